What follows belongs to an exercise in optimizing a design on an open flow for small area and a short achievable clock period; a production flow would make more cautious choices.
RTL that was checked went through simulation tests only; none was proved equivalent to the original.
Order is by start time. A run may have started before the one above it ended, and the first run may already hold edits.
The series may have gaps, and a smaller design here may also do less where the tests do not look.
Only the layout flow was run in run 1; the RTL was not checked for function there.
No driver is modelled on the clock port, so clocking that relies on it looks cheaper here than on a real chip.
Power and IR drop assume default switching activity.

$ cat flow/design.v
`timescale 1ns / 1ps
module Pipelined(s0, s1, s2, s3, s4, s5, s6, s7, t0, t1, t2, t3, t4, t5, t6, t7, t8, t9, CurrentPC, Instruction, SwitchClk_10, reset);
	input SwitchClk_10, reset;
	input [31:0] Instruction;
	output [31:0] s0, s1, s2, s3, s4, s5, s6, s7, t0, t1, t2, t3, t4, t5, t6, t7, t8, t9;
	output [31:0] CurrentPC;
	wire [31:0] ShowNum, PCAddFour, ReadData1, ReadData2, Immediate_32, s0, s1, s2, s3, s4, s5, s6, s7, t0, t1, t2, t3, t4, t5, t6, t7, t8, t9, WriteData;
	wire [31:0] BranchAddr, ALUResult, ReadData2toEXMEM, MemData;
	wire [27:0] JumpAddr_28; 
	wire PCWrite, BranchMuxSignal, RegWrite, MemtoReg, Branch, BranchN, MemWrite, MemRead, Jump, RegDst, ALUSrc;
	wire IFIDWrite, IDEXFlush1, Zero, IFIDFlush, IDEXFlush2, EXMEMFlush; 
	wire [1:0] ALUOp; 
	wire [4:0] RegDstAddr;
	reg [31:0] IFID_PC, IFID_Instruction, IDEX_JumpAddr, IDEX_PC, IDEX_ReadData1, IDEX_ReadData2, IDEX_Immediate_32;
	reg [31:0] EXMEM_JumpAddr, EXMEM_BranchAddr, EXMEM_ALUResult, EXMEM_ReadData2, MEMWB_MemData, MEMWB_ALUData;
	reg [1:0] IDEX_WB, EXMEM_WB, MEMWB_WB;
	reg [4:0] IDEX_MEM, IDEX_Rt, IDEX_Rd, IDEX_Rs, EXMEM_MEM, EXMEM_RegDst, MEMWB_RegDst;
	reg [3:0] IDEX_EX;
	reg EXMEM_Zero;
	reg [31:0] CurrentPC;
	always @(PCAddFour)
		CurrentPC=PCAddFour-4;
	IFStage M_IF(PCAddFour, PCWrite, EXMEM_MEM[0], EXMEM_JumpAddr, BranchMuxSignal, EXMEM_BranchAddr, SwitchClk_10, reset);
	IDStage M_ID(JumpAddr_28, RegWrite, MemtoReg, Branch, BranchN, MemWrite, MemRead, Jump, RegDst, ALUSrc, ALUOp, ReadData1, ReadData2, Immediate_32, PCWrite, IFIDWrite, IDEXFlush1, s0, s1, s2, s3, s4, s5, s6, s7, t0, t1, t2, t3, t4, t5, t6, t7, t8, t9, IFID_Instruction, MEMWB_RegDst, WriteData, MEMWB_WB[1], IDEX_Rt, IDEX_MEM[1], SwitchClk_10, reset);
	EXStage M_EX(BranchAddr, Zero, ALUResult, ReadData2toEXMEM, RegDstAddr, IDEX_PC, IDEX_ReadData1, IDEX_ReadData2, IDEX_Immediate_32, IDEX_Rt, IDEX_Rd, IDEX_Rs, WriteData, EXMEM_ALUResult, EXMEM_RegDst, EXMEM_WB[1], MEMWB_RegDst, MEMWB_WB[1], IDEX_EX);
	MEMStage M_MEM(IFIDFlush, IDEXFlush2, EXMEMFlush, MemData, BranchMuxSignal, EXMEM_MEM, EXMEM_Zero, EXMEM_ALUResult, EXMEM_ReadData2, WriteData, EXMEM_RegDst, MEMWB_WB[0], MEMWB_RegDst, SwitchClk_10, reset);
	WBStage M_WB(WriteData, MEMWB_MemData, MEMWB_ALUData, MEMWB_WB[0]);
	always @(posedge SwitchClk_10, posedge reset) begin
		if (reset==1) begin
			IFID_PC<=0;
			IFID_Instruction<=0;
		end
		else if (IFIDFlush==1) begin
			IFID_PC<=0;
			IFID_Instruction<=0;
		end
		else if (IFIDWrite==0) begin
			IFID_PC<=IFID_PC;
			IFID_Instruction<=IFID_Instruction;
		end
		else begin
			IFID_PC<=PCAddFour;
			IFID_Instruction<=Instruction;
		end
	end
	always @(posedge SwitchClk_10, posedge reset) begin
		if (reset==1) begin
			IDEX_JumpAddr<=0; 
			IDEX_PC<=0;
			IDEX_ReadData1<=0;
			IDEX_ReadData2<=0;
			IDEX_Immediate_32<=0;
			IDEX_WB<=0;
			IDEX_MEM<=0; 
			IDEX_Rt<=0; 
			IDEX_Rd<=0; 
			IDEX_Rs<=0;
			IDEX_EX<=0;
		end
		else if (IDEXFlush1==1) begin
			IDEX_JumpAddr<=0; 
			IDEX_PC<=0;
			IDEX_ReadData1<=0;
			IDEX_ReadData2<=0;
			IDEX_Immediate_32<=0;
			IDEX_WB<=0;
			IDEX_MEM<=0; 
			IDEX_Rt<=0; 
			IDEX_Rd<=0; 
			IDEX_Rs<=0;
			IDEX_EX<=0;
		end
		else if (IDEXFlush2==1) begin
			IDEX_JumpAddr<=0; 
			IDEX_PC<=0;
			IDEX_ReadData1<=0;
			IDEX_ReadData2<=0;
			IDEX_Immediate_32<=0;
			IDEX_WB<=0;
			IDEX_MEM<=0; 
			IDEX_Rt<=0; 
			IDEX_Rd<=0; 
			IDEX_Rs<=0;
			IDEX_EX<=0;
		end
		else begin
			IDEX_JumpAddr<={IFID_PC[31:20], JumpAddr_28}; 
			IDEX_PC<=IFID_PC;
			IDEX_ReadData1<=ReadData1;
			IDEX_ReadData2<=ReadData2;
			IDEX_Immediate_32<=Immediate_32;
			IDEX_WB<={RegWrite, MemtoReg};
			IDEX_MEM<={Branch, BranchN, MemWrite, MemRead, Jump}; 
			IDEX_Rt<=IFID_Instruction[20:16]; 
			IDEX_Rd<=IFID_Instruction[15:11]; 
			IDEX_Rs<=IFID_Instruction[25:21];
			IDEX_EX<={RegDst, ALUSrc, ALUOp};
		end
	end
	always @(posedge SwitchClk_10, posedge reset) begin
		if (reset==1) begin
			EXMEM_JumpAddr<=0; 
			EXMEM_BranchAddr<=0; 
			EXMEM_ALUResult<=0; 
			EXMEM_ReadData2<=0;
			EXMEM_WB<=0;
			EXMEM_MEM<=0; 
			EXMEM_RegDst<=0;
			EXMEM_Zero<=0;
		end
		else if (EXMEMFlush==1) begin
			EXMEM_JumpAddr<=0; 
			EXMEM_BranchAddr<=0; 
			EXMEM_ALUResult<=0; 
			EXMEM_ReadData2<=0;
			EXMEM_WB<=0;
			EXMEM_MEM<=0; 
			EXMEM_RegDst<=0;
			EXMEM_Zero<=0;
		end
		else begin
			EXMEM_JumpAddr<=IDEX_JumpAddr;
			EXMEM_BranchAddr<=BranchAddr; 
			EXMEM_ALUResult<=ALUResult;
			EXMEM_ReadData2<=ReadData2toEXMEM;
			EXMEM_WB<=IDEX_WB;
			EXMEM_MEM<=IDEX_MEM; 
			EXMEM_RegDst<=RegDstAddr;
			EXMEM_Zero<=Zero; 
		end
	end
	always @(posedge SwitchClk_10, posedge reset) begin
		if (reset==1) begin
			MEMWB_MemData<=0;
			MEMWB_ALUData<=0;
			MEMWB_WB<=0;
			MEMWB_RegDst<=0;
		end
		else begin
			MEMWB_MemData<=MemData;
			MEMWB_ALUData<=EXMEM_ALUResult;
			MEMWB_WB<=EXMEM_WB;
			MEMWB_RegDst<=EXMEM_RegDst;
		end
	end
endmodule
module IFStage(PCAddFour, PCWrite, Jump, JumpAddress, Branch, BranchAddress, clock, reset);
	input PCWrite, Jump, Branch, clock, reset;
	input [31:0] JumpAddress, BranchAddress;
	output [31:0] PCAddFour;
	wire [31:0] PCAddFour, PCIn, BranchOut;
	reg [31:0] PCOut; 
	always @(posedge clock, posedge reset) begin
		if(reset==1) PCOut<=0;
		else if(PCWrite==0 && Jump==0 && Branch==0) PCOut<=PCOut;
		else PCOut<=PCIn;
	end
	AddFour M_AddFour(PCAddFour, PCOut);
	Mux_32bit_2to1 M_Mux_Branch(BranchOut, PCAddFour, BranchAddress, Branch);
	Mux_32bit_2to1 M_Mux_Jump(PCIn, BranchOut, JumpAddress, Jump);
endmodule
module IDStage(JumpAddr_28, RegWrite, MemtoReg, Branch, BranchN, MemWrite, MemRead, Jump, RegDst, ALUSrc, ALUOp, ReadData1, ReadData2, Immediate_32, PCWrite, IFID_Write, IDEX_Flush1, s0, s1, s2, s3, s4, s5, s6, s7, t0, t1, t2, t3, t4, t5, t6, t7, t8, t9, Instruction, WriteReg, WriteData, MEMWB_RegWrite, IDEX_Rt, IDEX_MemRead, clock, reset);
	input MEMWB_RegWrite, IDEX_MemRead, clock, reset;
	input [31:0] Instruction, WriteData;
	input [4:0] IDEX_Rt, WriteReg;
	output [27:0] JumpAddr_28;
	output RegWrite, MemtoReg, Branch, BranchN, MemWrite, MemRead, Jump, RegDst, ALUSrc, PCWrite, IFID_Write, IDEX_Flush1;
	output [1:0] ALUOp;
	output [31:0] ReadData1, ReadData2, Immediate_32,s0, s1, s2, s3, s4, s5, s6, s7, t0, t1, t2, t3, t4, t5, t6, t7, t8, t9;
	wire [27:0] JumpAddr_28;
	wire RegWrite, MemtoReg, Branch, BranchN, MemWrite, MemRead, Jump, RegDst, ALUSrc, PCWrite, IFID_Write, IDEX_Flush1, Andi;
	wire [1:0] ALUOp;
	wire [31:0] ReadData1, ReadData2, Immediate_32, s0, s1, s2, s3, s4, s5, s6, s7, t0, t1, t2, t3, t4, t5, t6, t7, t8, t9, Immediate_Zero, Immediate_Sign;
	RegisterFile M_RegFile(ReadData1,ReadData2,s0, s1, s2, s3, s4, s5, s6, s7, t0, t1, t2, t3, t4, t5, t6, t7, t8, t9,Instruction[25:21],Instruction[20:16],WriteReg,WriteData,MEMWB_RegWrite,clock, reset);
	Control M_Control(RegDst, Jump, Branch, BranchN, MemRead, MemtoReg, ALUOp, MemWrite, ALUSrc, RegWrite, Andi, Instruction[31:26]);
	ZeroExtend M_ZeroExtend(Immediate_Zero, Instruction[15:0]);
	SignExtend M_SignExtend(Immediate_Sign, Instruction[15:0]);
	Mux_32bit_2to1 M_Mux_Addi(Immediate_32, Immediate_Sign, Immediate_Zero, Andi);
	ShiftLeftTwo_26to28 M_Shift_Jump(JumpAddr_28, Instruction[25:0]);
	LoadUseHazardDetectionUnit M_LoadUse(PCWrite, IFID_Write, IDEX_Flush1, Instruction[31:26], Instruction[25:21], Instruction[20:16], IDEX_MemRead, IDEX_Rt);
endmodule
module EXStage(BranchAddr, Zero, ALUResult, ReadData2, RegDst, IDEX_PC, IDEX_ReadData1, IDEX_ReadData2, IDEX_Immediate_32, IDEX_Rt, IDEX_Rd, IDEX_Rs, WriteData, EXMEM_ALUResult, EXMEM_RegDst, EXMEM_RegWrite, MEMWB_RegDst, MEMWB_RegWrite, IDEX_EX);
	input [31:0] IDEX_PC, IDEX_ReadData1, IDEX_ReadData2, IDEX_Immediate_32, WriteData, EXMEM_ALUResult;
	input [4:0] IDEX_Rt, IDEX_Rd, IDEX_Rs, EXMEM_RegDst, MEMWB_RegDst;
	input [3:0] IDEX_EX;
	input EXMEM_RegWrite, MEMWB_RegWrite;
	output [31:0] BranchAddr, ALUResult, ReadData2;
	output Zero;
	output [4:0] RegDst;
	wire [31:0] BranchAddr, ALUResult, ReadData2, BranchOffset, ALUInput1, ALUInput2;
	wire Zero;
	wire [4:0] RegDst;
	wire [1:0] ForwardA, ForwardB;
	wire [3:0] ALUControlSignal;
	Mux_5bit_2to1 M_Mux_RegDst(RegDst, IDEX_Rt, IDEX_Rd, IDEX_EX[3]);
	ForwardingUnit M_Forward(ForwardA, ForwardB, IDEX_Rs, IDEX_Rt, EXMEM_RegDst, EXMEM_RegWrite, MEMWB_RegDst, MEMWB_RegWrite);
	Alucontrol M_Alucontrol(ALUControlSignal,IDEX_EX[1:0],IDEX_Immediate_32[5:0]);
	ShiftLeftTwo_32to32 M_Shift_Immediate(BranchOffset, IDEX_Immediate_32);
	Adder_32bit M_Adder(BranchAddr, IDEX_PC, BranchOffset);
	Mux_32bit_3to1 M_Mux_ForwardA(ALUInput1, IDEX_ReadData1, WriteData, EXMEM_ALUResult, ForwardA);
	Mux_32bit_3to1 M_Mux_ForwardB(ReadData2, IDEX_ReadData2, WriteData, EXMEM_ALUResult, ForwardB);
	Mux_32bit_2to1 M_Mux_ALUSrc(ALUInput2, IDEX_Immediate_32, ReadData2, IDEX_EX[2]);
	ALU M_ALU(ALUResult,Zero,ALUControlSignal,ALUInput1,ALUInput2);
endmodule
module MEMStage(IFIDFlush, IDEXFlush2, EXMEMFlush, MemData, BranchMuxSignal, EXMEM_MEM, EXMEM_Zero, EXMEM_ALUResult, EXMEM_ReadData2, WriteData, EXMEM_RegDst, MEMWB_MemtoReg, MEMWB_RegDst, clock, reset);
	input [4:0] EXMEM_MEM;
	input EXMEM_Zero, MEMWB_MemtoReg, clock, reset;
	input [31:0] EXMEM_ALUResult, EXMEM_ReadData2, WriteData;
	input [4:0] EXMEM_RegDst, MEMWB_RegDst;
	output IFIDFlush, IDEXFlush2, EXMEMFlush, BranchMuxSignal;
	output [31:0] MemData;
	wire IFIDFlush, IDEXFlush2, EXMEMFlush, ForwardC;
	wire [31:0] MemData, MemWriteData;
	BrenchDetection M_BranchDetection(BranchMuxSignal, EXMEM_MEM[4], EXMEM_MEM[3], EXMEM_Zero);
	ControlHazardDetectionUnit M_ControlHazard(IFIDFlush, IDEXFlush2, EXMEMFlush, BranchMuxSignal, EXMEM_MEM[0]);
	LoadStoreHazardDetectionUnit M_LoadStore(ForwardC, EXMEM_MEM[2], EXMEM_RegDst, MEMWB_MemtoReg, MEMWB_RegDst);
	Mux_32bit_2to1 M_Mux_WriteData(MemWriteData, EXMEM_ReadData2, WriteData, ForwardC);
	DataMemory M_Dmemory(MemData, EXMEM_ALUResult, MemWriteData, EXMEM_MEM[2], EXMEM_MEM[1], clock, reset);
endmodule
module WBStage(WriteData, MEMWB_MemData, MEMWB_ALUData, MEMWB_MemtoReg);
	input [31:0] MEMWB_MemData, MEMWB_ALUData;
	input MEMWB_MemtoReg;
	output [31:0] WriteData;
	wire [31:0] WriteData;
	Mux_32bit_2to1 M_Mux_WriteData(WriteData, MEMWB_ALUData, MEMWB_MemData, MEMWB_MemtoReg);
endmodule
module RegisterFile(rddata1,rddata2,s0, s1, s2, s3, s4, s5, s6, s7, t0, t1, t2, t3, t4, t5, t6, t7, t8, t9, rdreg1,rdreg2,wrtreg,wrtdata,RegWrite,clock,reset);
	input [4:0] rdreg1,rdreg2,wrtreg;
	input [31:0] wrtdata;
	input RegWrite, clock, reset;
	output [31:0] rddata1,rddata2;
	output [31:0] s0, s1, s2, s3, s4, s5, s6, s7, t0, t1, t2, t3, t4, t5, t6, t7, t8, t9;
	wire [31:0] RegFile [31:0];
	assign RegFile[0] = 0;
	genvar g;
	generate
		for (g=1; g<32; g=g+1) begin : regs
			reg [31:0] r;
			always @(negedge clock, posedge reset) begin
				if (reset==1) r <= 0;
				else if (RegWrite && wrtreg==g) r <= wrtdata;
			end
			assign RegFile[g] = r;
		end
	endgenerate
	assign rddata1 = RegFile[rdreg1];
	assign rddata2 = RegFile[rdreg2];
	assign s0=RegFile[16];
	assign s1=RegFile[17];
	assign s2=RegFile[18];
	assign s3=RegFile[19];
	assign s4=RegFile[20];
	assign s5=RegFile[21];
	assign s6=RegFile[22];
	assign s7=RegFile[23];
	assign t0=RegFile[8];
	assign t1=RegFile[9];
	assign t2=RegFile[10];
	assign t3=RegFile[11];
	assign t4=RegFile[12];
	assign t5=RegFile[13];
	assign t6=RegFile[14];
	assign t7=RegFile[15];
	assign t8=RegFile[24];
	assign t9=RegFile[25];
endmodule
module ShiftLeftTwo_26to28(Q, I);
	input [25:0] I;
	output [27:0] Q;
	reg [27:0] Q;
	always @ (I)
	begin
		Q[27:2] = I[25:0];
		Q[1:0] = 2'b00;
	end
endmodule
module ShiftLeftTwo_32to32(Q, I);
	input [31:0] I;
	output [31:0] Q;
	reg [31:0] Q;
	always @ (I)
	begin
		Q[31:2] = I[29:0];
		Q[1:0] = 'b0;
	end
endmodule
module ALU(Alurlt,zero,Aluctrl,I1,I2);
	input [31:0] I1,I2;
	input [3:0] Aluctrl;
	output [31:0] Alurlt;
	output zero;
	reg [31:0] Alurlt;
	reg zero;
	always @ (I1 or I2 or Aluctrl)
	begin
		if(Aluctrl==4'b0010) Alurlt = I1 + I2;
		else if(Aluctrl==4'b0110) Alurlt=I1-I2;
		else if(Aluctrl==4'b0000) Alurlt = I1 & I2; 
		else if(Aluctrl==4'b0001) Alurlt = I1 | I2; 
		else begin
			if(I1<I2) Alurlt=1;
			else Alurlt=0;
		end
		if (I1==I2) zero=1;
		else zero=0;
	end
endmodule
module Alucontrol(Aluctrl,Aluop,funct);
	input [5:0] funct;
	input [1:0] Aluop;
	output [3:0] Aluctrl;
	reg [3:0] Aluctrl;
	always @ (Aluop or funct)
	begin
		Aluctrl=4'b0111;
		if(Aluop==2'b00) Aluctrl=4'b0010;
		else if(Aluop==2'b01) Aluctrl=4'b0110;
		else if(Aluop==2'b11) Aluctrl=4'b0000;
		else if(Aluop==2'b10 && funct==6'b100000) Aluctrl=4'b0010;
		else if(Aluop==2'b10 && funct==6'b100010) Aluctrl=4'b0110;
		else if(Aluop==2'b10 && funct==6'b100100) Aluctrl=4'b0000;
		else if(Aluop==2'b10 && funct==6'b100101) Aluctrl=4'b0001;
		else if(Aluop==2'b10 && funct==6'b101010) Aluctrl=4'b0111;
	end
endmodule
module ZeroExtend(Q, I);
	input [15:0] I;
	output [31:0] Q;
	reg [31:0] Q;
	always @ (I)
	begin
		Q[15:0] = I[15:0];
		Q[31:16] = 16'b0;
	end
endmodule
module SignExtend(Q, I);
	input [15:0] I;
	output [31:0] Q;
	reg [31:0] Q;
	always @ (I)
	begin
		Q[15:0] = I[15:0];
		Q[31:16] = {16{I[15]}};
	end
endmodule
module AddFour(Q, I);
	input [31:0] I;
	output [31:0] Q;
	reg [31:0] Q;
	always @ (I) begin
		Q=I+4;
	end
endmodule
module Adder_32bit(Q, I1, I2);
	input [31:0] I1;
	input [31:0] I2;
	output [31:0] Q;
	reg [31:0] Q;
	always @(I1, I2) begin
		Q=I1+I2;
	end
endmodule
module Mux_32bit_2to1(Q, I1, I2, s);
	input [31:0] I1;
	input [31:0] I2;
	input s;
	output [31:0] Q;
	reg [31:0] Q;
	always @(I1, I2, s) begin
		if (s==0) Q=I1;
		else Q=I2;
	end
endmodule
module Mux_32bit_3to1(Q, I0, I1, I2, s);
	input [31:0] I0, I1, I2;
	input [1:0] s;
	output [31:0] Q;
	reg [31:0] Q; 
	always @(I0, I1, I2, s) begin
		if (s==0) Q=I0;
		else if (s==1) Q=I1;
		else Q=I2;
	end
endmodule
module Mux_5bit_2to1(Q, I1, I2, s);
	input [4:0] I1;
	input [4:0] I2;
	input s;
	output [4:0] Q;
	reg [4:0] Q;
	always @(I1, I2, s) begin
		if (s==0) Q=I1;
		else Q=I2;
	end
endmodule
module Control(RegDst, Jump, Branch, BranchN, MemRead, MemtoReg, ALUOp, MemWrite, ALUSrc, RegWrite, Andi, I);
	input [5:0] I;
	output RegDst, Jump, Branch, BranchN, MemRead, MemtoReg, MemWrite, ALUSrc, RegWrite, Andi;
	output [1:0] ALUOp;
	reg RegDst, Jump, Branch, BranchN, MemRead, MemtoReg, MemWrite, ALUSrc, RegWrite, Andi;
	reg [1:0] ALUOp;
	always @(I) begin
		if (I==0) RegDst=1;
		else RegDst=0;
		if (I==2) Jump=1;
		else Jump=0;
		if (I==4) Branch=1;
		else Branch=0;
		if (I==5) BranchN=1;
		else BranchN=0;
		if (I==6'h23) MemRead=1;
		else MemRead=0;
		if (I==6'h23) MemtoReg=1;
		else MemtoReg=0;
		if (I==6'h23 || I==6'h2b || I==8) ALUOp=0;
		else if (I==4 || I==5) ALUOp=1;
		else if (I==6'h0c) ALUOp=3;
		else ALUOp=2;
		if (I==6'h2b) MemWrite=1;
		else MemWrite=0;
		if (I==0 || I==4 || I==5) ALUSrc=1;
		else ALUSrc=0;
		if (I==4 || I==5 || I==2 || I==6'h2b) RegWrite=0;
		else RegWrite=1;
		if (I==6'h0c) Andi=1;
		else Andi=0;
	end
endmodule
module DataMemory(ReadData, Address, WriteData, MemWrite, MemRead, clock, reset);
	input [31:0] Address, WriteData;
	input MemWrite, MemRead, clock, reset;
	output [31:0] ReadData;
	wire [31:0] Dmemory [31:0];
	genvar g;
	generate
		for (g=0; g<32; g=g+1) begin : words
			reg [31:0] m;
			always @(negedge clock, posedge reset) begin
				if (reset) m <= 0;
				else if (MemWrite && Address[6:2]==g) m <= WriteData;
			end
			assign Dmemory[g] = m;
		end
	endgenerate
	assign ReadData = Dmemory[Address[6:2]];
endmodule
module BrenchDetection(BranchMuxSignal, Branch, BranchN, Zero);
	input Branch, BranchN, Zero;
	output BranchMuxSignal;
	reg BranchMuxSignal;
	always @(Branch, BranchN, Zero) begin
		if (Branch && Zero || BranchN && ~Zero) BranchMuxSignal=1;
		else BranchMuxSignal=0;
	end
endmodule
module ForwardingUnit(ForwardA, ForwardB, IDEX_Rs, IDEX_Rt, EXMEM_RegDst, EXMEM_RegWrite, MEMWB_RegDst, MEMWB_RegWrite);
	input [4:0] IDEX_Rs, IDEX_Rt, EXMEM_RegDst, MEMWB_RegDst;
	input EXMEM_RegWrite, MEMWB_RegWrite;
	output [1:0] ForwardA, ForwardB;
	reg [1:0] ForwardA, ForwardB;
	always @(IDEX_Rs, IDEX_Rt, EXMEM_RegDst, EXMEM_RegWrite, MEMWB_RegDst, MEMWB_RegWrite) begin
		if (EXMEM_RegWrite==1 && EXMEM_RegDst!=0 && (EXMEM_RegDst==IDEX_Rs)) ForwardA=2'b10;
		else if (MEMWB_RegWrite==1 && MEMWB_RegDst!=0 && (MEMWB_RegDst==IDEX_Rs)) ForwardA=2'b01;
		else ForwardA=2'b00;
		if (EXMEM_RegWrite==1 && EXMEM_RegDst!=0 && (EXMEM_RegDst==IDEX_Rt)) ForwardB=2'b10;
		else if (MEMWB_RegWrite==1 && MEMWB_RegDst!=0 && (MEMWB_RegDst==IDEX_Rt)) ForwardB=2'b01;
		else ForwardB=2'b00;
	end
endmodule
module LoadUseHazardDetectionUnit(PCWrite, IFID_Write, IDEX_Flush1, IFID_Opcode, IFID_Rs, IFID_Rt, IDEX_MemRead, IDEX_Rt);
	input [5:0] IFID_Opcode;
	input [4:0] IFID_Rs, IFID_Rt, IDEX_Rt;
	input IDEX_MemRead;
	output PCWrite, IFID_Write, IDEX_Flush1;
	reg PCWrite, IFID_Write, IDEX_Flush1;
	always @(IFID_Opcode, IFID_Rs, IFID_Rt, IDEX_MemRead, IDEX_Rt) begin
		if ((IFID_Opcode!=2 && IDEX_MemRead==1 && IFID_Rs==IDEX_Rt) || ((IFID_Opcode==0 || IFID_Opcode==4 || IFID_Opcode==5) && IDEX_MemRead==1 && IFID_Rt==IDEX_Rt)) begin
			PCWrite=0; IFID_Write=0; IDEX_Flush1=1;
		end
		else begin
			PCWrite=1; IFID_Write=1; IDEX_Flush1=0; 
		end
	end
endmodule
module ControlHazardDetectionUnit(IFIDFlush, IDEXFlush2, EXMEMFlush, Branch, Jump);
	input Branch, Jump;
	output IFIDFlush, IDEXFlush2, EXMEMFlush;
	reg IFIDFlush, IDEXFlush2, EXMEMFlush;
	always @(Branch, Jump) begin
		if (Branch==1 || Jump==1) begin
			IFIDFlush=1;
			IDEXFlush2=1;
			EXMEMFlush=1;
		end
		else begin
			IFIDFlush=0;
			IDEXFlush2=0;
			EXMEMFlush=0;
		end
	end
endmodule
module LoadStoreHazardDetectionUnit(ForwardC, EXMEM_MemWrite, EXMEM_RegDst, MEMWB_MemtoReg, MEMWB_RegDst);
	input EXMEM_MemWrite, MEMWB_MemtoReg;
	input [4:0] EXMEM_RegDst, MEMWB_RegDst;
	output ForwardC;
	reg ForwardC;
	always @(EXMEM_MemWrite, EXMEM_RegDst, MEMWB_MemtoReg, MEMWB_RegDst) begin
		if(EXMEM_MemWrite==1 && MEMWB_MemtoReg==1 && MEMWB_RegDst!=0 && EXMEM_RegDst==MEMWB_RegDst) ForwardC=1;
		else ForwardC=0;
	end
endmodule
$ cat flow/run.sh
#!/bin/bash
# synth_recipe.tcl (not shown) runs the flow's synth.tcl, then flattens the netlist and writes it again
# the make line also repeats each setting of config.mk as NAME=value (left out here)
make -C /OpenROAD-flow-scripts/flow DESIGN_CONFIG=/design/flow/config.mk WORK_HOME=/design/flow/orfs CLKGATE_MAP_FILE= SYNTH_SCRIPT=/design/flow/synth_recipe.tcl finish
$ cat flow/constraint.sdc
create_clock -name core_clock -period 9.0 [get_ports {SwitchClk_10}]
set_input_delay 1.8000 -clock core_clock [delete_from_list [all_inputs] [get_ports {SwitchClk_10}]]
set_output_delay 1.8000 -clock core_clock [all_outputs]
set_load 0.01 [all_outputs]
$ cat flow/config.mk
export PLATFORM = sky130hd
export DESIGN_NAME = Pipelined
export DESIGN_NICKNAME = Pipelined
export VERILOG_FILES = /design/flow/design.v
export SDC_FILE = /design/flow/constraint.sdc
export NUM_CORES = 4
export LEC_CHECK = 0
export CAP_MARGIN = 20
export CORE_MARGIN = 2
export CORE_UTILIZATION = 30
export PLACE_DENSITY = 0.4
export SLEW_MARGIN = 20
==> results of run 1 <==
worst register-to-register path, cell delays in order, from the launching register on:
cell	delay (ns)
dfrtp_1	0.51
nand2b_1	0.27
nor3b_1	0.79
nand2_2	0.83
buf_4	0.54
nand2_1	0.11
o21ai_0	0.08
cells in the mapped netlist (126+ instances only):
library cell / count / area [µm²]
nand4_1: 144 / 901
nand2_1: 1683 / 6320
a221oi_1: 493 / 4320
o21ai_0: 1630 / 8160
a22oi_1: 444 / 3330
a21oi_1: 860 / 4300
nand3_1: 213 / 1070
dfrtn_1: 2016 / 50400
dfrtp_1: 438 / 11000
ha_1: 126 / 1580
a22o_1: 508 / 4450
nor2_1: 1092 / 4100
clkbuf_1: 988 / 3710
worst paths after layout:
kind	from	endpoint	slack [ns]	cells after the start
min	EXMEM_MEM[1]$_DFF_PP0_	MEMWB_WB[0]$_DFF_PP0_	0.35	0
min in group asynchronous	reset	IDEX_ReadData2[3]$_DFF_PP0_	1.74	3
max reg2reg	MEMWB_RegDst[1]$_DFF_PP0_	M_ID.M_RegFile.regs[1].r[3]$_DFFE_NP0P_	1.16	6
max in group asynchronous	reset	M_MEM.M_Dmemory.words[12].m[31]$_DFFE_NP0P_	1.55	4
min reg2reg	EXMEM_MEM[1]$_DFF_PP0_	MEMWB_WB[0]$_DFF_PP0_	0.35	0
max	M_ID.M_RegFile.regs[16].r[22]$_DFFE_NP0P_	s0[22]	0.40	1
power breakdown:
| group | total (µW) | switching, µW | leakage, µW | internal (µW) |
|---|---|---|---|---|
| Sequential | 17700 | 3950 | 0.0322 | 13800 |
| Combinational | 11700 | 7180 | 0.0196 | 4560 |
| Clock | 12600 | 5230 | 0.00492 | 7350 |
| Total | 42000 | 16400 | 0.0567 | 25700 |
flip-flops by register name (all words and copies together), names as in the netlist, 4 cells and up:
register and flops:
M_MEM.M_Dmemory.words.m 1024, M_ID.M_RegFile.regs.r 992, EXMEM_ALUResult 32, EXMEM_BranchAddr 32
EXMEM_ReadData2 32, IDEX_PC 32, IDEX_ReadData1 32, IDEX_ReadData2 32
IFID_Instruction 32, IFID_PC 32, MEMWB_ALUData 32, MEMWB_MemData 32
M_IF.PCOut 32, EXMEM_JumpAddr 30, IDEX_Immediate_32 13, EXMEM_MEM 5
EXMEM_RegDst 5, IDEX_MEM 5, MEMWB_RegDst 5, IDEX_EX 4
IDEX_Rd 4, IDEX_Rs 4, IDEX_Rt 4
cell type report:
type | instances | area share (%)
Sequential cell | 2454 | 45.3
Multi-Input combinational cell | 8037 | 34.5
Timing Repair Buffer | 1061 | 7.80
Clock buffer | 434 | 6.51
Tap cell | 4950 | 4.57
Clock inverter | 104 | 0.860
Inverter | 125 | 0.349
Antenna cell | 22 | 0.0406
metal layers:
metal | global-route usage, % | vias up | wire (µm)
li1 | - | 42700 | -
met1 | 42.0 | 52400 | 253000
met2 | 51.3 | 6073 | 281000
met3 | 8.02 | 1827 | 54400
met4 | 13.5 | 18 | 32500
met5 | 0 | - | 115
per-stage QoR:
stage	power (µW)	instance area, µm²
2_1_floorplan	21700	111000
3_3_place_gp	29100	125000
3_5_place_dp	29200	125000
4_1_cts	41900	135000
5_1_grt	43600	135000
6_report	42000	135000
kinds of logic (layout without fill, tap and decap cells):
logic type               count (synthesis)  in the layout  synth area share [%]
XOR/XNOR                               130            130                  1.03
other                                    0             22                     0
buffers and inverters                 1188           1724                  4.06
flip-flops                            2454           2454                  55.3
multiplexers                            44             44                 0.398
AO/OA/AOI/OAI                         4270           4270                  24.7
AND/OR/NAND/NOR                       3464           3464                  13.0
adder cells (fa/ha/maj)                129            129                  1.47
==> results by group, run 1 <==
Cells and area
  – Non-filler instance count after layout: 17,200
  – Leading cell type in the layout, fill and taps excluded: dfrtn_1
  – Net count, final: 12,100
  – Fill cell instance count of the final layout: 36,800
  – Multi-input gate area: 0.0468 mm²
  – Final standard cell utilization of the core: 36.7%
  – Leading cell types in the layout, fill and taps excluded: dfrtn_1 (2,016), nand2_1 (1,638), o21ai_0 (1,629)
  – Area growth from synthesis to final layout: 22.0%
  – Fraction of layout instances using a drive strength above 1: 9.53%
  – FF/Latch Area: 0.0614 mm²

STA
  – RSZ-0062 raised after global routing: no
  – Post-route worst setup slack: 0.402 ns
  – Setup Total Neg Slack: 0 ns
  – Finish-stage setup viols: 0
  – Measured slew at the worst slew-check pin: 1.32 ns
  – Final Hold Vio Count: 0
  – Hold Slack: 0.355 ns
  – Final-report max-slew violation count: 0
  – Slew HR: 11.4%
  – Max Clock Skew: 0.100 ns

CTS
  – Setup Fix Bufs, Post-CTS: 0
  – Root Buffer: clkbuf_16
  – Level count of the clock H-tree: 5
  – TritonCTS Buffers: 299
  – Number of clock sinks: 2,454
  – Post-CTS resize count: 0
  – CTS tree: built
  – CTS Hold Buffers Added: 0
  – Worst skew pair latency: 0.94 ns
  – Clock-pin transition on the worst setup and hold timing paths: 0.05 ns
  – Maximum count of clock buffers along a single path: 4

Place
  – DP Cell Count: 16,600
  – HPWL Detailed: 388,000 µm
  – Port Buffer Count: 641
  – GP Congestion: 0.945
  – Worst Setup Slack post-DPL: 0.624 ns

Run status
  – Status: complete, no violations

Synthesis
  – Cells after Synth: 11,700
  – Per-instance average area after synthesis: 9.50 µm²
  – Part of the Yosys area used for sequential elements: 55.3%
  – Number of enable-type register cells in the synthesized netlist: 0
  – Synthesized cell area: 0.111 mm²
  – Number of warnings printed during yosys synthesis: 21
  – Flip-flop and latch count after synthesis: 2,454
  – Post-synth ARST share: 100%
  – Primary flip-flop cell chosen by synthesis mapping: dfrtn_1
  – Post-synthesis cell type count: 82

Critical path
  – Critical Path Slowest Stage Cell: clkdlybuf4s50_1
  – Endpoint class of the critical path: output pin
  – WP buf/inv: 1
  – Series of cell instances along the critical path: clkdlybuf4s50_1
  – Required time worst endpoint: 7.20 ns
  – Largest stage delay, worst path: 0.95 ns
  – Startpoint-to-endpoint class of the critical path: reg -> out
  – Nature of the critical path startpoint: register
  – WP data arrival: 6.80 ns
  – Critical Path Fanout Max: 4
  – Family with the most delay on the worst path: buffers and inverters

Route
  – Remaining DRCs: 0
  – Count of routing violations after the opening detailed-route iteration: 13,200
  – Number of detailed-route iterations in the first pass: 9
  – Count of vias placed by the detailed router: 103,000
  – Detailed-route wire length: 621,000 µm
  – Ratio of routed vias to standard cells: 5.99
  – Number of routed nets with antenna violations: 0
  – Routed wirelength normalized by instance count: 36.1 µm

Floorplanning
  – Starting density of the core: 30.1%
  – Floorplan die width: 612 µm
  – Standard-cell row count: 223
  – Core region area: 0.369 mm²
  – Die boundary height: 612 µm
  – Number of top-level pins: 642
  – Die Footprint: 0.375 mm²

Run
  – Number of violations of the max-capacitance limit: 0

Power and ir drop
  – Cell leakage power: 0.0567 µW
  – Total power divided by cell area: 310 mW/mm²
  – Worst ir drop on vdd: 0.000187 V

Global routing
  – Combined global-route utilization of all metal layers: 32.4%
  – GR Overflow Total: 0
  – Largest net degree at the start of global routing: 124
  – Number of global-route vias before repair: 99,500
  – Antenna violations before repair: 35
  – Wire length of the first global-routing pass: 852,000 µm

Worst hold path
  – Worst min-delay path class: reg -> reg
==> run 2: changes to the inputs <==
==> flow/design.v (replaced) <==
`timescale 1ns / 1ps
module Pipelined(s0, s1, s2, s3, s4, s5, s6, s7, t0, t1, t2, t3, t4, t5, t6, t7, t8, t9, CurrentPC, Instruction, SwitchClk_10, reset);
	input SwitchClk_10, reset;
	input [31:0] Instruction;
	output [31:0] s0, s1, s2, s3, s4, s5, s6, s7, t0, t1, t2, t3, t4, t5, t6, t7, t8, t9;
	output [31:0] CurrentPC;
	wire clk = SwitchClk_10;
	reg [31:2] PC;
	reg [31:0] IFID_Instr;
	reg [31:0] IDEX_RD1, IDEX_RD2, IDEX_Imm;
	reg [4:0]  IDEX_Dest;
	reg        IDEX_RegWrite, IDEX_MemRead, IDEX_MemWrite, IDEX_Beq, IDEX_Bne, IDEX_Jump;
	reg        IDEX_FA, IDEX_FB, IDEX_UseRt, IDEX_BJ;
	reg        IDEX_Sub, IDEX_And, IDEX_Or, IDEX_Slt;
	reg [31:0] EXMEM_ALU, EXMEM_Data;
	reg [4:0]  EXMEM_Dest;
	reg        EXMEM_RegWrite, EXMEM_MemRead, EXMEM_MemWrite, EXMEM_Taken;
	assign CurrentPC = {PC, 2'b00};
	wire taken = EXMEM_Taken;
	wire [4:0] maddr = EXMEM_ALU[6:2];
	wire [31:0] dmem [0:31];
	wire [31:0] rf [0:31];
	assign rf[0] = 32'd0;
	genvar g;
	generate
		for (g = 0; g < 32; g = g + 1) begin : words
			reg [31:0] m;
			always @(posedge clk, posedge reset) begin
				if (reset) m <= 0;
				else if (EXMEM_MemWrite && maddr == g) m <= EXMEM_Data;
			end
			assign dmem[g] = m;
		end
	endgenerate
	wire [31:0] MemData = dmem[maddr];
	wire [31:0] WD = EXMEM_MemRead ? MemData : EXMEM_ALU;
	generate
		for (g = 1; g < 32; g = g + 1) begin : regs
			reg [31:0] r;
			always @(posedge clk, posedge reset) begin
				if (reset) r <= 0;
				else if (EXMEM_RegWrite && EXMEM_Dest == g) r <= WD;
			end
			assign rf[g] = r;
		end
	endgenerate
	assign t0 = rf[8];  assign t1 = rf[9];  assign t2 = rf[10]; assign t3 = rf[11];
	assign t4 = rf[12]; assign t5 = rf[13]; assign t6 = rf[14]; assign t7 = rf[15];
	assign s0 = rf[16]; assign s1 = rf[17]; assign s2 = rf[18]; assign s3 = rf[19];
	assign s4 = rf[20]; assign s5 = rf[21]; assign s6 = rf[22]; assign s7 = rf[23];
	assign t8 = rf[24]; assign t9 = rf[25];
	wire [5:0] op = IFID_Instr[31:26];
	wire [4:0] rs = IFID_Instr[25:21];
	wire [4:0] rt = IFID_Instr[20:16];
	wire [4:0] rd = IFID_Instr[15:11];
	wire [5:0] fn = IFID_Instr[5:0];
	wire [15:0] imm = IFID_Instr[15:0];
	wire isR   = op == 6'h00;
	wire isJ   = op == 6'h02;
	wire isBeq = op == 6'h04;
	wire isBne = op == 6'h05;
	wire isAndi = op == 6'h0c;
	wire isLw  = op == 6'h23;
	wire isSw  = op == 6'h2b;
	wire [4:0] dest = isR ? rd : rt;
	wire regWrite = !(isBeq || isBne || isJ || isSw) && dest != 0;
	wire useRt = isR || isBeq || isBne;
	wire stall = IDEX_MemRead && ((!isJ && rs == IDEX_Dest) || (useRt && rt == IDEX_Dest));
	wire fwdMemRs = EXMEM_RegWrite && EXMEM_Dest == rs;
	wire fwdMemRt = EXMEM_RegWrite && EXMEM_Dest == rt;
	wire [31:0] RD1 = fwdMemRs ? WD : rf[rs];
	wire [31:0] RD2 = fwdMemRt ? WD : rf[rt];
	wire [31:2] brTarget = PC + {{14{imm[15]}}, imm};
	wire [31:0] immOut = isJ ? {PC[23:20], IFID_Instr[25:0], 2'b00} :
	                     (isBeq || isBne) ? {brTarget, 2'b00} :
	                     isAndi ? {16'd0, imm} : {{16{imm[15]}}, imm};
	wire kill = stall || taken;
	always @(posedge clk, posedge reset) begin
		if (reset) begin
			IDEX_RegWrite <= 0; IDEX_MemRead <= 0; IDEX_MemWrite <= 0;
			IDEX_Beq <= 0; IDEX_Bne <= 0; IDEX_Jump <= 0;
		end else if (kill) begin
			IDEX_RegWrite <= 0; IDEX_MemRead <= 0; IDEX_MemWrite <= 0;
			IDEX_Beq <= 0; IDEX_Bne <= 0; IDEX_Jump <= 0;
		end else begin
			IDEX_RegWrite <= regWrite; IDEX_MemRead <= isLw; IDEX_MemWrite <= isSw;
			IDEX_Beq <= isBeq; IDEX_Bne <= isBne; IDEX_Jump <= isJ;
		end
	end
	always @(posedge clk) begin
		IDEX_RD1 <= RD1;
		IDEX_RD2 <= RD2;
		IDEX_Imm <= immOut;
		IDEX_Dest <= dest;
		IDEX_FA <= IDEX_RegWrite && IDEX_Dest == rs;
		IDEX_FB <= IDEX_RegWrite && IDEX_Dest == rt;
		IDEX_UseRt <= useRt;
		IDEX_BJ <= isBeq || isBne || isJ;
		IDEX_Sub <= isR && fn[2:1] == 2'b01 && !fn[3];
		IDEX_Slt <= isR && fn[2:1] == 2'b01 && fn[3];
		IDEX_And <= isAndi || (isR && fn[2] && !fn[0]);
		IDEX_Or  <= isR && fn[2] && fn[0];
	end
	wire [31:0] A = IDEX_FA ? EXMEM_ALU : IDEX_RD1;
	wire [31:0] Breg = IDEX_FB ? EXMEM_ALU : IDEX_RD2;
	wire [31:0] B = IDEX_UseRt ? Breg : IDEX_Imm;
	wire subOp = IDEX_Sub || IDEX_Slt;
	wire [32:0] sum = {1'b0, A} + {1'b0, subOp ? ~B : B} + {32'd0, subOp};
	wire [31:0] ALU = IDEX_And ? (A & B) :
	                  IDEX_Or ? (A | B) :
	                  IDEX_Slt ? {31'd0, !sum[32]} : sum[31:0];
	wire eq = A == Breg;
	wire fwdC = IDEX_MemWrite && EXMEM_MemRead && EXMEM_RegWrite && EXMEM_Dest == IDEX_Dest;
	wire [31:0] data = fwdC ? WD : IDEX_BJ ? IDEX_Imm : Breg;
	always @(posedge clk, posedge reset) begin
		if (reset) begin
			EXMEM_RegWrite <= 0; EXMEM_MemRead <= 0; EXMEM_MemWrite <= 0; EXMEM_Taken <= 0;
		end else if (taken) begin
			EXMEM_RegWrite <= 0; EXMEM_MemRead <= 0; EXMEM_MemWrite <= 0; EXMEM_Taken <= 0;
		end else begin
			EXMEM_RegWrite <= IDEX_RegWrite; EXMEM_MemRead <= IDEX_MemRead; EXMEM_MemWrite <= IDEX_MemWrite;
			EXMEM_Taken <= IDEX_Jump || (IDEX_Beq && eq) || (IDEX_Bne && !eq);
		end
	end
	always @(posedge clk) begin
		EXMEM_ALU <= ALU;
		EXMEM_Data <= data;
		EXMEM_Dest <= IDEX_Dest;
	end
	always @(posedge clk, posedge reset) begin
		if (reset) begin
			PC <= 0;
			IFID_Instr <= 0;
		end else if (taken) begin
			PC <= EXMEM_Data[31:2];
			IFID_Instr <= 0;
		end else if (!stall) begin
			PC <= PC + 1'b1;
			IFID_Instr <= Instruction;
		end
	end
endmodule
==> results by group, run 2 <==
Synthesis
  – Ranking of synthesized cells by area: dfrtp_1 (50%), mux2_2 (11%), a22oi_1 (4.1%)
  – Post-synth ARST share: 92.1%
  – Share of the synthesized area in the top cell type: 50.1%
  – Adder-Cell Fraction of Synth Area: 0.831%
  – Cell with the most instances after synthesis: dfrtp_1
  – Part of the Yosys area used for sequential elements: 53.6%
  – Number of warnings printed during yosys synthesis: 1
  – Per-instance average area after synthesis: 10.8 µm²
  – Primary flip-flop cell chosen by synthesis mapping: dfrtp_1
  – Post-synthesis mux area share: 12.2%
  – Simple-gate area share of the yosys netlist: 8.69%
  – Number of enable-type register cells in the synthesized netlist: 0
  – Share of the synthesized area in compound gates (AO/OA/AOI/OAI): 19.8%
  – Cells after Synth: 9,630
  – Leading post-synthesis cells by instance count: dfrtp_1 (2,088), mux2_2 (1,052), nor2_1 (707)
  – Post-synthesis cell type count: 80
  – Synthesized cell area: 0.104 mm²
  – Flip-flop and latch count after synthesis: 2,266
  – Xor/xnor cell area share of the yosys netlist: 1.34%
  – Top cell type by total area after synthesis: dfrtp_1
  – Main combinational cell family by area after synthesis: compound AO/OA/AOI/OAI gates

CTS
  – Clock-pin transition on the worst setup and hold timing paths: 0.06 ns
  – Number of clock sinks: 2,266
  – Setup Fix Bufs, Post-CTS: 0
  – Maximum count of clock buffers along a single path: 4
  – TritonCTS Buffers: 280
  – CTS tree: built
  – Post-CTS resize count: 0
  – CTS Hold Buffers Added: 0
  – Root Buffer: clkbuf_16
  – Worst skew pair latency: 0.98 ns
  – Level count of the clock H-tree: 5

Cells and area
  – Fraction of layout instances using a drive strength above 1: 20.4%
  – Largest registers: words.m x1024, regs.r x992
  – Largest reg by FF count: words.m
  – Leading cell types in the layout, fill and taps excluded: dfrtp_1 (2,085), mux2_2 (1,052), clkdlybuf4s50_1 (639)
  – Area growth from synthesis to final layout: 21.5%
  – Final cell area excluding filler cells: 0.127 mm²
  – Net count, final: 10,100
  – Leading cell type in the layout, fill and taps excluded: dfrtp_1
  – Flip-flop count of the largest register after layout: 1,024

Critical path
  – Launch point of the critical path: EXMEM_ALU[3]$_DFF_P_
  – Startpoint-to-endpoint class of the critical path: reg -> reg
  – Endpoint class of the critical path: register
  – Worst reg2reg startpoint: EXMEM_ALU[3]$_DFF_P_
  – Required time worst endpoint: 9.80 ns
  – Setup slack on the worst flop-to-flop path: 3.41 ns
  – Reg-to-reg endpoint: regs[4].r[22]$_DFFE_PP0P_
  – Nature of the critical path startpoint: register
  – Critical Path Fanout Max: 34
  – Depth of the worst register-to-register path: 10
  – WP data arrival: 6.38 ns

STA
  – Fin crit period: 5.59 ns
  – Finish-stage setup viols: 0
  – Slew HR: 18.2%
  – Final-report max-slew violation count: 0
  – Final Hold Vio Count: 0
  – Post-route worst setup slack: 3.41 ns
  – Setup Total Neg Slack: 0 ns
  – Maximum clock frequency: 179 MHz
  – RSZ-0062 raised after global routing: no
  – Max Clock Skew: 0.0824 ns
  – Period utilization: 62.1%
  – Measured slew at the worst slew-check pin: 1.23 ns

Route
  – Ratio of routed vias to standard cells: 6.22
  – Count of vias placed by the detailed router: 92,100
  – Number of routed nets with antenna violations: 0
  – Detailed-route wire length: 606,000 µm
  – Routed wirelength normalized by instance count: 40.9 µm
  – Remaining DRCs: 0
  – Number of detailed-route iterations in the first pass: 10
  – Count of routing violations after the opening detailed-route iteration: 12,600

Power and ir drop
  – Cell leakage power: 0.0553 µW
  – Total power divided by cell area: 336 mW/mm²
  – Worst ir drop on vdd: 0.000190 V
  – Total Power Consumption: 42,600 µW

Worst hold path
  – Worst min-delay path class: reg -> reg
  – Endpoint, Worst Hold: EXMEM_Dest[1]$_DFF_P_
  – Hold path start: IDEX_Dest[1]$_DFF_P_
  – Instance count along the most critical hold path: 0

Place
  – Port Buffer Count: 639
  – HPWL Detailed: 390,000 µm
  – Worst Setup Slack post-DPL: 3.41 ns
  – GP Congestion: 0.946
  – DP Area: 0.117 mm²

Floorplanning
  – Number of top-level pins: 642
  – Standard-cell row count: 216
  – Die boundary height: 593 µm
  – Floorplan die width: 593 µm
  – Core region area: 0.346 mm²
  – Die Footprint: 0.352 mm²
  – Starting density of the core: 30.1%

Global routing
  – Wire length of the first global-routing pass: 813,000 µm
  – Combined global-route utilization of all metal layers: 33.6%
  – Largest net degree at the start of global routing: 157
  – Number of global-route vias before repair: 90,100
  – Antenna violations before repair: 37
  – GR Overflow Total: 0

Run status
  – Status: complete, no violations

Run
  – Number of violations of the max-capacitance limit: 0
run 2: worst max path at each step:
stage	endpoint	slack, ns	depth (start not counted)
2_1_floorplan	EXMEM_MemRead$_DFF_PP0_	-21.80	1
3_3_place_gp	regs[8].r[24]$_DFFE_PP0P_	3.43	9
3_5_place_dp	regs[16].r[24]$_DFFE_PP0P_	3.41	10
4_1_cts	EXMEM_Data[24]$_DFF_P_	3.40	10
5_1_grt	regs[16].r[22]$_DFFE_PP0P_	3.29	10
6_report	regs[4].r[22]$_DFFE_PP0P_	3.41	10
run 2: layer usage:
layer / routed length [µm] / global-route usage (%) / vias to the layer above
met5: 149 / 0 / -
met4: 43500 / 19.7 / 22
met3: 52600 / 7.97 / 1929
met2: 271000 / 52.8 / 5845
met1: 238000 / 42.1 / 47600
li1: - / - / 36700
run 2: cells by family after synthesis:
family / count (synthesis)
flops: 2266
simple gates: 2044
compound gates: 3003
buf+inv: 955
mux: 1133
other cells: 1
xor+xnor: 160
fa+ha+maj: 68
run 2: layout make-up:
cell class	count	area (µm²)
diodes	15	37.5
clock buffers	423	8480
clock inverters	80	1050
fillers	34100	219000
inverters	51	195
multi-input cells	6410	46000
flip-flops and latches	2266	55800
well taps	4578	5730
repair buffers	976	9260
run 2: through the flow:
step | cells | hold slack (ns) | util, %
6_report | 14800 | 0.423 | 36.6
5_1_grt | 14800 | 0.440 | 36.6
4_1_cts | 14800 | 0.425 | 36.6
3_5_place_dp | 14300 | 0.417 | 33.8
3_3_place_gp | 14300 | 0.414 | 33.8
2_1_floorplan | 9631 | 0.395 | -
run 2: where the power goes:
group,internal [µW],switching [µW]
combinational,4950,7680
clock,7090,4830
sequential,12900,5110
run 2: critical path, cell delays in order, from the launching register on:
cell and delay [ns]:
dfxtp_1 0.86, nand2b_1 0.81, nor2_4 0.35, buf_4 0.35
buf_4 0.24, a22oi_1 0.19, nand4_1 0.13, nor4_2 0.91
nor3_1 0.38, a21oi_4 0.90, o21ai_0 0.23
==> run 3: changes to the inputs <==
--- a/flow/design.v
+++ b/flow/design.v
@@ -24,2 +24,3 @@
 	genvar g;
+	reg [31:0] dvalid;
 	generate
@@ -27,6 +28,7 @@
 			reg [31:0] m;
-			always @(posedge clk, posedge reset) begin
-				if (reset) m <= 0;
-				else if (EXMEM_MemWrite && maddr == g) m <= EXMEM_Data;
-			end
+			always @(posedge clk)
+				if (EXMEM_MemWrite && maddr == g) m <= EXMEM_Data;
+			always @(posedge clk, posedge reset)
+				if (reset) dvalid[g] <= 1'b0;
+				else if (EXMEM_MemWrite && maddr == g) dvalid[g] <= 1'b1;
 			assign dmem[g] = m;
@@ -34,4 +36,6 @@
 	endgenerate
-	wire [31:0] MemData = dmem[maddr];
+	wire [31:0] MemData = dvalid[maddr] ? dmem[maddr] : 32'd0;
 	wire [31:0] WD = EXMEM_MemRead ? MemData : EXMEM_ALU;
+	wire [31:0] rvalid;
+	assign rvalid[0] = 1'b1;
 	generate
@@ -39,5 +43,16 @@
 			reg [31:0] r;
-			always @(posedge clk, posedge reset) begin
-				if (reset) r <= 0;
-				else if (EXMEM_RegWrite && EXMEM_Dest == g) r <= WD;
+			if (g >= 8 && g <= 25) begin : vis
+				always @(posedge clk, posedge reset) begin
+					if (reset) r <= 0;
+					else if (EXMEM_RegWrite && EXMEM_Dest == g) r <= WD;
+				end
+				assign rvalid[g] = 1'b1;
+			end else begin : hid
+				reg v;
+				always @(posedge clk)
+					if (EXMEM_RegWrite && EXMEM_Dest == g) r <= WD;
+				always @(posedge clk, posedge reset)
+					if (reset) v <= 1'b0;
+					else if (EXMEM_RegWrite && EXMEM_Dest == g) v <= 1'b1;
+				assign rvalid[g] = v;
 			end
@@ -70,4 +85,4 @@
 	wire fwdMemRt = EXMEM_RegWrite && EXMEM_Dest == rt;
-	wire [31:0] RD1 = fwdMemRs ? WD : rf[rs];
-	wire [31:0] RD2 = fwdMemRt ? WD : rf[rt];
+	wire [31:0] RD1 = fwdMemRs ? WD : rvalid[rs] ? rf[rs] : 32'd0;
+	wire [31:0] RD2 = fwdMemRt ? WD : rvalid[rt] ? rf[rt] : 32'd0;
 	wire [31:2] brTarget = PC + {{14{imm[15]}}, imm};
@@ -107,3 +122,4 @@
 	wire subOp = IDEX_Sub || IDEX_Slt;
-	wire [32:0] sum = {1'b0, A} + {1'b0, subOp ? ~B : B} + {32'd0, subOp};
+	wire [33:0] sum2 = {1'b0, A, 1'b1} + {1'b0, subOp ? ~B : B, subOp};
+	wire [32:0] sum = sum2[33:1];
 	wire [31:0] ALU = IDEX_And ? (A & B) :
--- a/flow/config.mk
+++ b/flow/config.mk
@@ -11,2 +11,3 @@
 export PLACE_DENSITY = 0.4
+export SETUP_SLACK_MARGIN = 5
 export SLEW_MARGIN = 20
==> results by group, run 3 <==
Worst hold path
  – Hold path start: IDEX_Dest[3]$_DFF_P_
  – Worst min-delay path class: reg -> reg

Route
  – Detailed-route wire length: 578,000 µm
  – Routed wirelength normalized by instance count: 44.6 µm
  – Number of detailed-route iterations in the first pass: 14
  – Remaining DRCs: 0
  – Ratio of routed vias to standard cells: 6.34
  – Number of routed nets with antenna violations: 0
  – Count of routing violations after the opening detailed-route iteration: 13,800
  – Count of vias placed by the detailed router: 82,300

CTS
  – CTS Hold Buffers Added: 0
  – Root Buffer: clkbuf_16
  – Number of clock sinks: 2,311
  – CTS tree: built
  – Level count of the clock H-tree: 5
  – Maximum count of clock buffers along a single path: 4
  – Clock-pin transition on the worst setup and hold timing paths: 0.07 ns
  – Worst skew pair latency: 0.94 ns
  – TritonCTS Buffers: 274

Synthesis
  – Leading post-synthesis cells by instance count: edfxtp_1 (1,440), a22oi_1 (743), dfrtp_1 (693)
  – Post-synthesis cell type count: 89
  – Cells after Synth: 7,728
  – Number of enable-type register cells in the synthesized netlist: 1,440
  – Part of the Yosys area used for sequential elements: 65.9%
  – Xor/xnor cell area share of the yosys netlist: 1.40%
  – Main combinational cell family by area after synthesis: compound AO/OA/AOI/OAI gates
  – Cell with the most instances after synthesis: edfxtp_1
  – Number of warnings printed during yosys synthesis: 1
  – Post-synthesis mux area share: 1.32%
  – Flip-flop and latch count after synthesis: 2,311
  – Synthesized cell area: 0.0973 mm²
  – Per-instance average area after synthesis: 12.6 µm²
  – Top cell type by total area after synthesis: edfxtp_1
  – Share of the synthesized area in compound gates (AO/OA/AOI/OAI): 19.1%
  – Simple-gate area share of the yosys netlist: 8.48%
  – Share of the synthesized area in the top cell type: 44.4%
  – Post-synth ARST share: 30.0%
  – Adder-Cell Fraction of Synth Area: 0.828%
  – Primary flip-flop cell chosen by synthesis mapping: edfxtp_1
  – Ranking of synthesized cells by area: edfxtp_1 (44%), dfrtp_1 (18%), a22oi_1 (5.7%)

Place
  – Worst Setup Slack post-DPL: 3.64 ns
  – Port Buffer Count: 639
  – DP Cell Count: 12,400
  – GP Congestion: 0.948
  – HPWL Detailed: 369,000 µm

STA
  – Measured slew at the worst slew-check pin: 1.39 ns
  – Post-route worst setup slack: 4.79 ns
  – RSZ-0062 raised after global routing: yes
  – Final-report max-slew violation count: 0
  – Maximum clock frequency: 238 MHz
  – Slew HR: 6.72%
  – Final Hold Vio Count: 0
  – Period utilization: 46.7%
  – Max Clock Skew: 0.0647 ns
  – Finish-stage setup viols: 0
  – Fin crit period: 4.21 ns

Floorplanning
  – Floorplan die width: 573 µm
  – Die Footprint: 0.329 mm²
  – Standard-cell row count: 209
  – Die boundary height: 573 µm
  – Starting density of the core: 30.1%
  – Number of top-level pins: 642
  – Core region area: 0.323 mm²

Critical path
  – WP data arrival: 4.94 ns
  – Startpoint-to-endpoint class of the critical path: reg -> reg
  – Critical Path Fanout Max: 27
  – Crit path top cell by count: buf_4
  – Series of cell instances along the critical path: buf_4 > nand2_1 > nor2_4 > buf_4 > a22o_1 > a221oi_1 > nand4_1 > nor3_1 > o22ai_1
  – Largest stage delay, worst path: 0.86 ns
  – Launch point of the critical path: IFID_Instr[17]$_DFFE_PP0P_
  – Endpoint class of the critical path: register
  – Nature of the critical path startpoint: register
  – Required time worst endpoint: 9.73 ns
  – Family with the most delay on the worst path: simple AND/OR/NAND/NOR gates
  – Critical Path Slowest Stage Cell: nor3_1
  – WP buf/inv: 2
  – Worst reg2reg startpoint: IFID_Instr[17]$_DFFE_PP0P_

Cells and area
  – Largest registers: words.m x1024, regs.r x992
  – Largest reg by FF count: words.m
  – Fill cell instance count of the final layout: 31,000
  – Non-filler instance count after layout: 13,000
  – Leading cell type in the layout, fill and taps excluded: edfxtp_1
  – Leading cell types in the layout, fill and taps excluded: edfxtp_1 (1,440), a22oi_1 (742), dfrtp_1 (672)
  – Flip-flop count of the largest register after layout: 1,024
  – Net count, final: 8,516
  – Area growth from synthesis to final layout: 23.9%
  – Fraction of layout instances using a drive strength above 1: 14.0%

Global routing
  – Met2 Use GR: 53.0%
  – Combined global-route utilization of all metal layers: 33.9%
  – Wire length of the first global-routing pass: 757,000 µm
  – Gr busiest metal: met2
  – Number of global-route vias before repair: 77,100
  – GR Overflow Total: 0
  – Largest net degree at the start of global routing: 155
  – GRT met3 Usage: 9.29%
  – Antenna violations before repair: 35
  – Met1 Track Usage GR: 44.1%

Power and ir drop
  – Cell leakage power: 0.0428 µW
  – Worst ir drop on vdd: 0.000162 V
  – Total power divided by cell area: 340 mW/mm²

Run status
  – Status: complete, no violations

Run
  – Number of violations of the max-capacitance limit: 0
==> run 3: cell count changes after synthesis, moves of 91 or more <==
cell      delta
clkbuf_1   -248
edfxtp_1  +1440
a221oi_1   -105
o21ai_0    -193
a22o_1      -94
dfrtp_1   -1395
nor2_1     -164
buf_1       -91
a21oi_1    -190
mux2_2    -1034
a22oi_1    +170
nand2_1    -167
==> run 3: through the flow <==
stage | power [µW] | TNS, ns | util (%) | hold WS [ns] | instance area [µm²]
global route | 42000 | 0 | 37.2 | 0.452 | 120000
detailed placement | 28900 | 0 | 34.0 | 0.441 | 110000
global placement | 28900 | 0 | 34.0 | 0.437 | 110000
finish | 41000 | 0 | 37.2 | 0.449 | 120000
floorplan | 20300 | -1582.86 | - | 0.395 | 97300
CTS | 40400 | 0 | 37.0 | 0.453 | 120000
==> run 3: metal layers <==
metal	up-vias	share of wire, %
met5	-	0.021
met4	14	5.2
met3	1619	10
met2	6186	45
met1	42700	40
li1	31700	-
==> run 3: logic make-up after synthesis <==
family          Yosys count
simple gates           1785
mux                     109
flops                  2311
buf+inv                 682
fa+ha+maj                64
compound gates         2621
other cells               1
xor+xnor                155
==> run 3: layout make-up <==
class	instances	area, µm²	area share (%)
Antenna cell	19	47.5	0.0395
Clock buffer	364	7600	6.31
Clock inverter	128	1330	1.10
Inverter	85	372	0.308
Multi-Input combinational cell	4737	32000	26.6
Sequential cell	2311	64200	53.3
Tap cell	4325	5410	4.49
Timing Repair Buffer	997	9440	7.83
Timing Repair inverter	13	92.6	0.0768
==> run 3: power by group <==
group          leakage [µW]  total [µW]  internal (µW)  switching (µW)
Combinational        0.0154       12400           4680            7700
Sequential           0.0230       17300          13600            3650
Clock               0.00437       11300           6550            4750
Total                0.0428       41000          24800           16100
==> run 3: timing repair <==
action / 4_1_cts / 5_1_grt
setup endpoints to repair: 1392 / 367
buffers inserted: 34 / 18
gates resized for setup: 131 / 111
cloned: 6 / 9
pin swaps: 19 / 18
==> run 3: path summary, 6_finish.rpt <==
| path | endpoint | slack (ns) | depth (start not counted) |
|---|---|---|---|
| max | IDEX_RD2[29]$_DFF_P_ | 4.79 | 9 |
| min in group asynchronous | regs[24].r[12]$_DFFE_PP0P_ | 1.31 | 2 |
| max in group asynchronous | regs[17].r[5]$_DFFE_PP0P_ | 5.73 | 4 |
| min | EXMEM_Dest[3]$_DFF_P_ | 0.45 | 0 |
| max reg2reg | IDEX_RD2[29]$_DFF_P_ | 4.79 | 9 |
| min reg2reg | EXMEM_Dest[3]$_DFF_P_ | 0.45 | 0 |
==> run 4: changes to the inputs <==
==> flow/flow/run.sh (new file) <==
#!/bin/bash
# Own layout flow: the standard ORFS flow (standard.sh, unchanged synthesis),
# with a few extra optimisation knobs passed through the environment:
#  - ports are buffered with a small plain buffer instead of the delay buffer
#    OpenROAD picks by default (every port still gets its own buffer)
set -euo pipefail
export BUFFER_PORTS_ARGS="-buffer_cell sky130_fd_sc_hd__buf_2"
export SETUP_SLACK_MARGIN=${FLOW_FLOW_MARGIN:-5.6}
bash standard.sh finish > flow_standard.log 2>&1
==> flow/standard.sh (new file) <==
#!/bin/bash
# synth_recipe.tcl (not shown) runs the flow's synth.tcl, then flattens the netlist and writes it again
# the make line also repeats each setting of config.mk as NAME=value (left out here)
make -C /OpenROAD-flow-scripts/flow DESIGN_CONFIG=/design/flow/config.mk WORK_HOME=/design/flow/orfs CLKGATE_MAP_FILE= SYNTH_SCRIPT=/design/flow/synth_recipe.tcl "${@:-finish}"
--- a/flow/config.mk
+++ b/flow/config.mk
@@ -10,4 +10,5 @@
 export CORE_UTILIZATION = 30
+export CTS_CLUSTER_DIAMETER = 100
+export CTS_CLUSTER_SIZE = 24
 export PLACE_DENSITY = 0.4
-export SETUP_SLACK_MARGIN = 5
 export SLEW_MARGIN = 20
removed: flow/run.sh
==> results by group, run 4 <==
Synthesis
  – Post-synth ARST share: 30.0%
  – Cells after Synth: 7,728
  – Leading post-synthesis cells by instance count: edfxtp_1 (1,440), a22oi_1 (743), dfrtp_1 (693)
  – Share of the synthesized area in the top cell type: 44.4%
  – Top cell type by total area after synthesis: edfxtp_1
  – Part of the Yosys area used for sequential elements: 65.9%
  – Per-instance average area after synthesis: 12.6 µm²
  – Flip-flop and latch count after synthesis: 2,311
  – Number of warnings printed during yosys synthesis: 1
  – Number of enable-type register cells in the synthesized netlist: 1,440
  – Cell with the most instances after synthesis: edfxtp_1
  – Synthesized cell area: 0.0973 mm²
  – Primary flip-flop cell chosen by synthesis mapping: edfxtp_1
  – Ranking of synthesized cells by area: edfxtp_1 (44%), dfrtp_1 (18%), a22oi_1 (5.7%)
  – Post-synthesis cell type count: 89

STA
  – Slew HR: 6.81%
  – RSZ-0062 raised after global routing: yes
  – Hold Slack: 0.435 ns
  – Measured slew at the worst slew-check pin: 1.39 ns
  – Final-report max-slew violation count: 0
  – Period utilization: 41.7%
  – Fin crit period: 3.75 ns
  – Max Clock Skew: 0.0662 ns
  – Maximum clock frequency: 267 MHz
  – Final Hold Vio Count: 0
  – Finish-stage setup viols: 0
  – Setup Total Neg Slack: 0 ns

Global routing
  – Antenna violations before repair: 35
  – Wire length of the first global-routing pass: 779,000 µm
  – Combined global-route utilization of all metal layers: 35.0%
  – Number of global-route vias before repair: 77,900
  – Largest net degree at the start of global routing: 120
  – GR Overflow Total: 0

Power and ir drop
  – Sw Share: 42.9%
  – Total power divided by cell area: 327 mW/mm²
  – Sequential fraction of design power: 39.5%
  – Cell leakage power: 0.0462 µW
  – Share of total power in combinational logic: 44.4%
  – Total Power Consumption: 41,600 µW
  – Worst ir drop on vdd: 0.000195 V
  – Clock power share: 16.1%
  – Internal Dissipation: 23,800 µW
  – Net switching power figure: 17,900 µW

CTS
  – CTS tree: built
  – Maximum count of clock buffers along a single path: 4
  – Root Buffer: clkbuf_16
  – Worst skew pair latency: 0.96 ns
  – TritonCTS Buffers: 124
  – Clock-pin transition on the worst setup and hold timing paths: 0.10 ns
  – CTS Hold Buffers Added: 0
  – Number of clock sinks: 2,311
  – Level count of the clock H-tree: 3

Floorplanning
  – Starting density of the core: 30.1%
  – Floorplan die width: 573 µm
  – Number of top-level pins: 642
  – Standard-cell row count: 209
  – Die boundary height: 573 µm
  – Core region area: 0.323 mm²
  – Die Footprint: 0.329 mm²

Run status
  – Status: complete, no violations

Cells and area
  – Fill cell instance count of the final layout: 30,800
  – Final cell area excluding filler cells: 0.127 mm²
  – Leading cell type in the layout, fill and taps excluded: edfxtp_1
  – Largest registers: words.m x1024, regs.r x992
  – Area growth from synthesis to final layout: 30.7%
  – Flip-flop count of the largest register after layout: 1,024
  – Net count, final: 9,144
  – Leading cell types in the layout, fill and taps excluded: edfxtp_1 (1,440), buf_4 (779), a22oi_1 (676)
  – Fraction of layout instances using a drive strength above 1: 38.3%
  – Largest reg by FF count: words.m

Critical path
  – WP data arrival: 4.57 ns
  – Critical Path Fanout Max: 8
  – Endpoint class of the critical path: register
  – Required time worst endpoint: 9.82 ns
  – Nature of the critical path startpoint: register
  – Startpoint-to-endpoint class of the critical path: reg -> reg
  – Setup slack on the worst flop-to-flop path: 5.25 ns

Route
  – Remaining DRCs: 0
  – Ratio of routed vias to standard cells: 6.45
  – Count of routing violations after the opening detailed-route iteration: 14,600
  – Routed wirelength normalized by instance count: 45.8 µm
  – Count of vias placed by the detailed router: 86,900
  – Number of routed nets with antenna violations: 0
  – Number of detailed-route iterations in the first pass: 17
  – Detailed-route wire length: 617,000 µm

Worst hold path
  – Worst min-delay path class: reg -> reg

Place
  – GP Congestion: 0.951
  – HPWL Detailed: 364,000 µm
  – Port Buffer Count: 639
  – DP Area: 0.107 mm²

Run
  – Number of violations of the max-capacitance limit: 0
run 4: cell counts after synthesis:
No cell type changed its count.
run 4: per-layer routing:
layer	GRT usage, %	routed length [µm]
met2	53.7	267000
met4	16.7	40200
met1	45.6	240000
met5	0	301
met3	9.69	70200
run 4: per-stage QoR:
step	util (%)	std cells	setup slack, ns
3_3_place_gp	33.0	12400	3.67
3_5_place_dp	33.0	12400	3.74
4_1_cts	37.0	13200	5.19
5_1_grt	39.3	13500	5.15
2_1_floorplan	-	7729	-2.28
6_report	39.3	13500	5.25
run 4: worst paths after layout:
path | startpoint | to | depth (start not counted)
worst max-delay path | IDEX_FB$_DFF_P_ | EXMEM_ALU[30]$_DFF_P_ | 16
worst min-delay path | IDEX_Dest[4]$_DFF_P_ | EXMEM_Dest[4]$_DFF_P_ | 0
worst max register to register | IDEX_FB$_DFF_P_ | EXMEM_ALU[30]$_DFF_P_ | 16
worst min register to register | IDEX_Dest[4]$_DFF_P_ | EXMEM_Dest[4]$_DFF_P_ | 0
max in group asynchronous | reset | PC[9]$_DFFE_PP0P_ | 4
min in group asynchronous | reset | regs[9].r[16]$_DFFE_PP0P_ | 2
run 4: layout make-up:
class / count / area, µm² / area share (%)
diodes: 23 / 57.6 / 0.0453
clock inverters: 41 / 479 / 0.377
repair inverters: 28 / 210 / 0.165
multi-input cells: 4740 / 35900 / 28.3
well taps: 4325 / 5410 / 4.26
flip-flops and latches: 2311 / 64700 / 50.9
repair buffers: 1757 / 16500 / 13.0
clock buffers: 172 / 3360 / 2.64
inverters: 85 / 445 / 0.350
run 4: kinds of logic (layout without fill, tap and decap cells):
group | count (synthesis) | after routing | share of synthesized area (%)
multiplexers | 109 | 109 | 1.32
AO/OA/AOI/OAI | 2621 | 2621 | 19.1
flip-flops | 2311 | 2311 | 65.9
XOR/XNOR | 155 | 155 | 1.40
adder cells (fa/ha/maj) | 64 | 64 | 0.828
other | 1 | 25 | 0.00385
buffers and inverters | 682 | 2083 | 2.92
AND/OR/NAND/NOR | 1785 | 1789 | 8.48
run 4: what timing repair did:
action,CTS,global route
setup endpoints to repair,2342,1090
pin swaps,135,398
gates cloned,63,66
setup buffers,517,222
resized for setup,1158,1089
run 4: power by group through the flow:
stage	Clock (µW)	Combinational, µW	Sequential [µW]
floorplan	0	4420	15900
global placement	0	10600	17100
detailed placement	0	10700	17100
CTS	6710	15000	16300
global route	7040	18800	16500
finish	6690	18500	16400
run 4: worst max-delay path: stages, from the launching register on:
cell	delay, ns
dfxtp_4	0.45
buf_16	0.22
mux2i_4	0.25
nand2_1	0.08
o21ai_2	0.14
xor2_2	0.20
ha_4	0.24
buf_12	0.13
o21ai_1	0.36
nor3_2	0.13
o2111ai_4	0.15
nand3_2	0.14
a41o_4	0.31
a221oi_4	0.27
o21a_1	0.20
xnor2_1	0.09
o2111a_1	0.25
==> run 5: changes to the inputs <==
--- a/flow/design.v
+++ b/flow/design.v
@@ -9,8 +9,9 @@
 	reg [31:0] IFID_Instr;
-	reg [31:0] IDEX_RD1, IDEX_RD2, IDEX_Imm;
+	reg [31:0] IDEX_A, IDEX_B, IDEX_X;
 	reg [4:0]  IDEX_Dest;
 	reg        IDEX_RegWrite, IDEX_MemRead, IDEX_MemWrite, IDEX_Beq, IDEX_Bne, IDEX_Jump;
-	reg        IDEX_FA, IDEX_FB, IDEX_UseRt, IDEX_BJ;
-	reg        IDEX_Sub, IDEX_And, IDEX_Or, IDEX_Slt;
+	reg        IDEX_FA, IDEX_FBp, IDEX_FBn, IDEX_FX;
+	reg        IDEX_SubOp, IDEX_And, IDEX_Or, IDEX_Slt, IDEX_Logic;
 	reg [31:0] EXMEM_ALU, EXMEM_Data;
+	reg [31:0] EXMEM_AddrOH;	 
 	reg [4:0]  EXMEM_Dest;
@@ -19,3 +20,2 @@
 	wire taken = EXMEM_Taken;
-	wire [4:0] maddr = EXMEM_ALU[6:2];
 	wire [31:0] dmem [0:31];
@@ -29,6 +29,6 @@
 			always @(posedge clk)
-				if (EXMEM_MemWrite && maddr == g) m <= EXMEM_Data;
+				if (EXMEM_MemWrite && EXMEM_AddrOH[g]) m <= EXMEM_Data;
 			always @(posedge clk, posedge reset)
 				if (reset) dvalid[g] <= 1'b0;
-				else if (EXMEM_MemWrite && maddr == g) dvalid[g] <= 1'b1;
+				else if (EXMEM_MemWrite && EXMEM_AddrOH[g]) dvalid[g] <= 1'b1;
 			assign dmem[g] = m;
@@ -36,3 +36,9 @@
 	endgenerate
-	wire [31:0] MemData = dvalid[maddr] ? dmem[maddr] : 32'd0;
+	reg [31:0] MemData;
+	integer k;
+	always @* begin
+		MemData = 32'd0;
+		for (k = 0; k < 32; k = k + 1)
+			MemData = MemData | (dmem[k] & {32{EXMEM_AddrOH[k] & dvalid[k]}});
+	end
 	wire [31:0] WD = EXMEM_MemRead ? MemData : EXMEM_ALU;
@@ -87,2 +93,4 @@
 	wire [31:0] RD2 = fwdMemRt ? WD : rvalid[rt] ? rf[rt] : 32'd0;
+	wire subOp = isR && fn[2:1] == 2'b01;
+	wire fwdExRt = IDEX_RegWrite && IDEX_Dest == rt;
 	wire [31:2] brTarget = PC + {{14{imm[15]}}, imm};
@@ -105,27 +113,28 @@
 	always @(posedge clk) begin
-		IDEX_RD1 <= RD1;
-		IDEX_RD2 <= RD2;
-		IDEX_Imm <= immOut;
+		IDEX_A <= RD1;
+		IDEX_B <= useRt ? (RD2 ^ {32{subOp}}) : immOut;
+		IDEX_X <= isSw ? RD2 : immOut;
 		IDEX_Dest <= dest;
 		IDEX_FA <= IDEX_RegWrite && IDEX_Dest == rs;
-		IDEX_FB <= IDEX_RegWrite && IDEX_Dest == rt;
-		IDEX_UseRt <= useRt;
-		IDEX_BJ <= isBeq || isBne || isJ;
-		IDEX_Sub <= isR && fn[2:1] == 2'b01 && !fn[3];
-		IDEX_Slt <= isR && fn[2:1] == 2'b01 && fn[3];
+		IDEX_FBp <= fwdExRt && useRt && !subOp;
+		IDEX_FBn <= fwdExRt && useRt && subOp;
+		IDEX_FX <= fwdExRt && isSw;
+		IDEX_SubOp <= subOp;
+		IDEX_Slt <= subOp && fn[3];
 		IDEX_And <= isAndi || (isR && fn[2] && !fn[0]);
 		IDEX_Or  <= isR && fn[2] && fn[0];
+		IDEX_Logic <= isAndi || (isR && fn[2]);
 	end
-	wire [31:0] A = IDEX_FA ? EXMEM_ALU : IDEX_RD1;
-	wire [31:0] Breg = IDEX_FB ? EXMEM_ALU : IDEX_RD2;
-	wire [31:0] B = IDEX_UseRt ? Breg : IDEX_Imm;
-	wire subOp = IDEX_Sub || IDEX_Slt;
-	wire [33:0] sum2 = {1'b0, A, 1'b1} + {1'b0, subOp ? ~B : B, subOp};
+	wire [31:0] A = IDEX_FA ? EXMEM_ALU : IDEX_A;
+	wire [31:0] B = ({32{IDEX_FBp}} & EXMEM_ALU) | ({32{IDEX_FBn}} & ~EXMEM_ALU) |
+	                ({32{!(IDEX_FBp || IDEX_FBn)}} & IDEX_B);
+	wire [33:0] sum2 = {1'b0, A, 1'b1} + {1'b0, B, IDEX_SubOp};
 	wire [32:0] sum = sum2[33:1];
-	wire [31:0] ALU = IDEX_And ? (A & B) :
-	                  IDEX_Or ? (A | B) :
+	wire [31:0] logicRes = IDEX_And ? (A & B) : (A | B);
+	wire [31:0] ALU = IDEX_Logic ? logicRes :
 	                  IDEX_Slt ? {31'd0, !sum[32]} : sum[31:0];
-	wire eq = A == Breg;
+	wire eq = A == B;	 
 	wire fwdC = IDEX_MemWrite && EXMEM_MemRead && EXMEM_RegWrite && EXMEM_Dest == IDEX_Dest;
-	wire [31:0] data = fwdC ? WD : IDEX_BJ ? IDEX_Imm : Breg;
+	wire [31:0] data = fwdC ? WD : IDEX_FX ? EXMEM_ALU : IDEX_X;
+	wire [4:0] addr = sum[6:2];	 
 	always @(posedge clk, posedge reset) begin
@@ -142,2 +151,3 @@
 		EXMEM_ALU <= ALU;
+		EXMEM_AddrOH <= 32'd1 << addr;
 		EXMEM_Data <= data;
--- a/flow/flow/run.sh
+++ b/flow/flow/run.sh
@@ -7,3 +7,3 @@
 export BUFFER_PORTS_ARGS="-buffer_cell sky130_fd_sc_hd__buf_2"
-export SETUP_SLACK_MARGIN=${FLOW_FLOW_MARGIN:-5.6}
+export SETUP_SLACK_MARGIN=${FLOW_FLOW_MARGIN:-5.7}
 bash standard.sh finish > flow_standard.log 2>&1
==> results by group, run 5 <==
Critical path
  – Critical Path Fanout Max: 32
  – Critical Path Slowest Stage Cell: buf_4
  – WP data arrival: 4.09 ns
  – Launch point of the critical path: IFID_Instr[22]$_DFFE_PP0P_
  – Required time worst endpoint: 9.68 ns
  – Startpoint-to-endpoint class of the critical path: reg -> reg
  – Series of cell instances along the critical path: buf_4 > nor2b_1 > nand2_2 > nor2_4 > buf_4 > a22o_1 > a221oi_1 > nand4_1 > nor3_2 > o21ai_0
  – Crit path top cell by count: buf_4
  – Setup slack on the worst flop-to-flop path: 5.59 ns
  – Reg-to-reg endpoint: IDEX_A[9]$_DFF_P_
  – Depth of the worst register-to-register path: 10
  – Largest stage delay, worst path: 0.84 ns
  – Nature of the critical path startpoint: register
  – Worst reg2reg startpoint: IFID_Instr[22]$_DFFE_PP0P_
  – Endpoint class of the critical path: register

STA
  – Period utilization: 37.9%
  – Post-route worst setup slack: 5.59 ns
  – Max Clock Skew: 0.0815 ns
  – Final Hold Vio Count: 0
  – Finish-stage setup viols: 0
  – Measured slew at the worst slew-check pin: 1.21 ns
  – Slew HR: 19.4%
  – Fin crit period: 3.41 ns
  – Final-report max-slew violation count: 0
  – Setup Total Neg Slack: 0 ns
  – Maximum clock frequency: 293 MHz
  – RSZ-0062 raised after global routing: yes

Cells and area
  – Net count, final: 8,806
  – Fill cell instance count of the final layout: 31,800
  – Flip-flop count of the largest register after layout: 1,024
  – Fraction of layout instances using a drive strength above 1: 40.5%
  – Area growth from synthesis to final layout: 25.2%
  – Largest registers: words.m x1024, regs.r x992
  – Final standard cell utilization of the core: 37.7%
  – Largest reg by FF count: words.m
  – Leading cell type in the layout, fill and taps excluded: edfxtp_1
  – Leading cell types in the layout, fill and taps excluded: edfxtp_1 (1,440), buf_4 (944), a22oi_1 (922)
  – Non-filler instance count after layout: 13,200

CTS
  – CTS Hold Buffers Added: 0
  – CTS tree: built
  – Worst skew pair latency: 0.90 ns
  – Root Buffer: clkbuf_16
  – TritonCTS Buffers: 135
  – Number of clock sinks: 2,343
  – Level count of the clock H-tree: 4
  – Clock-pin transition on the worst setup and hold timing paths: 0.10 ns
  – Maximum count of clock buffers along a single path: 4

Synthesis
  – Primary flip-flop cell chosen by synthesis mapping: edfxtp_1
  – Cell with the most instances after synthesis: edfxtp_1
  – Flip-flop and latch count after synthesis: 2,343
  – Leading post-synthesis cells by instance count: edfxtp_1 (1,440), a22oi_1 (947), dfrtp_1 (693)
  – Number of enable-type register cells in the synthesized netlist: 1,440
  – Share of the synthesized area in the top cell type: 43.4%
  – Top cell type by total area after synthesis: edfxtp_1
  – Post-synthesis cell type count: 87
  – Cells after Synth: 7,416
  – Part of the Yosys area used for sequential elements: 65.0%
  – Post-synth ARST share: 29.6%
  – Ranking of synthesized cells by area: edfxtp_1 (43%), dfrtp_1 (17%), a22oi_1 (7.1%)
  – Per-instance average area after synthesis: 13.4 µm²
  – Synthesized cell area: 0.0996 mm²
  – Number of warnings printed during yosys synthesis: 1

Place
  – GP Congestion: 0.938
  – HPWL Detailed: 369,000 µm
  – Worst Setup Slack post-DPL: 4.47 ns
  – DP Cell Count: 12,100
  – Port Buffer Count: 639

Run status
  – Status: complete, no violations

Run
  – Number of violations of the max-capacitance limit: 0

Route
  – Remaining DRCs: 0
  – Detailed-route wire length: 608,000 µm
  – Count of vias placed by the detailed router: 82,700
  – Number of routed nets with antenna violations: 0
  – Routed wirelength normalized by instance count: 46.2 µm
  – Count of routing violations after the opening detailed-route iteration: 12,600
  – Ratio of routed vias to standard cells: 6.29
  – Number of detailed-route iterations in the first pass: 10

Power and ir drop
  – Total power divided by cell area: 298 mW/mm²
  – Sequential fraction of design power: 42.9%
  – Share of total power in combinational logic: 37.8%
  – Internal Dissipation: 22,400 µW
  – Cell leakage power: 0.0461 µW
  – Net switching power figure: 14,800 µW
  – Clock power share: 19.2%
  – Sw Share: 39.9%
  – Worst ir drop on vdd: 0.000224 V

Global routing
  – Combined global-route utilization of all metal layers: 34.9%
  – Wire length of the first global-routing pass: 790,000 µm
  – GR Overflow Total: 0
  – Number of global-route vias before repair: 79,500
  – Antenna violations before repair: 41
  – Largest net degree at the start of global routing: 128

Worst hold path
  – Instance count along the most critical hold path: 0
  – Worst min-delay path class: reg -> reg
  – Endpoint, Worst Hold: EXMEM_Dest[0]$_DFF_P_
  – Hold path start: IDEX_Dest[0]$_DFF_P_

Floorplanning
  – Core region area: 0.331 mm²
  – Floorplan die width: 580 µm
  – Number of top-level pins: 642
  – Starting density of the core: 30.1%
  – Die boundary height: 580 µm
  – Standard-cell row count: 211
  – Die Footprint: 0.337 mm²
## run 5: cell types whose count changed in the layout (fill, tap and decap cells not counted), sizes merged, moves of 49 or more
cell,delta
inv,+49
mux2,+567
a22o,-96
o22ai,-63
clkinvlp,-60
nand2,-51
nand3,-73
nor2,-203
o21ai,-266
a221oi,-66
a21oi,-276
a22oi,+179
## run 5: worst max path at each step
stage                                   end  slack, ns
detailed placement       IDEX_B[27]$_DFF_P_       4.47
global route           EXMEM_ALU[0]$_DFF_P_       5.56
floorplan           EXMEM_MemRead$_DFF_PP0_      -2.28
global placement         IDEX_B[27]$_DFF_P_       4.55
CTS                                  s1[14]       5.57
finish                    IDEX_A[9]$_DFF_P_       5.59
## run 5: metrics by stage
| stage | area (µm²) | hold WS, ns | total power, µW |
|---|---|---|---|
| floorplan | 99700 | 0.397 | 19200 |
| global placement | 109000 | 0.422 | 26000 |
| detailed placement | 109000 | 0.419 | 26000 |
| CTS | 123000 | 0.437 | 36500 |
| global route | 125000 | 0.443 | 38000 |
| finish | 125000 | 0.440 | 37200 |
## run 5: kinds of logic after synthesis
| family | count (synthesis) | share of synthesized area (%) |
|---|---|---|
| flops | 2343 | 65.0 |
| compound gates | 1989 | 15.0 |
| simple gates | 1477 | 7.07 |
| mux | 697 | 7.78 |
| buf+inv | 677 | 2.66 |
| xor+xnor | 136 | 1.20 |
| fa+ha+maj | 96 | 1.22 |
| other cells | 1 | 0.00376 |
## run 5: critical path, delay by kind of cell, from the launching register on
kind            cells  cell delay [ns]
buf+inv             2             1.11
simple gates        5             0.96
compound gates      3             0.79
flops               1             0.33
## run 5: repair_timing
item                       in CTS  in global routing
setup endpoints to repair    1576                282
hold endpoints to repair        0                  0
setup buffers                 712                 52
resized for setup            1217                199
gates cloned                   10                  4
pin swaps                      89                 92
## run 5: power groups by stage
stage | clock [µW] | sequential (µW) | combinational, µW
floorplan | 0 | 15600 | 3590
global placement | 0 | 17700 | 8240
detailed placement | 0 | 17700 | 8290
CTS | 7220 | 15900 | 13400
global route | 7570 | 16000 | 14400
finish | 7160 | 16000 | 14100
## run 5: final cells by class
type / instances / area [µm²] / area share, %
flip-flops and latches: 2343 / 65600 / 52.6
clock buffers: 188 / 3730 / 2.99
diodes: 21 / 52.6 / 0.0421
well taps: 4366 / 5460 / 4.38
inverters: 97 / 375 / 0.301
multi-input cells: 4403 / 35000 / 28.1
clock inverters: 47 / 508 / 0.407
repair buffers: 1696 / 14000 / 11.2
## run 5: per-layer routing
metal | GRT usage, % | vias up | part of all wire (%)
li1 | - | 31500 | -
met1 | 44.8 | 43600 | 39
met2 | 53.4 | 5874 | 44
met3 | 8.38 | 1696 | 9.2
met4 | 20.7 | 36 | 7.6
met5 | 0.0142 | - | 0.057
==> run 6: changes to the inputs <==
==> flow/flow/run.sh (replaced) <==
#!/bin/bash
# Own layout flow: the standard ORFS flow (standard.sh, unchanged synthesis
# and SDC), run in two parts with a few optimisation knobs set through the
# environment:
#  - ports are buffered with a plain buf_2 instead of the delay buffer OpenROAD
#    picks by default (every port still gets its own buffer)
set -euo pipefail
export BUFFER_PORTS_ARGS="-buffer_cell sky130_fd_sc_hd__buf_2"
export SETUP_SLACK_MARGIN=5.6
bash standard.sh cts > flow_to_cts.log 2>&1
export SETUP_SLACK_MARGIN=4.8
bash standard.sh finish > flow_to_finish.log 2>&1
==> results by group, run 6 <==
Run status
  – Status: complete, no violations

Power and ir drop
  – Cell leakage power: 0.0424 µW
  – Total power divided by cell area: 291 mW/mm²
  – Worst ir drop on vdd: 0.000200 V
  – Total Power Consumption: 33,900 µW

Cells and area
  – Final cell area excluding filler cells: 0.117 mm²
  – Leading cell type in the layout, fill and taps excluded: edfxtp_1
  – Net count, final: 8,186
  – Flip-flop count of the largest register after layout: 1,024
  – Largest reg by FF count: words.m
  – Leading cell types in the layout, fill and taps excluded: edfxtp_1 (1,440), a22oi_1 (926), buf_2 (609)
  – Fraction of layout instances using a drive strength above 1: 32.3%
  – Area growth from synthesis to final layout: 17.1%
  – Largest registers: words.m x1024, regs.r x992

Synthesis
  – Cells after Synth: 7,416
  – Cell with the most instances after synthesis: edfxtp_1
  – Number of enable-type register cells in the synthesized netlist: 1,440
  – Post-synthesis cell type count: 87
  – Post-synth ARST share: 29.6%
  – Flip-flop and latch count after synthesis: 2,343
  – Share of the synthesized area in the top cell type: 43.4%
  – Synthesized cell area: 0.0996 mm²
  – Leading post-synthesis cells by instance count: edfxtp_1 (1,440), a22oi_1 (947), dfrtp_1 (693)
  – Top cell type by total area after synthesis: edfxtp_1
  – Primary flip-flop cell chosen by synthesis mapping: edfxtp_1
  – Per-instance average area after synthesis: 13.4 µm²
  – Number of warnings printed during yosys synthesis: 1
  – Part of the Yosys area used for sequential elements: 65.0%
  – Ranking of synthesized cells by area: edfxtp_1 (43%), dfrtp_1 (17%), a22oi_1 (7.1%)

Route
  – Number of detailed-route iterations in the first pass: 10
  – Count of vias placed by the detailed router: 80,300
  – Remaining DRCs: 0
  – Routed wirelength normalized by instance count: 47.1 µm
  – Count of routing violations after the opening detailed-route iteration: 13,300
  – Detailed-route wire length: 591,000 µm
  – Ratio of routed vias to standard cells: 6.41
  – Number of routed nets with antenna violations: 0

Critical path
  – Startpoint-to-endpoint class of the critical path: reg -> reg
  – WP data arrival: 4.37 ns
  – Nature of the critical path startpoint: register
  – Required time worst endpoint: 9.69 ns
  – Critical Path Fanout Max: 25
  – Endpoint class of the critical path: register
  – Depth of the worst register-to-register path: 10

Place
  – GP Congestion: 0.949
  – DP Area: 0.109 mm²
  – HPWL Detailed: 363,000 µm
  – Port Buffer Count: 639
  – Worst Setup Slack post-DPL: 4.66 ns

Floorplanning
  – Die Footprint: 0.337 mm²
  – Standard-cell row count: 211
  – Core region area: 0.331 mm²
  – Starting density of the core: 30.1%
  – Floorplan die width: 580 µm
  – Number of top-level pins: 642
  – Die boundary height: 580 µm

STA
  – Fin crit period: 3.68 ns
  – Hold Slack: 0.443 ns
  – Final-report max-slew violation count: 0
  – Period utilization: 40.9%
  – Maximum clock frequency: 272 MHz
  – Slew HR: 17.8%
  – Post-route worst setup slack: 5.32 ns
  – Finish-stage setup viols: 0
  – Measured slew at the worst slew-check pin: 1.23 ns
  – Max Clock Skew: 0.0783 ns
  – RSZ-0062 raised after global routing: no
  – Final Hold Vio Count: 0

Global routing
  – Antenna violations before repair: 38
  – Wire length of the first global-routing pass: 768,000 µm
  – Largest net degree at the start of global routing: 152
  – Met1 Track Usage GR: 44.0%
  – Number of global-route vias before repair: 76,500
  – Combined global-route utilization of all metal layers: 33.9%
  – GRT met3 Usage: 7.67%
  – Met2 Use GR: 52.4%
  – GR Overflow Total: 0
  – Gr busiest metal: met2

CTS
  – Maximum count of clock buffers along a single path: 4
  – CTS tree: built
  – Worst skew pair latency: 0.91 ns
  – TritonCTS Buffers: 134
  – Number of clock sinks: 2,343
  – Level count of the clock H-tree: 4
  – Clock-pin transition on the worst setup and hold timing paths: 0.10 ns
  – Root Buffer: clkbuf_16

Worst hold path
  – Worst min-delay path class: reg -> reg
  – Instance count along the most critical hold path: 0

Run
  – Number of violations of the max-capacitance limit: 0
[run 6: changes by cell type in the layout (fill, tap and decap cells not counted), moves of 30 or more]
| cell | before | now |
|---|---|---|
| buf_6 | 315 | 59 |
| buf_2 | 357 | 609 |
| dfrtp_1 | 120 | 301 |
| dfrtp_2 | 566 | 385 |
| buf_4 | 944 | 378 |
| buf_12 | 51 | 21 |
[run 6: cells by family (layout without fill, tap and decap cells)]
kind of cell | count (synthesis) | count (layout) | share of synthesized area (%)
DFF | 2343 | 2343 | 65.0
AOI/OAI and AO/OA | 1989 | 1995 | 15.0
and+or+nand+nor | 1477 | 1477 | 7.07
muxes | 697 | 697 | 7.78
buffers and inverters | 677 | 1397 | 2.66
xor gates and xnor gates | 136 | 136 | 1.20
adders and majority gates | 96 | 96 | 1.22
other | 1 | 22 | 0.00376
[run 6: per-layer routing]
layer,part of all wire (%),routed length (µm),vias up
met5,0.033,195,-
met4,6.9,40800,16
met3,9.2,54600,1549
met2,44,261000,5879
met1,40,234000,42600
li1,-,-,30300
[run 6: critical path, cell delays in order (launching register included)]
cell	delay, ns
dfrtp_1	0.35
buf_4	0.28
nor2b_1	0.27
nand2_1	0.33
nor2_4	0.59
buf_6	0.57
a22o_1	0.24
a221oi_1	0.07
nand4_1	0.15
nor3_1	0.09
o21ai_1	0.50
[run 6: where the power goes]
part	switching [µW]	total (µW)	internal (µW)
sequential	3740	17400	13600
combinational	6130	9530	3410
clock	4090	7060	2970
[run 6: cell type report]
type,instances,area [µm²]
inverters,97,372
clock inverters,44,462
diodes,20,50.0
clock buffers,179,3640
fillers,32400,214000
repair buffers,1077,7170
multi-input cells,4403,34200
flip-flops and latches,2343,65300
well taps,4366,5460
[run 6: path summary, 6_finish.rpt]
check	startpoint	end	slack, ns
setup / recovery	IFID_Instr[21]$_DFFE_PP0P_	IDEX_A[17]$_DFF_P_	5.32
hold / removal	IDEX_Dest[2]$_DFF_P_	EXMEM_Dest[2]$_DFF_P_	0.44
setup reg to reg	IFID_Instr[21]$_DFFE_PP0P_	IDEX_A[17]$_DFF_P_	5.32
hold reg to reg	IDEX_Dest[2]$_DFF_P_	EXMEM_Dest[2]$_DFF_P_	0.44
max in group asynchronous	reset	regs[8].r[29]$_DFFE_PP0P_	6.24
min in group asynchronous	reset	IFID_Instr[29]$_DFFE_PP0P_	0.99
[run 6: metrics by stage]
stage	TNS, ns	util (%)	cells
2_1_floorplan	-1582.86	-	7417
3_3_place_gp	0	33.1	12100
3_5_place_dp	0	33.1	12100
4_1_cts	0	35.3	12500
5_1_grt	0	35.3	12500
6_report	0	35.3	12500
[run 6: what timing repair did]
item,CTS,global route
hold buffers,0,0
buffers inserted,163,0
endpoints found under the setup margin,1023,0
gates resized for setup,657,0
==> run 7: changes to the inputs <==
--- a/flow/config.mk
+++ b/flow/config.mk
@@ -9,6 +9,6 @@
 export CORE_MARGIN = 2
-export CORE_UTILIZATION = 30
+export CORE_UTILIZATION = 42
 export CTS_CLUSTER_DIAMETER = 100
 export CTS_CLUSTER_SIZE = 24
-export PLACE_DENSITY = 0.4
+export PLACE_DENSITY = 0.52
 export SLEW_MARGIN = 20
==> results by group, run 7 <==
Run status
  – Status: complete, no violations

STA
  – Maximum clock frequency: 254 MHz
  – Final-report max-slew violation count: 0
  – Slew HR: 17.8%
  – Period utilization: 43.8%
  – Measured slew at the worst slew-check pin: 1.22 ns
  – Finish-stage setup viols: 0
  – Final Hold Vio Count: 0
  – Max Clock Skew: 0.0626 ns
  – Post-route worst setup slack: 5.06 ns
  – Fin crit period: 3.94 ns
  – Setup Total Neg Slack: 0 ns
  – RSZ-0062 raised after global routing: no

CTS
  – Number of clock sinks: 2,343
  – Clock-pin transition on the worst setup and hold timing paths: 0.11 ns
  – Maximum count of clock buffers along a single path: 3
  – Root Buffer: clkbuf_16
  – CTS tree: built
  – TritonCTS Buffers: 116
  – Level count of the clock H-tree: 3
  – Worst skew pair latency: 0.90 ns

Synthesis
  – Synthesized cell area: 0.0996 mm²
  – Number of warnings printed during yosys synthesis: 1
  – Part of the Yosys area used for sequential elements: 65.0%
  – Cells after Synth: 7,416
  – Share of the synthesized area in the top cell type: 43.4%
  – Primary flip-flop cell chosen by synthesis mapping: edfxtp_1
  – Ranking of synthesized cells by area: edfxtp_1 (43%), dfrtp_1 (17%), a22oi_1 (7.1%)
  – Post-synth ARST share: 29.6%
  – Number of enable-type register cells in the synthesized netlist: 1,440
  – Cell with the most instances after synthesis: edfxtp_1
  – Post-synthesis cell type count: 87
  – Flip-flop and latch count after synthesis: 2,343
  – Leading post-synthesis cells by instance count: edfxtp_1 (1,440), a22oi_1 (947), dfrtp_1 (693)
  – Per-instance average area after synthesis: 13.4 µm²
  – Top cell type by total area after synthesis: edfxtp_1

Place
  – Worst Setup Slack post-DPL: 4.55 ns
  – GP Congestion: 0.968
  – HPWL Detailed: 327,000 µm
  – Port Buffer Count: 639
  – DP Cell Count: 10,900

Power and ir drop
  – Share of total power in combinational logic: 27.0%
  – Worst ir drop on vdd: 0.000191 V
  – Total power divided by cell area: 288 mW/mm²
  – Net switching power figure: 13,300 µW
  – Clock power share: 19.8%
  – Sequential fraction of design power: 53.2%
  – Sw Share: 40.9%
  – Cell leakage power: 0.0417 µW
  – Internal Dissipation: 19,300 µW

Route
  – Detailed-route wire length: 537,000 µm
  – Remaining DRCs: 0
  – Count of routing violations after the opening detailed-route iteration: 15,100
  – Routed wirelength normalized by instance count: 48.0 µm
  – Ratio of routed vias to standard cells: 7.26
  – Count of vias placed by the detailed router: 81,200
  – Number of routed nets with antenna violations: 0
  – Number of detailed-route iterations in the first pass: 14

Cells and area
  – Flip-flop count of the largest register after layout: 1,024
  – Largest reg by FF count: words.m
  – Non-filler instance count after layout: 11,200
  – Final standard cell utilization of the core: 48.1%
  – Area growth from synthesis to final layout: 13.8%
  – Leading cell types in the layout, fill and taps excluded: edfxtp_1 (1,440), a22oi_1 (937), buf_2 (615)
  – Leading cell type in the layout, fill and taps excluded: edfxtp_1
  – Fraction of layout instances using a drive strength above 1: 28.8%
  – Net count, final: 8,047
  – Fill cell instance count of the final layout: 21,000
  – Largest registers: words.m x1024, regs.r x992

Critical path
  – Largest stage delay, worst path: 0.92 ns
  – Startpoint-to-endpoint class of the critical path: reg -> reg
  – Depth of the worst register-to-register path: 11
  – Worst reg2reg startpoint: IFID_Instr[21]$_DFFE_PP0P_
  – Reg-to-reg endpoint: IDEX_A[25]$_DFF_P_
  – Crit path top cell by count: buf_4
  – Critical Path Slowest Stage Cell: nor3_2
  – Critical Path Fanout Max: 17
  – Required time worst endpoint: 9.75 ns
  – WP data arrival: 4.69 ns
  – Nature of the critical path startpoint: register
  – Setup slack on the worst flop-to-flop path: 5.06 ns
  – Endpoint class of the critical path: register
  – Series of cell instances along the critical path: buf_4 > or3_1 > nor2_4 > buf_4 > buf_4 > a22o_1 > a221oi_1 > nand4_1 > nor3_2 > buf_4 > o21ai_0

Floorplanning
  – Core region area: 0.236 mm²
  – Floorplan die width: 491 µm
  – Die boundary height: 491 µm
  – Die Footprint: 0.241 mm²
  – Number of top-level pins: 642
  – Standard-cell row count: 178
  – Starting density of the core: 42.3%

Worst hold path
  – Endpoint, Worst Hold: EXMEM_Dest[2]$_DFF_P_
  – Instance count along the most critical hold path: 0
  – Hold path start: IDEX_Dest[2]$_DFF_P_
  – Worst min-delay path class: reg -> reg

Global routing
  – Wire length of the first global-routing pass: 709,000 µm
  – Met2 Use GR: 61.4%
  – GR Overflow Total: 0
  – Gr busiest metal: met2
  – Number of global-route vias before repair: 76,300
  – Met1 Track Usage GR: 57.3%
  – GRT met3 Usage: 13.5%
  – Largest net degree at the start of global routing: 169
  – Combined global-route utilization of all metal layers: 43.2%
  – Antenna violations before repair: 37

Run
  – Number of violations of the max-capacitance limit: 0
run 7: cell counts after synthesis:
Identical to the previous run, type by type.
run 7: area by class of cell:
cell class	instances	area, µm²	share of cell area [%]
inverters	97	375	0.331
well taps	3150	3940	3.48
clock inverters	26	392	0.346
flip-flops and latches	2343	65100	57.5
diodes	19	47.5	0.0419
multi-input cells	4403	34100	30.1
repair buffers	956	6070	5.35
clock buffers	193	3270	2.88
run 7: worst max path at each step:
stage | from | to | slack (ns) | cells after the start
2_1_floorplan | reset | EXMEM_MemRead$_DFF_PP0_ | -2.28 | 1
3_3_place_gp | IFID_Instr[16]$_DFFE_PP0P_ | IDEX_B[5]$_DFF_P_ | 4.61 | 10
3_5_place_dp | IFID_Instr[16]$_DFFE_PP0P_ | IDEX_B[27]$_DFF_P_ | 4.55 | 10
4_1_cts | IDEX_FBp$_DFF_P_ | EXMEM_ALU[30]$_DFF_P_ | 5.60 | 15
5_1_grt | IFID_Instr[21]$_DFFE_PP0P_ | IDEX_A[25]$_DFF_P_ | 5.11 | 11
6_report | IFID_Instr[21]$_DFFE_PP0P_ | IDEX_A[25]$_DFF_P_ | 5.06 | 11
run 7: cells by family after synthesis:
kind of cell             share of synthesized area (%)
AO/OA/AOI/OAI                                     15.0
XOR/XNOR                                          1.20
adder cells (fa/ha/maj)                           1.22
buffers and inverters                             2.66
flip-flops                                        65.0
multiplexers                                      7.78
other                                          0.00376
AND/OR/NAND/NOR                                   7.07
run 7: what timing repair did:
item | CTS | global route
hold buffers | 0 | 0
buffers inserted | 79 | 0
resized for setup | 453 | 0
endpoints found under the setup margin | 799 | 0
run 7: worst max-delay path: cells and delay by family, from the launching register on:
family / cells / cell delay [ns]
AND/OR/NAND/NOR: 4 / 1.47
buffers and inverters: 4 / 1.28
AO/OA/AOI/OAI: 3 / 0.61
flip-flops: 1 / 0.36
run 7: layer usage:
layer	routed length (µm)	share of wire (%)
met2	222000	41
met5	419	0.078
met1	203000	38
met4	41900	7.8
met3	68900	13
run 7: power groups by stage:
stage	registers, µW	logic [µW]	clock network (µW)
2_1_floorplan	15600	3590	0
3_3_place_gp	17200	7980	0
3_5_place_dp	17200	8080	0
4_1_cts	17000	8510	6420
5_1_grt	17200	9080	6790
6_report	17300	8790	6470
run 7: through the flow:
stage | total power, µW | area (µm²) | hold slack [ns]
after floorplan | 19200 | 99600 | 0.397
after global placement | 25200 | 108000 | 0.414
after detailed placement | 25300 | 108000 | 0.414
after CTS | 32000 | 113000 | 0.428
after global routing | 33100 | 113000 | 0.441
final | 32600 | 113000 | 0.428
==> run 8: changes to the inputs <==
--- a/flow/flow/run.sh
+++ b/flow/flow/run.sh
@@ -8,5 +8,9 @@
 export BUFFER_PORTS_ARGS="-buffer_cell sky130_fd_sc_hd__buf_2"
-export SETUP_SLACK_MARGIN=5.6
+
+export SETUP_SLACK_MARGIN=5.65
 bash standard.sh cts > flow_to_cts.log 2>&1
-export SETUP_SLACK_MARGIN=4.8
+ws=$(sed -n 's/^worst slack max \([-0-9.]*\).*/\1/p' orfs/reports/*/Pipelined/base/4_cts_final.rpt | tail -1)
+m=$(awk -v w="${ws:-0}" 'BEGIN { m = w - 0.02; if (m > 5.65) m = 5.65; if (m < 0) m = 0; printf "%.2f", m }')
+echo "worst slack after CTS: ${ws:-unknown}; margin from global route on: $m" > flow_margin.log
+export SETUP_SLACK_MARGIN=$m
 bash standard.sh finish > flow_to_finish.log 2>&1
==> results by group, run 8 <==
Critical path
  – Critical Path Slowest Stage Cell: dfrtp_4
  – Crit path top cell by count: buf_6
  – Critical Path Fanout Max: 23
  – Series of cell instances along the critical path: buf_6 > or3b_4 > buf_4 > nor2_4 > buf_6 > a22oi_1 > and4_1 > nand4_1 > a22oi_2 > a221oi_1
  – Nature of the critical path startpoint: register
  – Setup slack on the worst flop-to-flop path: 5.48 ns
  – Required time worst endpoint: 9.70 ns
  – Endpoint class of the critical path: register
  – Largest stage delay, worst path: 0.58 ns
  – Startpoint-to-endpoint class of the critical path: reg -> reg
  – WP data arrival: 4.22 ns
  – Worst reg2reg startpoint: IFID_Instr[19]$_DFFE_PP0P_
  – Launch point of the critical path: IFID_Instr[19]$_DFFE_PP0P_

Synthesis
  – Cells after Synth: 7,416
  – Cell with the most instances after synthesis: edfxtp_1
  – Per-instance average area after synthesis: 13.4 µm²
  – Part of the Yosys area used for sequential elements: 65.0%
  – Primary flip-flop cell chosen by synthesis mapping: edfxtp_1
  – Flip-flop and latch count after synthesis: 2,343
  – Synthesized cell area: 0.0996 mm²
  – Leading post-synthesis cells by instance count: edfxtp_1 (1,440), a22oi_1 (947), dfrtp_1 (693)
  – Post-synth ARST share: 29.6%
  – Number of warnings printed during yosys synthesis: 1
  – Top cell type by total area after synthesis: edfxtp_1
  – Post-synthesis cell type count: 87
  – Ranking of synthesized cells by area: edfxtp_1 (43%), dfrtp_1 (17%), a22oi_1 (7.1%)
  – Number of enable-type register cells in the synthesized netlist: 1,440
  – Share of the synthesized area in the top cell type: 43.4%

Worst hold path
  – Hold path start: IDEX_Dest[0]$_DFF_P_
  – Worst min-delay path class: reg -> reg

Route
  – Count of vias placed by the detailed router: 81,800
  – Top layer used by detailed routing: met5
  – Detailed-route wire length: 543,000 µm
  – Remaining DRCs: 0
  – Ratio of routed vias to standard cells: 7.17
  – Count of routing violations after the opening detailed-route iteration: 15,700
  – Number of routed nets with antenna violations: 0
  – Met3 wire len: 67,300 µm
  – Met1 Wirelength: 196,000 µm
  – Detailed-routed wire length on met2: 229,000 µm
  – Number of detailed-route iterations in the first pass: 14
  – Routed wirelength normalized by instance count: 47.6 µm

STA
  – Final-report max-slew violation count: 0
  – Setup Total Neg Slack: 0 ns
  – Finish-stage setup viols: 0
  – Measured slew at the worst slew-check pin: 1.23 ns
  – Period utilization: 39.2%
  – Maximum clock frequency: 284 MHz
  – Final Hold Vio Count: 0
  – Fin crit period: 3.52 ns
  – Max Clock Skew: 0.0933 ns
  – Slew HR: 17.1%
  – Hold Slack: 0.430 ns
  – RSZ-0062 raised after global routing: yes

Power and ir drop
  – Total power divided by cell area: 289 mW/mm²
  – Sequential fraction of design power: 50.6%
  – Internal Dissipation: 20,000 µW
  – Sw Share: 40.4%
  – Total Power Consumption: 33,500 µW
  – Clock power share: 18.8%
  – Share of total power in combinational logic: 30.6%
  – Net switching power figure: 13,500 µW
  – Worst ir drop on vdd: 0.000231 V
  – Cell leakage power: 0.0428 µW

Run status
  – Status: complete, no violations

Place
  – DP Cell Count: 10,900
  – HPWL Detailed: 323,000 µm
  – Port Buffer Count: 639
  – GP Congestion: 0.993
  – DP Area: 0.107 mm²

Cells and area
  – Multi-input gate area: 0.0344 mm²
  – Non-filler instance count after layout: 11,400
  – Leading cell type in the layout, fill and taps excluded: edfxtp_1
  – Leading cell types in the layout, fill and taps excluded: edfxtp_1 (1,440), a22oi_1 (932), mux2_2 (585)
  – Net count, final: 8,281
  – Largest registers: words.m x1024, regs.r x992
  – Final cell area excluding filler cells: 0.116 mm²
  – Largest reg by FF count: words.m
  – Fill cell instance count of the final layout: 20,800
  – FF/Latch Area: 0.0654 mm²
  – Fraction of layout instances using a drive strength above 1: 33.7%
  – Flip-flop count of the largest register after layout: 1,024
  – Area growth from synthesis to final layout: 16.6%

Floorplanning
  – Standard-cell row count: 178
  – Die Footprint: 0.241 mm²
  – Number of top-level pins: 642
  – Floorplan die width: 491 µm
  – Core region area: 0.236 mm²
  – Starting density of the core: 42.3%
  – Die boundary height: 491 µm

Run
  – Number of violations of the max-capacitance limit: 0

CTS
  – Maximum count of clock buffers along a single path: 3
  – TritonCTS Buffers: 115
  – Number of clock sinks: 2,343
  – Root Buffer: clkbuf_16
  – Clock-pin transition on the worst setup and hold timing paths: 0.10 ns
  – Worst skew pair latency: 0.88 ns
  – CTS tree: built
  – Level count of the clock H-tree: 3

Global routing
  – Combined global-route utilization of all metal layers: 43.6%
  – Wire length of the first global-routing pass: 712,000 µm
  – GR Overflow Total: 0
  – Number of global-route vias before repair: 76,600
  – Largest net degree at the start of global routing: 166
  – Antenna violations before repair: 31
## run 8: cell counts after synthesis
No cell type changed its count.
## run 8: cells by family after synthesis
kind of cell	count (synthesis)	share of synthesized area [%]
buf+inv	677	2.66
flops	2343	65.0
simple gates	1477	7.07
other cells	1	0.00376
compound gates	1989	15.0
mux	697	7.78
fa+ha+maj	96	1.22
xor+xnor	136	1.20
## run 8: critical path, delay by kind of cell, from the launching register on
family	cells	cell delay [ns]
buf+inv	3	0.78
simple gates	4	1.31
flops	1	0.58
compound gates	3	0.69
## run 8: worst paths after layout
check	end	cells past startpoint
setup / recovery	IDEX_X[18]$_DFF_P_	10
hold / removal	EXMEM_Dest[0]$_DFF_P_	0
setup reg to reg	IDEX_X[18]$_DFF_P_	10
hold reg to reg	EXMEM_Dest[0]$_DFF_P_	0
max in group asynchronous	regs[10].r[25]$_DFFE_PP0P_	4
min in group asynchronous	regs[17].r[3]$_DFFE_PP0P_	2
## run 8: through the flow
stage                     utilization, %  setup WS (ns)
after detailed placement            45.6           4.73
after global routing                49.3           5.52
after floorplan                        -          -2.28
after CTS                           48.8           5.61
final                               49.3           5.48
after global placement              45.6           4.72
## run 8: per-layer routing
metal / up-vias / global-route usage [%]
met5: - / 0.952
met4: 22 / 30.5
met3: 2017 / 14.8
met2: 7156 / 63.3
met1: 42100 / 54.5
li1: 30500 / -
## run 8: timing repair
item	4_1_cts	5_1_grt
resized for setup	697	134
hold buffers	0	0
setup endpoints to repair	1024	89
pin swaps	60	43
setup buffers	268	45
cloned	9	1
## run 8: final cells by class
class	instances	share of cell area, %
flip-flops and latches	2343	56.3
multi-input cells	4402	29.6
repair buffers	1192	7.24
well taps	3150	3.39
clock buffers	174	2.74
clock inverters	29	0.329
inverters	97	0.323
diodes	20	0.0431
## run 8: power by group through the flow
| stage | sequential, µW | combinational, µW | clock, µW |
|---|---|---|---|
| floorplan | 15600 | 3590 | 0 |
| global placement | 17300 | 7970 | 0 |
| detailed placement | 17300 | 8040 | 0 |
| CTS | 16700 | 9680 | 6300 |
| global route | 16900 | 10500 | 6660 |
| finish | 17000 | 10200 | 6320 |
==> run 9: changes to the inputs <==
--- a/flow/design.v
+++ b/flow/design.v
@@ -15,3 +15,2 @@
 	reg [31:0] EXMEM_ALU, EXMEM_Data;
-	reg [31:0] EXMEM_AddrOH;	 
 	reg [4:0]  EXMEM_Dest;
@@ -29,6 +28,6 @@
 			always @(posedge clk)
-				if (EXMEM_MemWrite && EXMEM_AddrOH[g]) m <= EXMEM_Data;
+				if (EXMEM_MemWrite && EXMEM_ALU[6:2] == g) m <= EXMEM_Data;
 			always @(posedge clk, posedge reset)
 				if (reset) dvalid[g] <= 1'b0;
-				else if (EXMEM_MemWrite && EXMEM_AddrOH[g]) dvalid[g] <= 1'b1;
+				else if (EXMEM_MemWrite && EXMEM_ALU[6:2] == g) dvalid[g] <= 1'b1;
 			assign dmem[g] = m;
@@ -36,9 +35,3 @@
 	endgenerate
-	reg [31:0] MemData;
-	integer k;
-	always @* begin
-		MemData = 32'd0;
-		for (k = 0; k < 32; k = k + 1)
-			MemData = MemData | (dmem[k] & {32{EXMEM_AddrOH[k] & dvalid[k]}});
-	end
+	wire [31:0] MemData = dvalid[EXMEM_ALU[6:2]] ? dmem[EXMEM_ALU[6:2]] : 32'd0;
 	wire [31:0] WD = EXMEM_MemRead ? MemData : EXMEM_ALU;
@@ -138,3 +131,2 @@
 	wire [31:0] data = fwdC ? WD : IDEX_FX ? EXMEM_ALU : IDEX_X;
-	wire [4:0] addr = sum[6:2];	 
 	always @(posedge clk, posedge reset) begin
@@ -151,3 +143,2 @@
 		EXMEM_ALU <= ALU;
-		EXMEM_AddrOH <= 32'd1 << addr;
 		EXMEM_Data <= data;
==> results by group, run 9 <==
Worst hold path
  – Instance count along the most critical hold path: 0
  – Worst min-delay path class: reg -> reg
  – Hold path start: IDEX_Dest[0]$_DFF_P_
  – Endpoint, Worst Hold: EXMEM_Dest[0]$_DFF_P_

Floorplanning
  – Die boundary height: 489 µm
  – Standard-cell row count: 177
  – Floorplan die width: 489 µm
  – Core region area: 0.233 mm²
  – Starting density of the core: 42.3%
  – Number of top-level pins: 642
  – Die Footprint: 0.239 mm²

Cells and area
  – Fill cell instance count of the final layout: 20,800
  – Largest registers: words.m x1024, regs.r x992
  – FF/Latch Area: 0.0645 mm²
  – Leading cell type in the layout, fill and taps excluded: edfxtp_1
  – Leading cell types in the layout, fill and taps excluded: edfxtp_1 (1,440), a22oi_1 (1,104), nand2_1 (679)
  – Fraction of layout instances using a drive strength above 1: 23.7%
  – Largest reg by FF count: words.m
  – Area growth from synthesis to final layout: 16.2%
  – Multi-input gate area: 0.0341 mm²
  – Net count, final: 8,899
  – Flip-flop count of the largest register after layout: 1,024
  – Non-filler instance count after layout: 12,000

Place
  – Worst Setup Slack post-DPL: 3.87 ns
  – HPWL Detailed: 309,000 µm
  – DP Cell Count: 11,500
  – Port Buffer Count: 639
  – GP Congestion: 0.981

Synthesis
  – Cells after Synth: 8,130
  – Top cell type by total area after synthesis: edfxtp_1
  – Number of warnings printed during yosys synthesis: 1
  – Part of the Yosys area used for sequential elements: 65.0%
  – Per-instance average area after synthesis: 12.1 µm²
  – Leading post-synthesis cells by instance count: edfxtp_1 (1,440), a22oi_1 (1,110), dfrtp_1 (693)
  – Ranking of synthesized cells by area: edfxtp_1 (44%), dfrtp_1 (18%), a22oi_1 (8.4%)
  – Post-synth ARST share: 30.0%
  – Flip-flop and latch count after synthesis: 2,311
  – Cell with the most instances after synthesis: edfxtp_1
  – Share of the synthesized area in the top cell type: 43.8%
  – Post-synthesis cell type count: 81
  – Post-synthesis mux area share: 1.87%
  – Synthesized cell area: 0.0987 mm²
  – Main combinational cell family by area after synthesis: compound AO/OA/AOI/OAI gates
  – Simple-gate area share of the yosys netlist: 9.14%
  – Number of enable-type register cells in the synthesized netlist: 1,440
  – Adder-Cell Fraction of Synth Area: 1.23%
  – Share of the synthesized area in compound gates (AO/OA/AOI/OAI): 19.0%
  – Primary flip-flop cell chosen by synthesis mapping: edfxtp_1
  – Xor/xnor cell area share of the yosys netlist: 0.781%

STA
  – Fin crit period: 3.66 ns
  – Measured slew at the worst slew-check pin: 1.25 ns
  – Period utilization: 40.7%
  – Post-route worst setup slack: 5.34 ns
  – Finish-stage setup viols: 0
  – RSZ-0062 raised after global routing: yes
  – Maximum clock frequency: 273 MHz
  – Max Clock Skew: 0.0516 ns
  – Setup Total Neg Slack: 0 ns
  – Slew HR: 16.6%
  – Final Hold Vio Count: 0
  – Final-report max-slew violation count: 0

Global routing
  – Antenna violations before repair: 34
  – Wire length of the first global-routing pass: 693,000 µm
  – Number of global-route vias before repair: 79,300
  – Largest net degree at the start of global routing: 151
  – Combined global-route utilization of all metal layers: 42.5%
  – GR Overflow Total: 0

Power and ir drop
  – Clock power share: 17.9%
  – Share of total power in combinational logic: 35.4%
  – Sequential fraction of design power: 46.7%
  – Total power divided by cell area: 307 mW/mm²
  – Sw Share: 43.0%
  – Internal Dissipation: 20,000 µW
  – Worst ir drop on vdd: 0.000229 V
  – Cell leakage power: 0.0422 µW
  – Net switching power figure: 15,100 µW

CTS
  – Clock-pin transition on the worst setup and hold timing paths: 0.10 ns
  – Level count of the clock H-tree: 3
  – Maximum count of clock buffers along a single path: 3
  – Root Buffer: clkbuf_16
  – Number of clock sinks: 2,311
  – TritonCTS Buffers: 116
  – Worst skew pair latency: 0.87 ns
  – CTS Hold Buffers Added: 0
  – CTS tree: built

Critical path
  – Reg-to-reg endpoint: IDEX_A[26]$_DFF_P_
  – Required time worst endpoint: 9.71 ns
  – Nature of the critical path startpoint: register
  – Startpoint-to-endpoint class of the critical path: reg -> reg
  – Depth of the worst register-to-register path: 8
  – Endpoint class of the critical path: register
  – Critical Path Fanout Max: 24
  – Worst reg2reg startpoint: IFID_Instr[22]$_DFFE_PP0P_
  – Setup slack on the worst flop-to-flop path: 5.34 ns
  – WP data arrival: 4.37 ns

Route
  – Ratio of routed vias to standard cells: 7.04
  – Count of vias placed by the detailed router: 84,400
  – Met1 Wirelength: 185,000 µm
  – Count of routing violations after the opening detailed-route iteration: 15,700
  – Detailed-routed wire length on met2: 227,000 µm
  – Met3 wire len: 68,900 µm
  – Top layer used by detailed routing: met5
  – Detailed-route wire length: 521,000 µm
  – Routed wirelength normalized by instance count: 43.5 µm
  – Number of detailed-route iterations in the first pass: 14
  – Remaining DRCs: 0
  – Number of routed nets with antenna violations: 0

Run
  – Number of violations of the max-capacitance limit: 0

Run status
  – Status: complete, no violations
run 9: cell types whose count changed after synthesis, sizes merged, moves of 83 or more:
cell    previous run  this run
mux2             585         1
a21oi            152       593
nor2             348       583
nand2            461       691
o21ai            189       406
a22oi            948      1110
clkbuf           481       564
run 9: cell families after synthesis:
kind of cell,count (synthesis)
compound gates,2729
flops,2311
simple gates,1982
buf+inv,756
mux,167
fa+ha+maj,96
xor+xnor,88
other cells,1
run 9: area by class of cell:
class	instances	area share, %
sequential	2311	56.3
multi-input combinational	5071	29.7
timing repair buffer	1130	6.92
tap	3132	3.42
clock buffer	161	2.73
inverter	127	0.475
clock inverter	34	0.334
timing repair inverter	12	0.0764
antenna	16	0.0349
run 9: worst max-delay path by stage:
stage | from | endpoint
after floorplan | reset | EXMEM_MemRead$_DFF_PP0_
after global placement | EXMEM_ALU[5]$_DFF_P_ | regs[28].r[14]$_DFFE_PP_
after detailed placement | EXMEM_ALU[5]$_DFF_P_ | regs[7].r[14]$_DFFE_PP_
after CTS | IDEX_FBn$_DFF_P_ | EXMEM_ALU[29]$_DFF_P_
after global routing | IDEX_FBn$_DFF_P_ | EXMEM_ALU[26]$_DFF_P_
final | IFID_Instr[22]$_DFFE_PP0P_ | IDEX_A[26]$_DFF_P_
run 9: worst max-delay path: stages, from the launching register on:
cell      delay [ns]
dfrtp_2         0.67
or2_2           0.45
nor2_4          0.21
buf_4           0.42
a22o_1          0.36
a221oi_1        0.33
nand3_1         0.16
nor4_2          0.69
o22ai_1         0.15
run 9: what timing repair did:
action | 4_1_cts | 5_1_grt
buffers inserted | 224 | 7
pin swaps | 72 | 8
setup endpoints to repair | 1753 | 57
gates resized for setup | 661 | 40
cloned | 27 | 2
run 9: layer usage:
layer	global-route usage, %	up-vias
li1	-	32500
met1	52.2	42400
met2	63.9	7336
met3	15.5	2155
met4	25.4	22
met5	0.490	-
run 9: power by group through the flow:
stage                     logic, µW  registers, µW  clock network (µW)
after floorplan                4730          15500                   0
after global placement        10000          16500                   0
final                         12500          16400                6280
after detailed placement      10100          16500                   0
after CTS                     11900          16200                6260
after global routing          13000          16400                6600
run 9: per-stage QoR:
stage          hold slack (ns)  utilization (%)  area, µm²  total power, µW
2_1_floorplan            0.395                -      98700            20200
3_3_place_gp             0.428             45.7     107000            26500
3_5_place_dp             0.426             45.7     107000            26600
4_1_cts                  0.432             49.1     114000            34300
5_1_grt                  0.447             49.2     115000            36000
6_report                 0.445             49.2     115000            35200
==> run 10: changes to the inputs <==
--- a/flow/design.v
+++ b/flow/design.v
@@ -9,2 +9,3 @@
 	reg [31:0] IFID_Instr;
+	reg [31:1] IFID_RsOH, IFID_RtOH;
 	reg [31:0] IDEX_A, IDEX_B, IDEX_X;
@@ -15,2 +16,3 @@
 	reg [31:0] EXMEM_ALU, EXMEM_Data;
+	reg [31:0] EXMEM_AddrOH;	 
 	reg [4:0]  EXMEM_Dest;
@@ -28,6 +30,6 @@
 			always @(posedge clk)
-				if (EXMEM_MemWrite && EXMEM_ALU[6:2] == g) m <= EXMEM_Data;
+				if (EXMEM_MemWrite && EXMEM_AddrOH[g]) m <= EXMEM_Data;
 			always @(posedge clk, posedge reset)
 				if (reset) dvalid[g] <= 1'b0;
-				else if (EXMEM_MemWrite && EXMEM_ALU[6:2] == g) dvalid[g] <= 1'b1;
+				else if (EXMEM_MemWrite && EXMEM_AddrOH[g]) dvalid[g] <= 1'b1;
 			assign dmem[g] = m;
@@ -35,3 +37,9 @@
 	endgenerate
-	wire [31:0] MemData = dvalid[EXMEM_ALU[6:2]] ? dmem[EXMEM_ALU[6:2]] : 32'd0;
+	reg [31:0] MemData;
+	integer k;
+	always @* begin
+		MemData = 32'd0;
+		for (k = 0; k < 32; k = k + 1)
+			MemData = MemData | (dmem[k] & {32{EXMEM_AddrOH[k] & dvalid[k]}});
+	end
 	wire [31:0] WD = EXMEM_MemRead ? MemData : EXMEM_ALU;
@@ -84,4 +92,14 @@
 	wire fwdMemRt = EXMEM_RegWrite && EXMEM_Dest == rt;
-	wire [31:0] RD1 = fwdMemRs ? WD : rvalid[rs] ? rf[rs] : 32'd0;
-	wire [31:0] RD2 = fwdMemRt ? WD : rvalid[rt] ? rf[rt] : 32'd0;
+	reg [31:0] rfRs, rfRt;
+	integer j;
+	always @* begin
+		rfRs = 32'd0;
+		rfRt = 32'd0;
+		for (j = 1; j < 32; j = j + 1) begin
+			rfRs = rfRs | (rf[j] & {32{IFID_RsOH[j] & rvalid[j]}});
+			rfRt = rfRt | (rf[j] & {32{IFID_RtOH[j] & rvalid[j]}});
+		end
+	end
+	wire [31:0] RD1 = fwdMemRs ? WD : rfRs;
+	wire [31:0] RD2 = fwdMemRt ? WD : rfRt;
 	wire subOp = isR && fn[2:1] == 2'b01;
@@ -131,2 +149,3 @@
 	wire [31:0] data = fwdC ? WD : IDEX_FX ? EXMEM_ALU : IDEX_X;
+	wire [4:0] addr = sum[6:2];	 
 	always @(posedge clk, posedge reset) begin
@@ -143,2 +162,3 @@
 		EXMEM_ALU <= ALU;
+		EXMEM_AddrOH <= 32'd1 << addr;
 		EXMEM_Data <= data;
@@ -146,2 +166,7 @@
 	end
+	function [31:1] onehot(input [4:0] r);
+		integer i;
+		for (i = 1; i < 32; i = i + 1)
+			onehot[i] = r == i;
+	endfunction
 	always @(posedge clk, posedge reset) begin
@@ -150,2 +175,4 @@
 			IFID_Instr <= 0;
+			IFID_RsOH <= 0;
+			IFID_RtOH <= 0;
 		end else if (taken) begin
@@ -153,2 +180,4 @@
 			IFID_Instr <= 0;
+			IFID_RsOH <= 0;
+			IFID_RtOH <= 0;
 		end else if (!stall) begin
@@ -156,2 +185,4 @@
 			IFID_Instr <= Instruction;
+			IFID_RsOH <= onehot(Instruction[25:21]);
+			IFID_RtOH <= onehot(Instruction[20:16]);
 		end
==> results by group, run 10 <==
Cells and area
  – Area growth from synthesis to final layout: 14.1%
  – Leading cell type in the layout, fill and taps excluded: edfxtp_1
  – Leading cell types in the layout, fill and taps excluded: edfxtp_1 (1,440), a22oi_1 (606), mux2_2 (584)
  – Flip-flop count of the largest register after layout: 1,024
  – Net count, final: 8,150
  – Largest reg by FF count: words.m
  – Largest registers: words.m x1024, regs.r x992
  – Non-filler instance count after layout: 11,300
  – Final standard cell utilization of the core: 48.1%
  – Fill cell instance count of the final layout: 21,400
  – Fraction of layout instances using a drive strength above 1: 29.8%

Critical path
  – Nature of the critical path startpoint: register
  – Endpoint class of the critical path: register
  – Startpoint-to-endpoint class of the critical path: reg -> reg
  – Depth of the worst register-to-register path: 11
  – Setup slack on the worst flop-to-flop path: 5.49 ns
  – WP data arrival: 4.30 ns
  – Critical Path Fanout Max: 34
  – Series of cell instances along the critical path: and2_2 > buf_6 > a22o_1 > a221oi_1 > nand4_1 > o32a_1 > buf_4 > o21ai_4 > xnor2_1 > nor2_1 > a31oi_1
  – Critical Path Slowest Stage Cell: a221oi_1
  – Required time worst endpoint: 9.79 ns
  – Largest stage delay, worst path: 0.43 ns

Floorplanning
  – Floorplan die width: 496 µm
  – Standard-cell row count: 180
  – Die boundary height: 496 µm
  – Starting density of the core: 42.2%
  – Die Footprint: 0.246 mm²
  – Number of top-level pins: 642
  – Core region area: 0.241 mm²

Synthesis
  – Post-synth ARST share: 31.4%
  – Post-synthesis mux area share: 7.18%
  – Ranking of synthesized cells by area: edfxtp_1 (43%), dfrtp_1 (19%), mux2_2 (6.5%)
  – Number of enable-type register cells in the synthesized netlist: 1,440
  – Part of the Yosys area used for sequential elements: 65.3%
  – Leading post-synthesis cells by instance count: edfxtp_1 (1,440), dfrtp_1 (755), a22oi_1 (606)
  – Share of the synthesized area in compound gates (AO/OA/AOI/OAI): 15.6%
  – Main combinational cell family by area after synthesis: compound AO/OA/AOI/OAI gates
  – Cell with the most instances after synthesis: edfxtp_1
  – Flip-flop and latch count after synthesis: 2,405
  – Number of warnings printed during yosys synthesis: 1
  – Adder-Cell Fraction of Synth Area: 1.20%
  – Simple-gate area share of the yosys netlist: 6.70%
  – Top cell type by total area after synthesis: edfxtp_1
  – Post-synthesis cell type count: 82
  – Primary flip-flop cell chosen by synthesis mapping: edfxtp_1
  – Share of the synthesized area in the top cell type: 42.6%
  – Synthesized cell area: 0.102 mm²
  – Xor/xnor cell area share of the yosys netlist: 1.22%
  – Per-instance average area after synthesis: 13.6 µm²
  – Cells after Synth: 7,450

Power and ir drop
  – Total power divided by cell area: 285 mW/mm²
  – Cell leakage power: 0.0425 µW
  – Worst ir drop on vdd: 0.000198 V
  – Total Power Consumption: 33,000 µW

Route
  – Count of vias placed by the detailed router: 80,700
  – Number of detailed-route iterations in the first pass: 9
  – Remaining DRCs: 0
  – Ratio of routed vias to standard cells: 7.13
  – Count of routing violations after the opening detailed-route iteration: 13,900
  – Detailed-route wire length: 530,000 µm
  – Routed wirelength normalized by instance count: 46.9 µm
  – Number of routed nets with antenna violations: 0

STA
  – Post-route worst setup slack: 5.49 ns
  – Max Clock Skew: 0.0709 ns
  – Measured slew at the worst slew-check pin: 1.32 ns
  – Final Hold Vio Count: 0
  – Setup Total Neg Slack: 0 ns
  – Period utilization: 39.0%
  – Final-report max-slew violation count: 0
  – Slew HR: 11.5%
  – Finish-stage setup viols: 0
  – Maximum clock frequency: 285 MHz
  – Fin crit period: 3.51 ns
  – RSZ-0062 raised after global routing: yes

Global routing
  – Largest net degree at the start of global routing: 149
  – Number of global-route vias before repair: 76,200
  – Combined global-route utilization of all metal layers: 42.0%
  – GR Overflow Total: 0
  – Antenna violations before repair: 48
  – Wire length of the first global-routing pass: 698,000 µm

Worst hold path
  – Worst min-delay path class: reg -> reg
  – Instance count along the most critical hold path: 0

Run status
  – Status: complete, no violations

CTS
  – CTS tree: built
  – Maximum count of clock buffers along a single path: 3
  – TritonCTS Buffers: 121
  – CTS Hold Buffers Added: 0
  – Worst skew pair latency: 0.91 ns
  – Clock-pin transition on the worst setup and hold timing paths: 0.11 ns
  – Level count of the clock H-tree: 3
  – Root Buffer: clkbuf_16
  – Number of clock sinks: 2,405

Place
  – Port Buffer Count: 639
  – GP Congestion: 1.01
  – DP Cell Count: 10,900
  – Worst Setup Slack post-DPL: 4.82 ns
  – HPWL Detailed: 328,000 µm

Run
  – Number of violations of the max-capacitance limit: 0
-- run 10: cell count changes after synthesis, moves of 81 or more --
cell and delta:
mux2i_1 -81, mux2_2 +583, a22o_1 +201, nor2_1 -289
nand2_1 -379, a21oi_1 -340, a221oi_1 +233, a22oi_1 -504
o21ai_0 -246
-- run 10: worst max-delay path: cells and delay by family (launching register included) --
family          cells  cell delay, ns
xor+xnor            1            0.16
flops               1            0.38
buf+inv             2            0.58
simple gates        3            0.64
compound gates      5            1.60
-- run 10: path summary, 6_finish.rpt --
kind                                        start                         end
setup / recovery           dvalid[18]$_DFFE_PP0P_           IDEX_B[6]$_DFF_P_
hold / removal               IDEX_Dest[1]$_DFF_P_       EXMEM_Dest[1]$_DFF_P_
setup reg to reg           dvalid[18]$_DFFE_PP0P_           IDEX_B[6]$_DFF_P_
hold reg to reg              IDEX_Dest[1]$_DFF_P_       EXMEM_Dest[1]$_DFF_P_
max in group asynchronous                   reset  regs[14].r[11]$_DFFE_PP0P_
min in group asynchronous                   reset   regs[4].hid.v$_DFFE_PP0P_
-- run 10: area by class of cell --
cell class | instances | area (µm²) | area share (%)
inverter | 98 | 377 | 0.325
tap | 3185 | 3990 | 3.44
clock buffer | 163 | 3250 | 2.81
multi-input combinational | 4325 | 33700 | 29.1
timing repair buffer | 1069 | 7270 | 6.28
antenna | 21 | 52.6 | 0.0454
sequential | 2405 | 66700 | 57.6
clock inverter | 38 | 468 | 0.404
-- run 10: where the power goes --
group	internal, µW	switching (µW)	leakage (µW)	total [µW]
sequential	13800	2880	0.0239	16700
clock	2670	3910	0.00180	6580
combinational	3660	6130	0.0167	9790
total	20100	12900	0.0425	33000
-- run 10: per-stage QoR --
step,hold WS [ns],instance area (µm²)
after global routing,0.426,116000
after floorplan,0.397,102000
after CTS,0.421,116000
after global placement,0.415,109000
after detailed placement,0.409,109000
final,0.425,116000
-- run 10: routing by layer --
layer  global-route usage, %  share of wire, %  vias to the layer above
met5                       0             0.021                        -
li1                        -                 -                    30500
met4                    29.8               9.0                       16
met1                    52.9                36                    41800
met3                    11.8                12                     1769
met2                    62.5                43                     6607
-- run 10: timing repair --
action / in CTS / in global routing
gates cloned: 7 / 0
setup endpoints to repair: 627 / 15
resized for setup: 482 / 18
buffers inserted: 177 / 5
pin swaps: 37 / 8
-- run 10: cell families after synthesis --
family	count (synthesis)
AO/OA/AOI/OAI	2073
XOR/XNOR	142
adder cells (fa/ha/maj)	96
buffers and inverters	726
flip-flops	2405
multiplexers	655
other	1
AND/OR/NAND/NOR	1352
==> run 11: changes to the inputs <==
--- a/flow/design.v
+++ b/flow/design.v
@@ -9,3 +9,2 @@
 	reg [31:0] IFID_Instr;
-	reg [31:1] IFID_RsOH, IFID_RtOH;
 	reg [31:0] IDEX_A, IDEX_B, IDEX_X;
@@ -92,14 +91,4 @@
 	wire fwdMemRt = EXMEM_RegWrite && EXMEM_Dest == rt;
-	reg [31:0] rfRs, rfRt;
-	integer j;
-	always @* begin
-		rfRs = 32'd0;
-		rfRt = 32'd0;
-		for (j = 1; j < 32; j = j + 1) begin
-			rfRs = rfRs | (rf[j] & {32{IFID_RsOH[j] & rvalid[j]}});
-			rfRt = rfRt | (rf[j] & {32{IFID_RtOH[j] & rvalid[j]}});
-		end
-	end
-	wire [31:0] RD1 = fwdMemRs ? WD : rfRs;
-	wire [31:0] RD2 = fwdMemRt ? WD : rfRt;
+	wire [31:0] RD1 = fwdMemRs ? WD : rvalid[rs] ? rf[rs] : 32'd0;
+	wire [31:0] RD2 = fwdMemRt ? WD : rvalid[rt] ? rf[rt] : 32'd0;
 	wire subOp = isR && fn[2:1] == 2'b01;
@@ -107,5 +96,4 @@
 	wire [31:2] brTarget = PC + {{14{imm[15]}}, imm};
-	wire [31:0] immOut = isJ ? {PC[23:20], IFID_Instr[25:0], 2'b00} :
-	                     (isBeq || isBne) ? {brTarget, 2'b00} :
-	                     isAndi ? {16'd0, imm} : {{16{imm[15]}}, imm};
+	wire [31:0] target = isJ ? {PC[23:20], IFID_Instr[25:0], 2'b00} : {brTarget, 2'b00};
+	wire [31:0] immOut = isAndi ? {16'd0, imm} : {{16{imm[15]}}, imm};
 	wire kill = stall || taken;
@@ -126,3 +114,3 @@
 		IDEX_B <= useRt ? (RD2 ^ {32{subOp}}) : immOut;
-		IDEX_X <= isSw ? RD2 : immOut;
+		IDEX_X <= isSw ? RD2 : target;
 		IDEX_Dest <= dest;
@@ -166,7 +154,2 @@
 	end
-	function [31:1] onehot(input [4:0] r);
-		integer i;
-		for (i = 1; i < 32; i = i + 1)
-			onehot[i] = r == i;
-	endfunction
 	always @(posedge clk, posedge reset) begin
@@ -175,4 +158,2 @@
 			IFID_Instr <= 0;
-			IFID_RsOH <= 0;
-			IFID_RtOH <= 0;
 		end else if (taken) begin
@@ -180,4 +161,2 @@
 			IFID_Instr <= 0;
-			IFID_RsOH <= 0;
-			IFID_RtOH <= 0;
 		end else if (!stall) begin
@@ -185,4 +164,2 @@
 			IFID_Instr <= Instruction;
-			IFID_RsOH <= onehot(Instruction[25:21]);
-			IFID_RtOH <= onehot(Instruction[20:16]);
 		end
==> results by group, run 11 <==
Run
  – Number of violations of the max-capacitance limit: 0

Global routing
  – Combined global-route utilization of all metal layers: 45.8%
  – Largest net degree at the start of global routing: 161
  – Number of global-route vias before repair: 78,100
  – GR Overflow Total: 0
  – Wire length of the first global-routing pass: 749,000 µm
  – Antenna violations before repair: 46

Floorplanning
  – Standard-cell row count: 179
  – Number of top-level pins: 642
  – Die Footprint: 0.243 mm²
  – Starting density of the core: 42.3%
  – Core region area: 0.238 mm²
  – Die boundary height: 493 µm
  – Floorplan die width: 493 µm

Critical path
  – Required time worst endpoint: 9.82 ns
  – WP data arrival: 4.50 ns
  – Critical Path Fanout Max: 22
  – Endpoint class of the critical path: register
  – Startpoint-to-endpoint class of the critical path: reg -> reg
  – Nature of the critical path startpoint: register

Cells and area
  – Net count, final: 8,472
  – Largest reg by FF count: words.m
  – Area growth from synthesis to final layout: 17.0%
  – Leading cell type in the layout, fill and taps excluded: edfxtp_1
  – Largest registers: words.m x1024, regs.r x992
  – Leading cell types in the layout, fill and taps excluded: edfxtp_1 (1,440), a22oi_1 (935), buf_4 (627)
  – Final standard cell utilization of the core: 49.4%
  – Fraction of layout instances using a drive strength above 1: 35.7%
  – Flip-flop count of the largest register after layout: 1,024

Synthesis
  – Ranking of synthesized cells by area: edfxtp_1 (43%), dfrtp_1 (17%), a22oi_1 (7.0%)
  – Post-synthesis cell type count: 89
  – Share of the synthesized area in the top cell type: 43.0%
  – Number of enable-type register cells in the synthesized netlist: 1,440
  – Number of warnings printed during yosys synthesis: 1
  – Synthesized cell area: 0.101 mm²
  – Flip-flop and latch count after synthesis: 2,343
  – Cells after Synth: 7,503
  – Leading post-synthesis cells by instance count: edfxtp_1 (1,440), a22oi_1 (936), dfrtp_1 (693)
  – Primary flip-flop cell chosen by synthesis mapping: edfxtp_1
  – Cell with the most instances after synthesis: edfxtp_1
  – Post-synth ARST share: 29.6%
  – Per-instance average area after synthesis: 13.4 µm²
  – Top cell type by total area after synthesis: edfxtp_1
  – Part of the Yosys area used for sequential elements: 64.4%

CTS
  – CTS Hold Buffers Added: 0
  – CTS tree: built
  – Maximum count of clock buffers along a single path: 3
  – Number of clock sinks: 2,343
  – TritonCTS Buffers: 117
  – Root Buffer: clkbuf_16
  – Clock-pin transition on the worst setup and hold timing paths: 0.11 ns
  – Worst skew pair latency: 0.90 ns
  – Level count of the clock H-tree: 3

Route
  – Ratio of routed vias to standard cells: 7.31
  – Number of detailed-route iterations in the first pass: 22
  – Detailed-route wire length: 574,000 µm
  – Count of vias placed by the detailed router: 85,000
  – Routed wirelength normalized by instance count: 49.4 µm
  – Remaining DRCs: 0
  – Number of routed nets with antenna violations: 0
  – Count of routing violations after the opening detailed-route iteration: 16,500

Place
  – Worst Setup Slack post-DPL: 4.15 ns
  – HPWL Detailed: 358,000 µm
  – GP Congestion: 1.04
  – Port Buffer Count: 639

Worst hold path
  – Worst min-delay path class: reg -> reg

Run status
  – Status: complete, no violations

STA
  – Hold Slack: 0.446 ns
  – Max Clock Skew: 0.0585 ns
  – Final Hold Vio Count: 0
  – Finish-stage setup viols: 0
  – Measured slew at the worst slew-check pin: 1.31 ns
  – Final-report max-slew violation count: 0
  – Setup Total Neg Slack: 0 ns
  – Period utilization: 40.9%
  – Post-route worst setup slack: 5.32 ns
  – Fin crit period: 3.68 ns
  – Slew HR: 12.6%
  – RSZ-0062 raised after global routing: yes
  – Maximum clock frequency: 272 MHz

Power and ir drop
  – Total Power Consumption: 37,200 µW
  – Cell leakage power: 0.0443 µW
  – Worst ir drop on vdd: 0.000216 V
  – Total power divided by cell area: 316 mW/mm²
[run 11: cell count changes in the layout (fill, tap and decap cells not counted), sizes merged, moves of 48 or more]
| cell | delta |
|---|---|
| dfrtp | -62 |
| o21ai | -48 |
| mux2i | +49 |
| nand3 | +70 |
| a22o | -236 |
| nor3 | -71 |
| a22oi | +329 |
| a21oi | -132 |
| a221oi | -257 |
| nand2 | +100 |
| and3 | +232 |
| buf | +245 |
| a2111oi | +75 |
[run 11: timing repair]
action / CTS / global route
endpoints found under the setup margin: 813 / 21
setup buffers: 393 / 11
resized for setup: 864 / 18
pin swaps: 40 / 9
gates cloned: 3 / 1
[run 11: final timing paths]
path | slack (ns) | depth (start not counted) | startpoint | to
worst min register to register | 0.45 | 0 | IDEX_Dest[1]$_DFF_P_ | EXMEM_Dest[1]$_DFF_P_
worst min-delay path | 0.45 | 0 | IDEX_Dest[1]$_DFF_P_ | EXMEM_Dest[1]$_DFF_P_
worst max register to register | 5.32 | 8 | IFID_Instr[22]$_DFFE_PP0P_ | IDEX_A[0]$_DFF_P_
max in group asynchronous | 5.84 | 5 | reset | PC[12]$_DFFE_PP0P_
worst max-delay path | 5.32 | 8 | IFID_Instr[22]$_DFFE_PP0P_ | IDEX_A[0]$_DFF_P_
min in group asynchronous | 1.06 | 3 | reset | regs[25].r[11]$_DFFE_PP0P_
[run 11: through the flow]
stage,instances,instance area (µm²)
floorplan,7504,101000
global placement,11000,109000
detailed placement,11000,109000
CTS,11600,117000
global route,11600,118000
finish,11600,118000
[run 11: routing by layer]
metal | part of all wire (%) | track usage [%]
met1 | 39 | 64.1
met3 | 14 | 15.7
met2 | 40 | 62.7
met5 | 0.084 | 1.04
met4 | 6.3 | 23.3
[run 11: cells by family (layout without fill, tap and decap cells)]
| logic type | count (synthesis) | in the layout | synth area share [%] |
|---|---|---|---|
| buffers and inverters | 695 | 1631 | 2.79 |
| other | 1 | 19 | 0.00373 |
| AO/OA/AOI/OAI | 1895 | 1896 | 14.4 |
| adder cells (fa/ha/maj) | 97 | 97 | 1.22 |
| XOR/XNOR | 85 | 85 | 0.740 |
| multiplexers | 708 | 708 | 7.82 |
| AND/OR/NAND/NOR | 1679 | 1680 | 8.61 |
| flip-flops | 2343 | 2343 | 64.4 |
[run 11: layout make-up]
class	instances	area, µm²
fill	20900	120000
sequential	2343	65500
multi-input combinational	4468	35100
timing repair buffer	1316	9020
tap	3167	3960
clock buffer	183	3210
clock inverter	36	523
inverter	96	372
antenna	17	42.5
[run 11: where the power goes]
| part | internal (µW) | switching (µW) | leakage (µW) |
|---|---|---|---|
| combinational | 4610 | 8420 | 0.0198 |
| sequential | 14400 | 3200 | 0.0227 |
| clock | 2610 | 3900 | 0.00178 |
[run 11: critical path, cell delays in order (launching register included)]
cell,delay [ns]
dfrtp_2,0.72
nand3b_1,0.30
nor2_4,0.70
buf_4,0.71
a22oi_1,0.19
nand4_1,0.27
nor3_1,0.09
nand3_1,0.33
a22o_1,0.20
==> run 12: changes to the inputs <==
--- a/flow/design.v
+++ b/flow/design.v
@@ -9,2 +9,3 @@
 	reg [31:0] IFID_Instr;
+	reg [31:1] IFID_RsOH, IFID_RtOH;
 	reg [31:0] IDEX_A, IDEX_B, IDEX_X;
@@ -91,4 +92,14 @@
 	wire fwdMemRt = EXMEM_RegWrite && EXMEM_Dest == rt;
-	wire [31:0] RD1 = fwdMemRs ? WD : rvalid[rs] ? rf[rs] : 32'd0;
-	wire [31:0] RD2 = fwdMemRt ? WD : rvalid[rt] ? rf[rt] : 32'd0;
+	reg [31:0] rfRs, rfRt;
+	integer j;
+	always @* begin
+		rfRs = 32'd0;
+		rfRt = 32'd0;
+		for (j = 1; j < 32; j = j + 1) begin
+			rfRs = rfRs | (rf[j] & {32{IFID_RsOH[j] & rvalid[j]}});
+			rfRt = rfRt | (rf[j] & {32{IFID_RtOH[j] & rvalid[j]}});
+		end
+	end
+	wire [31:0] RD1 = fwdMemRs ? WD : rfRs;
+	wire [31:0] RD2 = fwdMemRt ? WD : rfRt;
 	wire subOp = isR && fn[2:1] == 2'b01;
@@ -154,2 +165,7 @@
 	end
+	function [31:1] onehot(input [4:0] r);
+		integer i;
+		for (i = 1; i < 32; i = i + 1)
+			onehot[i] = r == i;
+	endfunction
 	always @(posedge clk, posedge reset) begin
@@ -158,2 +174,4 @@
 			IFID_Instr <= 0;
+			IFID_RsOH <= 0;
+			IFID_RtOH <= 0;
 		end else if (taken) begin
@@ -161,2 +179,4 @@
 			IFID_Instr <= 0;
+			IFID_RsOH <= 0;
+			IFID_RtOH <= 0;
 		end else if (!stall) begin
@@ -164,2 +184,4 @@
 			IFID_Instr <= Instruction;
+			IFID_RsOH <= onehot(Instruction[25:21]);
+			IFID_RtOH <= onehot(Instruction[20:16]);
 		end
==> results by group, run 12 <==
Worst hold path
  – Instance count along the most critical hold path: 0
  – Worst min-delay path class: reg -> reg

Cells and area
  – Largest registers: words.m x1024, regs.r x992
  – FF/Latch Area: 0.0667 mm²
  – Final cell area excluding filler cells: 0.115 mm²
  – Leading cell types in the layout, fill and taps excluded: edfxtp_1 (1,440), a22oi_1 (662), mux2_2 (581)
  – Flip-flop count of the largest register after layout: 1,024
  – Fraction of layout instances using a drive strength above 1: 29.6%
  – Non-filler instance count after layout: 11,100
  – Area growth from synthesis to final layout: 13.8%
  – Leading cell type in the layout, fill and taps excluded: edfxtp_1
  – Fill cell instance count of the final layout: 21,300
  – Largest reg by FF count: words.m
  – Multi-input gate area: 0.0338 mm²
  – Net count, final: 7,962

Route
  – Number of routed nets with antenna violations: 0
  – Count of routing violations after the opening detailed-route iteration: 14,300
  – Remaining DRCs: 0
  – Ratio of routed vias to standard cells: 7.19
  – Number of detailed-route iterations in the first pass: 10
  – Count of vias placed by the detailed router: 79,900
  – Detailed-route wire length: 529,000 µm
  – Routed wirelength normalized by instance count: 47.5 µm

Place
  – DP Area: 0.109 mm²
  – DP Cell Count: 10,700
  – GP Congestion: 1.00
  – HPWL Detailed: 333,000 µm
  – Port Buffer Count: 639

Critical path
  – Critical Path Fanout Max: 19
  – Depth of the worst register-to-register path: 8
  – Endpoint class of the critical path: register
  – Required time worst endpoint: 9.73 ns
  – Startpoint-to-endpoint class of the critical path: reg -> reg
  – WP data arrival: 4.34 ns
  – Nature of the critical path startpoint: register

STA
  – Final-report max-slew violation count: 0
  – Fin crit period: 3.61 ns
  – Max Clock Skew: 0.0468 ns
  – Measured slew at the worst slew-check pin: 1.30 ns
  – Maximum clock frequency: 277 MHz
  – Final Hold Vio Count: 0
  – Finish-stage setup viols: 0
  – Period utilization: 40.1%
  – RSZ-0062 raised after global routing: yes
  – Slew HR: 13.0%

Synthesis
  – Post-synth ARST share: 31.4%
  – Post-synthesis cell type count: 93
  – Ranking of synthesized cells by area: edfxtp_1 (43%), dfrtp_1 (19%), mux2_2 (6.5%)
  – Flip-flop and latch count after synthesis: 2,405
  – Number of enable-type register cells in the synthesized netlist: 1,440
  – Per-instance average area after synthesis: 13.9 µm²
  – Leading post-synthesis cells by instance count: edfxtp_1 (1,440), dfrtp_1 (755), a22oi_1 (662)
  – Cell with the most instances after synthesis: edfxtp_1
  – Cells after Synth: 7,269
  – Synthesized cell area: 0.101 mm²
  – Share of the synthesized area in the top cell type: 42.7%
  – Part of the Yosys area used for sequential elements: 65.6%
  – Top cell type by total area after synthesis: edfxtp_1
  – Primary flip-flop cell chosen by synthesis mapping: edfxtp_1
  – Number of warnings printed during yosys synthesis: 1

CTS
  – Worst skew pair latency: 0.88 ns
  – Clock-pin transition on the worst setup and hold timing paths: 0.11 ns
  – Level count of the clock H-tree: 3
  – Number of clock sinks: 2,405
  – CTS tree: built
  – Root Buffer: clkbuf_16
  – Maximum count of clock buffers along a single path: 3
  – TritonCTS Buffers: 115

Power and ir drop
  – Clock power share: 18.2%
  – Cell leakage power: 0.0422 µW
  – Sw Share: 40.3%
  – Worst ir drop on vdd: 0.000239 V
  – Total power divided by cell area: 305 mW/mm²
  – Sequential fraction of design power: 51.8%
  – Share of total power in combinational logic: 30.1%
  – Internal Dissipation: 20,900 µW
  – Net switching power figure: 14,200 µW

Floorplanning
  – Die boundary height: 495 µm
  – Standard-cell row count: 180
  – Die Footprint: 0.245 mm²
  – Starting density of the core: 42.1%
  – Core region area: 0.240 mm²
  – Number of top-level pins: 642
  – Floorplan die width: 495 µm

Global routing
  – Number of global-route vias before repair: 74,900
  – Largest net degree at the start of global routing: 145
  – Combined global-route utilization of all metal layers: 42.1%
  – Antenna violations before repair: 40
  – Wire length of the first global-routing pass: 697,000 µm
  – GR Overflow Total: 0

Run status
  – Status: complete, no violations

Run
  – Number of violations of the max-capacitance limit: 0
## run 12: power groups by stage
| stage | logic (µW) | registers [µW] | clock network [µW] |
|---|---|---|---|
| 3_5_place_dp | 9020 | 18300 | 0 |
| 4_1_cts | 10100 | 17900 | 6340 |
| 5_1_grt | 10800 | 18200 | 6720 |
| 3_3_place_gp | 8950 | 18200 | 0 |
| 6_report | 10500 | 18200 | 6380 |
| 2_1_floorplan | 3880 | 17000 | 0 |
## run 12: repair_timing
item,4_1_cts,5_1_grt
endpoints found under the setup margin,751,17
pin swaps,63,13
resized for setup,488,15
buffers inserted,140,3
hold buffers,0,0
cloned,13,0
## run 12: critical path, stage by stage, from the launching register on
cell and delay, ns:
dfrtp_2 0.80, buf_4 0.50, a22o_1 0.32, a221oi_1 0.69, nand4_1 0.21, nand4b_1 0.43, o22ai_2 0.26, xnor2_1 0.15
o21ai_0 0.09
## run 12: routing by layer
metal  GRT usage (%)  part of all wire, %  vias up
met5               0                0.042        -
met4            29.2                  9.0       24
met3            15.8                   13     1912
met2            62.3                   43     6653
met1            50.8                   35    41200
li1                -                    -    30100
## run 12: path summary, 6_finish.rpt
| check | start | endpoint | slack, ns |
|---|---|---|---|
| max | IFID_RtOH[16]$_DFFE_PP0P_ | IDEX_B[17]$_DFF_P_ | 5.39 |
| max in group asynchronous | reset | regs[12].r[30]$_DFFE_PP0P_ | 5.96 |
| min | IDEX_Dest[3]$_DFF_P_ | EXMEM_Dest[3]$_DFF_P_ | 0.44 |
| max reg2reg | IFID_RtOH[16]$_DFFE_PP0P_ | IDEX_B[17]$_DFF_P_ | 5.39 |
| min in group asynchronous | reset | regs[24].r[8]$_DFFE_PP0P_ | 0.95 |
| min reg2reg | IDEX_Dest[3]$_DFF_P_ | EXMEM_Dest[3]$_DFF_P_ | 0.44 |
## run 12: cell families (layout without fill, tap and decap cells)
kind of cell,Yosys count,in the layout,share of synthesized area (%)
AND/OR/NAND/NOR,1269,1270,6.49
buffers and inverters,670,1308,2.66
AO/OA/AOI/OAI,2064,2073,15.9
flip-flops,2405,2405,65.6
multiplexers,651,651,7.16
other,1,21,0.00371
adder cells (fa/ha/maj),96,96,1.20
XOR/XNOR,113,113,0.978
## run 12: metrics by stage
step	worst slack, ns	hold WS, ns	util, %	setup TNS, ns	power [µW]
after floorplan	-3.15	0.397	-	-2379.23	20800
after global placement	4.13	0.442	45.2	0	27100
after detailed placement	4.49	0.445	45.2	0	27300
after CTS	5.52	0.446	47.9	0	34400
after global routing	5.38	0.463	47.9	0	35700
final	5.39	0.437	48.0	0	35100
## run 12: layout make-up
| cell class | instances | area share, % |
|---|---|---|
| sequential | 2405 | 57.9 |
| multi-input combinational | 4205 | 29.3 |
| timing repair buffer | 1014 | 5.93 |
| tap | 3185 | 3.46 |
| clock buffer | 179 | 2.78 |
| inverter | 91 | 0.300 |
| clock inverter | 24 | 0.274 |
| antenna | 19 | 0.0413 |
==> run 13: changes to the inputs <==
--- a/flow/design.v
+++ b/flow/design.v
@@ -42,5 +42,6 @@
 		for (k = 0; k < 32; k = k + 1)
-			MemData = MemData | (dmem[k] & {32{EXMEM_AddrOH[k] & dvalid[k]}});
+			MemData = MemData | (dmem[k] & {32{EXMEM_AddrOH[k]}});
 	end
-	wire [31:0] WD = EXMEM_MemRead ? MemData : EXMEM_ALU;
+	wire memOK = |(EXMEM_AddrOH & dvalid);
+	wire [31:0] WD = EXMEM_MemRead ? (memOK ? MemData : 32'd0) : EXMEM_ALU;
 	wire [31:0] rvalid;
@@ -102,4 +103,2 @@
 	end
-	wire [31:0] RD1 = fwdMemRs ? WD : rfRs;
-	wire [31:0] RD2 = fwdMemRt ? WD : rfRt;
 	wire subOp = isR && fn[2:1] == 2'b01;
@@ -123,5 +122,7 @@
 	always @(posedge clk) begin
-		IDEX_A <= RD1;
-		IDEX_B <= useRt ? (RD2 ^ {32{subOp}}) : immOut;
-		IDEX_X <= isSw ? RD2 : target;
+		IDEX_A <= fwdMemRs ? WD : rfRs;
+		IDEX_B <= (useRt && fwdMemRt && !subOp) ? WD :
+		          (useRt && fwdMemRt && subOp) ? ~WD :
+		          useRt ? (rfRt ^ {32{subOp}}) : immOut;
+		IDEX_X <= (isSw && fwdMemRt) ? WD : isSw ? rfRt : target;
 		IDEX_Dest <= dest;
==> results by group, run 13 <==
Synthesis
  – Flip-flop and latch count after synthesis: 2,405
  – Synthesized cell area: 0.100 mm²
  – Top cell type by total area after synthesis: edfxtp_1
  – Post-synth ARST share: 31.4%
  – Post-synthesis cell type count: 69
  – Cell with the most instances after synthesis: edfxtp_1
  – Per-instance average area after synthesis: 12.5 µm²
  – Share of the synthesized area in the top cell type: 43.3%
  – Cells after Synth: 7,971
  – Leading post-synthesis cells by instance count: edfxtp_1 (1,440), a22oi_1 (847), nand2_1 (764)
  – Part of the Yosys area used for sequential elements: 66.4%
  – Ranking of synthesized cells by area: edfxtp_1 (43%), dfrtp_1 (19%), a22oi_1 (6.4%)
  – Primary flip-flop cell chosen by synthesis mapping: edfxtp_1
  – Number of warnings printed during yosys synthesis: 1
  – Number of enable-type register cells in the synthesized netlist: 1,440

Global routing
  – Wire length of the first global-routing pass: 675,000 µm
  – Antenna violations before repair: 30
  – Gr busiest metal: met2
  – Number of global-route vias before repair: 76,600
  – Met1 Track Usage GR: 50.1%
  – Met2 Use GR: 62.1%
  – GR Overflow Total: 0
  – Combined global-route utilization of all metal layers: 40.5%
  – Largest net degree at the start of global routing: 165
  – GRT met3 Usage: 12.5%

Worst hold path
  – Worst min-delay path class: reg -> reg

Place
  – HPWL Detailed: 310,000 µm
  – Worst Setup Slack post-DPL: 4.38 ns
  – Port Buffer Count: 639
  – GP Congestion: 0.985
  – DP Area: 0.107 mm²

Route
  – Count of vias placed by the detailed router: 82,500
  – Count of routing violations after the opening detailed-route iteration: 14,300
  – Detailed-route wire length: 506,000 µm
  – Remaining DRCs: 0
  – Routed wirelength normalized by instance count: 42.9 µm
  – Number of detailed-route iterations in the first pass: 11
  – Number of routed nets with antenna violations: 0
  – Ratio of routed vias to standard cells: 7.00

Cells and area
  – Net count, final: 8,632
  – Leading cell type in the layout, fill and taps excluded: edfxtp_1
  – Flip-flop count of the largest register after layout: 1,024
  – Final standard cell utilization of the core: 47.9%
  – Largest registers: words.m x1024, regs.r x992
  – Multi-input gate area: 0.0315 mm²
  – Fill cell instance count of the final layout: 21,300
  – Fraction of layout instances using a drive strength above 1: 21.5%
  – Leading cell types in the layout, fill and taps excluded: edfxtp_1 (1,440), a22oi_1 (847), nand2_1 (749)
  – FF/Latch Area: 0.0668 mm²
  – Final cell area excluding filler cells: 0.114 mm²
  – Area growth from synthesis to final layout: 13.6%
  – Largest reg by FF count: words.m

STA
  – Measured slew at the worst slew-check pin: 1.40 ns
  – Post-route worst setup slack: 5.43 ns
  – Maximum clock frequency: 280 MHz
  – Final Hold Vio Count: 0
  – RSZ-0062 raised after global routing: yes
  – Setup Total Neg Slack: 0 ns
  – Final-report max-slew violation count: 0
  – Slew HR: 6.66%
  – Finish-stage setup viols: 0
  – Fin crit period: 3.57 ns
  – Period utilization: 39.7%
  – Max Clock Skew: 0.0641 ns

Run status
  – Status: complete, no violations

Floorplanning
  – Starting density of the core: 42.2%
  – Die Footprint: 0.242 mm²
  – Core region area: 0.237 mm²
  – Die boundary height: 492 µm
  – Number of top-level pins: 642
  – Floorplan die width: 492 µm
  – Standard-cell row count: 179

CTS
  – Level count of the clock H-tree: 3
  – Number of clock sinks: 2,405
  – CTS tree: built
  – Worst skew pair latency: 0.87 ns
  – Clock-pin transition on the worst setup and hold timing paths: 0.11 ns
  – Maximum count of clock buffers along a single path: 3
  – Root Buffer: clkbuf_16
  – TritonCTS Buffers: 119

Critical path
  – Nature of the critical path startpoint: register
  – Endpoint class of the critical path: register
  – Required time worst endpoint: 9.68 ns
  – WP data arrival: 4.25 ns
  – Startpoint-to-endpoint class of the critical path: reg -> reg
  – Critical Path Fanout Max: 14

Power and ir drop
  – Cell leakage power: 0.0421 µW
  – Total power divided by cell area: 323 mW/mm²
  – Total Power Consumption: 36,700 µW
  – Worst ir drop on vdd: 0.000210 V

Run
  – Number of violations of the max-capacitance limit: 0
## run 13: changes by cell type in the layout (fill, tap and decap cells not counted), moves of 45 or more
cell	previous run	this run
o21ai_0	132	732
mux2_2	581	5
nand2_1	270	749
a22oi_1	662	847
a22o_1	428	366
dfrtp_1	514	454
dfrtp_2	240	298
buf_4	385	432
nor2_1	215	260
nor2b_1	14	59
## run 13: routing by layer
layer  vias to the layer above  routed length (µm)
li1                      32000                   -
met1                     42100              180000
met2                      6628              225000
met3                      1769               62300
met4                        18               38600
met5                         -                 106
## run 13: power breakdown
part           internal, µW  leakage [µW]  switching (µW)  total, µW
Sequential            14500        0.0239            3460      18000
Combinational          3970        0.0164            8090      12100
Clock                  2720       0.00180            3870       6590
Total                 21200        0.0421           15400      36700
## run 13: critical path, cell delays in order, from the launching register on
cell and delay, ns:
dfrtp_2 0.63, buf_4 0.36, buf_4 0.34, a22o_1 0.28, a221oi_1 0.25, nand4_1 0.14, nor2_1 0.15, nand4_1 0.52
o21ai_0 0.57, a22oi_1 0.12
## run 13: layout make-up
type	count	share of cell area, %
clock inverters	28	0.304
repair buffers	1069	6.19
inverters	121	0.408
multi-input cells	4786	27.7
flip-flops and latches	2405	58.8
diodes	19	0.0419
well taps	3167	3.49
clock buffers	187	2.99
## run 13: path summary, 6_finish.rpt
check                      slack (ns)                    endpoint  cells past startpoint                       from
max                              5.43          IDEX_X[17]$_DFF_P_                      9  IFID_RtOH[21]$_DFFE_PP0P_
min                              0.44       EXMEM_Dest[1]$_DFF_P_                      0       IDEX_Dest[1]$_DFF_P_
max reg2reg                      5.43          IDEX_X[17]$_DFF_P_                      9  IFID_RtOH[21]$_DFFE_PP0P_
min reg2reg                      0.44       EXMEM_Dest[1]$_DFF_P_                      0       IDEX_Dest[1]$_DFF_P_
max in group asynchronous        5.86  regs[11].r[26]$_DFFE_PP0P_                      4                      reset
min in group asynchronous        1.07   IFID_Instr[9]$_DFFE_PP0P_                      2                      reset
## run 13: cells by family (layout without fill, tap and decap cells)
kind of cell / after synthesis / after routing / share of synthesized area (%)
xor gates and xnor gates: 131 / 131 / 1.26
adders and majority gates: 96 / 96 / 1.22
DFF: 2405 / 2405 / 66.4
buffers and inverters: 783 / 1405 / 2.99
other: 1 / 21 / 0.00375
AOI/OAI and AO/OA: 2793 / 2795 / 19.7
muxes: 42 / 42 / 0.427
and+or+nand+nor: 1720 / 1720 / 8.09
## run 13: what timing repair did
action | CTS | global route
buffers inserted | 179 | 11
endpoints found under the setup margin | 941 | 16
pin swaps | 16 | 11
resized for setup | 422 | 30
hold buffers | 0 | 0
gates cloned | 5 | 1
## run 13: through the flow
| step | hold slack (ns) | cells |
|---|---|---|
| floorplan | 0.397 | 7972 |
| global placement | 0.424 | 11400 |
| detailed placement | 0.424 | 11400 |
| CTS | 0.444 | 11800 |
| global route | 0.451 | 11800 |
| finish | 0.441 | 11800 |
==> run 14: changes to the inputs <==
==> flow/flow/run.sh (replaced) <==
#!/bin/bash
# Own layout flow: the standard ORFS flow (standard.sh, unchanged synthesis
# and SDC), run in two parts with a few optimisation knobs set through the
# environment:
#  - ports are buffered with a plain buf_1 instead of the delay buffer OpenROAD
#    picks by default (every port still gets its own buffer)
set -euo pipefail
export BUFFER_PORTS_ARGS="-buffer_cell sky130_fd_sc_hd__buf_1"

export SETUP_SLACK_MARGIN=5.65
bash standard.sh cts > flow_to_cts.log 2>&1
ws=$(sed -n 's/^worst slack max \([-0-9.]*\).*/\1/p' orfs/reports/*/Pipelined/base/4_cts_final.rpt | tail -1)
m=$(awk -v w="${ws:-0}" 'BEGIN { m = w + 0.05; if (m > 5.7) m = 5.7; if (m < 0) m = 0; printf "%.2f", m }')
echo "worst slack after CTS: ${ws:-unknown}; margin from global route on: $m" > flow_margin.log
export SETUP_SLACK_MARGIN=$m
bash standard.sh finish > flow_to_finish.log 2>&1
==> results by group, run 14 <==
Run status
  – Status: complete, no violations

Power and ir drop
  – Share of total power in combinational logic: 32.7%
  – Internal Dissipation: 20,900 µW
  – Cell leakage power: 0.0405 µW
  – Total power divided by cell area: 324 mW/mm²
  – Net switching power figure: 15,600 µW
  – Clock power share: 18.0%
  – Total Power Consumption: 36,500 µW
  – Worst ir drop on vdd: 0.000187 V
  – Sequential fraction of design power: 49.3%
  – Sw Share: 42.6%

Floorplanning
  – Floorplan die width: 492 µm
  – Core region area: 0.237 mm²
  – Die boundary height: 492 µm
  – Standard-cell row count: 179
  – Die Footprint: 0.242 mm²
  – Starting density of the core: 42.2%
  – Number of top-level pins: 642

Cells and area
  – Net count, final: 8,572
  – Largest registers: words.m x1024, regs.r x992
  – Final standard cell utilization of the core: 47.5%
  – Area growth from synthesis to final layout: 12.8%
  – Fraction of layout instances using a drive strength above 1: 15.6%
  – Non-filler instance count after layout: 11,700
  – Flip-flop count of the largest register after layout: 1,024
  – Leading cell types in the layout, fill and taps excluded: edfxtp_1 (1,440), a22oi_1 (846), nand2_1 (750)
  – Leading cell type in the layout, fill and taps excluded: edfxtp_1
  – Largest reg by FF count: words.m

Synthesis
  – Primary flip-flop cell chosen by synthesis mapping: edfxtp_1
  – Post-synth ARST share: 31.4%
  – Synthesized cell area: 0.100 mm²
  – Post-synthesis cell type count: 69
  – Share of the synthesized area in the top cell type: 43.3%
  – Ranking of synthesized cells by area: edfxtp_1 (43%), dfrtp_1 (19%), a22oi_1 (6.4%)
  – Flip-flop and latch count after synthesis: 2,405
  – Cells after Synth: 7,971
  – Part of the Yosys area used for sequential elements: 66.4%
  – Number of warnings printed during yosys synthesis: 1
  – Top cell type by total area after synthesis: edfxtp_1
  – Per-instance average area after synthesis: 12.5 µm²
  – Leading post-synthesis cells by instance count: edfxtp_1 (1,440), a22oi_1 (847), nand2_1 (764)
  – Cell with the most instances after synthesis: edfxtp_1
  – Number of enable-type register cells in the synthesized netlist: 1,440

STA
  – Post-route worst setup slack: 5.40 ns
  – Maximum clock frequency: 278 MHz
  – Final Hold Vio Count: 0
  – Max Clock Skew: 0.0518 ns
  – Slew HR: 14.7%
  – Finish-stage setup viols: 0
  – RSZ-0062 raised after global routing: yes
  – Fin crit period: 3.60 ns
  – Period utilization: 40.0%
  – Measured slew at the worst slew-check pin: 1.28 ns
  – Final-report max-slew violation count: 0

CTS
  – TritonCTS Buffers: 118
  – CTS tree: built
  – Level count of the clock H-tree: 3
  – CTS Hold Buffers Added: 0
  – Maximum count of clock buffers along a single path: 3
  – Worst skew pair latency: 0.85 ns
  – Root Buffer: clkbuf_16
  – Number of clock sinks: 2,405
  – Clock-pin transition on the worst setup and hold timing paths: 0.10 ns

Critical path
  – Reg-to-reg endpoint: IDEX_X[23]$_DFF_P_
  – Setup slack on the worst flop-to-flop path: 5.40 ns
  – Startpoint-to-endpoint class of the critical path: reg -> reg
  – WP data arrival: 4.31 ns
  – Launch point of the critical path: IFID_RtOH[21]$_DFFE_PP0P_
  – Worst reg2reg startpoint: IFID_RtOH[21]$_DFFE_PP0P_
  – Worst setup path end: IDEX_X[23]$_DFF_P_
  – Endpoint class of the critical path: register
  – Required time worst endpoint: 9.71 ns
  – Depth of the worst register-to-register path: 9
  – Critical Path Fanout Max: 18
  – Nature of the critical path startpoint: register

Route
  – Number of routed nets with antenna violations: 0
  – Number of detailed-route iterations in the first pass: 7
  – Count of vias placed by the detailed router: 82,100
  – Ratio of routed vias to standard cells: 7.01
  – Routed wirelength normalized by instance count: 43.5 µm
  – Detailed-route wire length: 509,000 µm
  – Count of routing violations after the opening detailed-route iteration: 13,700
  – Remaining DRCs: 0

Global routing
  – Largest net degree at the start of global routing: 134
  – Combined global-route utilization of all metal layers: 40.8%
  – Number of global-route vias before repair: 77,000
  – Antenna violations before repair: 28
  – Wire length of the first global-routing pass: 679,000 µm
  – GR Overflow Total: 0

Worst hold path
  – Hold path start: IDEX_Dest[1]$_DFF_P_
  – Worst min-delay path class: reg -> reg

Place
  – GP Congestion: 0.965
  – HPWL Detailed: 309,000 µm
  – Port Buffer Count: 639
  – Worst Setup Slack post-DPL: 4.45 ns
  – DP Cell Count: 11,300

Run
  – Number of violations of the max-capacitance limit: 0
==> run 14: cell counts after synthesis <==
No cell type changed its count.
==> run 14: how the worst min path moves through the flow <==
stage | cells after the start | to
2_1_floorplan | 0 | EXMEM_Dest[0]$_DFF_P_
3_3_place_gp | 0 | EXMEM_Dest[1]$_DFF_P_
3_5_place_dp | 0 | EXMEM_Dest[1]$_DFF_P_
4_1_cts | 0 | EXMEM_Dest[1]$_DFF_P_
5_1_grt | 0 | EXMEM_Dest[1]$_DFF_P_
6_report | 0 | EXMEM_Dest[1]$_DFF_P_
==> run 14: per-layer routing <==
metal  GRT usage [%]  up-vias  wire length (µm)
li1                -    31800                 -
met1            49.8    41900            179000
met5               0        -               219
met2            61.9     6498            223000
met3            13.8     1866             65100
met4            25.9       32             41000
==> run 14: logic make-up after synthesis <==
family	count (synthesis)	synth area share [%]
flops	2405	66.4
fa+ha+maj	96	1.22
xor+xnor	131	1.26
compound gates	2793	19.7
mux	42	0.427
other cells	1	0.00375
buf+inv	783	2.99
simple gates	1720	8.09
==> run 14: power by group through the flow <==
stage               Combinational, µW  Clock (µW)  Sequential, µW
finish                          11900        6580           18000
global placement                10200           0           18100
floorplan                        4710           0           16900
detailed placement              10200           0           18200
global route                    12400        6920           18000
CTS                             11500        6560           17800
==> run 14: final cells by class <==
class | instances | area [µm²]
Antenna cell | 11 | 27.5
Clock buffer | 185 | 3330
Clock inverter | 28 | 395
Fill cell | 21300 | 124000
Inverter | 121 | 460
Multi-Input combinational cell | 4787 | 31600
Sequential cell | 2405 | 66700
Tap cell | 3167 | 3960
Timing Repair Buffer | 1009 | 6220
==> run 14: critical path: stages (launching register included) <==
cell,delay [ns]
dfrtp_2,1.13
buf_4,0.59
a222oi_1,0.22
nand4_1,0.12
nor2_1,0.06
nand4_1,0.28
nor2_1,0.09
a211oi_2,0.50
a21oi_1,0.15
o21ai_1,0.27
==> run 14: repair_timing <==
| item | CTS | global route |
|---|---|---|
| cloned | 8 | 0 |
| endpoints found under the setup margin | 1181 | 48 |
| pin swaps | 27 | 9 |
| resized for setup | 681 | 15 |
| buffers inserted | 138 | 3 |
==> run 14: through the flow <==
step | setup TNS [ns] | hold WS (ns) | instance area, µm²
3_5_place_dp | 0 | 0.425 | 106000
5_1_grt | 0 | 0.452 | 113000
3_3_place_gp | 0 | 0.426 | 106000
2_1_floorplan | -2379.23 | 0.397 | 100000
6_report | 0 | 0.441 | 113000
4_1_cts | 0 | 0.439 | 113000
==> run 15: changes to the inputs <==
==> flow/run.sh (new file) <==
#!/bin/bash
# synth_recipe.tcl (not shown) runs the flow's synth.tcl, then flattens the netlist and writes it again
# the make line also repeats each setting of config.mk as NAME=value (left out here)
make -C /OpenROAD-flow-scripts/flow DESIGN_CONFIG=/design/flow/config.mk WORK_HOME=/design/flow/orfs CLKGATE_MAP_FILE= SYNTH_SCRIPT=/design/flow/synth_recipe.tcl finish
--- a/flow/config.mk
+++ b/flow/config.mk
@@ -13,2 +13,3 @@
 export PLACE_DENSITY = 0.52
+export SETUP_SLACK_MARGIN = 5
 export SLEW_MARGIN = 20
removed: flow/flow/run.sh
removed: flow/standard.sh
==> results by group, run 15 <==
Cells and area
  – Final cell area excluding filler cells: 0.114 mm²
  – Net count, final: 8,429
  – Leading cell types in the layout, fill and taps excluded: edfxtp_1 (1,440), a22oi_1 (847), nand2_1 (750)
  – Non-filler instance count after layout: 11,600
  – Flip-flop count of the largest register after layout: 1,024
  – Leading cell type in the layout, fill and taps excluded: edfxtp_1
  – Largest reg by FF count: words.m
  – Largest registers: words.m x1024, regs.r x992
  – Area growth from synthesis to final layout: 14.2%
  – Fill cell instance count of the final layout: 21,000
  – Fraction of layout instances using a drive strength above 1: 8.54%

STA
  – Final-report max-slew violation count: 0
  – Post-route worst setup slack: 4.95 ns
  – Final Hold Vio Count: 0
  – Maximum clock frequency: 247 MHz
  – Hold Slack: 0.422 ns
  – Finish-stage setup viols: 0
  – RSZ-0062 raised after global routing: yes
  – Measured slew at the worst slew-check pin: 1.28 ns
  – Fin crit period: 4.05 ns
  – Slew HR: 14.3%
  – Period utilization: 45.0%
  – Max Clock Skew: 0.0470 ns

Global routing
  – Wire length of the first global-routing pass: 675,000 µm
  – Antenna violations before repair: 30
  – Number of global-route vias before repair: 76,200
  – GR Overflow Total: 0
  – GRT met3 Usage: 11.6%
  – Met2 Use GR: 63.4%
  – Gr busiest metal: met2
  – Largest net degree at the start of global routing: 164
  – Met1 Track Usage GR: 51.1%
  – Combined global-route utilization of all metal layers: 40.6%

Critical path
  – Endpoint class of the critical path: output pin
  – Setup slack on the worst flop-to-flop path: 5.06 ns
  – Critical Path Slowest Stage Cell: dfrtp_1
  – Worst reg2reg startpoint: EXMEM_AddrOH[25]$_SDFF_PP0_
  – Critical Path Fanout Max: 4
  – WP buf/inv: 1
  – Family with the most delay on the worst path: flip-flops
  – Largest stage delay, worst path: 0.74 ns
  – WP data arrival: 2.25 ns
  – Depth of the worst register-to-register path: 10
  – Series of cell instances along the critical path: clkdlybuf4s50_1
  – Nature of the critical path startpoint: register
  – Reg-to-reg endpoint: IDEX_A[1]$_DFF_P_
  – Required time worst endpoint: 7.20 ns
  – Startpoint-to-endpoint class of the critical path: reg -> out

CTS
  – Number of clock sinks: 2,405
  – Level count of the clock H-tree: 3
  – CTS tree: built
  – Clock-pin transition on the worst setup and hold timing paths: 0.10 ns
  – Root Buffer: clkbuf_16
  – Worst skew pair latency: 0.86 ns
  – Maximum count of clock buffers along a single path: 3
  – TritonCTS Buffers: 119

Synthesis
  – Flip-flop and latch count after synthesis: 2,405
  – Ranking of synthesized cells by area: edfxtp_1 (43%), dfrtp_1 (19%), a22oi_1 (6.4%)
  – Primary flip-flop cell chosen by synthesis mapping: edfxtp_1
  – Number of warnings printed during yosys synthesis: 1
  – Post-synth ARST share: 31.4%
  – Number of enable-type register cells in the synthesized netlist: 1,440
  – Per-instance average area after synthesis: 12.5 µm²
  – Cells after Synth: 7,971
  – Share of the synthesized area in the top cell type: 43.3%
  – Cell with the most instances after synthesis: edfxtp_1
  – Post-synthesis cell type count: 69
  – Part of the Yosys area used for sequential elements: 66.4%
  – Leading post-synthesis cells by instance count: edfxtp_1 (1,440), a22oi_1 (847), nand2_1 (764)
  – Synthesized cell area: 0.100 mm²
  – Top cell type by total area after synthesis: edfxtp_1

Route
  – Detailed-route wire length: 506,000 µm
  – Number of routed nets with antenna violations: 0
  – Ratio of routed vias to standard cells: 7.00
  – Routed wirelength normalized by instance count: 43.7 µm
  – Count of routing violations after the opening detailed-route iteration: 14,600
  – Number of detailed-route iterations in the first pass: 10
  – Remaining DRCs: 0
  – Count of vias placed by the detailed router: 81,000

Run status
  – Status: complete, no violations

Worst hold path
  – Instance count along the most critical hold path: 0
  – Worst min-delay path class: reg -> reg
  – Endpoint, Worst Hold: EXMEM_Dest[4]$_DFF_P_
  – Hold path start: IDEX_Dest[4]$_DFF_P_

Floorplanning
  – Standard-cell row count: 179
  – Starting density of the core: 42.2%
  – Number of top-level pins: 642
  – Floorplan die width: 492 µm
  – Die boundary height: 492 µm
  – Core region area: 0.237 mm²
  – Die Footprint: 0.242 mm²

Power and ir drop
  – Sw Share: 41.3%
  – Share of total power in combinational logic: 31.9%
  – Clock power share: 17.7%
  – Net switching power figure: 15,300 µW
  – Cell leakage power: 0.0406 µW
  – Internal Dissipation: 21,700 µW
  – Total power divided by cell area: 324 mW/mm²
  – Sequential fraction of design power: 50.4%
  – Worst ir drop on vdd: 0.000179 V

Place
  – DP Cell Count: 11,300
  – HPWL Detailed: 310,000 µm
  – Worst Setup Slack post-DPL: 4.25 ns
  – Port Buffer Count: 639
  – GP Congestion: 0.962
  – DP Area: 0.110 mm²

Run
  – Number of violations of the max-capacitance limit: 0
[run 15: cells by family (layout without fill, tap and decap cells)]
kind of cell    after synthesis  count (layout)  share of synthesized area, %
flops                      2405            2405                          66.4
simple gates               1720            1720                          8.09
compound gates             2793            2794                          19.7
fa+ha+maj                    96              96                          1.22
xor+xnor                    131             131                          1.26
mux                          42              42                         0.427
other cells                   1              19                       0.00375
buf+inv                     783            1198                          2.99
[run 15: what timing repair did]
item / in CTS / in global routing
endpoints found under the setup margin: 61 / 21
pin swaps: 2 / 2
gates cloned: 1 / 0
gates resized for setup: 42 / 20
setup buffers: 6 / 1
hold buffers: 0 / 0
[run 15: area by class of cell]
type	count	area, µm²	share of cell area (%)
antenna	17	42.5	0.0373
clock buffer	177	3280	2.87
clock inverter	33	425	0.373
inverter	121	462	0.405
multi-input combinational	4785	31200	27.4
sequential	2405	66500	58.3
tap	3167	3960	3.47
timing repair buffer	867	8240	7.22
[run 15: stage by stage]
stage / total power [µW] / utilization, % / TNS (ns)
floorplan: 21600 / - / -2379.23
global placement: 29900 / 46.4 / 0
detailed placement: 30100 / 46.4 / 0
CTS: 36400 / 48.0 / 0
global route: 37900 / 48.1 / 0
finish: 37000 / 48.1 / 0
[run 15: worst max-delay path by stage]
stage	startpoint	to	slack [ns]	cells after the start
finish	regs[17].r[18]$_DFFE_PP0P_	s1[18]	4.95	1
global route	IDEX_FBn$_DFF_P_	EXMEM_ALU[30]$_DFF_P_	4.98	15
CTS	IDEX_FBp$_DFF_P_	EXMEM_ALU[31]$_DFF_P_	4.94	15
detailed placement	IDEX_FBn$_DFF_P_	EXMEM_ALU[31]$_DFF_P_	4.25	15
global placement	IDEX_FBn$_DFF_P_	EXMEM_ALU[31]$_DFF_P_	4.23	15
floorplan	reset	EXMEM_MemRead$_DFF_PP0_	-3.15	1
[run 15: power by group through the flow]
stage / Clock (µW) / Sequential (µW) / Combinational (µW)
2_1_floorplan: 0 / 16900 / 4700
3_3_place_gp: 0 / 18500 / 11400
3_5_place_dp: 0 / 18500 / 11500
4_1_cts: 6530 / 18300 / 11600
5_1_grt: 6910 / 18600 / 12400
6_report: 6560 / 18600 / 11800
[run 15: routing by layer]
metal	wire, µm	share of wire (%)
met4	35900	7.1
met3	59900	12
met2	228000	45
met5	151	0.030
met1	183000	36
==> run 16: changes to the inputs <==
==> flow/flow/run.sh (new file) <==
#!/bin/bash
# Own layout flow: the standard ORFS flow (standard.sh, unchanged synthesis
# and SDC), run in two parts with a few optimisation knobs set through the
# environment:
#  - ports are buffered with a plain buf_2 instead of the delay buffer OpenROAD
#    picks by default (every port still gets its own buffer)
set -euo pipefail
export BUFFER_PORTS_ARGS="-buffer_cell sky130_fd_sc_hd__buf_2"

export SETUP_SLACK_MARGIN=5.75
bash standard.sh cts > flow_to_cts.log 2>&1
ws=$(sed -n 's/^worst slack max \([-0-9.]*\).*/\1/p' orfs/reports/*/Pipelined/base/4_cts_final.rpt | tail -1)
m=$(awk -v w="${ws:-0}" 'BEGIN { m = w - 0.02; if (m > 5.75) m = 5.75; if (m < 0) m = 0; printf "%.2f", m }')
echo "worst slack after CTS: ${ws:-unknown}; margin from global route on: $m" > flow_margin.log
export SETUP_SLACK_MARGIN=$m
bash standard.sh finish > flow_to_finish.log 2>&1
==> flow/standard.sh (new file) <==
#!/bin/bash
# synth_recipe.tcl (not shown) runs the flow's synth.tcl, then flattens the netlist and writes it again
# the make line also repeats each setting of config.mk as NAME=value (left out here)
make -C /OpenROAD-flow-scripts/flow DESIGN_CONFIG=/design/flow/config.mk WORK_HOME=/design/flow/orfs CLKGATE_MAP_FILE= SYNTH_SCRIPT=/design/flow/synth_recipe.tcl "${@:-finish}"
--- a/flow/config.mk
+++ b/flow/config.mk
@@ -13,3 +13,2 @@
 export PLACE_DENSITY = 0.52
-export SETUP_SLACK_MARGIN = 5
 export SLEW_MARGIN = 20
removed: flow/run.sh
==> results by group, run 16 <==
Synthesis
  – Cells after Synth: 7,971
  – Flip-flop and latch count after synthesis: 2,405
  – Share of the synthesized area in the top cell type: 43.3%
  – Top cell type by total area after synthesis: edfxtp_1
  – Post-synthesis cell type count: 69
  – Leading post-synthesis cells by instance count: edfxtp_1 (1,440), a22oi_1 (847), nand2_1 (764)
  – Part of the Yosys area used for sequential elements: 66.4%
  – Synthesized cell area: 0.100 mm²
  – Post-synth ARST share: 31.4%
  – Number of enable-type register cells in the synthesized netlist: 1,440
  – Primary flip-flop cell chosen by synthesis mapping: edfxtp_1
  – Number of warnings printed during yosys synthesis: 1
  – Ranking of synthesized cells by area: edfxtp_1 (43%), dfrtp_1 (19%), a22oi_1 (6.4%)
  – Cell with the most instances after synthesis: edfxtp_1
  – Per-instance average area after synthesis: 12.5 µm²

Cells and area
  – Largest registers: words.m x1024, regs.r x992
  – Area growth from synthesis to final layout: 19.2%
  – Largest reg by FF count: words.m
  – Multi-input gate area: 0.0316 mm²
  – Fill cell instance count of the final layout: 20,900
  – Leading cell type in the layout, fill and taps excluded: edfxtp_1
  – Flip-flop count of the largest register after layout: 1,024
  – Fraction of layout instances using a drive strength above 1: 26.1%
  – Net count, final: 9,109
  – Leading cell types in the layout, fill and taps excluded: edfxtp_1 (1,440), buf_4 (859), a22oi_1 (846)
  – FF/Latch Area: 0.0669 mm²

Floorplanning
  – Floorplan die width: 492 µm
  – Number of top-level pins: 642
  – Starting density of the core: 42.2%
  – Standard-cell row count: 179
  – Core region area: 0.237 mm²
  – Die Footprint: 0.242 mm²
  – Die boundary height: 492 µm

CTS
  – Worst skew pair latency: 0.87 ns
  – Clock-pin transition on the worst setup and hold timing paths: 0.11 ns
  – Maximum count of clock buffers along a single path: 3
  – CTS tree: built
  – TritonCTS Buffers: 116
  – CTS Hold Buffers Added: 0
  – Root Buffer: clkbuf_16
  – Number of clock sinks: 2,405
  – Level count of the clock H-tree: 3

STA
  – Final Hold Vio Count: 0
  – RSZ-0062 raised after global routing: yes
  – Hold Slack: 0.390 ns
  – Setup Total Neg Slack: 0 ns
  – Final-report max-slew violation count: 0
  – Measured slew at the worst slew-check pin: 1.23 ns
  – Finish-stage setup viols: 0
  – Max Clock Skew: 0.0571 ns
  – Maximum clock frequency: 283 MHz
  – Slew HR: 18.0%
  – Fin crit period: 3.54 ns
  – Period utilization: 39.3%

Critical path
  – Series of cell instances along the critical path: buf_4 > buf_4 > a221oi_1 > nand4_1 > nor2_1 > nand4_1 > nor2_1 > a211oi_2 > a21oi_1 > o21ai_0
  – Launch point of the critical path: IFID_RtOH[11]$_DFFE_PP0P_
  – Required time worst endpoint: 9.72 ns
  – Critical Path Slowest Stage Cell: dfrtp_2
  – Endpoint class of the critical path: register
  – Worst reg2reg startpoint: IFID_RtOH[11]$_DFFE_PP0P_
  – Setup slack on the worst flop-to-flop path: 5.46 ns
  – Critical Path Fanout Max: 14
  – Largest stage delay, worst path: 0.63 ns
  – Startpoint-to-endpoint class of the critical path: reg -> reg
  – Nature of the critical path startpoint: register
  – WP buf/inv: 2
  – Family with the most delay on the worst path: compound AO/OA/AOI/OAI gates
  – WP data arrival: 4.26 ns

Power and ir drop
  – Clock power share: 16.1%
  – Internal Dissipation: 23,100 µW
  – Net switching power figure: 16,200 µW
  – Cell leakage power: 0.0448 µW
  – Total power divided by cell area: 330 mW/mm²
  – Sw Share: 41.2%
  – Worst ir drop on vdd: 0.000221 V
  – Share of total power in combinational logic: 40.1%
  – Sequential fraction of design power: 43.8%

Route
  – Remaining DRCs: 0
  – Number of detailed-route iterations in the first pass: 11
  – Count of routing violations after the opening detailed-route iteration: 14,000
  – Routed wirelength normalized by instance count: 41.9 µm
  – Detailed-route wire length: 514,000 µm
  – Ratio of routed vias to standard cells: 6.93
  – Number of routed nets with antenna violations: 0
  – Count of vias placed by the detailed router: 84,900

Run status
  – Status: complete, no violations

Global routing
  – Largest net degree at the start of global routing: 161
  – Number of global-route vias before repair: 80,400
  – Wire length of the first global-routing pass: 690,000 µm
  – Antenna violations before repair: 34
  – GR Overflow Total: 0
  – Combined global-route utilization of all metal layers: 41.2%

Place
  – Port Buffer Count: 639
  – HPWL Detailed: 309,000 µm
  – GP Congestion: 0.983

Worst hold path
  – Worst min-delay path class: reg -> reg
  – Hold path start: IDEX_Dest[1]$_DFF_P_

Run
  – Number of violations of the max-capacitance limit: 0
## run 16: cell counts after synthesis
Identical to the previous run, type by type.
## run 16: cell families (layout without fill, tap and decap cells)
group	after synthesis	count (layout)	synth area share, %
buffers and inverters	783	1878	2.99
DFF	2405	2405	66.4
muxes	42	42	0.427
adders and majority gates	96	96	1.22
AOI/OAI and AO/OA	2793	2795	19.7
and+or+nand+nor	1720	1720	8.09
xor gates and xnor gates	131	131	1.26
other	1	26	0.00375
## run 16: final cells by class
class	instances	area share [%]
multi-input cells	4786	26.6
clock inverters	27	0.236
clock buffers	181	2.68
repair inverters	2	0.00840
well taps	3167	3.32
diodes	24	0.0504
repair buffers	1547	10.7
flip-flops and latches	2405	56.1
inverters	121	0.393
## run 16: path summary, 6_finish.rpt
check,cells after the start,endpoint
hold / removal,0,EXMEM_Dest[1]$_DFF_P_
hold reg to reg,0,EXMEM_Dest[1]$_DFF_P_
min in group asynchronous,2,IFID_Instr[2]$_DFFE_PP0P_
setup reg to reg,10,IDEX_X[23]$_DFF_P_
max in group asynchronous,4,regs[25].r[2]$_DFFE_PP0P_
setup / recovery,10,IDEX_X[23]$_DFF_P_
## run 16: layer usage
layer	routed length, µm	GRT usage [%]	vias to the layer above
li1	-	-	32900
met1	181000	50.4	43200
met2	227000	62.9	6983
met3	65700	13.7	1849
met4	40800	25.7	14
met5	122	0.218	-
## run 16: power by group through the flow
stage | registers (µW) | logic (µW) | clock network, µW
final | 17200 | 15700 | 6340
after global routing | 17200 | 16300 | 6650
after CTS | 17000 | 15100 | 6300
after detailed placement | 18200 | 10600 | 0
after global placement | 18100 | 10500 | 0
after floorplan | 16900 | 4710 | 0
## run 16: metrics by stage
step | util (%) | instance area (µm²) | instances | total power, µW | setup slack, ns
final | 50.3 | 119000 | 12300 | 39300 | 5.46
after global routing | 50.2 | 119000 | 12200 | 40200 | 5.48
after CTS | 50.2 | 119000 | 12200 | 38400 | 5.56
after detailed placement | 45.2 | 107000 | 11400 | 28800 | 4.72
after global placement | 45.2 | 107000 | 11400 | 28600 | 4.62
after floorplan | - | 100000 | 7972 | 21600 | -3.15
## run 16: what timing repair did
action / 4_1_cts / 5_1_grt
gates resized for setup: 986 / 11
gates cloned: 10 / 0
pin swaps: 40 / 2
setup endpoints to repair: 1693 / 16
setup buffers: 653 / 6

[port drivers added, routing unchanged]
How much do the figures lean on ideal ports? The routed layouts below were timed once more, with nothing changed but the port constraints. Step 1, drivers: a clkbuf_16 drives SwitchClk_10 and a buf_2 each remaining input, both assumed. Step 2 also shifts input and output timing later by t, the mid clock arrival at the registers, as if the neighbouring blocks saw the same clock. Three values: ideal ports, drivers, drivers and shift; two values: the first two.
| run | t, ns | setup WS [ns] | worst register clock-pin slew, ns | cell pins on the clock port's net |
|---|---|---|---|---|
| run 2 | 1.053 | 3.412 / 3.412 / 3.412 | 0.07 / 0.07 | 1 |
| run 3 | 1.021 | 4.795 / 4.795 / 4.795 | 0.07 / 0.07 | 1 |
| run 4 | 1.036 | 5.249 / 5.249 / 4.999 | 0.11 / 0.11 | 1 |
| run 5 | 0.989 | 5.587 / 5.487 / 5.178 | 0.11 / 0.11 | 1 |
| run 6 | 0.998 | 5.318 / 5.318 / 5.318 | 0.11 / 0.11 | 1 |
| run 7 | 0.980 | 5.061 / 5.061 / 5.061 | 0.12 / 0.12 | 1 |
| run 8 | 0.952 | 5.476 / 5.414 / 5.023 | 0.11 / 0.11 | 1 |
| run 9 | 0.956 | 5.340 / 5.340 / 5.204 | 0.11 / 0.11 | 1 |
| run 10 | 0.984 | 5.487 / 5.420 / 5.132 | 0.11 / 0.11 | 1 |
| run 11 | 0.976 | 5.322 / 5.322 / 4.899 | 0.11 / 0.11 | 1 |
| run 12 | 0.969 | 5.388 / 5.388 / 5.077 | 0.11 / 0.11 | 1 |
| run 13 | 0.951 | 5.430 / 5.430 / 4.989 | 0.11 / 0.11 | 1 |
| run 14 | 0.941 | 5.399 / 5.399 / 5.192 | 0.11 / 0.11 | 1 |
| run 15 | 0.941 | 4.947 / 4.840 / 5.008 | 0.11 / 0.11 | 1 |
| run 16 | 0.958 | 5.463 / 5.463 / 5.002 | 0.11 / 0.11 | 1 |
After both steps setup and hold are still met in every run listed. For run 16, which loses most, drivers alone change the setup slack by 0.000 ns; drivers and shift together by -0.461 ns. The worst setup slack also covers recovery checks on asynchronous resets.
